Source: an optimization exercise on an open RTL-to-GDS flow (aim: small area). Production flows keep margins and buffers that such runs may drop.
At most, simulation tests tie the RTL to the original design; equivalence was not proved.
The runs stand in the order in which they began. Some may have run side by side, so a run need not build on the results above it, and the first need not be the original design.
The series may have gaps, and a smaller design here may also do less where the tests do not look.
Function not checked in runs 3 to 5: the RTL went through the layout flow alone.
Power is estimated from default activity; no workload was simulated. The flow treats the clock pin as an ideal source, which a real chip does not have.

--- flow/constraint.sdc ---
create_clock -name core_clock -period 10.0 [get_ports {CLOCK_25}]
set_input_delay 2.0000 -clock core_clock [delete_from_list [all_inputs] [get_ports {CLOCK_25}]]
set_output_delay 2.0000 -clock core_clock [all_outputs]
set_load 0.01 [all_outputs]
--- flow/design.v ---
module motorCtrlSimple_v2(
	input CLK,
	input reset,
	input [15:0] divider,
	input [15:0] stepsToGo,
	input dirInput,
	output reg dir,
	output step,
	output reg activeMode
);
reg [15:0] clockCounter;
reg [15:0] dividerLoc;
reg [15:0] stepsCnt;
reg stepInt;
assign step = stepInt;  
reg [7:0] delayCounter;
reg [1:0] state;
always @(posedge CLK) begin
	if(reset) begin
		dir <= 0;
		activeMode <= 0;
		clockCounter <= 0;
		dividerLoc <= 0;
		stepsCnt <= 0;
		stepInt <= 0;
		delayCounter <= 0;
		state <= 2'b00;
	end
	else
	case(state)
	2'b00: begin
		activeMode <= 0;		
		stepsCnt <= stepsToGo[15:0];	
		dividerLoc <= divider;
		dir <= dirInput;
		delayCounter <= 8'hff;
		if(stepsToGo[15:0] != 0) begin
			if(dir != dirInput) begin
				state <= 2'b01;	
			end
			else if(dir == dirInput) begin
				state <= 2'b11;
			end
		end
	end
	2'b01: begin			
		if(delayCounter == 0) begin
			state <= 2'b11;		
		end
		else begin			
			delayCounter <= delayCounter - 1;
		end
	end
	2'b11: begin		
		activeMode <= 1;	
		if((stepsCnt==16'h0)&&(clockCounter==15'h0)) begin
			state <= 2'b00;	
		end
		else begin		
			if(clockCounter == 0) begin
				stepInt <= 1;	
				clockCounter <= dividerLoc;	
				stepsCnt <= stepsCnt - 16'h1;
			end
			else begin
				clockCounter <= clockCounter - 16'h1;						
				if(clockCounter == {1'b0, dividerLoc[15:1]})
					stepInt <= 0;	
			end
		end
	end
	endcase
end
endmodule
module async_transmitter(
	input clk,
	input rst,
	input TxD_start,
	input [7:0] TxD_data,
	output TxD,
	output TxD_busy
);
parameter ClkFrequency = 10000000;	 
parameter Baud = 115200;
wire BitTick;
BaudTickGen #(ClkFrequency, Baud) tickgen(.clk(clk), .rst(rst), .enable(TxD_busy), .tick(BitTick));
reg [3:0] TxD_state;
wire TxD_ready = (TxD_state==0);
assign TxD_busy = ~TxD_ready;
reg [7:0] TxD_shift;
always @(posedge clk)
if(rst) begin
	TxD_shift <= 0;
	TxD_state <= 0;
end
else
begin
	if(TxD_ready & TxD_start)
		TxD_shift <= TxD_data;
	else
	if(TxD_state[3] & BitTick)
		TxD_shift <= (TxD_shift >> 1);
	case(TxD_state)
		4'b0000: if(TxD_start) TxD_state <= 4'b0100;
		4'b0100: if(BitTick) TxD_state <= 4'b1000;   
		4'b1000: if(BitTick) TxD_state <= 4'b1001;   
		4'b1001: if(BitTick) TxD_state <= 4'b1010;   
		4'b1010: if(BitTick) TxD_state <= 4'b1011;   
		4'b1011: if(BitTick) TxD_state <= 4'b1100;   
		4'b1100: if(BitTick) TxD_state <= 4'b1101;   
		4'b1101: if(BitTick) TxD_state <= 4'b1110;   
		4'b1110: if(BitTick) TxD_state <= 4'b1111;   
		4'b1111: if(BitTick) TxD_state <= 4'b0010;   
		4'b0010: if(BitTick) TxD_state <= 4'b0011;   
		4'b0011: if(BitTick) TxD_state <= 4'b0000;   
		default: if(BitTick) TxD_state <= 4'b0000;
	endcase
end
assign TxD = (TxD_state<4) | (TxD_state[3] & TxD_shift[0]);   
endmodule
module async_receiver(
	input clk,
	input rst,
	input RxD,
	output reg RxD_data_ready,
	output reg [7:0] RxD_data,   
	output RxD_idle,   
	output reg RxD_endofpacket   
);
parameter ClkFrequency = 25000000;  
parameter Baud = 115200;
parameter Oversampling = 16;   
reg [3:0] RxD_state;
wire OversamplingTick;
BaudTickGen #(ClkFrequency, Baud, Oversampling) tickgen(.clk(clk), .rst(rst), .enable(1'b1), .tick(OversamplingTick));
reg [1:0] RxD_sync;
always @(posedge clk) if(rst) RxD_sync <= 2'b11; else if(OversamplingTick) RxD_sync <= {RxD_sync[0], RxD};
reg [1:0] Filter_cnt;
reg RxD_bit;
always @(posedge clk)
if(rst) begin
	Filter_cnt <= 2'b11;
	RxD_bit <= 1'b1;
end
else if(OversamplingTick)
begin
	if(RxD_sync[1]==1'b1 && Filter_cnt!=2'b11) Filter_cnt <= Filter_cnt + 1'd1;
	else 
	if(RxD_sync[1]==1'b0 && Filter_cnt!=2'b00) Filter_cnt <= Filter_cnt - 1'd1;
	if(Filter_cnt==2'b11) RxD_bit <= 1'b1;
	else
	if(Filter_cnt==2'b00) RxD_bit <= 1'b0;
end
function integer log2(input integer v); begin log2=0; while(v>>log2) log2=log2+1; end endfunction
localparam l2o = log2(Oversampling);
reg [l2o-2:0] OversamplingCnt;
always @(posedge clk) if(rst) OversamplingCnt <= 0; else if(OversamplingTick) OversamplingCnt <= (RxD_state==0) ? 1'd0 : OversamplingCnt + 1'd1;
wire sampleNow = OversamplingTick && (OversamplingCnt==Oversampling/2-1);
always @(posedge clk)
if(rst) RxD_state <= 4'b0000; else
case(RxD_state)
	4'b0000: if(~RxD_bit) RxD_state <=     4'b0001 ;   
	4'b0001: if(sampleNow) RxD_state <= 4'b1000;   
	4'b1000: if(sampleNow) RxD_state <= 4'b1001;   
	4'b1001: if(sampleNow) RxD_state <= 4'b1010;   
	4'b1010: if(sampleNow) RxD_state <= 4'b1011;   
	4'b1011: if(sampleNow) RxD_state <= 4'b1100;   
	4'b1100: if(sampleNow) RxD_state <= 4'b1101;   
	4'b1101: if(sampleNow) RxD_state <= 4'b1110;   
	4'b1110: if(sampleNow) RxD_state <= 4'b1111;   
	4'b1111: if(sampleNow) RxD_state <= 4'b0010;   
	4'b0010: if(sampleNow) RxD_state <= 4'b0000;   
	default: RxD_state <= 4'b0000;
endcase
always @(posedge clk)
if(rst) RxD_data <= 0; else
if(sampleNow && RxD_state[3]) RxD_data <= {RxD_bit, RxD_data[7:1]};
always @(posedge clk)
if(rst) RxD_data_ready <= 0; else
begin
	RxD_data_ready <= (sampleNow && RxD_state==4'b0010 && RxD_bit);   
end
reg [l2o+1:0] GapCnt;
always @(posedge clk) if (rst) GapCnt<=0; else if (RxD_state!=0) GapCnt<=0; else if(OversamplingTick & ~GapCnt[log2(Oversampling)+1]) GapCnt <= GapCnt + 1'h1;
assign RxD_idle = GapCnt[l2o+1];
always @(posedge clk) if (rst) RxD_endofpacket <= 0; else RxD_endofpacket <= OversamplingTick & ~GapCnt[l2o+1] & &GapCnt[l2o:0];
endmodule
module ASSERTION_ERROR();
endmodule
module BaudTickGen(
	input clk, rst, enable,
	output tick   
);
parameter ClkFrequency = 25000000;
parameter Baud = 115200;
parameter Oversampling = 1;
function integer log2(input integer v); begin log2=0; while(v>>log2) log2=log2+1; end endfunction
localparam AccWidth = log2(ClkFrequency/Baud)+8;   
reg [AccWidth:0] Acc;
localparam ShiftLimiter = log2(Baud*Oversampling >> (31-AccWidth));   
localparam Inc = ((Baud*Oversampling << (AccWidth-ShiftLimiter))+(ClkFrequency>>(ShiftLimiter+1)))/(ClkFrequency>>ShiftLimiter);
always @(posedge clk) if(rst) Acc <= 0; else if(enable) Acc <= Acc[AccWidth-1:0] + Inc[AccWidth:0]; else Acc <= Inc[AccWidth:0];
assign tick = Acc[AccWidth];
endmodule
module top(
	input  CLOCK_25,
	input reset,
	output LED,
output [9:0] step,
output [9:0] dir,
input [9:0] term,
input 	UART_RX,
output 	UART_TX,
output DebugPin1,
output reg DebugPin2,
output reg DebugPin3,
output DebugPin_85,
output DebugPin5,
output DebugPin6,
output DebugPin7,
output DebugPin8,
output DebugPin9,
output debugPin106,
output DebugPin_86,
output DebugPin_87,
output DebugPin_103
);
assign LED = ledReg[24];
reg [24:0] ledReg;
always @(posedge CLOCK_25) begin
	if(reset) ledReg <= 0; else
	ledReg <= ledReg + 1;	
end
wire rst;
wire [9:0] fifoEmpty;
wire [9:0] mrCtrlActive;
reg [9:0] mrCtrlActiveR;
reg [15:0] divider[9:0];
reg [15:0] stepCounter[9:0];
reg dirReg[9:0];
reg [9:0] dataPending;
assign DebugPin_87 = step[0];
assign DebugPin_103 = dir[0];
assign DebugPin5 = mrCtrlActive[0];
assign DebugPin6 = dataPending[0];
wire stepCommonWire;
genvar i;
generate
for(i = 0; i < 10; i = i + 1 ) begin : motorControlBlock
motorCtrlSimple_v2 mr(.CLK(CLOCK_25), 
							 .reset(reset),
							 .divider(divider[i][15:0]), 
							 .stepsToGo(stepCounter[i][15:0]), 
							 .dirInput(dirReg[i]),
							 .dir(dir[i]), 
							 .step( step[i]), 
							 .activeMode(mrCtrlActive[i]));
end
endgenerate
reg [31:0] timerCounter; always @(posedge CLOCK_25) timerCounter <= timerCounter + 31'h1;
wire uartRxDataReady;
wire [7:0] uartRxData;
reg uartRxDataReadyL; always @(posedge CLOCK_25) if(reset) uartRxDataReadyL <= 1'b0; else uartRxDataReadyL <= uartRxDataReady;
wire uartRxDataReadyPE = ((uartRxDataReady==1'b1)&&(uartRxDataReadyL==1'b0));
wire uartRxDataReadyNE = ((uartRxDataReady==1'b0)&&(uartRxDataReadyL==1'b1));
reg uartRxDataReadyPEregDebug; always @(posedge CLOCK_25) uartRxDataReadyPEregDebug <= ((uartRxDataReady==1'b1)&&(uartRxDataReadyL==1'b0));
assign DebugPin1 = uartRxDataReadyPE;
assign DebugPin7 = uartRxDataReady;
async_receiver #(.ClkFrequency(25000000), .Baud(115200)) RX(.clk(CLOCK_25), .rst(reset),
																					.RxD(UART_RX), 
																					.RxD_data_ready(uartRxDataReady), 
																					.RxD_data(uartRxData)
 );
assign DebugPin_85 = 1'b0;
assign DebugPin9 = 1'b0;
assign DebugPin_86 = 1'b0;
reg [3:0] uartRecvState;	
reg [3:0] curMrCtrl;
reg [47:0] uartCmd;
reg [17:0] uartTimeOutCounter;
wire sendDriveStatus = uartRxDataReady && (uartRecvState==0) && (uartRxData[3:0] == 4'hF);
assign debugPin106 = sendDriveStatus;
integer c;
always @(posedge CLOCK_25) begin
	if(reset) begin
		uartRecvState <= 0;
		curMrCtrl <= 0;
		uartCmd <= 0;
		uartTimeOutCounter <= 0;
		DebugPin2 <= 0;
		DebugPin3 <= 0;
		dataPending <= 0;
		mrCtrlActiveR <= 0;
		for ( c = 0; c < 10; c = c + 1) begin
			divider[c] <= 0;
			stepCounter[c] <= 0;
			dirReg[c] <= 0;
		end
	end
	else begin
	if(uartRxDataReadyPE) begin
		if(uartRecvState == 0) begin
			if(uartRxData[3:0] == 4'hF) begin				
				uartRecvState <= 0;					
			end
			else begin
				curMrCtrl <= uartRxData[3:0];
				uartRecvState <= uartRecvState + 4'h1;
			end		
		end
		else begin
			uartRecvState <= uartRecvState + 4'h1;		
		end
		uartCmd[47:0] <= {uartRxData[7:0], uartCmd[47:8]}; 		
	end	
	else begin		
		if(uartTimeOutCounter == 18'h0) begin
			uartRecvState <= 4'h0;	
			DebugPin3 <= 1;
		end
		else begin
			DebugPin3 <= 0;
		end
	end
	if(uartRxDataReadyPE) begin
		uartTimeOutCounter <= 18'h3ffff;		 
	end
	else if(uartTimeOutCounter>0) begin
		uartTimeOutCounter <= uartTimeOutCounter - 18'h1;		
	end
	DebugPin2 <=  uartRxDataReadyNE && (uartRecvState == 5);
	if(uartRxDataReadyNE) begin	
		if(uartRecvState == 6) begin
			uartRecvState <= 0;		
			if((curMrCtrl < 4'd10) && (dataPending[curMrCtrl] == 0)) begin
				divider[curMrCtrl] <= uartCmd[31:16];
				stepCounter[curMrCtrl] <= uartCmd[47:32];		
				dirReg[curMrCtrl] <= uartCmd[15];
				dataPending[curMrCtrl] <= 1;
			end
		end		
	end
	else begin	
		mrCtrlActiveR <= mrCtrlActive;		
		for ( c = 0; c < 10; c = c + 1) begin: lbl        
			if({mrCtrlActive[c], mrCtrlActiveR[c]}==2'b10) begin
				dataPending[c] <= 0;
				stepCounter[c] <= 0;
			end	
		end		
	end
	end
end
reg [17:0] sendDelay;
wire uartBusy; reg uartBusyR; 
reg [2:0] uartSendState;
reg uartStartSignal;
reg [7:0] uartTxData;
assign DebugPin8 = uartStartSignal;
async_transmitter #(.ClkFrequency(25000000), .Baud(115200)) TX(.clk(CLOCK_25), .rst(reset),
																					.TxD(UART_TX), 
																					.TxD_start(uartStartSignal), 
																					.TxD_data(uartTxData),
																					.TxD_busy(uartBusy));
parameter delay_between_bytes=18'hfff;
parameter delay_between_packs=18'h3ffff;
always @(posedge CLOCK_25) begin
	if(reset) begin
		uartSendState <= 3'b111;
		uartStartSignal <= 0;
		uartTxData <= 0;
		sendDelay <= 0;
	end
	else
	case(uartSendState)
		3'b000:  begin
			if(sendDriveStatus == 1) begin
				uartTxData[7:0] <= {2'h0, 1'b0, dataPending[4:0]};
				uartStartSignal <= 1;				
				sendDelay <= delay_between_bytes;	
				uartSendState <= 3'b001;			
			end		
			else begin
				uartStartSignal <= 0;
			end
		end
		3'b001: begin
			uartStartSignal <= 0;			
			if(sendDelay == 0) begin
				uartSendState <= 3'b010;
			end
			else begin
				sendDelay <= sendDelay - 18'h1;
			end			
		end		
		3'b010: begin			
			uartTxData[7:0] <= {2'h1, 1'b0, dataPending[9:5]};
			uartStartSignal <= 1;									
			sendDelay <= delay_between_bytes;
			uartSendState <= 3'b011;
		end
		3'b011: begin
			uartStartSignal <= 0;					
			if(sendDelay == 0) begin
				uartSendState <= 3'b100;
			end
			else begin
				sendDelay <= sendDelay - 18'h1;
			end	
		end				
		3'b100: begin
			uartTxData[7:0] <= {2'h2, 1'b0, ~term[4:0]};
			uartStartSignal <= 1;				
			sendDelay <= delay_between_bytes;
			uartSendState <= 3'b101;	
		end	
		3'b101: begin
			uartStartSignal <= 0;			
			if(sendDelay == 0) begin
				uartSendState <= 3'b110;
			end
			else begin
				sendDelay <= sendDelay - 18'h1;
			end	
		end	
		3'b110: begin
			uartTxData[7:0] <= {2'h3, 1'b0, ~term[9:5]};
			uartStartSignal <= 1;									
			sendDelay <= delay_between_packs;
			uartSendState <= 3'b111;
		end	
		3'b111: begin
			uartStartSignal <= 0;					
				uartSendState <= 3'b000;
		end	
		default: begin
			uartStartSignal <= 0;		
		end
	endcase	
end
endmodule
--- flow/run.sh ---
#!/bin/bash
# synth_recipe.tcl (not shown) runs the flow's synth.tcl, then flattens the netlist and writes it again
# the make line also repeats each setting of config.mk as NAME=value (left out here)
make -C /OpenROAD-flow-scripts/flow DESIGN_CONFIG=/design/flow/config.mk WORK_HOME=/design/flow/orfs CLKGATE_MAP_FILE= SYNTH_SCRIPT=/design/flow/synth_recipe.tcl finish
--- flow/config.mk ---
export PLATFORM = sky130hd
export DESIGN_NAME = top
export DESIGN_NICKNAME = top
export VERILOG_FILES = /design/flow/design.v
export SDC_FILE = /design/flow/constraint.sdc
export NUM_CORES = 4
export LEC_CHECK = 0
export CAP_MARGIN = 20
export CORE_MARGIN = 2
export CORE_UTILIZATION = 40
export PLACE_DENSITY = 0.6
export SLEW_MARGIN = 20
==> qor.yml, run 1 <==
sta:
  hold_viol: 0
  maxSlewViolCount: 0
  setup_viol: 0
  max_freq_mhz: 207
  fin_ws_ns: 5.17
  period_minus_slack_ns: 4.83
  clock_skew_ns: 0.0376
  final.period_utilization_pct: 48.3
  worst_slew_pin_slew_ns: 1.07
  rsz0062_at_grt: "no"
  slew_headroom_pct: 28.3
  finalSetupTns_ns: 0
clock_tree:
  numCtsBuffers: 121
  cts_sinks: 1138
  clock_latency_ns: 0.76
  cts.clk_slew.worst_paths_ns: 0.06
  cts_tree: "yes"
  cts_hold_buf: 0
  post_cts_buffers: 0
  root_buffer: "clkbuf_16"
  post_cts_resize_count: 0
  cts_max_level: 3
  cts.path.max_buffers: 3
grt:
  grtUsageTotal_pct: 21.3
  grt_pass1_wl_um: 244000
  grt_overflow: 0
  grt_max_degree: 177
  grt_pass1_vias: 42500
  antenna_found_initial: 12
synthesis:
  syn_inst: 6194
  synth_top_family_by_area: "simple AND/OR/NAND/NOR gates"
  ys_seq_area_share_pct: 46.5
  avgSynthCellArea_um2: 9.05
  synth_compound_area_share_pct: 15.7
  synth_seq_cells: 1138
  netlist_area_um2: 56000
  synth_top_area_share_pct: 28.9
  yosysTopAreaCell: "dfxtp_1"
  synthTopCellsByArea: "dfxtp_1 29%, edfxtp_1 18%, a21oi_1 4.2%"
  synth_xor_xnor_area_share_pct: 4.44
  synth_fa_ha_area_share_pct: 2.84
  synth_flop_cell: "dfxtp_1"
  synth_cell_type_count: 91
  synth_edf_count: 330
  synth_mux_area_share_pct: 4.24
  yosys_warnings: 6
  async_reset_ff_share_pct: 0
  synth-simple-area-share_pct: 22.2
drt:
  wirelength_um: 156000
  via_count: 46100
  drt_iter0_drc: 4306
  routedWlPerCell_um: 19.5
  wl_met1_um: 71200
  dr_wl_met3_um: 9510
  top_layer_used: "met5"
  dr.pass1.iters: 7
  viasPerCell: 5.74
  drt.antenna.violating_nets: 0
  remaining_drc_errors: 0
  wl_met2_um: 71100
worst_setup_path:
  cp-start-kind: "register"
  reg2reg_slack_ns: 5.90
  max_stage_delay_ns: 0.55
  crit_path_top_delay_cell: "clkdlybuf4s50_1"
  worstSetupPathType: "reg -> out"
  crit_arrival_ns: 2.83
  cpMostUsedCell: "inv_1"
  crit_chain: "inv_1, ha_1, nor3b_1, nand3_1, inv_1, clkdlybuf4s50_1"
  required_ns: 8.00
  cp_max_fo: 5
  worst_setup_path_end_kind: "output pin"
floorplanning:
  pin_count: 48
  core_region_area_um2: 139000
  fp.dieW_um: 378
  die_h_um: 378
  num_rows: 137
  die-area_um2: 143000
  start_util_pct: 40.2
layout:
  multi_input_area_um2: 27700
  seqCellArea_um2: 26100
  final_common_cell: "dfxtp_1"
  area_growth_pct: 11.1
  final_cell_mix: "808 x dfxtp_1, 607 x nor2_1, 524 x nand2_1, 471 x a21oi_1, 330 x edfxtp_1"
  fill_cells: 13400
  nNetsFinal: 6181
  drive_gt1_share_pct: 6.23
placement:
  place_ws_ns: 4.80
  gp_congestion: 0.904
  port_buffers: 44
  hpwl_um: 103000
outcome:
  outcome: "no timing/DRC/antenna violations"
hold_path:
  worst_hold_path_type: "reg -> reg"
flow_run:
  maxCapViolations: 0
## synthesized netlist by cell type (17+ instances only)
library cell,instances
dfxtp_1,808
nor2_1,608
nand2_1,524
a21oi_1,471
clkbuf_1,361
edfxtp_1,330
and2_1,306
o21ai_0,263
mux2i_1,209
nor3_1,169
nor4_1,162
nand3_1,160
inv_1,159
xor2_1,148
xnor2_1,136
ha_1,127
and3_1,108
a31oi_1,97
a22oi_1,88
or3_1,75
nand4_1,69
or4_1,57
a211oi_1,51
nand2b_1,46
o211ai_1,37
o31ai_1,37
nor2b_1,35
a21o_1,34
nor4b_1,34
buf_1,27
o32ai_1,25
o41ai_1,25
buf_4,23
a32o_1,22
mux2_2,21
o22ai_1,21
o21a_1,20
nor3b_1,19
o311ai_0,19
or2_2,17
## cell type report
cell class	instances	share of cell area (%)
Tap cell	1876	3.77
Clock inverter	69	1.54
Sequential cell	1138	41.9
Multi-Input combinational cell	4478	44.5
Antenna cell	2	0.00804
Inverter	166	1.01
Clock buffer	162	5.39
Timing Repair Buffer	136	1.84
## per-stage QoR
stage          area [µm²]  hold WS (ns)  cells  util, %
3_5_place_dp        57900         0.445   7793     41.6
6_report            62300         0.454   8027     44.7
5_1_grt             62300         0.467   8025     44.7
4_1_cts             62200         0.451   8024     44.7
2_1_floorplan       56000         0.426   6196        -
3_3_place_gp        57900         0.439   7793     41.6
## critical path: cells and delay by family (launching register included)
kind / cells / cell delay (ns)
flip-flops: 1 / 0.36
AND/OR/NAND/NOR: 2 / 0.79
buffers and inverters: 3 / 0.79
adder cells (fa/ha/maj): 1 / 0.14
## routing by layer
metal  GRT usage [%]  vias up
li1                -    22100
met1            30.0    22200
met2            33.8     1472
met3            2.54      257
met4            7.05        2
met5               0        -
## worst paths after layout
kind	cells after the start	start	endpoint
max	6	uartRecvState[0]	debugPin106
min	2	uartTxData[0]	uartTxData[0]
max reg2reg	8	motorControlBlock[8].mr.clockCounter[0]	motorControlBlock[8].mr.state[1]
min reg2reg	2	uartTxData[0]	uartTxData[0]
## logic make-up (layout without fill, tap and decap cells)
logic type               count (synthesis)  count (layout)
multiplexers                           232             232
flip-flops                            1138            1138
other                                    1               5
AO/OA/AOI/OAI                         1382            1382
AND/OR/NAND/NOR                       2450            2450
XOR/XNOR                               284             284
buffers and inverters                  580             533
adder cells (fa/ha/maj)                127             127
## registers in the layout, summed over array words and instances (netlist names), 12 cells and up
name	count
divider	160
motorControlBlock.mr.clockCounter	160
motorControlBlock.mr.dividerLoc	160
motorControlBlock.mr.stepsCnt	160
stepCounter	160
motorControlBlock.mr.delayCounter	80
uartCmd	33
ledReg	25
motorControlBlock.mr.state	20
sendDelay	18
uartTimeOutCounter	18
TX.tickgen.Acc	16
RX.tickgen.Acc	12
Power of run 1 is not shown: the default activity estimate is doubtful for this run.
==> inputs of run 2 (changes only) <==
==> flow/design.v (replaced) <==
module motorCtrlSimple_v2(
	input CLK,
	input reset,
	input [15:0] divider,
	input [15:0] stepsToGo,
	input go,
	input dirInput,
	output reg dir,
	output reg step,
	output reg activeMode
);
reg [15:0] cnt;
reg [15:0] div;
reg [15:0] steps;
reg [1:0] state;    
wire idle = (state == 2'b00);
wire dly  = (state == 2'b01);
wire R    = ~activeMode | (cnt == 16'h0);    
always @(posedge CLK) begin
	if (reset) begin
		state <= 2'b00;
		activeMode <= 1'b0;
		dir <= 1'b0;
		step <= 1'b0;
	end else begin
		case (state)
		2'b00: begin
			activeMode <= 1'b0;
			dir <= dirInput;
			if (go) state <= (dir != dirInput) ? 2'b01 : 2'b11;
		end
		2'b01: if (cnt[7:0] == 8'h0) state <= 2'b11;
		default: begin
			activeMode <= 1'b1;
			if (R) begin
				if (steps == 16'h0) state <= 2'b00;
				else step <= 1'b1;
			end else if (cnt == {1'b0, div[15:1]})
				step <= 1'b0;
		end
		endcase
	end
	if (idle) begin
		cnt <= 16'h00ff;
		div <= divider;
		steps <= stepsToGo;
	end else if (dly) begin
		cnt <= cnt - 16'h1;
	end else if (R) begin
		cnt <= div;
		steps <= steps - 16'h1;
	end else begin
		cnt <= cnt - 16'h1;
	end
end
endmodule
module async_transmitter(
	input clk,
	input rst,
	input TxD_start,
	input TxD_load,           
	input [7:0] TxD_data,
	output TxD,
	output TxD_willBeReady    
);
reg [3:0] TxD_state;
reg [7:0] TxD_shift;
reg [7:0] bitCnt;           
wire TxD_busy = (TxD_state != 4'b0000);
wire BitTick = (bitCnt == 8'd217);
assign TxD_willBeReady = ~TxD_busy | ((TxD_state == 4'b0011) & BitTick);
always @(posedge clk) begin
	if (~TxD_busy) bitCnt <= 8'd0;
	else if (BitTick) bitCnt <= 8'd1;
	else bitCnt <= bitCnt + 8'd1;
	if (TxD_load) TxD_shift <= TxD_data;
	else if (TxD_state[3] & BitTick) TxD_shift <= (TxD_shift >> 1);
end
always @(posedge clk)
if (rst) TxD_state <= 4'b0000;
else case (TxD_state)
	4'b0000: if (TxD_start) TxD_state <= 4'b0100;
	4'b0100: if (BitTick) TxD_state <= 4'b1000;
	4'b1000: if (BitTick) TxD_state <= 4'b1001;
	4'b1001: if (BitTick) TxD_state <= 4'b1010;
	4'b1010: if (BitTick) TxD_state <= 4'b1011;
	4'b1011: if (BitTick) TxD_state <= 4'b1100;
	4'b1100: if (BitTick) TxD_state <= 4'b1101;
	4'b1101: if (BitTick) TxD_state <= 4'b1110;
	4'b1110: if (BitTick) TxD_state <= 4'b1111;
	4'b1111: if (BitTick) TxD_state <= 4'b0010;
	4'b0010: if (BitTick) TxD_state <= 4'b0011;
	4'b0011: if (BitTick) TxD_state <= 4'b0000;
	default: if (BitTick) TxD_state <= 4'b0000;
endcase
assign TxD = (TxD_state < 4) | (TxD_state[3] & TxD_shift[0]);
endmodule
module async_receiver(
	input clk,
	input rst,
	input RxD,
	output reg RxD_data_ready,
	output reg [7:0] RxD_data
);
reg [10:0] acc;
reg tick;
always @(posedge clk)
	if (rst) {tick, acc} <= 12'd0;
	else {tick, acc} <= {1'b0, acc} + 12'd151;
reg [3:0] RxD_state;
reg [1:0] RxD_sync;
always @(posedge clk) if (rst) RxD_sync <= 2'b11; else if (tick) RxD_sync <= {RxD_sync[0], RxD};
reg [1:0] Filter_cnt;
reg RxD_bit;
always @(posedge clk)
if (rst) begin
	Filter_cnt <= 2'b11;
	RxD_bit <= 1'b1;
end else if (tick) begin
	if (RxD_sync[1] == 1'b1 && Filter_cnt != 2'b11) Filter_cnt <= Filter_cnt + 1'd1;
	else if (RxD_sync[1] == 1'b0 && Filter_cnt != 2'b00) Filter_cnt <= Filter_cnt - 1'd1;
	if (Filter_cnt == 2'b11) RxD_bit <= 1'b1;
	else if (Filter_cnt == 2'b00) RxD_bit <= 1'b0;
end
reg [3:0] OversamplingCnt;
always @(posedge clk) if (rst) OversamplingCnt <= 0; else if (tick) OversamplingCnt <= (RxD_state == 0) ? 4'd0 : OversamplingCnt + 4'd1;
wire sampleNow = tick && (OversamplingCnt == 4'd7);
always @(posedge clk)
if (rst) RxD_state <= 4'b0000; else
case (RxD_state)
	4'b0000: if (~RxD_bit) RxD_state <= 4'b0001;
	4'b0001: if (sampleNow) RxD_state <= 4'b1000;
	4'b1000: if (sampleNow) RxD_state <= 4'b1001;
	4'b1001: if (sampleNow) RxD_state <= 4'b1010;
	4'b1010: if (sampleNow) RxD_state <= 4'b1011;
	4'b1011: if (sampleNow) RxD_state <= 4'b1100;
	4'b1100: if (sampleNow) RxD_state <= 4'b1101;
	4'b1101: if (sampleNow) RxD_state <= 4'b1110;
	4'b1110: if (sampleNow) RxD_state <= 4'b1111;
	4'b1111: if (sampleNow) RxD_state <= 4'b0010;
	4'b0010: if (sampleNow) RxD_state <= 4'b0000;
	default: RxD_state <= 4'b0000;
endcase
always @(posedge clk)
	if (sampleNow && RxD_state[3]) RxD_data <= {RxD_bit, RxD_data[7:1]};
always @(posedge clk)
	if (rst) RxD_data_ready <= 1'b0;
	else RxD_data_ready <= (sampleNow && RxD_state == 4'b0010 && RxD_bit);
endmodule
module top(
	input  CLOCK_25,
	input reset,
	output LED,
	output [9:0] step,
	output [9:0] dir,
	input [9:0] term,
	input 	UART_RX,
	output 	UART_TX,
	output DebugPin1,
	output reg DebugPin2,
	output reg DebugPin3,
	output DebugPin_85,
	output DebugPin5,
	output DebugPin6,
	output DebugPin7,
	output DebugPin8,
	output DebugPin9,
	output debugPin106,
	output DebugPin_86,
	output DebugPin_87,
	output DebugPin_103
);
reg [24:0] ledReg;
always @(posedge CLOCK_25)
	if (reset) ledReg <= 25'd0; else ledReg <= ledReg + 25'd1;
assign LED = ledReg[24];
wire rxReady;           
wire [7:0] rxData;
reg rxReadyL;           
always @(posedge CLOCK_25) if (reset) rxReadyL <= 1'b0; else rxReadyL <= rxReady;
async_receiver RX(.clk(CLOCK_25), .rst(reset), .RxD(UART_RX),
	.RxD_data_ready(rxReady), .RxD_data(rxData));
assign DebugPin1 = rxReady;
assign DebugPin7 = rxReady;
assign DebugPin_85 = 1'b0;
assign DebugPin9 = 1'b0;
assign DebugPin_86 = 1'b0;
reg [2:0] recvState;            
reg [3:0] curAxis;
reg [17:0] timeOut;
reg [7:0] cmdB3, cmdB2, cmdB1;  
reg cmdB0;                      
reg [9:0] pending;
reg [9:0] activeR;
wire [9:0] active;
reg [9:0] dirReg;
reg [15:0] divider [0:9];
reg [15:0] stepCounter [0:9];
wire sendDriveStatus = rxReady && (recvState == 3'd0) && (rxData[3:0] == 4'hF);
assign debugPin106 = sendDriveStatus;
assign DebugPin5 = active[0];
assign DebugPin6 = pending[0];
assign DebugPin_87 = step[0];
assign DebugPin_103 = dir[0];
wire cmdDone = rxReadyL && (recvState == 3'd6);
wire store = cmdDone && (curAxis < 4'd10) && !pending[curAxis];
integer c;
always @(posedge CLOCK_25) begin
	if (reset) begin
		recvState <= 3'd0;
		timeOut <= 18'd0;
		DebugPin2 <= 1'b0;
		DebugPin3 <= 1'b0;
		pending <= 10'd0;
		activeR <= 10'd0;
		dirReg <= 10'd0;
	end else begin
		if (rxReady) begin
			if (recvState == 3'd0) begin
				if (rxData[3:0] != 4'hF) recvState <= 3'd1;
			end else
				recvState <= recvState + 3'd1;
			timeOut <= 18'h3ffff;
		end else begin
			if (timeOut == 18'h0) recvState <= 3'd0;
			DebugPin3 <= (timeOut == 18'h0);
			if (timeOut != 18'h0) timeOut <= timeOut - 18'h1;
		end
		DebugPin2 <= rxReadyL && (recvState == 3'd5);
		if (rxReadyL) begin
			if (recvState == 3'd6) recvState <= 3'd0;
			if (store) begin
				pending[curAxis] <= 1'b1;
				dirReg[curAxis] <= cmdB0;
			end
		end else begin
			activeR <= active;
			pending <= pending & ~(active & ~activeR);
		end
	end
	if (rxReady && recvState == 3'd0) curAxis <= rxData[3:0];
	if (rxReadyL) begin
		cmdB3 <= rxData;
		cmdB2 <= cmdB3;
		cmdB1 <= cmdB2;
		cmdB0 <= cmdB1[7];
	end
	for (c = 0; c < 10; c = c + 1)
		if (store && curAxis == c) begin
			divider[c] <= {cmdB2, cmdB1};
			stepCounter[c] <= {rxData, cmdB3};
		end
end
genvar i;
generate
for (i = 0; i < 10; i = i + 1) begin : motorControlBlock
	motorCtrlSimple_v2 mr(.CLK(CLOCK_25), .reset(reset),
		.divider(divider[i]), .stepsToGo(stepCounter[i]),
		.go(pending[i] && (stepCounter[i] != 16'h0)),
		.dirInput(dirReg[i]), .dir(dir[i]), .step(step[i]), .activeMode(active[i]));
end
endgenerate
reg [2:0] sendState;
reg uartStartSignal;
reg [11:0] sendDelay;
wire txWillBeReady;
assign DebugPin8 = uartStartSignal;
wire sendNow = (sendState == 3'd0) ? sendDriveStatus : (sendState[0] == 1'b0);
reg [7:0] txData;
always @(*)
	case (sendState[2:1])
		2'd0: txData = {3'b000, pending[4:0]};
		2'd1: txData = {3'b010, pending[9:5]};
		2'd2: txData = {3'b100, ~term[4:0]};
		default: txData = {3'b110, ~term[9:5]};
	endcase
always @(posedge CLOCK_25) begin
	if (reset) begin
		sendState <= 3'd7;
		uartStartSignal <= 1'b0;
	end else begin
		uartStartSignal <= sendNow;
		if (sendState[0]) begin
			if (sendState == 3'd7 || sendDelay == 12'h0) sendState <= sendState + 3'd1;
		end else if (sendNow)
			sendState <= sendState + 3'd1;
	end
	if (sendState[0]) sendDelay <= sendDelay - 12'h1;
	else sendDelay <= 12'hfff;
end
async_transmitter TX(.clk(CLOCK_25), .rst(reset), .TxD(UART_TX),
	.TxD_start(uartStartSignal), .TxD_load(sendNow & txWillBeReady),
	.TxD_data(txData), .TxD_willBeReady(txWillBeReady));
endmodule
==> run 2 against run 1 <==
Cell area shrank 18%. Routed wire length is 29% lower. Die area down 19%. Sequential share of layout area increased by 12 points. Area after synthesis fell by 19%. Clock skew decreased by 0.015 ns. First-iteration DRC count shrank 27%. Critical path depth fell by 3. Setup slack improved by 0.12 ns.
==> qor.yml, run 2 <==
outcome:
  outcome: "no timing/DRC/antenna violations"  # unchanged
placement:
  place_inst: 5393  # was 7,793
  gp_congestion: 0.836  # was 0.904
  port_buffers: 44  # unchanged
  place_ws_ns: 6.04  # was 4.80 ns
  hpwl_um: 71600  # was 103,000 µm
sta:
  setup_viol: 0  # unchanged
  slew_headroom_pct: 24.2  # was 28.3%
  worst_slew_pin_slew_ns: 1.14  # was 1.07 ns
  maxSlewViolCount: 0  # unchanged
  finalSetupTns_ns: 0  # unchanged
  rsz0062_at_grt: "no"  # unchanged
  max_freq_mhz: 212  # was 207 MHz
  clock_skew_ns: 0.0222  # was 0.0376 ns
  hold_viol: 0  # unchanged
  period_minus_slack_ns: 4.71  # was 4.83 ns
  final.period_utilization_pct: 47.1  # was 48.3%
  fin_ws_ns: 5.29  # was 5.17 ns
clock_tree:
  post_cts_buffers: 0  # unchanged
  cts_tree: "yes"  # unchanged
  cts_max_level: 3  # unchanged
  cts.clk_slew.worst_paths_ns: 0.06  # about the same
  numCtsBuffers: 108  # was 121
  root_buffer: "clkbuf_16"  # unchanged
  clock_latency_ns: 0.70  # was 0.76 ns
  cts.path.max_buffers: 3  # unchanged
  cts_sinks: 1028  # was 1,138
  post_cts_resize_count: 0  # unchanged
  cts_hold_buf: 0  # unchanged
drt:
  drt_iter0_drc: 3156  # was 4,306
  viasPerCell: 5.46  # was 5.74
  routedWlPerCell_um: 19.9  # was 19.5 µm
  wirelength_um: 112000  # was 156,000 µm
  dr.pass1.iters: 6  # was 7
  drt.antenna.violating_nets: 0  # unchanged
  via_count: 30600  # was 46,100
  remaining_drc_errors: 0  # unchanged
synthesis:
  synth_seq_cells: 1028  # was 1,138
  syn_inst: 3987  # was 6,194
  async_reset_ff_share_pct: 0  # unchanged
  yosysMostFrequentCell: "edfxtp_1"  # was dfxtp_1
  synth_flop_cell: "edfxtp_1"  # was dfxtp_1
  synth_top_area_share_pct: 45.1  # was 28.9%
  synth_cell_type_count: 85  # was 91
  synth_edf_count: 685  # was 330
  yosys_warnings: 8  # was 6
  netlist_area_um2: 45600  # was 56,000 µm²
  yosysTopAreaCell: "edfxtp_1"  # was dfxtp_1
  synthTopCellsByArea: "edfxtp_1 45%, dfxtp_1 15%, xnor2_1 4.6%"  # was dfxtp_1 29%, edfxtp_1 18%, a21oi_1 4.2%
  avgSynthCellArea_um2: 11.4  # was 9.05 µm²
  ys_top_cells_by_count: "685 x edfxtp_1, 432 x nand2_1, 343 x dfxtp_1"  # was 808 x dfxtp_1, 608 x nor2_1, 524 x nand2_1
  ys_seq_area_share_pct: 60.2  # was 46.5%
floorplanning:
  die-area_um2: 117000  # was 143,000 µm²
  die_h_um: 342  # was 378 µm
  core_region_area_um2: 113000  # was 139,000 µm²
  num_rows: 123  # was 137
  pin_count: 48  # unchanged
  fp.dieW_um: 342  # was 378 µm
  start_util_pct: 40.4  # was 40.2%
worst_setup_path:
  reg2reg_slack_ns: 6.87  # was 5.90 ns
  rr_worst_depth: 8  # unchanged
  cp-start-kind: "register"  # unchanged
  worstSetupPathType: "reg -> out"  # unchanged
  crit_arrival_ns: 2.71  # was 2.83 ns
  cp_max_fo: 14  # was 5
  worst_setup_path_end_kind: "output pin"  # unchanged
  required_ns: 8.00  # about the same
layout:
  nNetsFinal: 4069  # was 6,181
  fin_cells: 5604  # was 8,027
  finish.utilization_pct: 45.5  # was 44.7%
  drive_gt1_share_pct: 7.76  # was 6.23%
  area_growth_pct: 12.6  # was 11.1%
  fill_cells: 10300  # was 13,400
  final_cell_mix: "685 x edfxtp_1, 432 x nand2_1, 342 x dfxtp_1, 299 x nor2_1, 239 x xnor2_1"  # was 808 x dfxtp_1, 607 x nor2_1, 524 x nand2_1, 471 x a21oi_1, 330 x edfxtp_1
  final_common_cell: "edfxtp_1"  # was dfxtp_1
  seqCellArea_um2: 27400  # was 26,100 µm²
  multi_input_area_um2: 16900  # was 27,700 µm²
hold_path:
  worst_hold_path_type: "reg -> reg"  # unchanged
  hold_depth: 0  # was 2
grt:
  grt_pass1_vias: 28900  # was 42,500
  antenna_found_initial: 18  # was 12
  grt_pass1_wl_um: 171000  # was 244,000 µm
  grt_max_degree: 77  # was 177
  grt_overflow: 0  # unchanged
  grtUsageTotal_pct: 18.8  # was 21.3%
pwr:
  power.density_nw_per_um2: 193
  vdd_drop_max_mv: 0.139
  leakagePower_nw: 17.4
  total_power_w: 0.00990
flow_run:
  maxCapViolations: 0  # unchanged
-- run 2: changes by cell type in the layout (fill, tap and decap cells not counted), moves of 143 or more --
cell      previous run  this run
dfxtp_1            808       342
edfxtp_1           330       685
a21oi_1            471       131
nor2_1             607       299
and2_1             306        13
mux2i_1            209        66
-- run 2: cell families after synthesis --
kind of cell / after synthesis / synth area share, %
buffers and inverters: 300 / 2.78
muxes: 77 / 1.80
DFF: 1028 / 60.2
adders and majority gates: 52 / 1.43
AOI/OAI and AO/OA: 635 / 8.99
and+or+nand+nor: 1441 / 16.1
xor gates and xnor gates: 453 / 8.71
other: 1 / 0.00823
-- run 2: cell type report --
class                           instances  area share (%)
Sequential cell                      1028            53.5
Multi-Input combinational cell       2661            32.9
Clock buffer                          132            5.54
Tap cell                             1500            3.66
Clock inverter                         74            1.91
Timing Repair Buffer                  106            1.78
Inverter                               99           0.724
Antenna cell                            4          0.0195
-- run 2: stage by stage --
| stage | hold WS, ns | area [µm²] |
|---|---|---|
| finish | 0.410 | 51300 |
| CTS | 0.414 | 51300 |
| floorplan | 0.380 | 45600 |
| global placement | 0.398 | 47500 |
| detailed placement | 0.399 | 47500 |
| global route | 0.421 | 51300 |
-- run 2: power by group --
group / internal (W) / leakage [nW] / switching (W)
Clock: 0.00256 / 1.86 / 0.00174
Sequential: 0.00468 / 9.36 / 0.000183
Combinational: 0.000316 / 6.21 / 0.000419
-- run 2: critical path, stage by stage (launching register included) --
cell and delay, ns:
edfxtp_1 0.77, and4_1 0.41, and3_1 0.27, clkdlybuf4s50_1 0.56
-- run 2: routing by layer --
metal  up-vias  track usage, %  part of all wire (%)
met5         -               0                 0.024
met4         4            5.48                   2.6
met3       173            2.88                   6.9
met2       899            29.6                    45
met1     14900            27.0                    45
li1      14600               -                     -
-- run 2: final timing paths --
kind,from,end
setup / recovery,RX.RxD_data[2],debugPin106
hold / removal,divider[8][9],motorControlBlock[8].mr.div[9]
hold reg to reg,divider[8][9],motorControlBlock[8].mr.div[9]
setup reg to reg,motorControlBlock[9].mr.cnt[0],motorControlBlock[9].mr.step
==> inputs of run 3 (changes only) <==
--- a/flow/design.v
+++ b/flow/design.v
@@ -9,13 +9,20 @@
 	output reg step,
 	output reg activeMode
 );
-reg [15:0] cnt;
-reg [15:0] div;
+reg [14:0] cnt;
+reg [14:0] half;     
+reg odd;             
 reg [15:0] steps;
-reg [1:0] state;    
+reg [1:0] state;     
+reg extra;           
 wire idle = (state == 2'b00);
 wire dly  = (state == 2'b01);
-wire R    = ~activeMode | (cnt == 16'h0);    
+wire cz   = (cnt[14:1] == 14'h0);
+wire c0   = cz & ~cnt[0];
+wire c1   = cz & cnt[0];
+wire hz   = (half == 15'h0);
+wire hiEnd = step & (extra | (c0 & ~odd));
+wire R = ~activeMode | (~step & c1) | (hiEnd & hz);
 always @(posedge CLK) begin
 	if (reset) begin
 		state <= 2'b00;
@@ -29,28 +36,29 @@
 			dir <= dirInput;
 			if (go) state <= (dir != dirInput) ? 2'b01 : 2'b11;
 		end
-		2'b01: if (cnt[7:0] == 8'h0) state <= 2'b11;
+		2'b01: if (c0) state <= 2'b11;
 		default: begin
 			activeMode <= 1'b1;
 			if (R) begin
 				if (steps == 16'h0) state <= 2'b00;
 				else step <= 1'b1;
-			end else if (cnt == {1'b0, div[15:1]})
+			end else if (hiEnd)
 				step <= 1'b0;
 		end
 		endcase
 	end
+	extra <= ~R & step & ~extra & c0 & odd;
 	if (idle) begin
-		cnt <= 16'h00ff;
-		div <= divider;
+		cnt <= 15'h00ff;
+		half <= divider[15:1];
+		odd <= divider[0];
 		steps <= stepsToGo;
 	end else if (dly) begin
-		cnt <= cnt - 16'h1;
-	end else if (R) begin
-		cnt <= div;
-		steps <= steps - 16'h1;
+		cnt <= cnt - 15'h1;
 	end else begin
-		cnt <= cnt - 16'h1;
+		if (R | hiEnd) cnt <= half;
+		else cnt <= cnt - 15'h1;
+		if (R) steps <= steps - 16'h1;
 	end
 end
 endmodule
@@ -67,12 +75,12 @@
 reg [7:0] TxD_shift;
 reg [7:0] bitCnt;           
 wire TxD_busy = (TxD_state != 4'b0000);
-wire BitTick = (bitCnt == 8'd217);
+wire BitTick = (bitCnt == 8'hff);
 assign TxD_willBeReady = ~TxD_busy | ((TxD_state == 4'b0011) & BitTick);
 always @(posedge clk) begin
-	if (~TxD_busy) bitCnt <= 8'd0;
-	else if (BitTick) bitCnt <= 8'd1;
-	else bitCnt <= bitCnt + 8'd1;
+	if (~TxD_busy) bitCnt <= 8'h89;
+	else if (BitTick) bitCnt <= 8'h12;
+	else bitCnt <= {bitCnt[6:0], bitCnt[7] ^ bitCnt[5] ^ bitCnt[4] ^ bitCnt[3]};
 	if (TxD_load) TxD_shift <= TxD_data;
 	else if (TxD_state[3] & BitTick) TxD_shift <= (TxD_shift >> 1);
 end
@@ -170,10 +178,18 @@
 	output DebugPin_87,
 	output DebugPin_103
 );
-reg [24:0] ledReg;
+reg [23:0] ledCnt;
+reg ledReg;
+wire ledZ = (ledCnt[22:0] == 23'h0);
 always @(posedge CLOCK_25)
-	if (reset) ledReg <= 25'd0; else ledReg <= ledReg + 25'd1;
-assign LED = ledReg[24];
+	if (reset) begin
+		ledCnt <= 24'h0;
+		ledReg <= 1'b0;
+	end else begin
+		ledCnt <= {ledCnt[22:0], ledCnt[23] ^ ledCnt[22] ^ ledCnt[21] ^ ledCnt[16] ^ ledZ};
+		ledReg <= ledReg ^ (ledCnt[23] & ledZ);
+	end
+assign LED = ledReg;
 wire rxReady;           
 wire [7:0] rxData;
 reg rxReadyL;           
@@ -188,6 +204,7 @@
 reg [2:0] recvState;            
 reg [3:0] curAxis;
 reg [17:0] timeOut;
+reg timeOutDone;
 reg [7:0] cmdB3, cmdB2, cmdB1;  
 reg cmdB0;                      
 reg [9:0] pending;
@@ -208,7 +225,7 @@
 always @(posedge CLOCK_25) begin
 	if (reset) begin
 		recvState <= 3'd0;
-		timeOut <= 18'd0;
+		timeOutDone <= 1'b1;
 		DebugPin2 <= 1'b0;
 		DebugPin3 <= 1'b0;
 		pending <= 10'd0;
@@ -220,11 +237,11 @@
 				if (rxData[3:0] != 4'hF) recvState <= 3'd1;
 			end else
 				recvState <= recvState + 3'd1;
-			timeOut <= 18'h3ffff;
+			timeOutDone <= 1'b0;
 		end else begin
-			if (timeOut == 18'h0) recvState <= 3'd0;
-			DebugPin3 <= (timeOut == 18'h0);
-			if (timeOut != 18'h0) timeOut <= timeOut - 18'h1;
+			if (timeOutDone) recvState <= 3'd0;
+			DebugPin3 <= timeOutDone;
+			if (&timeOut) timeOutDone <= 1'b1;
 		end
 		DebugPin2 <= rxReadyL && (recvState == 3'd5);
 		if (rxReadyL) begin
@@ -238,6 +255,8 @@
 			pending <= pending & ~(active & ~activeR);
 		end
 	end
+	if (rxReady) timeOut <= 18'h3fffe;
+	else timeOut <= {timeOut[16:0], timeOut[17] ^ timeOut[10]};
 	if (rxReady && recvState == 3'd0) curAxis <= rxData[3:0];
 	if (rxReadyL) begin
 		cmdB3 <= rxData;
@@ -262,7 +281,8 @@
 endgenerate
 reg [2:0] sendState;
 reg uartStartSignal;
-reg [11:0] sendDelay;
+reg [11:0] sendDelay;    
+wire sendDelayEnd = sendDelay[11] & (sendDelay[10:0] == 11'h0);
 wire txWillBeReady;
 assign DebugPin8 = uartStartSignal;
 wire sendNow = (sendState == 3'd0) ? sendDriveStatus : (sendState[0] == 1'b0);
@@ -281,12 +301,12 @@
 	end else begin
 		uartStartSignal <= sendNow;
 		if (sendState[0]) begin
-			if (sendState == 3'd7 || sendDelay == 12'h0) sendState <= sendState + 3'd1;
+			if (sendState == 3'd7 || sendDelayEnd) sendState <= sendState + 3'd1;
 		end else if (sendNow)
 			sendState <= sendState + 3'd1;
 	end
-	if (sendState[0]) sendDelay <= sendDelay - 12'h1;
-	else sendDelay <= 12'hfff;
+	if (sendState[0]) sendDelay <= {sendDelay[10:0], sendDelay[11] ^ sendDelay[10] ^ sendDelay[9] ^ sendDelay[3] ^ (sendDelay[10:0] == 11'h0)};
+	else sendDelay <= 12'h0;
 end
 async_transmitter TX(.clk(CLOCK_25), .rst(reset), .TxD(UART_TX),
 	.TxD_start(uartStartSignal), .TxD_load(sendNow & txWillBeReady),
--- a/flow/config.mk
+++ b/flow/config.mk
@@ -8,5 +8,7 @@
 export CAP_MARGIN = 20
 export CORE_MARGIN = 2
 export CORE_UTILIZATION = 40
+export CTS_CLUSTER_DIAMETER = 100
+export CTS_CLUSTER_SIZE = 30
 export PLACE_DENSITY = 0.6
 export SLEW_MARGIN = 20
==> run 3 against run 2 <==
Still clean. Clock skew down 0.00056 ns. Cell area down 13%. Die area down 8.4%. Critical path type unchanged. Largest cell class unchanged.
==> qor.yml, run 3 <==
layout:
  largest_registers: "divider x160, motorControlBlock.mr.steps x160, stepCounter x160"
  final_cell_mix: "685 x edfxtp_1, 343 x dfxtp_1, 328 x nand2_1, 274 x nor2_1, 197 x o21ai_0"  # was 685 x edfxtp_1, 432 x nand2_1, 342 x dfxtp_1, 299 x nor2_1, 239 x xnor2_1
  area_growth_pct: 7.39  # was 12.6%
  drive_gt1_share_pct: 4.79  # was 7.76%
  final_common_cell: "edfxtp_1"  # unchanged
  nNetsFinal: 3507  # was 4,069
synthesis:
  yosysTopAreaCell: "edfxtp_1"  # unchanged
  yosysMostFrequentCell: "edfxtp_1"  # unchanged
  synthTopCellsByArea: "edfxtp_1 49%, dfxtp_1 17%, xnor2_1 3.7%"  # was edfxtp_1 45%, dfxtp_1 15%, xnor2_1 4.6%
  yosys_warnings: 8  # unchanged
  synth_top_family_by_area: "simple AND/OR/NAND/NOR gates"  # unchanged
  synth-simple-area-share_pct: 15.4  # was 16.1%
  ys_seq_area_share_pct: 65.9  # was 60.2%
  synth_cell_type_count: 77  # was 85
  ys_top_cells_by_count: "685 x edfxtp_1, 344 x dfxtp_1, 328 x nand2_1"  # was 685 x edfxtp_1, 432 x nand2_1, 343 x dfxtp_1
  synth_mux_area_share_pct: 1.27  # was 1.80%
  syn_inst: 3476  # was 3,987
  synth_xor_xnor_area_share_pct: 5.82  # was 8.71%
  synth_edf_count: 685  # unchanged
  synth_top_area_share_pct: 49.3  # was 45.1%
  synth_fa_ha_area_share_pct: 1.08  # was 1.43%
  netlist_area_um2: 41700  # was 45,600 µm²
  synth_seq_cells: 1029  # was 1,028
  synth_flop_cell: "edfxtp_1"  # unchanged
  async_reset_ff_share_pct: 0  # unchanged
  synth_compound_area_share_pct: 8.08  # was 8.99%
  avgSynthCellArea_um2: 12.0  # was 11.4 µm²
sta:
  slew_headroom_pct: 31.1  # was 24.2%
  maxSlewViolCount: 0  # unchanged
  clock_skew_ns: 0.0217  # was 0.0222 ns
  period_minus_slack_ns: 4.83  # was 4.71 ns
  finalSetupTns_ns: 0  # unchanged
  final.period_utilization_pct: 48.3  # was 47.1%
  worst_slew_pin_slew_ns: 1.03  # was 1.14 ns
  rsz0062_at_grt: "no"  # unchanged
  max_freq_mhz: 207  # was 212 MHz
  setup_viol: 0  # unchanged
  hold_viol: 0  # unchanged
placement:
  gp_congestion: 0.821  # was 0.836
  hpwl_um: 61700  # was 71,600 µm
  port_buffers: 44  # unchanged
clock_tree:
  cts_sinks: 1029  # was 1,028
  cts_tree: "yes"  # unchanged
  cts.clk_slew.worst_paths_ns: 0.11  # was 0.06 ns
  clock_latency_ns: 0.62  # was 0.70 ns
  post_cts_buffers: 0  # unchanged
  cts_max_level: 2  # was 3
  numCtsBuffers: 40  # was 108
  cts.path.max_buffers: 3  # unchanged
  cts_hold_buf: 0  # unchanged
  root_buffer: "clkbuf_16"  # unchanged
  post_cts_resize_count: 0  # unchanged
floorplanning:
  core_region_area_um2: 103000  # was 113,000 µm²
  die-area_um2: 107000  # was 117,000 µm²
  die_h_um: 327  # was 342 µm
  num_rows: 118  # was 123
  fp.dieW_um: 327  # was 342 µm
  start_util_pct: 40.3  # was 40.4%
  pin_count: 48  # unchanged
pwr:
  vdd_drop_max_mv: 0.115  # was 0.139 mV
  power.density_nw_per_um2: 188  # was 193 nW/µm²
  leakagePower_nw: 14.9  # was 17.4 nW
  total_power_w: 0.00844  # was 0.00990 W
drt:
  routedWlPerCell_um: 19.4  # was 19.9 µm
  viasPerCell: 5.35  # was 5.46
  drt.antenna.violating_nets: 0  # unchanged
  dr.pass1.iters: 5  # was 6
  remaining_drc_errors: 0  # unchanged
  drt_iter0_drc: 2481  # was 3,156
  via_count: 26100  # was 30,600
  wirelength_um: 94300  # was 112,000 µm
outcome:
  outcome: "no timing/DRC/antenna violations"  # unchanged
hold_path:
  worst_hold_path_type: "reg -> reg"  # unchanged
grt:
  grt_max_degree: 75  # was 77
  grtUsageTotal_pct: 17.3  # was 18.8%
  antenna_found_initial: 10  # was 18
  grt_pass1_vias: 24200  # was 28,900
  grt_overflow: 0  # unchanged
  grt_pass1_wl_um: 143000  # was 171,000 µm
worst_setup_path:
  cp-start-kind: "register"  # unchanged
  worst_setup_path_end_kind: "output pin"  # unchanged
  cp_max_fo: 13  # was 14
  crit_path_top_delay_cell: "edfxtp_1"  # unchanged
  crit_chain: "nand4_1, nor3b_1, nand2_1, inv_1, clkdlybuf4s50_1"  # was and4_1, and3_1, clkdlybuf4s50_1
  max_stage_delay_ns: 0.74  # was 0.77 ns
  required_ns: 8.00  # about the same
  crit_arrival_ns: 2.83  # was 2.71 ns
  worstSetupPathType: "reg -> out"  # unchanged
flow_run:
  maxCapViolations: 0  # unchanged
[run 3: cell count changes after synthesis, sizes merged, moves of 39 or more]
cell	delta
xnor2	-65
nand3	-107
nor3	+87
a211oi	+39
nand2	-105
xor2	-111
[run 3: path summary, 6_finish.rpt]
| check | startpoint | slack, ns | to | depth (start not counted) |
|---|---|---|---|---|
| hold reg to reg | divider[2][7] | 0.42 | motorControlBlock[2].mr.half[6] | 0 |
| setup reg to reg | rxReadyL | 6.84 | divider[5][10] | 7 |
| hold / removal | divider[2][7] | 0.42 | motorControlBlock[2].mr.half[6] | 0 |
| setup / recovery | RX.RxD_data[0] | 5.17 | debugPin106 | 5 |
[run 3: cell families after synthesis]
family	count (synthesis)
compound gates	560
fa+ha+maj	36
simple gates	1277
xor+xnor	277
buf+inv	249
flops	1029
mux	47
other cells	1
[run 3: area by class of cell]
class | instances | area, µm²
repair buffers | 94 | 813
inverters | 93 | 350
flip-flops and latches | 1029 | 27500
multi-input cells | 2200 | 13200
well taps | 1380 | 1730
clock buffers | 68 | 1140
clock inverters | 4 | 26.3
diodes | 4 | 10.0
fillers | 9517 | 58700
[run 3: layer usage]
| layer | vias to the layer above | track usage (%) | part of all wire, % |
|---|---|---|---|
| met5 | - | 0 | 0 |
| met4 | 0 | 4.14 | 2.0 |
| met3 | 79 | 1.95 | 5.5 |
| met2 | 577 | 28.0 | 46 |
| met1 | 12700 | 24.9 | 46 |
| li1 | 12700 | - | - |
[run 3: power breakdown]
part / leakage, nW / switching (W) / internal, W
registers: 9.46 / 0.000327 / 0.00494
logic: 4.89 / 0.000657 / 0.000448
clock network: 0.558 / 0.00127 / 0.000798
total: 14.9 / 0.00225 / 0.00619
[run 3: per-stage QoR]
stage | util (%) | hold slack (ns) | instances | area (µm²) | worst slack [ns]
floorplan | - | 0.397 | 3478 | 41700 | 5.46
global placement | 42.1 | 0.400 | 4796 | 43600 | 5.81
detailed placement | 42.1 | 0.405 | 4796 | 43600 | 5.75
CTS | 43.2 | 0.423 | 4868 | 44700 | 5.07
global route | 43.2 | 0.434 | 4868 | 44800 | 4.97
finish | 43.3 | 0.421 | 4872 | 44800 | 5.17
[run 3: critical path: cells and delay by family (launching register included)]
kind / cells / cell delay [ns]
flip-flops: 1 / 0.74
AND/OR/NAND/NOR: 3 / 0.83
buffers and inverters: 2 / 0.63
==> inputs of run 4 (changes only) <==
--- a/flow/config.mk
+++ b/flow/config.mk
@@ -8,7 +8,7 @@
 export CAP_MARGIN = 20
 export CORE_MARGIN = 2
 export CORE_UTILIZATION = 40
-export CTS_CLUSTER_DIAMETER = 100
+export CTS_CLUSTER_DIAMETER = 60
 export CTS_CLUSTER_SIZE = 30
 export PLACE_DENSITY = 0.6
 export SLEW_MARGIN = 20
==> run 4 against run 3 <==
Die area did not move. Routed wire length rose by 1.3%. Setup slack got worse by 0.060 ns. Critical endpoint unchanged. Area after synthesis unchanged. Sequential power about the same. Sequential cell count did not move. Register-to-register slack about the same. Hold slack worse by 0.017 ns. Highest routed layer unchanged. Clock skew rose by 0.024 ns.
==> qor.yml, run 4 <==
outcome:
  outcome: "no timing/DRC/antenna violations"  # unchanged
synthesis:
  async_reset_ff_share_pct: 0  # unchanged
  synth_compound_area_share_pct: 8.08  # unchanged
  synth_fa_ha_area_share_pct: 1.08  # unchanged
  yosys_warnings: 8  # unchanged
  syn_inst: 3476  # unchanged
  synth_edf_count: 685  # unchanged
  ys_top_cells_by_count: "685 x edfxtp_1, 344 x dfxtp_1, 328 x nand2_1"  # unchanged
  synth_top_family_by_area: "simple AND/OR/NAND/NOR gates"  # unchanged
  netlist_area_um2: 41700  # unchanged
  synth_top_area_share_pct: 49.3  # unchanged
  yosysTopAreaCell: "edfxtp_1"  # unchanged
  synth_seq_cells: 1029  # unchanged
  synthTopCellsByArea: "edfxtp_1 49%, dfxtp_1 17%, xnor2_1 3.7%"  # unchanged
  ys_seq_area_share_pct: 65.9  # unchanged
  synth_mux_area_share_pct: 1.27  # unchanged
  synth_cell_type_count: 77  # unchanged
  yosysMostFrequentCell: "edfxtp_1"  # unchanged
  avgSynthCellArea_um2: 12.0  # unchanged
  synth-simple-area-share_pct: 15.4  # unchanged
  synth_flop_cell: "edfxtp_1"  # unchanged
  synth_xor_xnor_area_share_pct: 5.82  # unchanged
layout:
  area_growth_pct: 12.0  # was 7.39%
  fill_cells: 9313  # was 9,517
  drive_gt1_share_pct: 7.65  # was 4.79%
  final_cell_mix: "685 x edfxtp_1, 343 x dfxtp_1, 328 x nand2_1, 274 x nor2_1, 197 x o21ai_0"  # unchanged
  fin_cells: 4950  # was 4,872
  final_common_cell: "edfxtp_1"  # unchanged
  nNetsFinal: 3548  # was 3,507
  finish.utilization_pct: 45.1  # was 43.3%
  largest_registers: "divider x160, motorControlBlock.mr.steps x160, stepCounter x160"  # unchanged
pwr:
  vdd_drop_max_mv: 0.132  # was 0.115 mV
  combPwrFrac_pct: 11.1  # was 13.1%
  clockPowerShare_pct: 36.2  # was 24.5%
  internal_power_w: 0.00714  # was 0.00619 W
  p_sw_share_pct: 28.5  # was 26.7%
  leakagePower_nw: 15.8  # was 14.9 nW
  power.density_nw_per_um2: 214  # was 188 nW/µm²
  power.switching_w: 0.00285  # was 0.00225 W
  pwr-share-seq_pct: 52.7  # was 62.4%
clock_tree:
  cts.path.max_buffers: 3  # unchanged
  cts_sinks: 1029  # unchanged
  post_cts_buffers: 0  # unchanged
  cts_hold_buf: 0  # unchanged
  post_cts_resize_count: 0  # unchanged
  numCtsBuffers: 81  # was 40
  cts_tree: "yes"  # unchanged
  cts_max_level: 3  # was 2
  root_buffer: "clkbuf_16"  # unchanged
  cts.clk_slew.worst_paths_ns: 0.10  # was 0.11 ns
  clock_latency_ns: 0.69  # was 0.62 ns
floorplanning:
  core_region_area_um2: 103000  # unchanged
  die_h_um: 327  # unchanged
  die-area_um2: 107000  # unchanged
  fp.dieW_um: 327  # unchanged
  start_util_pct: 40.3  # unchanged
  pin_count: 48  # unchanged
  num_rows: 118  # unchanged
sta:
  fin_ws_ns: 5.11  # was 5.17 ns
  rsz0062_at_grt: "no"  # unchanged
  hold_viol: 0  # unchanged
  slew_headroom_pct: 30.5  # was 31.1%
  period_minus_slack_ns: 4.89  # was 4.83 ns
  setup_viol: 0  # unchanged
  hold_ws_ns: 0.404  # was 0.421 ns
  maxSlewViolCount: 0  # unchanged
  finalSetupTns_ns: 0  # unchanged
  max_freq_mhz: 204  # was 207 MHz
  worst_slew_pin_slew_ns: 1.04  # was 1.03 ns
  final.period_utilization_pct: 48.9  # was 48.3%
  clock_skew_ns: 0.0459  # was 0.0217 ns
grt:
  grt_overflow: 0  # unchanged
  grt_pass1_wl_um: 145000  # was 143,000 µm
  grtUsageTotal_pct: 17.6  # was 17.3%
  grt_pass1_vias: 24700  # was 24,200
  antenna_found_initial: 10  # unchanged
  grt_max_degree: 75  # unchanged
drt:
  routedWlPerCell_um: 19.3  # was 19.4 µm
  remaining_drc_errors: 0  # unchanged
  drt_iter0_drc: 2298  # was 2,481
  viasPerCell: 5.33  # was 5.35
  via_count: 26400  # was 26,100
  dr.pass1.iters: 5  # unchanged
  wirelength_um: 95500  # was 94,300 µm
  drt.antenna.violating_nets: 0  # unchanged
worst_setup_path:
  cp_max_fo: 14  # was 13
  crit_arrival_ns: 2.89  # was 2.83 ns
  worstSetupPathType: "reg -> out"  # unchanged
  required_ns: 8.00  # about the same
  cp-start-kind: "register"  # unchanged
  worst_setup_path_end_kind: "output pin"  # unchanged
flow_run:
  maxCapViolations: 0  # unchanged
placement:
  place_inst: 4796  # unchanged
  hpwl_um: 61700  # unchanged
  port_buffers: 44  # unchanged
  place_ws_ns: 5.75  # unchanged
  gp_congestion: 0.821  # unchanged
hold_path:
  worst_hold_path_type: "reg -> reg"  # unchanged
==> run 4: metal layers <==
layer	vias to the layer above	wire, µm	global-route usage [%]
met3	125	4830	2.56
li1	12800	-	-
met1	12900	43800	24.8
met2	574	44100	28.2
met4	0	2770	5.43
met5	-	0	0
==> run 4: layout make-up <==
| class | instances | area, µm² | share of cell area (%) |
|---|---|---|---|
| clock inverters | 68 | 1030 | 2.21 |
| inverters | 93 | 350 | 0.750 |
| repair buffers | 94 | 813 | 1.74 |
| flip-flops and latches | 1029 | 27500 | 58.8 |
| well taps | 1380 | 1730 | 3.70 |
| clock buffers | 84 | 2070 | 4.43 |
| multi-input cells | 2200 | 13200 | 28.4 |
| diodes | 2 | 5.00 | 0.0107 |
==> run 4: logic make-up (layout without fill, tap and decap cells) <==
family,count (synthesis),after routing
compound gates,560,560
xor+xnor,277,277
other cells,1,5
fa+ha+maj,36,36
buf+inv,249,339
simple gates,1277,1277
flops,1029,1029
mux,47,47
==> run 4: per-stage QoR <==
step,power (W),area (µm²)
final,0.00999,46700
after global routing,0.0104,46700
after CTS,0.0101,46700
after detailed placement,0.00647,43600
after global placement,0.00644,43600
after floorplan,0.00616,41700
==> run 4: power groups by stage <==
stage	Clock [W]	Combinational (W)	Sequential [W]
after CTS	0.00370	0.00111	0.00527
after floorplan	0	0.000913	0.00525
after detailed placement	0	0.00111	0.00536
final	0.00362	0.00111	0.00527
after global routing	0.00386	0.00126	0.00532
after global placement	0	0.00109	0.00535
==> run 4: final timing paths <==
kind / slack (ns) / to / depth (start not counted) / from
min reg2reg: 0.40 / motorControlBlock[8].mr.half[14] / 0 / divider[8][15]
min: 0.40 / motorControlBlock[8].mr.half[14] / 0 / divider[8][15]
max reg2reg: 6.83 / divider[5][10] / 7 / rxReadyL
max: 5.11 / debugPin106 / 5 / RX.RxD_data[2]
==> run 4: worst max-delay path, stage by stage (launching register included) <==
cell and delay [ns]:
edfxtp_1 0.72, nand4_1 0.18, nor3b_1 0.44, nand2_1 0.22, inv_1 0.11, clkdlybuf4s50_1 0.54
==> inputs of run 5 (changes only) <==
--- a/flow/config.mk
+++ b/flow/config.mk
@@ -8,7 +8,7 @@
 export CAP_MARGIN = 20
 export CORE_MARGIN = 2
 export CORE_UTILIZATION = 40
-export CTS_CLUSTER_DIAMETER = 60
-export CTS_CLUSTER_SIZE = 30
+export CTS_CLUSTER_DIAMETER = 100
+export CTS_CLUSTER_SIZE = 25
 export PLACE_DENSITY = 0.6
 export SLEW_MARGIN = 20
==> run 5 against run 4 <==
Largest power group unchanged. Die area did not move. Global-route usage fell by 0.30 points. Cell area fell by 3.6%. Hold slack improved by 0.016 ns. Clock power fell by 38%. Sequential share of layout area rose by 2.2 points. Via count fell by 1.1%. Setup slack improved by 0.058 ns.
==> qor.yml, run 5 <==
placement:
  port_buffers: 44  # unchanged
  place_area_um2: 43600  # unchanged
  place_inst: 4796  # unchanged
  gp_congestion: 0.821  # unchanged
  hpwl_um: 61700  # unchanged
sta:
  period_minus_slack_ns: 4.83  # was 4.89 ns
  setup_viol: 0  # unchanged
  final.period_utilization_pct: 48.3  # was 48.9%
  worst_slew_pin_slew_ns: 1.06  # was 1.04 ns
  maxSlewViolCount: 0  # unchanged
  finalSetupTns_ns: 0  # unchanged
  max_freq_mhz: 207  # was 204 MHz
  clock_skew_ns: 0.0281  # was 0.0459 ns
  rsz0062_at_grt: "no"  # unchanged
  hold_viol: 0  # unchanged
  slew_headroom_pct: 29.3  # was 30.5%
drt:
  wirelength_um: 94200  # was 95,500 µm
  routedWlPerCell_um: 19.3  # about the same
  remaining_drc_errors: 0  # unchanged
  dr.pass1.iters: 5  # unchanged
  drt.antenna.violating_nets: 0  # unchanged
  viasPerCell: 5.35  # was 5.33
  via_count: 26100  # was 26,400
  drt_iter0_drc: 2364  # was 2,298
pwr:
  vdd_drop_max_mv: 0.133  # was 0.132 mV
  power.density_nw_per_um2: 191  # was 214 nW/µm²
  internal_power_w: 0.00634  # was 0.00714 W
  power.switching_w: 0.00228  # was 0.00285 W
  leakagePower_nw: 15.0  # was 15.8 nW
  clockPowerShare_pct: 26.0  # was 36.2%
  combPwrFrac_pct: 12.8  # was 11.1%
  p_sw_share_pct: 26.5  # was 28.5%
  pwr-share-seq_pct: 61.1  # was 52.7%
worst_setup_path:
  worst_setup_path_end_kind: "output pin"  # unchanged
  cp_max_fo: 14  # unchanged
  required_ns: 8.00  # about the same
  cp-start-kind: "register"  # unchanged
  crit_arrival_ns: 2.83  # was 2.89 ns
  worstSetupPathType: "reg -> out"  # unchanged
synthesis:
  synth_seq_cells: 1029  # unchanged
  yosysTopAreaCell: "edfxtp_1"  # unchanged
  netlist_area_um2: 41700  # unchanged
  synth_flop_cell: "edfxtp_1"  # unchanged
  synthTopCellsByArea: "edfxtp_1 49%, dfxtp_1 17%, xnor2_1 3.7%"  # unchanged
  avgSynthCellArea_um2: 12.0  # unchanged
  synth_top_area_share_pct: 49.3  # unchanged
  synth_edf_count: 685  # unchanged
  syn_inst: 3476  # unchanged
  ys_seq_area_share_pct: 65.9  # unchanged
  ys_top_cells_by_count: "685 x edfxtp_1, 344 x dfxtp_1, 328 x nand2_1"  # unchanged
  yosys_warnings: 8  # unchanged
  async_reset_ff_share_pct: 0  # unchanged
  synth_cell_type_count: 77  # unchanged
  yosysMostFrequentCell: "edfxtp_1"  # unchanged
clock_tree:
  numCtsBuffers: 47  # was 81
  root_buffer: "clkbuf_16"  # unchanged
  cts_max_level: 2  # was 3
  cts_tree: "yes"  # unchanged
  clock_latency_ns: 0.63  # was 0.69 ns
  post_cts_resize_count: 0  # unchanged
  cts.path.max_buffers: 3  # unchanged
  cts_hold_buf: 0  # unchanged
  post_cts_buffers: 0  # unchanged
  cts.clk_slew.worst_paths_ns: 0.10  # about the same
  cts_sinks: 1029  # unchanged
layout:
  largest_registers: "divider x160, motorControlBlock.mr.steps x160, stepCounter x160"  # unchanged
  nNetsFinal: 3514  # was 3,548
  final_area_um2: 45000  # was 46,700 µm²
  final_cell_mix: "685 x edfxtp_1, 343 x dfxtp_1, 328 x nand2_1, 274 x nor2_1, 197 x o21ai_0"  # unchanged
  drive_gt1_share_pct: 5.08  # was 7.65%
  area_growth_pct: 7.97  # was 12.0%
  fill_cells: 9482  # was 9,313
  fin_cells: 4885  # was 4,950
  final_common_cell: "edfxtp_1"  # unchanged
outcome:
  outcome: "no timing/DRC/antenna violations"  # unchanged
grt:
  grt_pass1_vias: 24400  # was 24,700
  grtUsageTotal_pct: 17.3  # was 17.6%
  grt_pass1_wl_um: 144000  # was 145,000 µm
  grt_max_degree: 75  # unchanged
  antenna_found_initial: 11  # was 10
  grt_overflow: 0  # unchanged
floorplanning:
  fp.dieW_um: 327  # unchanged
  core_region_area_um2: 103000  # unchanged
  pin_count: 48  # unchanged
  start_util_pct: 40.3  # unchanged
  die_h_um: 327  # unchanged
  num_rows: 118  # unchanged
  die-area_um2: 107000  # unchanged
flow_run:
  maxCapViolations: 0  # unchanged
hold_path:
  worst_hold_path_type: "reg -> reg"  # unchanged
## run 5: cell counts after synthesis
Identical to the previous run, type by type.
## run 5: path summary, 6_finish.rpt
kind	start	to	slack, ns	cells after the start
worst max register to register	rxReadyL	divider[1][11]	6.85	7
worst max-delay path	RX.RxD_data[3]	debugPin106	5.17	5
worst min register to register	divider[9][4]	motorControlBlock[9].mr.half[3]	0.42	0
worst min-delay path	divider[9][4]	motorControlBlock[9].mr.half[3]	0.42	0
## run 5: logic make-up (layout without fill, tap and decap cells)
| family | count (synthesis) | in the layout | synth area share, % |
|---|---|---|---|
| other | 1 | 4 | 0.00900 |
| and+or+nand+nor | 1277 | 1277 | 15.4 |
| buffers and inverters | 249 | 275 | 2.50 |
| DFF | 1029 | 1029 | 65.9 |
| xor gates and xnor gates | 277 | 277 | 5.82 |
| AOI/OAI and AO/OA | 560 | 560 | 8.08 |
| muxes | 47 | 47 | 1.27 |
| adders and majority gates | 36 | 36 | 1.08 |
## run 5: final cells by class
cell class,instances,area [µm²],share of cell area [%]
diodes,1,2.50,0.00556
clock buffers,81,1350,2.99
clock inverters,7,66.3,0.147
inverters,93,350,0.778
multi-input cells,2200,13200,29.4
flip-flops and latches,1029,27500,61.0
well taps,1380,1730,3.84
repair buffers,94,813,1.81
## run 5: power by group through the flow
stage / Clock [W] / Combinational [W] / Sequential [W]
floorplan: 0 / 0.000913 / 0.00525
global placement: 0 / 0.00109 / 0.00535
detailed placement: 0 / 0.00111 / 0.00536
CTS: 0.00231 / 0.00111 / 0.00527
global route: 0.00246 / 0.00126 / 0.00532
finish: 0.00224 / 0.00111 / 0.00527
## run 5: per-layer routing
metal  wire, µm  vias to the layer above  track usage (%)
met1      43800                    12800             25.0
met4       1440                        0             3.16
met2      44400                      509             28.5
met5          0                        -                0
met3       4560                       74             1.74
li1           -                    12700                -
## run 5: stage by stage
step | total power, W | util [%] | setup slack, ns | hold slack [ns]
floorplan | 0.00616 | - | 5.46 | 0.397
CTS | 0.00869 | 43.5 | 5.07 | 0.422
global placement | 0.00644 | 42.1 | 5.81 | 0.400
global route | 0.00904 | 43.5 | 4.97 | 0.429
detailed placement | 0.00647 | 42.1 | 5.75 | 0.405
finish | 0.00862 | 43.5 | 5.17 | 0.420
## run 5: worst max-delay path, cell delays in order (launching register included)
cell and delay [ns]:
edfxtp_1 0.73, nand4_1 0.19, nor3b_1 0.43, nand2_1 0.21, inv_1 0.10, clkdlybuf4s50_1 0.53
==> inputs of run 6 (changes only) <==
--- a/flow/design.v
+++ b/flow/design.v
@@ -48,17 +48,16 @@
 		endcase
 	end
 	extra <= ~R & step & ~extra & c0 & odd;
+	steps <= idle ? stepsToGo : steps - {15'h0, state[1] & R};
 	if (idle) begin
 		cnt <= 15'h00ff;
 		half <= divider[15:1];
 		odd <= divider[0];
-		steps <= stepsToGo;
 	end else if (dly) begin
 		cnt <= cnt - 15'h1;
 	end else begin
 		if (R | hiEnd) cnt <= half;
 		else cnt <= cnt - 15'h1;
-		if (R) steps <= steps - 16'h1;
 	end
 end
 endmodule
--- a/flow/config.mk
+++ b/flow/config.mk
@@ -9,6 +9,7 @@
 export CORE_MARGIN = 2
 export CORE_UTILIZATION = 40
 export CTS_CLUSTER_DIAMETER = 100
-export CTS_CLUSTER_SIZE = 25
+export CTS_CLUSTER_SIZE = 30
+export GPL_TIMING_DRIVEN = 0
 export PLACE_DENSITY = 0.6
 export SLEW_MARGIN = 20
==> run 6 against run 5 <==
Cell area fell by 2.8%. Combinational power grew 41%. Clock power shrank 8%. Clock skew fell by 0.0017 ns. Critical endpoint is now TX.TxD_state[1]. Largest cell class unchanged. Largest power group unchanged.
==> qor.yml, run 6 <==
clock_tree:
  cts.path.max_buffers: 3  # unchanged
  cts_max_level: 2  # unchanged
  post_cts_buffers: 0  # unchanged
  cts.clk_slew.worst_paths_ns: 0.11  # was 0.10 ns
  cts_tree: "yes"  # unchanged
  post_cts_resize_count: 0  # unchanged
  clock_latency_ns: 0.61  # was 0.63 ns
  numCtsBuffers: 40  # was 47
  root_buffer: "clkbuf_16"  # unchanged
  cts_hold_buf: 0  # unchanged
  cts_sinks: 1029  # unchanged
synthesis:
  synth_seq_cells: 1029  # unchanged
  yosysTopAreaCell: "edfxtp_1"  # unchanged
  synth_cell_type_count: 71  # was 77
  synth_compound_area_share_pct: 8.65  # was 8.08%
  async_reset_ff_share_pct: 0  # unchanged
  ys_top_cells_by_count: "525 x edfxtp_1, 504 x dfxtp_1, 333 x nand2_1"  # was 685 x edfxtp_1, 344 x dfxtp_1, 328 x nand2_1
  yosysMostFrequentCell: "edfxtp_1"  # unchanged
  yosys_warnings: 8  # unchanged
  synth_edf_count: 525  # was 685
  synth_mux_area_share_pct: 0.996  # was 1.27%
  syn_inst: 3475  # was 3,476
  avgSynthCellArea_um2: 11.5  # was 12.0 µm²
  synth_xor_xnor_area_share_pct: 6.03  # was 5.82%
  synth-simple-area-share_pct: 15.8  # was 15.4%
  synth_flop_cell: "edfxtp_1"  # unchanged
  netlist_area_um2: 40100  # was 41,700 µm²
  synthTopCellsByArea: "edfxtp_1 39%, dfxtp_1 25%, xnor2_1 3.9%"  # was edfxtp_1 49%, dfxtp_1 17%, xnor2_1 3.7%
  synth_top_area_share_pct: 39.3  # was 49.3%
  ys_seq_area_share_pct: 64.5  # was 65.9%
  synth_top_family_by_area: "simple AND/OR/NAND/NOR gates"  # unchanged
  synth_fa_ha_area_share_pct: 1.44  # was 1.08%
layout:
  largest_registers: "divider x160, motorControlBlock.mr.steps x160, stepCounter x160"  # unchanged
  drive_gt1_share_pct: 5.22  # was 5.08%
  final_common_cell: "edfxtp_1"  # unchanged
  final_cell_mix: "525 x edfxtp_1, 503 x dfxtp_1, 333 x nand2_1, 293 x nor2_1, 200 x o21ai_0"  # was 685 x edfxtp_1, 343 x dfxtp_1, 328 x nand2_1, 274 x nor2_1, 197 x o21ai_0
  area_growth_pct: 9.20  # was 7.97%
  nNetsFinal: 3648  # was 3,514
drt:
  drt_iter0_drc: 2082  # was 2,364
  drt.antenna.violating_nets: 0  # unchanged
  viasPerCell: 5.29  # was 5.35
  wirelength_um: 95600  # was 94,200 µm
  via_count: 26000  # was 26,100
  routedWlPerCell_um: 19.4  # was 19.3 µm
  remaining_drc_errors: 0  # unchanged
  dr.pass1.iters: 5  # unchanged
worst_setup_path:
  crit_arrival_ns: 5.22  # was 2.83 ns
  cp-start-kind: "input port"  # was register
  worstSetupPathType: "in -> reg"  # was reg -> out
  crit_chain: "clkdlybuf4s50_1, clkbuf_1, clkbuf_1, buf_1, nor2_1"  # was nand4_1, nor3b_1, nand2_1, inv_1, clkdlybuf4s50_1
  crit_path_top_delay_cell: "clkbuf_1"  # was edfxtp_1
  worst_setup_path_end_kind: "register"  # was output pin
  required_ns: 10.47  # was 8.00 ns
  max_stage_delay_ns: 0.88  # was 0.73 ns
  reg2reg_slack_ns: 5.83  # was 6.85 ns
  cp_max_fo: 10  # was 14
  cpMostUsedCell: "clkbuf_1"
pwr:
  vdd_drop_max_mv: 0.116  # was 0.133 mV
  power.density_nw_per_um2: 204  # was 191 nW/µm²
  leakagePower_nw: 14.9  # was 15.0 nW
floorplanning:
  pin_count: 48  # unchanged
  fp.dieW_um: 321  # was 327 µm
  die-area_um2: 103000  # was 107,000 µm²
  die_h_um: 321  # was 327 µm
  num_rows: 116  # was 118
  core_region_area_um2: 99700  # was 103,000 µm²
  start_util_pct: 40.2  # was 40.3%
sta:
  period_minus_slack_ns: 4.75  # was 4.83 ns
  worst_slew_pin_slew_ns: 1.26  # was 1.06 ns
  finalSetupTns_ns: 0  # unchanged
  slew_headroom_pct: 15.9  # was 29.3%
  max_freq_mhz: 211  # was 207 MHz
  hold_viol: 0  # unchanged
  final.period_utilization_pct: 47.5  # was 48.3%
  clock_skew_ns: 0.0264  # was 0.0281 ns
  hold_ws_ns: 0.423  # was 0.420 ns
  setup_viol: 0  # unchanged
  rsz0062_at_grt: "no"  # unchanged
  maxSlewViolCount: 0  # unchanged
hold_path:
  worst_hold_path_type: "reg -> reg"  # unchanged
grt:
  grtUsageTotal_pct: 18.4  # was 17.3%
  grt_pass1_vias: 24600  # was 24,400
  antenna_found_initial: 10  # was 11
  grt_max_degree: 33  # was 75
  grt_pass1_wl_um: 146000  # was 144,000 µm
  grt_overflow: 0  # unchanged
outcome:
  outcome: "no timing/DRC/antenna violations"  # unchanged
placement:
  port_buffers: 44  # unchanged
  gp_congestion: 0.833  # was 0.821
  hpwl_um: 66000  # was 61,700 µm
flow_run:
  maxCapViolations: 0  # unchanged
-- run 6: cell count changes after synthesis, moves of 12 or more --
| cell | previous run | this run |
|---|---|---|
| a21oi_1 | 121 | 107 |
| or4_1 | 37 | 18 |
| clkbuf_1 | 124 | 112 |
| mux2i_1 | 36 | 23 |
| a31oi_1 | 85 | 66 |
| edfxtp_1 | 685 | 525 |
| and3_1 | 19 | 34 |
| nor2_1 | 276 | 293 |
| dfxtp_1 | 344 | 504 |
| nand3_1 | 35 | 50 |
| nor3_1 | 176 | 160 |
| nor2b_1 | 35 | 53 |
-- run 6: cells by family after synthesis --
family	after synthesis
buffers and inverters	241
other	1
flip-flops	1029
AND/OR/NAND/NOR	1286
AO/OA/AOI/OAI	560
XOR/XNOR	276
multiplexers	36
adder cells (fa/ha/maj)	46
-- run 6: cell type report --
| class | count | area (µm²) |
|---|---|---|
| diodes | 1 | 2.50 |
| clock buffers | 68 | 1130 |
| inverters | 89 | 334 |
| fillers | 9153 | 55900 |
| well taps | 1298 | 1620 |
| repair buffers | 70 | 862 |
| clock inverters | 4 | 27.5 |
| flip-flops and latches | 1029 | 25900 |
| plain buffers | 152 | 701 |
| multi-input cells | 2207 | 13200 |
-- run 6: where the power goes --
| group | total [W] | internal [W] | switching [W] |
|---|---|---|---|
| registers | 0.00532 | 0.00492 | 0.000400 |
| logic | 0.00156 | 0.000618 | 0.000940 |
| clock network | 0.00206 | 0.000792 | 0.00126 |
-- run 6: routing by layer --
| metal | global-route usage [%] | up-vias | routed length (µm) |
|---|---|---|---|
| met5 | 0 | - | 0 |
| met4 | 5.56 | 0 | 2860 |
| met3 | 1.91 | 112 | 4140 |
| met2 | 30.7 | 533 | 44800 |
| met1 | 25.2 | 12600 | 43800 |
| li1 | - | 12800 | - |
-- run 6: worst max-delay path: cells and delay by family --
family        cells  cell delay (ns)
buf+inv           4             3.08
simple gates      1             0.11
-- run 6: worst paths after layout --
| check | from | end | cells after the start |
|---|---|---|---|
| setup / recovery | reset | TX.TxD_state[1] | 5 |
| hold / removal | divider[5][9] | motorControlBlock[5].mr.half[8] | 0 |
| hold reg to reg | divider[5][9] | motorControlBlock[5].mr.half[8] | 0 |
| setup reg to reg | motorControlBlock[0].mr.cnt[8] | motorControlBlock[0].mr.steps[11] | 13 |
-- run 6: through the flow --
step                      power [W]  instances  util (%)  cell area (µm²)  setup WS (ns)
after CTS                   0.00899       4917      43.9            43800           5.20
after global routing        0.00941       4917      43.9            43800           5.16
after detailed placement    0.00696       4845      42.7            42600           4.58
after global placement      0.00694       4819      42.3            42100           4.24
final                       0.00893       4918      43.9            43800           5.25
after floorplan             0.00649       3477         -            40100           5.90
==> inputs of run 7 (changes only) <==
--- a/flow/config.mk
+++ b/flow/config.mk
@@ -10,6 +10,5 @@
 export CORE_UTILIZATION = 40
 export CTS_CLUSTER_DIAMETER = 100
 export CTS_CLUSTER_SIZE = 30
-export GPL_TIMING_DRIVEN = 0
 export PLACE_DENSITY = 0.6
 export SLEW_MARGIN = 20
==> run 7 against run 6 <==
Still clean. Cell area down 1.7%. First-iteration DRC count is 2.4% lower. Routed wire length down 7.8%. Maximum frequency grew 7.0%. Synthesized cell count unchanged. Setup slack improved by 0.31 ns. Critical path type is now reg -> out. Critical endpoint is now debugPin106.
==> qor.yml, run 7 <==
sta:
  max_freq_mhz: 225  # was 211 MHz
  setup_viol: 0  # unchanged
  final.period_utilization_pct: 44.4  # was 47.5%
  period_minus_slack_ns: 4.44  # was 4.75 ns
  maxSlewViolCount: 0  # unchanged
  fin_ws_ns: 5.56  # was 5.25 ns
  rsz0062_at_grt: "no"  # unchanged
  hold_viol: 0  # unchanged
  finalSetupTns_ns: 0  # unchanged
  worst_slew_pin_slew_ns: 1.10  # was 1.26 ns
  hold_ws_ns: 0.405  # was 0.423 ns
  clock_skew_ns: 0.0269  # was 0.0264 ns
  slew_headroom_pct: 26.9  # was 15.9%
layout:
  area_growth_pct: 7.37  # was 9.20%
  nNetsFinal: 3506  # was 3,648
  seqCellArea_um2: 25900  # unchanged
  final_common_cell: "edfxtp_1"  # unchanged
  final_cell_mix: "525 x edfxtp_1, 503 x dfxtp_1, 333 x nand2_1, 293 x nor2_1, 201 x o21ai_0"  # was 525 x edfxtp_1, 503 x dfxtp_1, 333 x nand2_1, 293 x nor2_1, 200 x o21ai_0
  final_area_um2: 43000  # was 43,800 µm²
  fill_cells: 9131  # was 9,153
  multi_input_area_um2: 13300  # was 13,200 µm²
  largest_registers: "divider x160, motorControlBlock.mr.steps x160, stepCounter x160"  # unchanged
  drive_gt1_share_pct: 4.49  # was 5.22%
flow_run:
  maxCapViolations: 0  # unchanged
hold_path:
  min_from: "divider[6][14]"  # was divider[5][9]
  worst_hold_path_type: "reg -> reg"  # unchanged
drt:
  remaining_drc_errors: 0  # unchanged
  viasPerCell: 5.24  # was 5.29
  routedWlPerCell_um: 18.4  # was 19.4 µm
  wirelength_um: 88100  # was 95,600 µm
  drt_iter0_drc: 2031  # was 2,082
  drt.antenna.violating_nets: 0  # unchanged
  via_count: 25000  # was 26,000
  dr.pass1.iters: 5  # unchanged
worst_setup_path:
  crit_arrival_ns: 2.44  # was 5.22 ns
  cp_max_fo: 14  # was 10
  cp-startpoint: "RX.RxD_data[3]"  # was reset
  worst_r2r_startpoint: "motorControlBlock[0].mr.cnt[8]"  # unchanged
  reg2reg_slack_ns: 5.99  # was 5.83 ns
  worstSetupPathType: "reg -> out"  # was in -> reg
  regToRegEndpoint: "motorControlBlock[0].mr.steps[11]"  # unchanged
  rr_worst_depth: 12  # was 13
  required_ns: 8.00  # was 10.47 ns
  endpoint: "debugPin106"  # was TX.TxD_state[1]
  cp-start-kind: "register"  # was input port
  worst_setup_path_end_kind: "output pin"  # was register
clock_tree:
  cts_tree: "yes"  # unchanged
  cts.path.max_buffers: 3  # unchanged
  root_buffer: "clkbuf_16"  # unchanged
  numCtsBuffers: 41  # was 40
  cts.clk_slew.worst_paths_ns: 0.11  # about the same
  cts_hold_buf: 0  # unchanged
  post_cts_resize_count: 0  # unchanged
  post_cts_buffers: 0  # unchanged
  cts_sinks: 1029  # unchanged
  cts_max_level: 2  # unchanged
  clock_latency_ns: 0.62  # was 0.61 ns
floorplanning:
  core_region_area_um2: 99700  # unchanged
  die-area_um2: 103000  # unchanged
  pin_count: 48  # unchanged
  fp.dieW_um: 321  # unchanged
  die_h_um: 321  # unchanged
  start_util_pct: 40.2  # unchanged
  num_rows: 116  # unchanged
grt:
  grtUsageTotal_pct: 16.9  # was 18.4%
  grt_overflow: 0  # unchanged
  grt_pass1_vias: 23700  # was 24,600
  antenna_found_initial: 11  # was 10
  grt_max_degree: 75  # was 33
  grt_pass1_wl_um: 136000  # was 146,000 µm
synthesis:
  yosysMostFrequentCell: "edfxtp_1"  # unchanged
  synthTopCellsByArea: "edfxtp_1 39%, dfxtp_1 25%, xnor2_1 3.9%"  # unchanged
  yosys_warnings: 8  # unchanged
  synth_cell_type_count: 71  # unchanged
  avgSynthCellArea_um2: 11.5  # unchanged
  netlist_area_um2: 40100  # unchanged
  synth_top_area_share_pct: 39.3  # unchanged
  synth_flop_cell: "edfxtp_1"  # unchanged
  async_reset_ff_share_pct: 0  # unchanged
  synth_seq_cells: 1029  # unchanged
  synth_edf_count: 525  # unchanged
  yosysTopAreaCell: "edfxtp_1"  # unchanged
  ys_top_cells_by_count: "525 x edfxtp_1, 504 x dfxtp_1, 333 x nand2_1"  # unchanged
  syn_inst: 3475  # unchanged
  ys_seq_area_share_pct: 64.5  # unchanged
placement:
  place_area_um2: 41800  # was 42,600 µm²
  place_ws_ns: 6.04  # was 4.58 ns
  hpwl_um: 57800  # was 66,000 µm
  gp_congestion: 0.834  # was 0.833
  port_buffers: 44  # unchanged
pwr:
  power.density_nw_per_um2: 206  # was 204 nW/µm²
  vdd_drop_max_mv: 0.115  # was 0.116 mV
  leakagePower_nw: 14.5  # was 14.9 nW
outcome:
  outcome: "no timing/DRC/antenna violations"  # unchanged
run 7: cell types whose count changed in the layout (fill, tap and decap cells not counted), sizes merged:
cell / change
buf: -30
clkbuf: -112
diode: +1
clkinvlp: +1
clkdlybuf4s50: -1
run 7: final cells by class:
class	instances	share of cell area, %
Antenna cell	2	0.0116
Clock buffer	68	2.64
Clock inverter	5	0.137
Inverter	89	0.776
Multi-Input combinational cell	2207	30.9
Sequential cell	1029	60.1
Tap cell	1298	3.77
Timing Repair Buffer	79	1.63
run 7: per-layer routing:
| metal | global-route usage, % | part of all wire [%] | up-vias | wire [µm] |
|---|---|---|---|---|
| li1 | - | - | 12500 | - |
| met1 | 23.4 | 46 | 12100 | 40700 |
| met2 | 28.5 | 47 | 372 | 41900 |
| met3 | 1.87 | 4.2 | 86 | 3740 |
| met4 | 3.69 | 2.1 | 0 | 1820 |
| met5 | 0 | 0 | - | 0 |
run 7: cell families after synthesis:
group	after synthesis	synth area share, %
buffers and inverters	241	2.54
and+or+nand+nor	1286	15.8
adders and majority gates	46	1.44
muxes	36	0.996
xor gates and xnor gates	276	6.03
other	1	0.00936
AOI/OAI and AO/OA	560	8.65
DFF	1029	64.5
run 7: per-stage QoR:
stage	util [%]	power, W	std cells
final	43.2	0.00885	4777
after global placement	41.9	0.00683	4702
after floorplan	-	0.00649	3477
after detailed placement	41.9	0.00686	4702
after global routing	43.1	0.00933	4775
after CTS	43.1	0.00892	4775
run 7: worst min path at each step:
stage | endpoint | slack (ns) | cells after the start
floorplan | motorControlBlock[4].mr.extra | 0.40 | 1
global placement | motorControlBlock[1].mr.half[8] | 0.40 | 0
detailed placement | motorControlBlock[0].mr.half[1] | 0.40 | 0
CTS | motorControlBlock[6].mr.half[13] | 0.41 | 0
global route | motorControlBlock[6].mr.half[13] | 0.42 | 0
finish | motorControlBlock[6].mr.half[13] | 0.40 | 0
run 7: power breakdown:
group          switching, W  leakage [nW]  internal (W)  total (W)
sequential         0.000428          9.03       0.00492    0.00535
combinational      0.000844          4.93      0.000584    0.00143
clock               0.00127         0.571      0.000808    0.00208
run 7: worst max-delay path, stage by stage, from the launching register on:
cell and delay (ns):
edfxtp_1 0.71, and4_1 0.34, nand3_1 0.16, inv_1 0.08
clkdlybuf4s50_1 0.53
==> inputs of run 8 (changes only) <==
--- a/flow/design.v
+++ b/flow/design.v
@@ -66,12 +66,12 @@
 	input rst,
 	input TxD_start,
 	input TxD_load,           
-	input [7:0] TxD_data,
+	input [7:0] TxD_data,     
 	output TxD,
 	output TxD_willBeReady    
 );
 reg [3:0] TxD_state;
-reg [7:0] TxD_shift;
+reg [7:0] TxD_byte;         
 reg [7:0] bitCnt;           
 wire TxD_busy = (TxD_state != 4'b0000);
 wire BitTick = (bitCnt == 8'hff);
@@ -80,8 +80,10 @@
 	if (~TxD_busy) bitCnt <= 8'h89;
 	else if (BitTick) bitCnt <= 8'h12;
 	else bitCnt <= {bitCnt[6:0], bitCnt[7] ^ bitCnt[5] ^ bitCnt[4] ^ bitCnt[3]};
-	if (TxD_load) TxD_shift <= TxD_data;
-	else if (TxD_state[3] & BitTick) TxD_shift <= (TxD_shift >> 1);
+	if (TxD_load) begin
+		TxD_byte[7:6] <= TxD_data[7:6];
+		TxD_byte[4:0] <= TxD_data[4:0];
+	end
 end
 always @(posedge clk)
 if (rst) TxD_state <= 4'b0000;
@@ -100,7 +102,8 @@
 	4'b0011: if (BitTick) TxD_state <= 4'b0000;
 	default: if (BitTick) TxD_state <= 4'b0000;
 endcase
-assign TxD = (TxD_state < 4) | (TxD_state[3] & TxD_shift[0]);
+wire [7:0] txBits = {TxD_byte[7:6], 1'b0, TxD_byte[4:0]};
+assign TxD = (TxD_state < 4) | (TxD_state[3] & txBits[TxD_state[2:0]]);
 endmodule
 module async_receiver(
 	input clk,
==> flow/flow/run.sh (new file) <==
#!/bin/bash
set -e
cp standard.sh standard_sh_copy.txt
export BUFFER_PORTS_ARGS="-buffer_cell sky130_fd_sc_hd__buf_1"
bash standard.sh > standard_flow.log 2>&1
==> flow/standard.sh (new file) <==
#!/bin/bash
# synth_recipe.tcl (not shown) runs the flow's synth.tcl, then flattens the netlist and writes it again
# the make line also repeats each setting of config.mk as NAME=value (left out here)
make -C /OpenROAD-flow-scripts/flow DESIGN_CONFIG=/design/flow/config.mk WORK_HOME=/design/flow/orfs CLKGATE_MAP_FILE= SYNTH_SCRIPT=/design/flow/synth_recipe.tcl "${@:-finish}"
removed: flow/run.sh
==> run 8 against run 7 <==
Still clean on timing, DRC and antenna. Via count grew 0.40%. Setup slack gained 0.13 ns. Area after synthesis shrank 0.14%. Combinational power shrank 33%. Sequential power shrank 5.0%. First-iteration DRC count shrank 2.3%. Sequential cell count shrank 1. Critical path depth is the same. Critical endpoint unchanged. Largest cell class unchanged.
==> qor.yml, run 8 <==
outcome:
  outcome: "no timing/DRC/antenna violations"  # unchanged
grt:
  grt.met3_usage_pct: 2.00  # was 1.87%
  antenna_found_initial: 10  # was 11
  grt_max_degree: 68  # was 75
  busiest_layer: "met2"  # unchanged
  grt_overflow: 0  # unchanged
  grtUsageTotal_pct: 17.0  # was 16.9%
  met2_usage_pct: 27.7  # was 28.5%
  met1_usage_pct: 23.9  # was 23.4%
  grt_pass1_vias: 23500  # was 23,700
  grt_pass1_wl_um: 136000  # about the same
worst_setup_path:
  cp-start-kind: "register"  # unchanged
  cp_max_fo: 14  # unchanged
  worstSetupPathType: "reg -> out"  # unchanged
  rr_worst_depth: 12  # unchanged
  reg2reg_slack_ns: 6.26  # was 5.99 ns
  worst_setup_path_end_kind: "output pin"  # unchanged
  cp_num_buf_inv: 2  # unchanged
  required_ns: 8.00  # about the same
  cpLargestDelayFamily: "flip-flops"  # unchanged
  crit_arrival_ns: 2.30  # was 2.44 ns
  crit_chain: "and4_1, nand3_1, inv_1, buf_1"  # was and4_1, nand3_1, inv_1, clkdlybuf4s50_1
  worst_r2r_startpoint: "motorControlBlock[0].mr.cnt[5]"  # was motorControlBlock[0].mr.cnt[8]
  regToRegEndpoint: "motorControlBlock[0].mr.steps[13]"  # was motorControlBlock[0].mr.steps[11]
  max_stage_delay_ns: 0.82  # was 0.71 ns
  crit_path_top_delay_cell: "edfxtp_1"  # unchanged
hold_path:
  worst_hold_path_type: "reg -> reg"  # unchanged
  min_from: "divider[0][3]"  # was divider[6][14]
  hold_depth: 0  # unchanged
  whs_endpoint: "motorControlBlock[0].mr.half[2]"  # was motorControlBlock[6].mr.half[13]
clock_tree:
  cts.path.max_buffers: 3  # unchanged
  root_buffer: "clkbuf_16"  # unchanged
  post_cts_resize_count: 0  # unchanged
  clock_latency_ns: 0.63  # was 0.62 ns
  cts.clk_slew.worst_paths_ns: 0.11  # about the same
  numCtsBuffers: 40  # was 41
  cts_tree: "yes"  # unchanged
  cts_max_level: 2  # unchanged
  cts_hold_buf: 0  # unchanged
  cts_sinks: 1028  # was 1,029
  post_cts_buffers: 0  # unchanged
synthesis:
  synth_top_area_share_pct: 39.3  # about the same
  async_reset_ff_share_pct: 0  # unchanged
  yosysMostFrequentCell: "edfxtp_1"  # unchanged
  synth_seq_cells: 1028  # was 1,029
  synth_fa_ha_area_share_pct: 1.44  # about the same
  synth_flop_cell: "edfxtp_1"  # unchanged
  synth_mux_area_share_pct: 1.21  # was 0.996%
  synthTopCellsByArea: "edfxtp_1 39%, dfxtp_1 25%, xnor2_1 3.9%"  # unchanged
  netlist_area_um2: 40000  # was 40,100 µm²
  yosysTopAreaCell: "edfxtp_1"  # unchanged
  synth_compound_area_share_pct: 8.71  # was 8.65%
  synth-simple-area-share_pct: 15.4  # was 15.8%
  synth_cell_type_count: 74  # was 71
  syn_inst: 3471  # was 3,475
  ys_seq_area_share_pct: 64.5  # about the same
  synth_edf_count: 524  # was 525
  synth_top_family_by_area: "simple AND/OR/NAND/NOR gates"  # unchanged
  ys_top_cells_by_count: "524 x edfxtp_1, 504 x dfxtp_1, 348 x nand2_1"  # was 525 x edfxtp_1, 504 x dfxtp_1, 333 x nand2_1
  synth_xor_xnor_area_share_pct: 6.13  # was 6.03%
  yosys_warnings: 8  # unchanged
  avgSynthCellArea_um2: 11.5  # about the same
layout:
  largest_registers: "divider x160, motorControlBlock.mr.steps x160, stepCounter x160"  # unchanged
  final_common_cell: "edfxtp_1"  # unchanged
  drive_gt1_share_pct: 4.51  # was 4.49%
  final_cell_mix: "524 x edfxtp_1, 503 x dfxtp_1, 348 x nand2_1, 275 x nor2_1, 214 x o21ai_0"  # was 525 x edfxtp_1, 503 x dfxtp_1, 333 x nand2_1, 293 x nor2_1, 201 x o21ai_0
  area_growth_pct: 6.97  # was 7.37%
  nNetsFinal: 3509  # was 3,506
sta:
  period_minus_slack_ns: 4.30  # was 4.44 ns
  final.period_utilization_pct: 43.0  # was 44.4%
  slew_headroom_pct: 28.6  # was 26.9%
  setup_viol: 0  # unchanged
  worst_slew_pin_slew_ns: 1.07  # was 1.10 ns
  clock_skew_ns: 0.0367  # was 0.0269 ns
  hold_viol: 0  # unchanged
  max_freq_mhz: 232  # was 225 MHz
  maxSlewViolCount: 0  # unchanged
  hold_ws_ns: 0.421  # was 0.405 ns
  rsz0062_at_grt: "no"  # unchanged
  finalSetupTns_ns: 0  # unchanged
drt:
  via_count: 25100  # was 25,000
  routedWlPerCell_um: 18.5  # was 18.4 µm
  dr.pass1.iters: 5  # unchanged
  viasPerCell: 5.25  # was 5.24
  wirelength_um: 88500  # was 88,100 µm
  drt_iter0_drc: 1985  # was 2,031
  remaining_drc_errors: 0  # unchanged
  drt.antenna.violating_nets: 0  # unchanged
pwr:
  power.density_nw_per_um2: 190  # was 206 nW/µm²
  vdd_drop_max_mv: 0.119  # was 0.115 mV
  leakagePower_nw: 14.4  # was 14.5 nW
floorplanning:
  start_util_pct: 40.2  # about the same
  core_region_area_um2: 99600  # was 99,700 µm²
  die_h_um: 320  # was 321 µm
  die-area_um2: 103000  # about the same
  num_rows: 116  # unchanged
  pin_count: 48  # unchanged
  fp.dieW_um: 320  # was 321 µm
placement:
  port_buffers: 44  # unchanged
  hpwl_um: 58000  # was 57,800 µm
  gp_congestion: 0.809  # was 0.834
flow_run:
  maxCapViolations: 0  # unchanged
run 8: report_power, final:
part | switching, W | leakage [nW] | internal [W]
Clock | 0.00125 | 0.586 | 0.000830
Sequential | 0.000314 | 9.04 | 0.00476
Combinational | 0.000554 | 4.81 | 0.000406
run 8: worst max-delay path by stage:
stage / startpoint / to / slack [ns] / cells past startpoint
6_report: RX.RxD_data[3] / debugPin106 / 5.70 / 4
5_1_grt: RX.RxD_data[3] / debugPin106 / 5.61 / 4
4_1_cts: RX.RxD_data[3] / debugPin106 / 5.65 / 4
3_5_place_dp: reset / dirReg[9] / 5.85 / 7
3_3_place_gp: reset / dirReg[9] / 5.86 / 7
2_1_floorplan: rxReadyL / divider[0][0] / 5.47 / 6
run 8: layer usage:
| metal | routed length [µm] | share of wire [%] |
|---|---|---|
| met5 | 0 | 0 |
| met4 | 2540 | 2.9 |
| met3 | 4040 | 4.6 |
| met2 | 40600 | 46 |
| met1 | 41300 | 47 |
run 8: cells by family after synthesis:
kind of cell             count (synthesis)
buffers and inverters                  244
other                                    1
multiplexers                            44
XOR/XNOR                               280
AND/OR/NAND/NOR                       1260
adder cells (fa/ha/maj)                 46
flip-flops                            1028
AO/OA/AOI/OAI                          568
run 8: layout make-up:
class                   count  area [µm²]
diodes                      5        12.5
clock buffers              68        1150
clock inverters             4        57.6
fillers                  9279       56800
inverters                  92         345
multi-input cells        2201       13300
flip-flops and latches   1028       25800
well taps                1298        1620
repair buffers             87         510
run 8: metrics by stage:
stage	setup slack (ns)	instance area, µm²	power (W)	cells	util (%)
after floorplan	5.47	40000	0.00589	3473	-
after detailed placement	5.85	41600	0.00614	4706	41.7
after global routing	5.61	42800	0.00852	4778	43.0
final	5.70	42800	0.00812	4783	43.0
after global placement	5.86	41500	0.00612	4703	41.7
after CTS	5.65	42800	0.00820	4778	42.9
==> inputs of run 9 (changes only) <==
==> flow/flow/run.sh (replaced) <==
#!/bin/bash
set -e
export BUFFER_PORTS_ARGS="-buffer_cell sky130_fd_sc_hd__buf_1"
export CTS_ARGS="-sink_clustering_enable -repair_clock_nets -sink_clustering_size 30 -sink_clustering_max_diameter 100 -dont_use_dummy_load"
export RECOVER_POWER=100
bash standard.sh > standard_flow.log 2>&1
==> run 9 against run 8 <==
The layout now fails its checks (max-capacitance violations, max-slew violations). Area after synthesis is the same. Routed wire length is essentially flat. Die area is the same. Register-to-register slack lost 2.1 ns. Non-clock buffer count is the same. Global-route usage is essentially flat. Largest cell class unchanged. Combinational power shrank 1%. Setup slack lost 2.3 ns. Sequential power is essentially flat.
==> qor.yml, run 9 <==
synthesis:
  synth_seq_cells: 1028  # unchanged
  netlist_area_um2: 40000  # unchanged
  synth_cell_type_count: 74  # unchanged
  synth_top_area_share_pct: 39.3  # unchanged
  yosys_warnings: 8  # unchanged
  synth_edf_count: 524  # unchanged
  synthTopCellsByArea: "edfxtp_1 39%, dfxtp_1 25%, xnor2_1 3.9%"  # unchanged
  ys_top_cells_by_count: "524 x edfxtp_1, 504 x dfxtp_1, 348 x nand2_1"  # unchanged
  async_reset_ff_share_pct: 0  # unchanged
  syn_inst: 3471  # unchanged
  synth_flop_cell: "edfxtp_1"  # unchanged
  yosysMostFrequentCell: "edfxtp_1"  # unchanged
  avgSynthCellArea_um2: 11.5  # unchanged
  ys_seq_area_share_pct: 64.5  # unchanged
  yosysTopAreaCell: "edfxtp_1"  # unchanged
worst_setup_path:
  cp-start-kind: "input port"  # was register
  worst_r2r_startpoint: "rxReadyL"  # was motorControlBlock[0].mr.cnt[5]
  reg2reg_slack_ns: 4.12  # was 6.26 ns
  regToRegEndpoint: "divider[1][15]"  # was motorControlBlock[0].mr.steps[13]
  cp_max_fo: 67  # was 14
  crit_arrival_ns: 6.91  # was 2.30 ns
  worst_setup_path_end_kind: "register"  # was output pin
  cp-startpoint: "reset"  # was RX.RxD_data[3]
  required_ns: 10.36  # was 8.00 ns
  worstSetupPathType: "in -> reg"  # was reg -> out
  rr_worst_depth: 7  # was 12
drt:
  routedWlPerCell_um: 18.6  # was 18.5 µm
  viasPerCell: 5.26  # was 5.25
  wl_met2_um: 40200  # was 40,600 µm
  wirelength_um: 88500  # about the same
  dr_wl_met3_um: 4130  # was 4040 µm
  via_count: 25000  # was 25,100
  drt.antenna.violating_nets: 0  # unchanged
  wl_met1_um: 41400  # was 41,300 µm
  top_layer_used: "met4"  # unchanged
  drt_iter0_drc: 1971  # was 1,985
  dr.pass1.iters: 7  # was 5
  remaining_drc_errors: 0  # unchanged
sta:
  clock_skew_ns: 0.0469  # was 0.0367 ns
  finalSetupTns_ns: 0  # unchanged
  slew_headroom_pct: -145  # was 28.6%
  setup_viol: 0  # unchanged
  rsz0062_at_grt: "no"  # unchanged
  period_minus_slack_ns: 6.56  # was 4.30 ns
  max_freq_mhz: 153  # was 232 MHz
  final.period_utilization_pct: 65.6  # was 43.0%
  maxSlewViolCount: 788  # was 0
  worst_slew_pin_slew_ns: 3.68  # was 1.07 ns
  hold_ws_ns: 0.414  # was 0.421 ns
  hold_viol: 0  # unchanged
  fin_ws_ns: 3.44  # was 5.70 ns
grt:
  grt_pass1_wl_um: 136000  # about the same
  antenna_found_initial: 9  # was 10
  grt_max_degree: 68  # unchanged
  grtUsageTotal_pct: 17.0  # about the same
  grt_pass1_vias: 23500  # about the same
  grt_overflow: 0  # unchanged
pwr:
  power.switching_w: 0.00209  # was 0.00212 W
  total_power_w: 0.00798  # was 0.00812 W
  clockPowerShare_pct: 24.5  # was 25.6%
  internal_power_w: 0.00590  # was 0.00600 W
  vdd_drop_max_mv: 0.116  # was 0.119 mV
  power.density_nw_per_um2: 188  # was 190 nW/µm²
  pwr-share-seq_pct: 63.7  # was 62.5%
  leakagePower_nw: 14.1  # was 14.4 nW
  combPwrFrac_pct: 11.9  # was 11.8%
  p_sw_share_pct: 26.1  # about the same
placement:
  port_buffers: 44  # unchanged
  place_area_um2: 41600  # unchanged
  place_ws_ns: 5.85  # unchanged
  hpwl_um: 58000  # unchanged
  gp_congestion: 0.809  # unchanged
clock_tree:
  cts_hold_buf: 0  # unchanged
  cts.clk_slew.worst_paths_ns: 0.12  # was 0.11 ns
  post_cts_buffers: 0  # unchanged
  cts_sinks: 1028  # unchanged
  cts.path.max_buffers: 3  # unchanged
  post_cts_resize_count: 0  # unchanged
  cts_max_level: 2  # unchanged
  clock_latency_ns: 0.64  # was 0.63 ns
  root_buffer: "clkbuf_16"  # unchanged
  cts_tree: "yes"  # unchanged
  numCtsBuffers: 40  # unchanged
floorplanning:
  die-area_um2: 103000  # unchanged
  die_h_um: 320  # unchanged
  fp.dieW_um: 320  # unchanged
  start_util_pct: 40.2  # unchanged
  pin_count: 48  # unchanged
  num_rows: 116  # unchanged
  core_region_area_um2: 99600  # unchanged
layout:
  fill_cells: 9328  # was 9,279
  nNetsFinal: 3509  # unchanged
  final_area_um2: 42400  # was 42,800 µm²
  area_growth_pct: 5.84  # was 6.97%
  drive_gt1_share_pct: 2.47  # was 4.51%
  largest_registers: "divider x160, motorControlBlock.mr.steps x160, stepCounter x160"  # unchanged
  final_common_cell: "edfxtp_1"  # unchanged
  final_cell_mix: "524 x edfxtp_1, 504 x dfxtp_1, 348 x nand2_1, 276 x nor2_1, 217 x o21ai_0"  # was 524 x edfxtp_1, 503 x dfxtp_1, 348 x nand2_1, 275 x nor2_1, 214 x o21ai_0
hold_path:
  worst_hold_path_type: "reg -> reg"  # unchanged
  whs_endpoint: "motorControlBlock[4].mr.half[14]"  # was motorControlBlock[0].mr.half[2]
  hold_depth: 0  # unchanged
  min_from: "divider[4][15]"  # was divider[0][3]
outcome:
  so_faults: "max-capacitance violations, max-slew violations"
  outcome: "finished with violations"  # was no timing/DRC/antenna violations
flow_run:
  maxCapViolations: 22  # was 0
run 9: cell counts after synthesis:
No cell type changed its count.
run 9: layer usage:
metal,GRT usage [%],vias to the layer above
li1,-,12400
met1,23.9,12000
met2,27.7,425
met3,2.13,115
met4,5.10,0
met5,0,-
run 9: cells by family (layout without fill, tap and decap cells):
| logic type | Yosys count | count (layout) | synth area share (%) |
|---|---|---|---|
| xor gates and xnor gates | 280 | 280 | 6.13 |
| and+or+nand+nor | 1260 | 1260 | 15.4 |
| other | 1 | 6 | 0.00937 |
| muxes | 44 | 44 | 1.21 |
| adders and majority gates | 46 | 46 | 1.44 |
| DFF | 1028 | 1028 | 64.5 |
| buffers and inverters | 244 | 219 | 2.54 |
| AOI/OAI and AO/OA | 568 | 568 | 8.71 |
run 9: power groups by stage:
stage / Clock [W] / Combinational (W) / Sequential (W)
2_1_floorplan: 0 / 0.000815 / 0.00507
3_3_place_gp: 0 / 0.000948 / 0.00517
3_5_place_dp: 0 / 0.000962 / 0.00517
4_1_cts: 0.00201 / 0.000968 / 0.00508
5_1_grt: 0.00214 / 0.00110 / 0.00514
6_report: 0.00195 / 0.000949 / 0.00508
run 9: final cells by class:
cell class | instances | area (µm²) | share of cell area (%)
sequential | 1028 | 25800 | 61.0
multi-input combinational | 2201 | 13200 | 31.2
tap | 1298 | 1620 | 3.83
clock buffer | 40 | 1000 | 2.36
inverter | 92 | 345 | 0.815
timing repair buffer | 87 | 338 | 0.798
antenna | 3 | 7.51 | 0.0177
run 9: through the flow:
step                utilization, %  std cells
floorplan                        -       3473
global placement              41.7       4703
detailed placement            41.7       4706
CTS                           42.7       4746
global route                  42.5       4746
finish                        42.5       4749
run 9: how the worst max path moves through the flow:
stage	depth (start not counted)	slack, ns	endpoint
after floorplan	6	5.47	divider[0][0]
after global placement	7	5.86	dirReg[9]
after detailed placement	7	5.85	dirReg[9]
after CTS	4	5.65	debugPin106
after global routing	4	2.98	motorControlBlock[0].mr.state[0]
final	4	3.44	motorControlBlock[0].mr.state[1]
run 9: critical path, stage by stage:
cell and delay, ns:
clkbuf_1 1.75, clkbuf_1 2.69, or3_1 0.34, o32ai_1 0.08
==> inputs of run 10 (changes only) <==
==> flow/flow/run.sh (replaced) <==
#!/bin/bash
set -e
export BUFFER_PORTS_ARGS="-buffer_cell sky130_fd_sc_hd__buf_1"
export CTS_ARGS="-sink_clustering_enable -repair_clock_nets -sink_clustering_size 30 -sink_clustering_max_diameter 100 -dont_use_dummy_load"
bash standard.sh > standard_flow.log 2>&1
==> run 10 against run 9 <==
The run now finishes clean. Setup slack better by 2.3 ns. Clock skew up 0.0037 ns. Maximum frequency up 53%. Clock power about the same. Non-clock buffer count unchanged. Largest cell class unchanged.
==> qor.yml, run 10 <==
outcome:
  outcome: "no timing/DRC/antenna violations"  # was finished with violations
sta:
  setup_viol: 0  # unchanged
  worst_slew_pin_slew_ns: 1.10  # was 3.68 ns
  finalSetupTns_ns: 0  # unchanged
  final.period_utilization_pct: 42.8  # was 65.6%
  period_minus_slack_ns: 4.28  # was 6.56 ns
  maxSlewViolCount: 0  # was 788
  slew_headroom_pct: 26.5  # was -145%
  max_freq_mhz: 234  # was 153 MHz
  hold_viol: 0  # unchanged
  rsz0062_at_grt: "no"  # unchanged
  hold_ws_ns: 0.414  # about the same
  clock_skew_ns: 0.0506  # was 0.0469 ns
layout:
  drive_gt1_share_pct: 4.35  # was 2.47%
  final_area_um2: 42600  # was 42,400 µm²
  fin_cells: 4747  # was 4,749
  finish.utilization_pct: 42.8  # was 42.5%
  final_common_cell: "edfxtp_1"  # unchanged
  largest_registers: "divider x160, motorControlBlock.mr.steps x160, stepCounter x160"  # unchanged
  area_growth_pct: 6.43  # was 5.84%
  final_cell_mix: "524 x edfxtp_1, 503 x dfxtp_1, 348 x nand2_1, 275 x nor2_1, 214 x o21ai_0"  # was 524 x edfxtp_1, 504 x dfxtp_1, 348 x nand2_1, 276 x nor2_1, 217 x o21ai_0
  nNetsFinal: 3509  # unchanged
placement:
  gp_congestion: 0.809  # unchanged
  place_area_um2: 41600  # unchanged
  place_inst: 4706  # unchanged
  hpwl_um: 58000  # unchanged
  port_buffers: 44  # unchanged
clock_tree:
  cts_sinks: 1028  # unchanged
  root_buffer: "clkbuf_16"  # unchanged
  cts.clk_slew.worst_paths_ns: 0.12  # about the same
  cts.path.max_buffers: 3  # unchanged
  clock_latency_ns: 0.64  # about the same
  cts_hold_buf: 0  # unchanged
  post_cts_resize_count: 0  # unchanged
  post_cts_buffers: 0  # unchanged
  numCtsBuffers: 40  # unchanged
  cts_tree: "yes"  # unchanged
  cts_max_level: 2  # unchanged
synthesis:
  synth_top_area_share_pct: 39.3  # unchanged
  synthTopCellsByArea: "edfxtp_1 39%, dfxtp_1 25%, xnor2_1 3.9%"  # unchanged
  ys_top_cells_by_count: "524 x edfxtp_1, 504 x dfxtp_1, 348 x nand2_1"  # unchanged
  synth_flop_cell: "edfxtp_1"  # unchanged
  syn_inst: 3471  # unchanged
  avgSynthCellArea_um2: 11.5  # unchanged
  yosysMostFrequentCell: "edfxtp_1"  # unchanged
  yosys_warnings: 8  # unchanged
  netlist_area_um2: 40000  # unchanged
  async_reset_ff_share_pct: 0  # unchanged
  yosysTopAreaCell: "edfxtp_1"  # unchanged
  ys_seq_area_share_pct: 64.5  # unchanged
  synth_cell_type_count: 74  # unchanged
  synth_edf_count: 524  # unchanged
  synth_seq_cells: 1028  # unchanged
worst_setup_path:
  rr_worst_depth: 12  # was 7
  required_ns: 8.00  # was 10.36 ns
  cpLargestDelayFamily: "flip-flops"  # was buffers and inverters
  worstSetupPathType: "reg -> out"  # was in -> reg
  crit_path_top_delay_cell: "edfxtp_1"  # was clkbuf_1
  worst_setup_path_end_kind: "output pin"  # was register
  cp_max_fo: 14  # was 67
  regToRegEndpoint: "motorControlBlock[0].mr.steps[13]"  # was divider[1][15]
  worst_r2r_startpoint: "motorControlBlock[0].mr.cnt[5]"  # was rxReadyL
  cp-start-kind: "register"  # was input port
  cp_num_buf_inv: 2  # unchanged
  crit_chain: "and4_1, nand3_1, inv_1, buf_1"  # was clkbuf_1, clkbuf_1, or3_1, o32ai_1
  crit_arrival_ns: 2.28  # was 6.91 ns
  reg2reg_slack_ns: 6.28  # was 4.12 ns
  max_stage_delay_ns: 0.78  # was 2.69 ns
hold_path:
  whs_endpoint: "motorControlBlock[7].mr.half[11]"  # was motorControlBlock[4].mr.half[14]
  hold_depth: 0  # unchanged
  worst_hold_path_type: "reg -> reg"  # unchanged
  min_from: "divider[7][12]"  # was divider[4][15]
floorplanning:
  core_region_area_um2: 99600  # unchanged
  num_rows: 116  # unchanged
  die_h_um: 320  # unchanged
  pin_count: 48  # unchanged
  fp.dieW_um: 320  # unchanged
  die-area_um2: 103000  # unchanged
  start_util_pct: 40.2  # unchanged
pwr:
  vdd_drop_max_mv: 0.117  # was 0.116 mV
  leakagePower_nw: 14.3  # was 14.1 nW
  power.density_nw_per_um2: 188  # about the same
drt:
  routedWlPerCell_um: 18.7  # was 18.6 µm
  dr.pass1.iters: 5  # was 7
  remaining_drc_errors: 0  # unchanged
  wirelength_um: 88700  # was 88,500 µm
  via_count: 25000  # about the same
  drt.antenna.violating_nets: 0  # unchanged
  drt_iter0_drc: 1997  # was 1,971
  viasPerCell: 5.27  # was 5.26
flow_run:
  maxCapViolations: 0  # was 22
grt:
  antenna_found_initial: 9  # unchanged
  grt_max_degree: 68  # unchanged
  grt_overflow: 0  # unchanged
  grt_pass1_vias: 23500  # unchanged
  grtUsageTotal_pct: 17.0  # unchanged
  grt_pass1_wl_um: 136000  # unchanged
run 10: through the flow:
stage                     power [W]  setup slack [ns]
after global placement      0.00612              5.86
after detailed placement    0.00614              5.85
final                       0.00799              5.72
after global routing        0.00838              5.61
after floorplan             0.00589              5.47
after CTS                   0.00806              5.65
run 10: worst reg2reg max path: cells and delay by family, from the launching register on:
| family | cells | cell delay [ns] |
|---|---|---|
| and+or+nand+nor | 7 | 2.33 |
| AOI/OAI and AO/OA | 3 | 0.60 |
| DFF | 1 | 0.36 |
| adders and majority gates | 1 | 0.20 |
| xor gates and xnor gates | 1 | 0.16 |
run 10: final cells by class:
type / count / area, µm²
fillers: 9285 / 57000
flip-flops and latches: 1028 / 25800
multi-input cells: 2201 / 13300
well taps: 1298 / 1620
clock buffers: 40 / 1000
repair buffers: 87 / 510
inverters: 92 / 345
diodes: 1 / 2.50
run 10: routing by layer:
layer  global-route usage [%]  wire length, µm  up-vias
li1                         -                -    12400
met1                     23.9            41800    12100
met2                     27.7            40500      412
met3                     2.13             3760      112
met4                     5.10             2660        0
met5                        0                0        -
run 10: worst max path at each step:
stage                               from            end  depth (start not counted)
after floorplan                 rxReadyL  divider[0][0]                          6
after global placement             reset      dirReg[9]                          7
after detailed placement           reset      dirReg[9]                          7
after CTS                 RX.RxD_data[3]    debugPin106                          4
after global routing      RX.RxD_data[3]    debugPin106                          4
final                     RX.RxD_data[1]    debugPin106                          4
run 10: cells by family (layout without fill, tap and decap cells):
| group | Yosys count | count (layout) | share of synthesized area [%] |
|---|---|---|---|
| muxes | 44 | 44 | 1.21 |
| xor gates and xnor gates | 280 | 280 | 6.13 |
| adders and majority gates | 46 | 46 | 1.44 |
| buffers and inverters | 244 | 219 | 2.54 |
| AOI/OAI and AO/OA | 568 | 568 | 8.71 |
| other | 1 | 4 | 0.00937 |
| DFF | 1028 | 1028 | 64.5 |
| and+or+nand+nor | 1260 | 1260 | 15.4 |
run 10: report_power, final:
group | switching [W] | total, W | internal, W
registers | 0.000314 | 0.00508 | 0.00476
clock network | 0.00122 | 0.00195 | 0.000727
logic | 0.000553 | 0.000959 | 0.000406
total | 0.00209 | 0.00799 | 0.00590
==> inputs of run 11 (changes only) <==
--- a/flow/config.mk
+++ b/flow/config.mk
@@ -5,10 +5,10 @@
 export SDC_FILE = /design/flow/constraint.sdc
 export NUM_CORES = 4
 export LEC_CHECK = 0
-export CAP_MARGIN = 20
+export CAP_MARGIN = 0
 export CORE_MARGIN = 2
 export CORE_UTILIZATION = 40
 export CTS_CLUSTER_DIAMETER = 100
 export CTS_CLUSTER_SIZE = 30
 export PLACE_DENSITY = 0.6
-export SLEW_MARGIN = 20
+export SLEW_MARGIN = 0
==> run 11 against run 10 <==
Still clean. Hold slack got worse by 0.0063 ns. Register-to-register slack lost 0.20 ns. Maximum frequency increased by 0.31%. Sequential power barely moved. Global-route usage is essentially flat. First-iteration DRC count increased by 2.6%. Area after synthesis unchanged. Clock-buffer cell count unchanged. Routed wire length about the same. Critical path depth unchanged. Die area did not move. Largest cell class unchanged.
==> qor.yml, run 11 <==
floorplanning:
  die-area_um2: 103000  # unchanged
  fp.dieW_um: 320  # unchanged
  die_h_um: 320  # unchanged
  num_rows: 116  # unchanged
  pin_count: 48  # unchanged
  start_util_pct: 40.2  # unchanged
  core_region_area_um2: 99600  # unchanged
layout:
  final_area_um2: 42500  # was 42,600 µm²
  nNetsFinal: 3506  # was 3,509
  seqCellArea_um2: 25800  # unchanged
  area_growth_pct: 6.26  # was 6.43%
  finish.utilization_pct: 42.7  # was 42.8%
  largest_registers: "divider x160, motorControlBlock.mr.steps x160, stepCounter x160"  # unchanged
  final_common_cell: "edfxtp_1"  # unchanged
  drive_gt1_share_pct: 4.27  # was 4.35%
  fill_cells: 9268  # was 9,285
  final_cell_mix: "524 x edfxtp_1, 503 x dfxtp_1, 348 x nand2_1, 275 x nor2_1, 215 x o21ai_0"  # was 524 x edfxtp_1, 503 x dfxtp_1, 348 x nand2_1, 275 x nor2_1, 214 x o21ai_0
  multi_input_area_um2: 13200  # was 13,300 µm²
pwr:
  leakagePower_nw: 14.3  # about the same
  vdd_drop_max_mv: 0.101  # was 0.117 mV
  p_sw_share_pct: 26.1  # was 26.2%
  clockPowerShare_pct: 24.4  # about the same
  combPwrFrac_pct: 12.0  # about the same
  power.density_nw_per_um2: 188  # about the same
  power.switching_w: 0.00208  # was 0.00209 W
  internal_power_w: 0.00590  # about the same
  pwr-share-seq_pct: 63.7  # was 63.6%
worst_setup_path:
  max_stage_delay_ns: 0.79  # was 0.78 ns
  worstSetupPathType: "reg -> out"  # unchanged
  cp-start-kind: "register"  # unchanged
  cp_max_fo: 13  # was 14
  worst_setup_path_end_kind: "output pin"  # unchanged
  required_ns: 8.00  # about the same
  crit_chain: "and4_1, nand3_1, inv_1, buf_1"  # unchanged
  crit_arrival_ns: 2.26  # was 2.28 ns
  crit_path_top_delay_cell: "edfxtp_1"  # unchanged
clock_tree:
  cts_max_level: 2  # unchanged
  post_cts_resize_count: 0  # unchanged
  cts_sinks: 1028  # unchanged
  cts_tree: "yes"  # unchanged
  post_cts_buffers: 0  # unchanged
  root_buffer: "clkbuf_16"  # unchanged
  cts_hold_buf: 0  # unchanged
  numCtsBuffers: 40  # unchanged
  cts.clk_slew.worst_paths_ns: 0.11  # was 0.12 ns
  cts.path.max_buffers: 3  # unchanged
  clock_latency_ns: 0.62  # was 0.64 ns
synthesis:
  synth_flop_cell: "edfxtp_1"  # unchanged
  netlist_area_um2: 40000  # unchanged
  syn_inst: 3471  # unchanged
  synth_cell_type_count: 74  # unchanged
  synth_top_area_share_pct: 39.3  # unchanged
  synthTopCellsByArea: "edfxtp_1 39%, dfxtp_1 25%, xnor2_1 3.9%"  # unchanged
  ys_top_cells_by_count: "524 x edfxtp_1, 504 x dfxtp_1, 348 x nand2_1"  # unchanged
  synth_seq_cells: 1028  # unchanged
  yosys_warnings: 8  # unchanged
  yosysTopAreaCell: "edfxtp_1"  # unchanged
  synth_edf_count: 524  # unchanged
  yosysMostFrequentCell: "edfxtp_1"  # unchanged
  ys_seq_area_share_pct: 64.5  # unchanged
  async_reset_ff_share_pct: 0  # unchanged
  avgSynthCellArea_um2: 11.5  # unchanged
sta:
  maxSlewViolCount: 0  # unchanged
  clock_skew_ns: 0.0455  # was 0.0506 ns
  finalSetupTns_ns: 0  # unchanged
  hold_viol: 0  # unchanged
  max_freq_mhz: 235  # was 234 MHz
  period_minus_slack_ns: 4.26  # was 4.28 ns
  slew_headroom_pct: 19.9  # was 26.5%
  setup_viol: 0  # unchanged
  rsz0062_at_grt: "no"  # unchanged
  final.period_utilization_pct: 42.6  # was 42.8%
  worst_slew_pin_slew_ns: 1.19  # was 1.10 ns
drt:
  drt_iter0_drc: 2048  # was 1,997
  drt.antenna.violating_nets: 0  # unchanged
  viasPerCell: 5.28  # was 5.27
  via_count: 25100  # was 25,000
  dr.pass1.iters: 5  # unchanged
  routedWlPerCell_um: 18.7  # about the same
  remaining_drc_errors: 0  # unchanged
  wirelength_um: 88700  # about the same
grt:
  grtUsageTotal_pct: 17.0  # about the same
  grt_pass1_wl_um: 136000  # about the same
  grt_max_degree: 68  # unchanged
  grt_pass1_vias: 23500  # about the same
  grt_overflow: 0  # unchanged
  antenna_found_initial: 11  # was 9
placement:
  hpwl_um: 57700  # was 58,000 µm
  port_buffers: 44  # unchanged
  gp_congestion: 0.809  # unchanged
  place_area_um2: 41500  # was 41,600 µm²
outcome:
  outcome: "no timing/DRC/antenna violations"  # unchanged
hold_path:
  worst_hold_path_type: "reg -> reg"  # unchanged
flow_run:
  maxCapViolations: 0  # unchanged
==> run 11: final timing paths <==
path / start / endpoint / depth (start not counted) / slack [ns]
max: RX.RxD_data[0] / debugPin106 / 4 / 5.74
min: divider[7][9] / motorControlBlock[7].mr.half[8] / 0 / 0.41
max reg2reg: motorControlBlock[0].mr.cnt[5] / motorControlBlock[0].mr.steps[13] / 12 / 6.08
min reg2reg: divider[7][9] / motorControlBlock[7].mr.half[8] / 0 / 0.41
==> run 11: layout make-up <==
| class | instances | area share (%) |
|---|---|---|
| timing repair buffer | 84 | 1.10 |
| sequential | 1028 | 60.7 |
| clock buffer | 40 | 2.35 |
| antenna | 4 | 0.0235 |
| multi-input combinational | 2201 | 31.2 |
| tap | 1298 | 3.82 |
| inverter | 92 | 0.812 |
==> run 11: kinds of logic (layout without fill, tap and decap cells) <==
| family | after synthesis | count (layout) | share of synthesized area, % |
|---|---|---|---|
| compound gates | 568 | 568 | 8.71 |
| mux | 44 | 44 | 1.21 |
| other cells | 1 | 7 | 0.00937 |
| simple gates | 1260 | 1260 | 15.4 |
| fa+ha+maj | 46 | 46 | 1.44 |
| xor+xnor | 280 | 280 | 6.13 |
| buf+inv | 244 | 216 | 2.54 |
| flops | 1028 | 1028 | 64.5 |
==> run 11: metal layers <==
| layer | up-vias | global-route usage [%] | share of wire, % |
|---|---|---|---|
| met5 | - | 0 | 0 |
| met3 | 102 | 1.84 | 4.0 |
| li1 | 12400 | - | - |
| met1 | 12100 | 24.0 | 47 |
| met2 | 410 | 27.8 | 46 |
| met4 | 0 | 4.60 | 2.6 |
==> run 11: metrics by stage <==
| step | hold WS [ns] | power [W] | instances | worst slack (ns) |
|---|---|---|---|---|
| detailed placement | 0.405 | 0.00614 | 4703 | 5.85 |
| finish | 0.408 | 0.00798 | 4747 | 5.74 |
| floorplan | 0.396 | 0.00589 | 3473 | 5.47 |
| CTS | 0.412 | 0.00806 | 4743 | 5.64 |
| global route | 0.410 | 0.00838 | 4743 | 5.61 |
| global placement | 0.400 | 0.00612 | 4703 | 5.86 |
==> run 11: power by group through the flow <==
stage	Clock, W	Combinational (W)	Sequential [W]
floorplan	0	0.000815	0.00507
global placement	0	0.000948	0.00517
detailed placement	0	0.000963	0.00517
CTS	0.00201	0.000968	0.00508
global route	0.00214	0.00110	0.00513
finish	0.00194	0.000956	0.00508
==> run 11: critical path, delay by kind of cell (launching register included) <==
kind,cells,cell delay [ns]
buffers and inverters,2,0.29
and+or+nand+nor,2,0.58
DFF,1,0.79
==> inputs of run 12 (changes only) <==
==> flow/flow/run.sh (replaced) <==
#!/bin/bash
set -e
cfg() { sed -n "s/^export $1 *= *//p" config.mk | tail -n 1; }
SIZE=$(cfg CTS_CLUSTER_SIZE); SIZE=${SIZE:-30}
DIAM=$(cfg CTS_CLUSTER_DIAMETER); DIAM=${DIAM:-100}
export BUFFER_PORTS_ARGS="-buffer_cell sky130_fd_sc_hd__buf_1"
export CTS_ARGS="-sink_clustering_enable -repair_clock_nets -sink_clustering_size $SIZE -sink_clustering_max_diameter $DIAM -dont_use_dummy_load"
echo "CTS_ARGS=$CTS_ARGS" > run_settings.log
bash standard.sh > standard_flow.log 2>&1
--- a/flow/config.mk
+++ b/flow/config.mk
@@ -7,8 +7,8 @@
 export LEC_CHECK = 0
 export CAP_MARGIN = 0
 export CORE_MARGIN = 2
-export CORE_UTILIZATION = 40
+export CORE_UTILIZATION = 70
 export CTS_CLUSTER_DIAMETER = 100
 export CTS_CLUSTER_SIZE = 30
-export PLACE_DENSITY = 0.6
+export PLACE_DENSITY = 0.85
 export SLEW_MARGIN = 0
==> run 12 against run 11 <==
Still clean. Hold slack worse by 0.048 ns. Area after synthesis did not move. Die area fell by 42%. Via count grew 5.4%. Register-to-register slack got worse by 0.13 ns. First-iteration DRC count rose by 42%. Highest routed layer unchanged.
==> qor.yml, run 12 <==
outcome:
  outcome: "no timing/DRC/antenna violations"  # unchanged
synthesis:
  synth_flop_cell: "edfxtp_1"  # unchanged
  ys_top_cells_by_count: "524 x edfxtp_1, 504 x dfxtp_1, 348 x nand2_1"  # unchanged
  async_reset_ff_share_pct: 0  # unchanged
  netlist_area_um2: 40000  # unchanged
  synth_top_area_share_pct: 39.3  # unchanged
  syn_inst: 3471  # unchanged
  yosys_warnings: 8  # unchanged
  yosysMostFrequentCell: "edfxtp_1"  # unchanged
  synth_edf_count: 524  # unchanged
  ys_seq_area_share_pct: 64.5  # unchanged
  yosysTopAreaCell: "edfxtp_1"  # unchanged
  avgSynthCellArea_um2: 11.5  # unchanged
  synthTopCellsByArea: "edfxtp_1 39%, dfxtp_1 25%, xnor2_1 3.9%"  # unchanged
  synth_seq_cells: 1028  # unchanged
  synth_cell_type_count: 74  # unchanged
sta:
  setup_viol: 0  # unchanged
  final.period_utilization_pct: 43.0  # was 42.6%
  period_minus_slack_ns: 4.30  # was 4.26 ns
  clock_skew_ns: 0.0701  # was 0.0455 ns
  max_freq_mhz: 233  # was 235 MHz
  hold_ws_ns: 0.360  # was 0.408 ns
  slew_headroom_pct: 19.6  # was 19.9%
  hold_viol: 0  # unchanged
  finalSetupTns_ns: 0  # unchanged
  maxSlewViolCount: 0  # unchanged
  worst_slew_pin_slew_ns: 1.21  # was 1.19 ns
  rsz0062_at_grt: "no"  # unchanged
grt:
  grt_pass1_vias: 25800  # was 23,500
  antenna_found_initial: 5  # was 11
  grt_pass1_wl_um: 137000  # was 136,000 µm
  grt_max_degree: 95  # was 68
  grt_overflow: 0  # unchanged
  grtUsageTotal_pct: 29.6  # was 17.0%
drt:
  viasPerCell: 6.29  # was 5.28
  via_count: 26400  # was 25,100
  dr.pass1.iters: 8  # was 5
  wirelength_um: 87700  # was 88,700 µm
  drt.antenna.violating_nets: 0  # unchanged
  remaining_drc_errors: 0  # unchanged
  drt_iter0_drc: 2912  # was 2,048
  routedWlPerCell_um: 20.9  # was 18.7 µm
clock_tree:
  root_buffer: "clkbuf_16"  # unchanged
  cts.clk_slew.worst_paths_ns: 0.11  # about the same
  cts_sinks: 1028  # unchanged
  cts_max_level: 2  # unchanged
  cts.path.max_buffers: 3  # unchanged
  clock_latency_ns: 0.62  # about the same
  cts_hold_buf: 0  # unchanged
  post_cts_resize_count: 0  # unchanged
  post_cts_buffers: 0  # unchanged
  cts_tree: "yes"  # unchanged
  numCtsBuffers: 40  # unchanged
layout:
  largest_registers: "divider x160, motorControlBlock.mr.steps x160, stepCounter x160"  # unchanged
  final_area_um2: 41800  # was 42,500 µm²
  final_common_cell: "edfxtp_1"  # unchanged
  nNetsFinal: 3498  # was 3,506
  area_growth_pct: 4.41  # was 6.26%
  drive_gt1_share_pct: 4.02  # was 4.27%
  fin_cells: 4197  # was 4,747
  final_cell_mix: "524 x edfxtp_1, 503 x dfxtp_1, 348 x nand2_1, 275 x nor2_1, 215 x o21ai_0"  # unchanged
worst_setup_path:
  cp_max_fo: 14  # was 13
  crit_arrival_ns: 2.30  # was 2.26 ns
  max_stage_delay_ns: 0.79  # about the same
  required_ns: 8.00  # about the same
  cp-start-kind: "register"  # unchanged
  crit_path_top_delay_cell: "edfxtp_1"  # unchanged
  worstSetupPathType: "reg -> out"  # unchanged
  worst_setup_path_end_kind: "output pin"  # unchanged
  crit_chain: "and4_1, nand3_1, inv_1, buf_1"  # unchanged
  reg2reg_slack_ns: 5.95  # was 6.08 ns
flow_run:
  maxCapViolations: 0  # unchanged
placement:
  place_inst: 4152  # was 4,703
  gp_congestion: 0.887  # was 0.809
  port_buffers: 44  # unchanged
  hpwl_um: 58000  # was 57,700 µm
  place_area_um2: 40800  # was 41,500 µm²
pwr:
  vdd_drop_max_mv: 0.164  # was 0.101 mV
  leakagePower_nw: 14.3  # about the same
  power.density_nw_per_um2: 191  # was 188 nW/µm²
floorplanning:
  die-area_um2: 59100  # was 103,000 µm²
  start_util_pct: 70.8  # was 40.2%
  pin_count: 48  # unchanged
  core_region_area_um2: 56500  # was 99,600 µm²
  die_h_um: 243  # was 320 µm
  num_rows: 87  # was 116
  fp.dieW_um: 243  # was 320 µm
hold_path:
  worst_hold_path_type: "reg -> reg"  # unchanged
## run 12: cell type report
type	instances	area, µm²
sequential	1028	25800
inverter	92	345
antenna	4	10.0
timing repair buffer	76	407
clock buffer	40	1000
fill	3512	14700
tap	756	946
multi-input combinational	2201	13200
## run 12: power by group
part	internal, W	switching (W)	leakage, nW
clock network	0.000725	0.00117	0.493
registers	0.00477	0.000321	9.04
logic	0.000402	0.000578	4.75
## run 12: kinds of logic (layout without fill, tap and decap cells)
group	count (synthesis)	count (layout)	share of synthesized area (%)
fa+ha+maj	46	46	1.44
buf+inv	244	208	2.54
flops	1028	1028	64.5
other cells	1	7	0.00937
simple gates	1260	1260	15.4
compound gates	568	568	8.71
xor+xnor	280	280	6.13
mux	44	44	1.21
## run 12: per-layer routing
metal / up-vias / part of all wire, % / global-route usage (%)
li1: 12400 / - / -
met1: 12800 / 40 / 38.8
met2: 988 / 48 / 49.5
met3: 226 / 7.9 / 4.74
met4: 0 / 4.4 / 12.6
met5: - / 0 / 0
## run 12: path summary, 6_finish.rpt
check | cells past startpoint | from | to
worst max register to register | 12 | motorControlBlock[0].mr.cnt[5] | motorControlBlock[0].mr.steps[13]
worst min register to register | 0 | divider[1][3] | motorControlBlock[1].mr.half[2]
worst max-delay path | 4 | RX.RxD_data[1] | debugPin106
worst min-delay path | 0 | divider[1][3] | motorControlBlock[1].mr.half[2]
## run 12: critical path: cells and delay by family (launching register included)
| kind | cells | cell delay [ns] |
|---|---|---|
| buffers and inverters | 2 | 0.30 |
| DFF | 1 | 0.79 |
| and+or+nand+nor | 2 | 0.59 |
## run 12: metrics by stage
stage          utilization, %  setup WS, ns  power [W]
6_report                 74.0          5.70    0.00797
5_1_grt                  73.9          5.60    0.00829
4_1_cts                  73.9          5.70    0.00798
3_5_place_dp             72.2          6.00    0.00614
3_3_place_gp             72.2          6.15    0.00605
2_1_floorplan               -          5.47    0.00589
==> inputs of run 13 (changes only) <==
--- a/flow/config.mk
+++ b/flow/config.mk
@@ -7,8 +7,8 @@
 export LEC_CHECK = 0
 export CAP_MARGIN = 0
 export CORE_MARGIN = 2
-export CORE_UTILIZATION = 70
+export CORE_UTILIZATION = 80
 export CTS_CLUSTER_DIAMETER = 100
-export CTS_CLUSTER_SIZE = 30
-export PLACE_DENSITY = 0.85
+export CTS_CLUSTER_SIZE = 33
+export PLACE_DENSITY = 0.9
 export SLEW_MARGIN = 0
==> run 13 against run 12 <==
Core utilization increased by 11 points. Highest routed layer is now met5. Area after synthesis did not move. Synthesized cell count is the same. Cell area shrank 0.47%. Via count rose by 2.5%. Still clean. Critical endpoint unchanged. Maximum frequency about the same.
==> qor.yml, run 13 <==
worst_setup_path:
  cpLargestDelayFamily: "flip-flops"  # unchanged
  cp_max_fo: 14  # unchanged
  crit_arrival_ns: 2.30  # about the same
  crit_path_top_delay_cell: "edfxtp_1"  # unchanged
  worst_setup_path_end_kind: "output pin"  # unchanged
  required_ns: 8.00  # about the same
  cp_num_buf_inv: 2  # unchanged
  max_stage_delay_ns: 0.79  # about the same
  worstSetupPathType: "reg -> out"  # unchanged
  cp-start-kind: "register"  # unchanged
  crit_chain: "and4_1, nand3_1, inv_1, buf_1"  # unchanged
sta:
  clock_skew_ns: 0.0944  # was 0.0701 ns
  finalSetupTns_ns: 0  # unchanged
  slew_headroom_pct: 17.0  # was 19.6%
  rsz0062_at_grt: "no"  # unchanged
  hold_ws_ns: 0.418  # was 0.360 ns
  worst_slew_pin_slew_ns: 1.24  # was 1.21 ns
  final.period_utilization_pct: 43.0  # about the same
  maxSlewViolCount: 0  # unchanged
  hold_viol: 0  # unchanged
  setup_viol: 0  # unchanged
  max_freq_mhz: 232  # was 233 MHz
  period_minus_slack_ns: 4.30  # about the same
synthesis:
  netlist_area_um2: 40000  # unchanged
  yosys_warnings: 8  # unchanged
  synth_edf_count: 524  # unchanged
  ys_seq_area_share_pct: 64.5  # unchanged
  synth_cell_type_count: 74  # unchanged
  synthTopCellsByArea: "edfxtp_1 39%, dfxtp_1 25%, xnor2_1 3.9%"  # unchanged
  synth_top_area_share_pct: 39.3  # unchanged
  yosysMostFrequentCell: "edfxtp_1"  # unchanged
  synth_seq_cells: 1028  # unchanged
  yosysTopAreaCell: "edfxtp_1"  # unchanged
  ys_top_cells_by_count: "524 x edfxtp_1, 504 x dfxtp_1, 348 x nand2_1"  # unchanged
  synth_flop_cell: "edfxtp_1"  # unchanged
  async_reset_ff_share_pct: 0  # unchanged
  syn_inst: 3471  # unchanged
  avgSynthCellArea_um2: 11.5  # unchanged
pwr:
  total_power_w: 0.00794  # was 0.00797 W
  power.density_nw_per_um2: 191  # about the same
  vdd_drop_max_mv: 0.243  # was 0.164 mV
  leakagePower_nw: 14.2  # was 14.3 nW
hold_path:
  worst_hold_path_type: "reg -> reg"  # unchanged
layout:
  finish.utilization_pct: 84.6  # was 74.0%
  final_cell_mix: "524 x edfxtp_1, 503 x dfxtp_1, 348 x nand2_1, 275 x nor2_1, 215 x o21ai_0"  # unchanged
  fin_cells: 4101  # was 4,197
  drive_gt1_share_pct: 3.90  # was 4.02%
  largest_registers: "divider x160, motorControlBlock.mr.steps x160, stepCounter x160"  # unchanged
  nNetsFinal: 3494  # was 3,498
  area_growth_pct: 3.92  # was 4.41%
  final_common_cell: "edfxtp_1"  # unchanged
clock_tree:
  cts_sinks: 1028  # unchanged
  post_cts_resize_count: 0  # unchanged
  numCtsBuffers: 37  # was 40
  cts_max_level: 2  # unchanged
  cts_hold_buf: 0  # unchanged
  clock_latency_ns: 0.63  # was 0.62 ns
  cts.clk_slew.worst_paths_ns: 0.12  # was 0.11 ns
  cts_tree: "yes"  # unchanged
  root_buffer: "clkbuf_16"  # unchanged
  post_cts_buffers: 0  # unchanged
  cts.path.max_buffers: 3  # unchanged
placement:
  port_buffers: 44  # unchanged
  gp_congestion: 0.897  # was 0.887
  place_inst: 4060  # was 4,152
  hpwl_um: 58800  # was 58,000 µm
floorplanning:
  core_region_area_um2: 49200  # was 56,500 µm²
  start_util_pct: 81.4  # was 70.8%
  pin_count: 48  # unchanged
  fp.dieW_um: 228  # was 243 µm
  die_h_um: 228  # was 243 µm
  num_rows: 81  # was 87
  die-area_um2: 51800  # was 59,100 µm²
drt:
  dr.pass1.iters: 6  # was 8
  drt.antenna.violating_nets: 0  # unchanged
  routedWlPerCell_um: 22.2  # was 20.9 µm
  via_count: 27100  # was 26,400
  viasPerCell: 6.60  # was 6.29
  drt_iter0_drc: 3304  # was 2,912
  wirelength_um: 90900  # was 87,700 µm
  remaining_drc_errors: 0  # unchanged
grt:
  grt_pass1_wl_um: 138000  # was 137,000 µm
  antenna_found_initial: 4  # was 5
  grtUsageTotal_pct: 35.1  # was 29.6%
  grt_max_degree: 79  # was 95
  grt_overflow: 0  # unchanged
  grt_pass1_vias: 25800  # about the same
outcome:
  outcome: "no timing/DRC/antenna violations"  # unchanged
flow_run:
  maxCapViolations: 0  # unchanged
run 13: cell counts after synthesis:
Identical to the previous run, type by type.
run 13: final timing paths:
| kind | from | depth (start not counted) | slack [ns] | end |
|---|---|---|---|---|
| worst max-delay path | RX.RxD_data[3] | 4 | 5.70 | debugPin106 |
| worst min-delay path | divider[7][4] | 0 | 0.42 | motorControlBlock[7].mr.half[3] |
| worst max register to register | motorControlBlock[0].mr.cnt[5] | 12 | 5.92 | motorControlBlock[0].mr.steps[13] |
| worst min register to register | divider[7][4] | 0 | 0.42 | motorControlBlock[7].mr.half[3] |
run 13: final cells by class:
cell class,count,area (µm²)
antenna,4,10.0
multi-input combinational,2201,13200
sequential,1028,25800
inverter,92,345
timing repair buffer,75,402
tap,664,831
clock buffer,37,926
fill,2472,7560
run 13: worst reg2reg max path: stages, from the launching register on:
cell and delay, ns:
dfxtp_1 0.37, or4_1 0.60, or4_1 0.56, o21ai_2 0.23
o21ai_0 0.44, nor2_1 0.27, ha_1 0.23, nor3b_1 0.31
nor2b_1 0.28, nand2_1 0.17, nor4_1 0.27, xnor2_1 0.15
o21ai_0 0.09
run 13: metal layers:
| metal | global-route usage (%) | share of wire [%] | wire length, µm |
|---|---|---|---|
| met5 | 0 | 0.0099 | 9 |
| met2 | 58.2 | 48 | 44000 |
| met3 | 5.59 | 9.2 | 8410 |
| met4 | 16.5 | 4.7 | 4310 |
| met1 | 46.0 | 38 | 34200 |
run 13: logic make-up after synthesis:
family | count (synthesis) | share of synthesized area [%]
simple gates | 1260 | 15.4
compound gates | 568 | 8.71
fa+ha+maj | 46 | 1.44
other cells | 1 | 0.00937
buf+inv | 244 | 2.54
xor+xnor | 280 | 6.13
mux | 44 | 1.21
flops | 1028 | 64.5
run 13: per-stage QoR:
step           instance area (µm²)  setup slack (ns)
6_report                     41600              5.70
5_1_grt                      41600              5.58
4_1_cts                      41600              5.74
3_5_place_dp                 40600              5.96
3_3_place_gp                 40600              6.18
2_1_floorplan                40000              5.47
run 13: report_power, final:
group | internal (W) | switching [W] | leakage (nW) | total [W]
sequential | 0.00477 | 0.000329 | 9.04 | 0.00510
combinational | 0.000402 | 0.000601 | 4.75 | 0.00100
clock | 0.000676 | 0.00117 | 0.456 | 0.00184
total | 0.00584 | 0.00210 | 14.2 | 0.00794
==> inputs of run 14 (changes only) <==
==> flow/run.sh (new file) <==
#!/bin/bash
# synth_recipe.tcl (not shown) runs the flow's synth.tcl, then flattens the netlist and writes it again
# the make line also repeats each setting of config.mk as NAME=value (left out here)
make -C /OpenROAD-flow-scripts/flow DESIGN_CONFIG=/design/flow/config.mk WORK_HOME=/design/flow/orfs CLKGATE_MAP_FILE= SYNTH_SCRIPT=/design/flow/synth_recipe.tcl finish
--- a/flow/config.mk
+++ b/flow/config.mk
@@ -7,8 +7,8 @@
 export LEC_CHECK = 0
 export CAP_MARGIN = 0
 export CORE_MARGIN = 2
-export CORE_UTILIZATION = 80
+export CORE_UTILIZATION = 70
 export CTS_CLUSTER_DIAMETER = 100
-export CTS_CLUSTER_SIZE = 33
-export PLACE_DENSITY = 0.9
+export CTS_CLUSTER_SIZE = 30
+export PLACE_DENSITY = 0.85
 export SLEW_MARGIN = 0
removed: flow/flow/run.sh
removed: flow/standard.sh
==> run 14 against run 13 <==
Still clean on timing, DRC and antenna. Combinational power about the same. Cell area increased by 1.5%. Die area increased by 14%. Maximum frequency decreased by 4.7%. Clock power increased by 9%. Critical path type unchanged. Largest power group unchanged.
==> qor.yml, run 14 <==
layout:
  fin_cells: 4227  # was 4,101
  seqCellArea_um2: 25800  # unchanged
  fill_cells: 3466  # was 2,472
  largest_registers: "divider x160, motorControlBlock.mr.steps x160, stepCounter x160"  # unchanged
  nNetsFinal: 3501  # was 3,494
  area_growth_pct: 5.51  # was 3.92%
  drive_gt1_share_pct: 4.15  # was 3.90%
  multi_input_area_um2: 13200  # unchanged
  final_cell_mix: "524 x edfxtp_1, 503 x dfxtp_1, 348 x nand2_1, 275 x nor2_1, 215 x o21ai_0"  # unchanged
  final_common_cell: "edfxtp_1"  # unchanged
  finish.utilization_pct: 74.7  # was 84.6%
  antenna_cells: 0  # was 4
synthesis:
  syn_inst: 3471  # unchanged
  synth_xor_xnor_area_share_pct: 6.13  # unchanged
  synth_mux_area_share_pct: 1.21  # unchanged
  avgSynthCellArea_um2: 11.5  # unchanged
  async_reset_ff_share_pct: 0  # unchanged
  ys_top_cells_by_count: "524 x edfxtp_1, 504 x dfxtp_1, 348 x nand2_1"  # unchanged
  yosysMostFrequentCell: "edfxtp_1"  # unchanged
  synth_seq_cells: 1028  # unchanged
  synth_top_family_by_area: "simple AND/OR/NAND/NOR gates"  # unchanged
  netlist_area_um2: 40000  # unchanged
  yosysTopAreaCell: "edfxtp_1"  # unchanged
  synth-simple-area-share_pct: 15.4  # unchanged
  synth_edf_count: 524  # unchanged
  synth_flop_cell: "edfxtp_1"  # unchanged
  synthTopCellsByArea: "edfxtp_1 39%, dfxtp_1 25%, xnor2_1 3.9%"  # unchanged
  ys_seq_area_share_pct: 64.5  # unchanged
  synth_compound_area_share_pct: 8.71  # unchanged
  synth_top_area_share_pct: 39.3  # unchanged
  synth_cell_type_count: 74  # unchanged
  synth_fa_ha_area_share_pct: 1.44  # unchanged
  yosys_warnings: 8  # unchanged
drt:
  drt_iter0_drc: 2818  # was 3,304
  routedWlPerCell_um: 20.5  # was 22.2 µm
  via_count: 26400  # was 27,100
  drt.antenna.violating_nets: 0  # unchanged
  remaining_drc_errors: 0  # unchanged
  wirelength_um: 86800  # was 90,900 µm
  dr.pass1.iters: 6  # unchanged
  viasPerCell: 6.25  # was 6.60
worst_setup_path:
  crit_path_top_delay_cell: "edfxtp_1"  # unchanged
  crit_chain: "and4_1, nand3_1, inv_1, clkdlybuf4s50_1"  # was and4_1, nand3_1, inv_1, buf_1
  required_ns: 8.00  # about the same
  cp-start-kind: "register"  # unchanged
  cp_max_fo: 14  # unchanged
  cpLargestDelayFamily: "flip-flops"  # unchanged
  worstSetupPathType: "reg -> out"  # unchanged
  worst_setup_path_end_kind: "output pin"  # unchanged
  cp_num_buf_inv: 2  # unchanged
  max_stage_delay_ns: 0.72  # was 0.79 ns
  crit_arrival_ns: 2.52  # was 2.30 ns
placement:
  place_ws_ns: 6.02  # was 5.96 ns
  port_buffers: 44  # unchanged
  hpwl_um: 56600  # was 58,800 µm
  place_inst: 4155  # was 4,060
  gp_congestion: 0.909  # was 0.897
grt:
  antenna_found_initial: 5  # was 4
  grt_overflow: 0  # unchanged
  met2_usage_pct: 48.7  # was 58.2%
  grt_pass1_wl_um: 136000  # was 138,000 µm
  busiest_layer: "met2"  # unchanged
  grt_max_degree: 79  # unchanged
  grt_pass1_vias: 25500  # was 25,800
  grt.met3_usage_pct: 4.22  # was 5.59%
  met1_usage_pct: 39.2  # was 46.0%
  grtUsageTotal_pct: 29.3  # was 35.1%
pwr:
  leakagePower_nw: 14.5  # was 14.2 nW
  vdd_drop_max_mv: 0.230  # was 0.243 mV
  power.density_nw_per_um2: 191  # about the same
floorplanning:
  start_util_pct: 70.8  # was 81.4%
  core_region_area_um2: 56500  # was 49,200 µm²
  fp.dieW_um: 243  # was 228 µm
  num_rows: 87  # was 81
  die-area_um2: 59100  # was 51,800 µm²
  die_h_um: 243  # was 228 µm
  pin_count: 48  # unchanged
clock_tree:
  post_cts_buffers: 0  # unchanged
  cts_tree: "yes"  # unchanged
  cts.clk_slew.worst_paths_ns: 0.11  # was 0.12 ns
  root_buffer: "clkbuf_16"  # unchanged
  cts_sinks: 1028  # unchanged
  cts.path.max_buffers: 3  # unchanged
  clock_latency_ns: 0.62  # was 0.63 ns
  cts_max_level: 2  # unchanged
  numCtsBuffers: 40  # was 37
  post_cts_resize_count: 0  # unchanged
  cts_hold_buf: 0  # unchanged
sta:
  rsz0062_at_grt: "no"  # unchanged
  hold_viol: 0  # unchanged
  clock_skew_ns: 0.0276  # was 0.0944 ns
  fin_ws_ns: 5.48  # was 5.70 ns
  setup_viol: 0  # unchanged
  period_minus_slack_ns: 4.52  # was 4.30 ns
  final.period_utilization_pct: 45.2  # was 43.0%
  maxSlewViolCount: 0  # unchanged
  slew_headroom_pct: 8.91  # was 17.0%
  max_freq_mhz: 221  # was 232 MHz
  worst_slew_pin_slew_ns: 1.37  # was 1.24 ns
  finalSetupTns_ns: 0  # unchanged
outcome:
  outcome: "no timing/DRC/antenna violations"  # unchanged
flow_run:
  maxCapViolations: 0  # unchanged
hold_path:
  worst_hold_path_type: "reg -> reg"  # unchanged
-- run 14: cell types whose count changed in the layout (fill, tap and decap cells not counted), sizes merged --
| cell | before | now |
|---|---|---|
| clkinv | 5 | 6 |
| clkbuf | 38 | 70 |
| clkdlybuf4s50 | 0 | 43 |
| buf | 74 | 35 |
| inv | 87 | 88 |
| diode | 4 | 0 |
-- run 14: cells by family after synthesis --
kind of cell	after synthesis
other	1
DFF	1028
muxes	44
adders and majority gates	46
xor gates and xnor gates	280
buffers and inverters	244
AOI/OAI and AO/OA	568
and+or+nand+nor	1260
-- run 14: path summary, 6_finish.rpt --
check | cells after the start | endpoint | start | slack, ns
hold reg to reg | 0 | motorControlBlock[1].mr.half[11] | divider[1][12] | 0.41
setup reg to reg | 12 | motorControlBlock[0].mr.steps[13] | motorControlBlock[0].mr.cnt[5] | 5.93
hold / removal | 0 | motorControlBlock[1].mr.half[11] | divider[1][12] | 0.41
setup / recovery | 4 | debugPin106 | RX.RxD_data[2] | 5.48
-- run 14: power breakdown --
group / switching, W / internal (W) / leakage, nW
Clock: 0.00121 / 0.000792 / 0.551
Sequential: 0.000323 / 0.00477 / 9.04
Combinational: 0.000575 / 0.000416 / 4.87
-- run 14: area by class of cell --
| cell class | instances | share of cell area [%] |
|---|---|---|
| Inverter | 92 | 0.818 |
| Clock buffer | 69 | 2.68 |
| Timing Repair Buffer | 79 | 1.65 |
| Clock inverter | 2 | 0.0652 |
| Tap cell | 756 | 2.24 |
| Sequential cell | 1028 | 61.2 |
| Multi-Input combinational cell | 2201 | 31.4 |
-- run 14: metal layers --
metal,wire [µm],vias up
li1,-,12400
met1,34900,12700
met2,41500,1066
met3,6980,201
met4,3430,0
met5,0,-
-- run 14: metrics by stage --
step                      area (µm²)  hold slack (ns)  power [W]
after floorplan                40000            0.396    0.00589
final                          42200            0.409    0.00808
after global placement         41100            0.400    0.00606
after global routing           42200            0.425    0.00843
after CTS                      42200            0.416    0.00809
after detailed placement       41100            0.405    0.00614
==> inputs of run 15 (changes only) <==
==> flow/flow/run.sh (new file) <==
#!/bin/bash
set -e
cfg() { sed -n "s/^export $1 *= *//p" config.mk | tail -n 1; }
SIZE=$(cfg CTS_CLUSTER_SIZE); SIZE=${SIZE:-30}
DIAM=$(cfg CTS_CLUSTER_DIAMETER); DIAM=${DIAM:-100}
export BUFFER_PORTS_ARGS="-buffer_cell sky130_fd_sc_hd__buf_1"
export CTS_ARGS="-sink_clustering_enable -repair_clock_nets -sink_clustering_size $SIZE -sink_clustering_max_diameter $DIAM -dont_use_dummy_load"
export PRE_GLOBAL_PLACE_TCL="$PWD/flow/pre_gpl.tcl"
echo "CTS_ARGS=$CTS_ARGS" > run_settings.log
bash standard.sh > standard_flow.log 2>&1
==> flow/flow/pre_gpl.tcl (new file) <==
# Before global placement: remove the buffers synthesis inserted (what the
# standard flow does when placement is timing-driven); repair_design after
# placement buffers the nets that need it.
remove_buffers
==> flow/standard.sh (new file) <==
#!/bin/bash
# synth_recipe.tcl (not shown) runs the flow's synth.tcl, then flattens the netlist and writes it again
# the make line also repeats each setting of config.mk as NAME=value (left out here)
make -C /OpenROAD-flow-scripts/flow DESIGN_CONFIG=/design/flow/config.mk WORK_HOME=/design/flow/orfs CLKGATE_MAP_FILE= SYNTH_SCRIPT=/design/flow/synth_recipe.tcl "${@:-finish}"
--- a/flow/config.mk
+++ b/flow/config.mk
@@ -10,5 +10,6 @@
 export CORE_UTILIZATION = 70
 export CTS_CLUSTER_DIAMETER = 100
 export CTS_CLUSTER_SIZE = 30
+export GPL_TIMING_DRIVEN = 0
 export PLACE_DENSITY = 0.85
 export SLEW_MARGIN = 0
removed: flow/run.sh
==> run 15 against run 14 <==
Still clean. Clock power is 5% lower. Hold slack worse by 0.037 ns. Synthesized cell count stayed put. Critical endpoint unchanged.
==> qor.yml, run 15 <==
outcome:
  outcome: "no timing/DRC/antenna violations"  # unchanged
clock_tree:
  cts_max_level: 2  # unchanged
  root_buffer: "clkbuf_16"  # unchanged
  post_cts_resize_count: 0  # unchanged
  post_cts_buffers: 0  # unchanged
  cts_hold_buf: 0  # unchanged
  cts.path.max_buffers: 3  # unchanged
  cts.clk_slew.worst_paths_ns: 0.11  # about the same
  cts_sinks: 1028  # unchanged
  cts_tree: "yes"  # unchanged
  clock_latency_ns: 0.61  # was 0.62 ns
  numCtsBuffers: 40  # unchanged
pwr:
  clockPowerShare_pct: 23.8  # was 24.8%
  power.density_nw_per_um2: 191  # about the same
  vdd_drop_max_mv: 0.229  # was 0.230 mV
  pwr-share-seq_pct: 63.8  # was 62.9%
  internal_power_w: 0.00591  # was 0.00597 W
  leakagePower_nw: 14.3  # was 14.5 nW
  p_sw_share_pct: 26.0  # was 26.1%
  power.switching_w: 0.00208  # was 0.00211 W
  combPwrFrac_pct: 12.5  # was 12.3%
placement:
  hpwl_um: 55800  # was 56,600 µm
  place_inst: 4139  # was 4,155
  port_buffers: 44  # unchanged
  gp_congestion: 0.900  # was 0.909
  place_ws_ns: 5.41  # was 6.02 ns
worst_setup_path:
  cp_num_buf_inv: 2  # unchanged
  required_ns: 8.00  # about the same
  worstSetupPathType: "reg -> out"  # unchanged
  crit_chain: "and4_1, nand3_1, inv_1, buf_1"  # was and4_1, nand3_1, inv_1, clkdlybuf4s50_1
  cp_max_fo: 13  # was 14
  cpLargestDelayFamily: "flip-flops"  # unchanged
  crit_path_top_delay_cell: "edfxtp_1"  # unchanged
  worst_setup_path_end_kind: "output pin"  # unchanged
  max_stage_delay_ns: 0.97  # was 0.72 ns
  crit_arrival_ns: 2.41  # was 2.52 ns
  cp-start-kind: "register"  # unchanged
synthesis:
  avgSynthCellArea_um2: 11.5  # unchanged
  async_reset_ff_share_pct: 0  # unchanged
  synth_top_area_share_pct: 39.3  # unchanged
  synth_flop_cell: "edfxtp_1"  # unchanged
  yosys_warnings: 8  # unchanged
  synth_edf_count: 524  # unchanged
  synth_seq_cells: 1028  # unchanged
  synth_cell_type_count: 74  # unchanged
  yosysMostFrequentCell: "edfxtp_1"  # unchanged
  ys_top_cells_by_count: "524 x edfxtp_1, 504 x dfxtp_1, 348 x nand2_1"  # unchanged
  ys_seq_area_share_pct: 64.5  # unchanged
  syn_inst: 3471  # unchanged
  synthTopCellsByArea: "edfxtp_1 39%, dfxtp_1 25%, xnor2_1 3.9%"  # unchanged
  yosysTopAreaCell: "edfxtp_1"  # unchanged
  netlist_area_um2: 40000  # unchanged
sta:
  fin_ws_ns: 5.59  # was 5.48 ns
  hold_viol: 0  # unchanged
  final.period_utilization_pct: 44.1  # was 45.2%
  rsz0062_at_grt: "no"  # unchanged
  slew_headroom_pct: 13.4  # was 8.91%
  clock_skew_ns: 0.0479  # was 0.0276 ns
  setup_viol: 0  # unchanged
  max_freq_mhz: 227  # was 221 MHz
  maxSlewViolCount: 0  # unchanged
  worst_slew_pin_slew_ns: 1.30  # was 1.37 ns
  hold_ws_ns: 0.372  # was 0.409 ns
  period_minus_slack_ns: 4.41  # was 4.52 ns
drt:
  routedWlPerCell_um: 20.6  # was 20.5 µm
  drt_iter0_drc: 2732  # was 2,818
  remaining_drc_errors: 0  # unchanged
  dr.pass1.iters: 6  # unchanged
  wirelength_um: 86000  # was 86,800 µm
  drt.antenna.violating_nets: 0  # unchanged
  via_count: 26400  # about the same
  viasPerCell: 6.30  # was 6.25
floorplanning:
  die_h_um: 243  # unchanged
  num_rows: 87  # unchanged
  pin_count: 48  # unchanged
  die-area_um2: 59100  # unchanged
  start_util_pct: 70.8  # unchanged
  fp.dieW_um: 243  # unchanged
  core_region_area_um2: 56500  # unchanged
layout:
  nNetsFinal: 3484  # was 3,501
  area_growth_pct: 4.56  # was 5.51%
  drive_gt1_share_pct: 3.94  # was 4.15%
  fill_cells: 3465  # was 3,466
  final_cell_mix: "524 x edfxtp_1, 503 x dfxtp_1, 348 x nand2_1, 275 x nor2_1, 215 x o21ai_0"  # unchanged
  final_common_cell: "edfxtp_1"  # unchanged
  largest_registers: "divider x160, motorControlBlock.mr.steps x160, stepCounter x160"  # unchanged
  fin_cells: 4181  # was 4,227
grt:
  grt_pass1_wl_um: 133000  # was 136,000 µm
  grtUsageTotal_pct: 28.6  # was 29.3%
  grt_max_degree: 63  # was 79
  grt_pass1_vias: 25000  # was 25,500
  antenna_found_initial: 8  # was 5
  grt_overflow: 0  # unchanged
flow_run:
  maxCapViolations: 0  # unchanged
hold_path:
  worst_hold_path_type: "reg -> reg"  # unchanged
[run 15: cell counts after synthesis]
Identical to the previous run, type by type.
[run 15: worst reg2reg max path, cell delays in order (launching register included)]
cell     delay [ns]
dfxtp_1        0.37
or4_1          0.61
or4_1          0.55
o21ai_2        0.23
o21ai_0        0.45
nor2_1         0.27
ha_1           0.22
nor3b_1        0.31
nor2b_1        0.26
nand2_1        0.16
nor4_1         0.29
xnor2_1        0.18
o21ai_0        0.11
[run 15: through the flow]
step	total power (W)	utilization, %	TNS (ns)	instance area, µm²
2_1_floorplan	0.00589	-	0	40000
3_3_place_gp	0.00604	71.6	-1.12	40500
3_5_place_dp	0.00615	72.3	0	40800
4_1_cts	0.00800	74.1	0	41800
5_1_grt	0.00830	74.1	0	41800
6_report	0.00799	74.1	0	41800
[run 15: path summary, 6_finish.rpt]
check	start	endpoint	slack [ns]	cells after the start
setup reg to reg	motorControlBlock[0].mr.cnt[5]	motorControlBlock[0].mr.steps[13]	5.86	12
setup / recovery	RX.RxD_data[0]	debugPin106	5.59	4
hold / removal	divider[4][4]	motorControlBlock[4].mr.half[3]	0.37	0
hold reg to reg	divider[4][4]	motorControlBlock[4].mr.half[3]	0.37	0
[run 15: cell type report]
class                      instances  area, µm²  area share [%]
sequential                      1028      25800            61.7
multi-input combinational       2201      13300            31.7
clock buffer                      40       1000            2.39
tap                              756        946            2.26
timing repair buffer              62        454            1.09
inverter                          92        347           0.828
antenna                            2       5.00          0.0120
[run 15: cells by family after synthesis]
kind of cell / count (synthesis) / share of synthesized area [%]
DFF: 1028 / 64.5
and+or+nand+nor: 1260 / 15.4
AOI/OAI and AO/OA: 568 / 8.71
muxes: 44 / 1.21
buffers and inverters: 244 / 2.54
xor gates and xnor gates: 280 / 6.13
adders and majority gates: 46 / 1.44
other: 1 / 0.00937
[run 15: power groups by stage]
stage | combinational, W | sequential (W) | clock (W)
2_1_floorplan | 0.000815 | 0.00507 | 0
3_3_place_gp | 0.000896 | 0.00514 | 0
3_5_place_dp | 0.000978 | 0.00518 | 0
4_1_cts | 0.000993 | 0.00508 | 0.00192
5_1_grt | 0.00111 | 0.00514 | 0.00205
6_report | 0.000995 | 0.00509 | 0.00190
[run 15: layer usage]
layer	vias to the layer above	GRT usage, %	wire (µm)
met5	-	0	0
met2	1030	47.3	41000
met4	0	11.9	3580
li1	12400	-	-
met3	201	3.91	6690
met1	12700	38.3	34700

## port drivers added, routing unchanged
Ports are ideal in the flow. The routed layouts listed here were re-timed in OpenROAD.
Step 1 assumes that a clkbuf_16 drives the clock port and a buf_2 every other input.
Step 2 adds t to the input delays and takes it off the output delays; t is the mean of the earliest and latest rising clock arrival at the registers after step 1. Input paths then give back, and output paths get back, about the clock's delay inside the block.
a / b / c = ideal / step 1 / step 2; a / b = the first two.
run	t, ns	setup WS [ns]	worst hold slack (ns)
run 1	0.813	5.166 / 5.094 / 4.773	0.454 / 0.454 / 0.454
run 2	0.756	5.291 / 5.222 / 5.978	0.410 / 0.410 / 0.410
run 3	0.684	5.169 / 5.100 / 5.784	0.421 / 0.421 / 0.421
run 4	0.732	5.109 / 5.041 / 5.773	0.404 / 0.404 / 0.404
run 5	0.682	5.167 / 5.098 / 5.780	0.420 / 0.420 / 0.420
run 6	0.669	5.254 / 5.215 / 4.627	0.423 / 0.423 / 0.423
run 7	0.669	5.565 / 5.499 / 5.987	0.405 / 0.405 / 0.405
run 8	0.686	5.696 / 5.626 / 5.844	0.421 / 0.421 / 0.421
run 9	0.684	3.444 / 3.473 / 2.788	0.414 / 0.414 / 0.414
run 10	0.685	5.723 / 5.653 / 5.850	0.414 / 0.414 / 0.414
run 11	0.665	5.736 / 5.668 / 5.873	0.408 / 0.408 / 0.408
run 12	0.649	5.699 / 5.640 / 5.953	0.360 / 0.360 / 0.360
run 13	0.646	5.697 / 5.635 / 5.919	0.418 / 0.418 / 0.418
run 14	0.666	5.484 / 5.423 / 5.931	0.409 / 0.409 / 0.409
run 15	0.646	5.592 / 5.534 / 5.331	0.372 / 0.372 / 0.372
The setup slack of run 9, which loses most, moves by +0.029 ns with the drivers and by -0.656 ns with both steps.
